Source: an optimization exercise on an open RTL-to-GDS flow (aim: small area, a short achievable clock period and few clock cycles per item). Production flows keep margins and buffers that such runs may drop. Only simulation tests tie the RTL to the original design; equivalence was not proved. The runs stand in the order in which they began. Some may have run side by side, so a run need not build on the results above it, and the first need not be the original design. Some runs may be left out. An edit can pass the tests and still lose a function that they never use.

## flow/config.mk

```make
export PLATFORM = sky130hd
export DESIGN_NAME = fpu_top
export DESIGN_NICKNAME = fpu_top
export VERILOG_FILES = /design/flow/design.v
export SDC_FILE = /design/flow/constraint.sdc
export NUM_CORES = 4
export LEC_CHECK = 0
export CAP_MARGIN = 20
export CORE_MARGIN = 2
export CORE_UTILIZATION = 45
export PLACE_DENSITY = 0.6
export SLEW_MARGIN = 20
```

## flow/constraint.sdc

```tcl
create_clock -name core_clock -period 150.0 [get_ports {clk}]
set_input_delay 30.0000 -clock core_clock [delete_from_list [all_inputs] [get_ports {clk}]]
set_output_delay 30.0000 -clock core_clock [all_outputs]
set_load 0.01 [all_outputs]
```

## flow/design.v

```verilog
module add_sub(
    input clk,                  
    input [31:0] A, B,          
    input control, reset, addsub,  
    output reg [31:0] out,      
    output reg exception        
);
    reg [7:0] expA, expB, expOut;      
    reg [24:0] mantA, mantB, mantOut;  
    reg signA, signB, signOut;         
    reg [7:0] expDiff;                 
	 integer i;
    always @(*) begin
            signA = A[31];
            if (addsub) signB = ~B[31];  
            else signB = B[31];
            expA = A[30:23];
            expB = B[30:23];
            mantA = {2'b01, A[22:0]};  
            mantB = {2'b01, B[22:0]};  
            if (expA > expB) begin
                expDiff = expA - expB;
                mantB = mantB >> expDiff;
                expOut = expA;
            end else begin
                expDiff = expB - expA;
                mantA = mantA >> expDiff;
                expOut = expB;
            end
            if (signA == signB) begin
                mantOut = mantA + mantB;
                signOut = signA;
            end else begin
                if (mantA >= mantB) begin
                    mantOut = mantA - mantB;
                    signOut = signA;
                end else begin
                    mantOut = mantB - mantA;
                    signOut = signB;
                end
            end
            if (mantOut[24]) begin
                mantOut = mantOut >> 1;
                expOut = expOut + 1;
            end else begin
					for (i = 0; i < 23; i = i + 1) begin
						if (mantOut[23] == 0 && expOut > 0) begin
							mantOut = mantOut << 1;
							expOut = expOut - 1;
						end
					end
            end
    end
    always @(posedge clk or posedge reset) begin
        if (reset) begin
            out <= 32'h00000000;   
            exception <= 0;        
        end else if (control) begin
            out <= {signOut, expOut, mantOut[22:0]};
            exception <= (expOut == 8'hFF);  
        end
    end
endmodule
module multiplier (
    input clk,                 
    input [31:0] A, B,        
    input control, reset,      
    output reg [31:0] out,     
    output reg exception       
);
    reg sign_A, sign_B, sign_out;   
    reg [7:0] exp_A, exp_B, exp_out;   
    reg [23:0] mant_A, mant_B;   
    reg [47:0] product;   
    reg [31:0] out_n;     
    reg exception_n;      
    function [47:0] booth_multiply(input [23:0] m1, input [23:0] m2);
        reg [47:0] P;   
        integer i;
        begin
            P = 0;
            for (i = 0; i < 24; i = i + 1) begin
                if (m2[i])   
                    P = P + (m1 << i);
            end
            booth_multiply = P;   
        end
    endfunction
    always @(*) begin
            sign_A = A[31];
            sign_B = B[31];
            exp_A = A[30:23];
            exp_B = B[30:23];
            mant_A = {1'b1, A[22:0]};   
            mant_B = {1'b1, B[22:0]};   
            sign_out = sign_A ^ sign_B;
            exp_out = exp_A + exp_B - 127;
            product = booth_multiply(mant_A, mant_B);
            if (product[47]) begin
                out_n[22:0] = product[46:24];   
                exp_out = exp_out + 1;        
            end else begin
                out_n[22:0] = product[45:23];   
            end
            out_n[31] = sign_out;
            out_n[30:23] = exp_out;
            exception_n = (exp_out >= 255) ? 1 : 0;
    end
    always @(posedge clk or posedge reset) begin
        if (reset) begin
            out <= 32'b0;
            exception <= 0;
        end else if (control) begin
            out <= out_n;
            exception <= exception_n;
        end
    end
endmodule
module divider (
    input clk,           
    input [31:0] DD,     
    input [31:0] DS,     
    input control,       
    input reset,         
    output reg [31:0] out,       
    output reg exception,        
    output reg zeroDiv           
);
    reg [7:0] exp_dd, exp_ds, exp_out;
    reg [23:0] mant_dd, mant_ds;
    reg [24:0] mant_out;
    reg sign_dd, sign_ds, sign_out;
    reg [31:0] out_n;
    reg exception_n, zeroDiv_n;
    function [24:0] performDiv;
        input [23:0] DD;  
        input [23:0] DS;  
        reg [24:0] remainder;  
        reg [24:0] quotient;   
        integer i;
        begin
            remainder = {1'b0, DD};
            quotient = 25'b0;       
            for (i = 24; i >= 0; i = i - 1) begin
                if (remainder >= {1'b0, DS}) begin
                    remainder = remainder - {1'b0, DS};
                    quotient[i] = 1'b1;  
                end else begin
                    quotient[i] = 1'b0;  
                end
                remainder = remainder << 1;  
            end
            performDiv = quotient;
        end
    endfunction
    always @(*) begin
            sign_dd = DD[31];
            sign_ds = DS[31];
            exp_dd = DD[30:23];
            exp_ds = DS[30:23];
            mant_dd = {1'b1, DD[22:0]};  
            mant_ds = {1'b1, DS[22:0]};  
            sign_out = sign_dd ^ sign_ds;
            exp_out = 8'b0;
            mant_out = 25'b0;
            if (DS == 0) begin
                zeroDiv_n = 1;
                if (DD == 0) begin
                    out_n = 32'hFFC00000;  
                    exception_n = 1;
                end else begin
                    out_n = {sign_out, 8'hFF, 23'b0};  
                    exception_n = 1;
                end
            end else if (DD == 0) begin
                zeroDiv_n = 0;
                exception_n = 0;
                out_n = 32'h00000000;  
            end else begin
                zeroDiv_n = 0;
                exception_n = 0;
                exp_out = exp_dd - exp_ds + 127;
                mant_out = performDiv(mant_dd, mant_ds);
                if (mant_out[24] == 1) begin
                    out_n = {sign_out, exp_out[7:0], mant_out[23:1]};
                end else begin
                    exp_out = exp_out - 1;
                    out_n = {sign_out, exp_out[7:0], mant_out[22:0]};
                end
            end
    end
    always @(posedge clk or posedge reset) begin
        if (reset) begin
            out <= 32'b0;
            exception <= 1'b0;
            zeroDiv <= 1'b0;
        end else if (control) begin
            out <= out_n;
            exception <= exception_n;
            zeroDiv <= zeroDiv_n;
        end
    end
endmodule
module fpu_top (
    input clk,                 
    input reset,               
    input control,             
    input [1:0] select,        
    input [31:0] A,            
    input [31:0] B,            
    output reg [31:0] result,  
    output reg exception,      
    output reg zeroDiv,        
    output reg done            
);
    wire [31:0] add_sub_out, mul_out, div_out;
    wire add_sub_exception, mul_exception, div_exception, div_zeroDiv;
    reg [1:0] select_q;        
    reg pending;               
    add_sub add_sub_inst (
        .clk(clk),
        .A(A),
        .B(B),
        .control(control),
        .reset(reset),
        .addsub(select[0]),
        .out(add_sub_out),
        .exception(add_sub_exception)
    );
    multiplier mul_inst (
        .clk(clk),
        .A(A),
        .B(B),
        .control(control),
        .reset(reset),
        .out(mul_out),
        .exception(mul_exception)
    );
    divider div_inst (
        .clk(clk),
        .DD(A),
        .DS(B),
        .control(control),
        .reset(reset),
        .out(div_out),
        .exception(div_exception),
        .zeroDiv(div_zeroDiv)
    );
    always @(posedge clk or posedge reset) begin
        if (reset) begin
            result <= 32'b0;
            exception <= 1'b0;
            zeroDiv <= 1'b0;
            done <= 1'b0;
            pending <= 1'b0;
            select_q <= 2'b00;
        end else begin
            pending <= control;
            done <= pending;
            if (control)
                select_q <= select;
            if (pending) begin
                case (select_q)
                    2'b00, 2'b01: begin  
                        result <= add_sub_out;
                        exception <= add_sub_exception;
                        zeroDiv <= 1'b0;
                    end
                    2'b10: begin  
                        result <= mul_out;
                        exception <= mul_exception;
                        zeroDiv <= 1'b0;
                    end
                    default: begin  
                        result <= div_out;
                        exception <= div_exception;
                        zeroDiv <= div_zeroDiv;
                    end
                endcase
            end
        end
    end
endmodule
```

## flow/run.sh

```bash
#!/bin/bash
# synth_recipe.tcl (not shown) runs the flow's synth.tcl, then flattens the netlist and writes it again
# the make line also repeats each setting of config.mk as NAME=value (left out here)
make -C /OpenROAD-flow-scripts/flow DESIGN_CONFIG=/design/flow/config.mk WORK_HOME=/design/flow/orfs CLKGATE_MAP_FILE= SYNTH_SCRIPT=/design/flow/synth_recipe.tcl finish
```

==> PnR_summary.wiki, run 1 <==
{| class="wikitable"
! Metric !! Value
|-
| Final GP Congestion || 0.947
|-
| Number of different library cells in the post-synthesis netlist || 144
|-
| Via count of the routed design || 90.9k
|-
| Post-Syn Area || 84,500 µm²
|-
| Root buffer cell || sky130_fd_sc_hd__clkbuf_16
|-
| Number of flops mapped to enable cells by yosys || 0
|-
| Remaining design rule violation count || 0
|-
| Category of the most critical setup path || input port to flop
|-
| Worst Clk Skew || 28.6 ps
|-
| Combinational family with the most area after synthesis || compound AO/OA/AOI/OAI gates
|-
| Crit. Startpoint || B[0]
|-
| Max-capacitance violation count || 0
|-
| Post-layout min period || 143,250 ps
|-
| Met2 global-route usage || 51.6%
|-
| Crit. path cell count || 1,115
|-
| Critical register-to-register path endpoint || result[2]
|-
| Buffering stage count on the worst path with inverters included || 25
|-
| Post-layout nets || 13.5k
|-
| Clk slew on worst S/H paths || 80 ps
|-
| Post-layout utilization of the core || 49.0%
|-
| Instance count of the mapped netlist || 12.1k
|-
| Aggregate routed wire length || 313,000 µm
|-
| Most common flop cell mapped by yosys || sky130_fd_sc_hd__dfrtp_1
|-
| Met1 usage in global routing || 41.5%
|-
| Number of global-route vias before repair || 85.4k
|-
| Ratio of cells with drive above 1 in the final layout || 10.8%
|-
| Count of boundary I/O pins || 104
|-
| Overall die height || 437 µm
|-
| Critical-path maximum fanout || 22
|-
| Nets in the synthesized netlist || 13.4k
|-
| Share of the yosys chip area belonging to registers || 4.05%
|-
| Mux cell area share after synthesis || 10.0%
|-
| Hold/Removal Path Class || flop to flop
|-
| Seq cells post-synth || 137
|-
| Antenna violations before repair || 13
|-
| Crit. End Element || flop
|-
| Count of cells along the worst hold path || 1
|-
| Start of the worst register-to-register path || select_q[0]
|-
| Synth Area in Adders || 18.8%
|-
| Total iterations of the first detailed-routing run || 8
|-
| GRT Total Usage || 31.1%
|-
| Final setup vio count || 0
|-
| Clock latency of the later-clocked register in the worst-skew pair || 520 ps
|-
| Cell type with the highest occurrence count on the critical path || sky130_fd_sc_hd__a21o_1
|-
| Max Transition Viols Final || 0
|-
| Port-buffer cells || 103
|-
| Basic-gate share of the synthesized area counting and, or, nand and nor cells || 22.1%
|-
| Residual antenna-violating net count after detailed routing || 0
|-
| Starting density of the core || 45.2%
|-
| CORE AREA || 187,000 µm²
|-
| WHS Endpoint || add_sub_inst.out[27]
|-
| Congestion Overflow GR || 0
|-
| Crit path arrival time || 143,610 ps
|-
| Die Width || 437 µm
|-
| Status || timing/DRC/antenna clean
|-
| Req. time, crit path || 150,370 ps
|-
| Met3 global-route usage || 2.68%
|-
| Critical path endpoint || div_inst.out[0]
|-
| Clock tree buffer depth || 2
|-
| Category of the worst setup path launch point || input port
|-
| GRT busiest layer || met2
|-
| Final Cycle Share || 95.5%
|-
| Relative area change from synthesis to final layout || 8.44%
|-
| WHS || 492 ps
|-
| Achievable clock frequency || 0.00698 GHz
|-
| Yosys warnings || 4
|-
| Number of DRC markers after the initial detailed-route iteration || 6,805
|-
| Mean post-synth cell area || 6.97 µm²
|-
| Peak per-stage delay on the critical path || 410 ps
|-
| Die Area || 191,000 µm²
|-
| Via density per instance || 6.18
|-
| Standard-cell row count || 159
|-
| Leading cell type in the layout, fill and taps excluded || sky130_fd_sc_hd__ha_1
|-
| Post-synth ARST share || 100%
|-
| R2R Setup Slk || 147,550 ps
|-
| H-Tree Level Count || 4
|-
| Detail-routed net length per standard cell || 21.3 µm
|-
| Min-delay src || add_sub_inst.out[27]
|-
| Post-synthesis compound-gate area fraction || 32.3%
|-
| Final-layout setup total negative slack || 0 ps
|-
| Xor/xnor share of the synthesized area || 7.65%
|-
| Clock buffer count from CTS || 17
|-
| Slew HR || 23.5%
|-
| Number of buffers inserted for hold repair after clock tree synthesis || 0
|-
| Worst Max-Slew Pin Slew || 1150 ps
|-
| Wire length of the first global-routing pass || 482,000 µm
|-
| Library cell contributing the largest single delay on the critical path || sky130_fd_sc_hd__a221o_1
|-
| Maximum number of pins on one net before global-route repair || 73
|-
| Hold Vio Cnt, Final || 0
|-
| Commonest cells after routing, fill and taps aside || sky130_fd_sc_hd__ha_1, sky130_fd_sc_hd__nor2_1, sky130_fd_sc_hd__nand2_1
|-
| Sinks on Clock Net || 137
|-
| TritonCTS clock tree || yes
|-
| HPWL reported at the end of detailed placement || 247,000 µm
|-
| Worst reg2reg path depth || 4
|-
| Cell type group with the largest total delay on the critical path || compound AO/OA/AOI/OAI gates
|}
## layout make-up
type,count,area [µm²]
diodes,7,17.5
clock buffers,18,429
clock inverters,14,131
fillers,18800,95500
inverters,649,2440
multi-input cells,10900,78100
flip-flops and latches,137,3430
well taps,2495,3120
repair buffers,497,4040
## sequential cells by signal, summed over array words and instances, names as in the netlist
register                cells
result                     32
zeroDiv                     1
mul_inst.exception          1
div_inst.zeroDiv            1
exception                   1
pending                     1
done                        1
div_inst.out               32
select_q                    2
add_sub_inst.exception      1
mul_inst.out               32
add_sub_inst.out           32
## metal layers
metal	routed length (µm)	share of wire, %	up-vias
met2	142000	45	2556
li1	-	-	44600
met4	13600	4.3	0
met1	141000	45	43200
met3	17300	5.5	563
met5	0	0	-
## kinds of logic (layout without fill, tap and decap cells)
logic type | Yosys count | in the layout
AOI/OAI and AO/OA | 4227 | 4233
xor gates and xnor gates | 731 | 731
adders and majority gates | 1249 | 1249
buffers and inverters | 1112 | 1178
DFF | 137 | 137
muxes | 774 | 774
other | 0 | 7
and+or+nand+nor | 3900 | 3900
## metrics by stage
stage / cells / setup slack (ps) / instance area (µm²)
after floorplan: 12100 / 20.1 / 84900
after global placement: 14600 / 157 / 89300
after detailed placement: 14600 / -1680 / 89300
after CTS: 14600 / 23.4 / 90100
after global routing: 14700 / -723 / 91700
final: 14700 / 6750 / 91700
## synth_stat cells, drive strengths merged (148+ instances only)
master / instances / share of area, %
nand3: 189 / 1.1
nor2: 1217 / 5.4
and2: 252 / 1.9
nor3: 272 / 1.7
o31ai: 225 / 2.1
ha: 1211 / 18
clkbuf: 352 / 1.6
a21boi: 148 / 1.3
a21o: 475 / 4.2
o21ai: 1135 / 6.8
nand2b: 195 / 1.4
xor2: 200 / 2.1
a21oi: 1064 / 6.3
nand4: 153 / 1.1
o21a: 439 / 3.9
mux2: 417 / 5.6
nand2: 1031 / 4.6
nor2b: 153 / 1.1
mux2i: 345 / 4.1
inv: 640 / 2.8
xnor2: 530 / 5.5
## repair_timing
item                       in CTS  in global routing
gates cloned                    3                  6
resized for setup              19                339
setup endpoints to repair       1                  3
setup buffers                   8                 78
pin swaps                       3                129
Testbench counts, summed over its fixed seeds: cycles 19,200, ops 9,600.
Power of run 1 is not shown: the default activity estimate is doubtful for this run.
==> inputs of run 2 (changes only) <==
==> flow/design.v (replaced) <==
module add_sub (
    input  [31:0] A, B,
    input         addsub,           
    output [31:0] out,
    output        exception
);
    wire       signA = A[31];
    wire       signB = B[31] ^ addsub;
    wire [7:0] expA  = A[30:23];
    wire [7:0] expB  = B[30:23];
    wire [8:0] dAB = {1'b0, expA} - {1'b0, expB};
    wire [7:0] dBA = expB - expA;
    wire       agt = ~dAB[8] & (dAB[7:0] != 8'd0);    
    wire       aeq = (dAB[7:0] == 8'd0);
    wire [7:0] diff = agt ? dAB[7:0] : dBA;
    wire [7:0] expBig = agt ? expA : expB;
    wire [23:0] mBig = agt ? {1'b1, A[22:0]} : {1'b1, B[22:0]};
    wire [23:0] mSml = agt ? {1'b1, B[22:0]} : {1'b1, A[22:0]};
    wire [23:0] mShf = (diff[7:5] != 3'd0) ? 24'd0 : (mSml >> diff[4:0]);
    wire        same = (signA == signB);
    wire [24:0] sum  = {1'b0, mBig} + {1'b0, mShf};
    wire [24:0] dif  = {1'b0, mBig} - {1'b0, mShf};    
    wire        neg  = dif[24];
    wire [23:0] mag  = neg ? (mShf - mBig) : dif[23:0];
    wire [24:0] m    = same ? sum : {1'b0, mag};
    wire aGE = neg | (dif[23:0] == 24'd0);               
    wire signOut = (same | agt | (aeq & aGE)) ? signA : signB;
    reg [4:0] lz;
    integer i;
    always @(*) begin
        lz = 5'd23;
        for (i = 0; i < 23; i = i + 1)
            if (m[i + 1]) lz = 5'd22 - i[4:0];
        if (m[23]) lz = 5'd0;
    end
    wire [4:0] sh = (expBig < {3'b000, lz}) ? expBig[4:0] : lz;
    wire [23:0] mNorm = m[23:0] << sh;
    wire [7:0]  expOut = m[24] ? expBig + 8'd1 : expBig - {3'b000, sh};
    wire [22:0] frac   = m[24] ? m[23:1] : mNorm[22:0];
    assign out = {signOut, expOut, frac};
    assign exception = (expOut == 8'hFF);
endmodule
module multiplier (
    input  [31:0] A, B,
    output [31:0] out,
    output        exception
);
    wire [47:0] p = {1'b1, A[22:0]} * {1'b1, B[22:0]};
    wire [7:0]  e = A[30:23] + B[30:23] + 8'd129 + {7'd0, p[47]};    
    assign out = {A[31] ^ B[31], e, p[47] ? p[46:24] : p[45:23]};
    assign exception = (e == 8'hFF);
endmodule
module div_steps #(parameter N = 13) (
    input  [26:0]    ys, yc,        
    input  [23:0]    dv,            
    output [26:0]    ws, wc,        
    output [N-1:0]   qp, qn         
);
    reg [26:0] s, c, x, sn, cn;
    reg [3:0]  t;
    reg [N-1:0] p, n;
    integer k;
    always @(*) begin
        s = ys;
        c = yc;
        for (k = N - 1; k >= 0; k = k - 1) begin
            t = s[26:23] + c[26:23];               
            p[k] = ~t[3];                           
            n[k] = t[3] & (t != 4'b1111);           
            x = p[k] ? ~{3'b000, dv} : (n[k] ? {3'b000, dv} : 27'd0);
            sn = s ^ c ^ x;
            cn = {(s[25:0] & c[25:0]) | (s[25:0] & x[25:0]) | (c[25:0] & x[25:0]), p[k]};
            if (k > 0) begin
                s = {sn[25:0], 1'b0};
                c = {cn[25:0], 1'b0};
            end else begin
                s = sn;
                c = cn;
            end
        end
    end
    assign ws = s;
    assign wc = c;
    assign qp = p;
    assign qn = n;
endmodule
module divider (
    input  [31:0] DD, DS,
    input  [24:0] qp, qn,
    input  [26:0] ws, wc,
    output [31:0] out,
    output        exception,
    output        zeroDiv
);
    wire [26:0] w   = ws + wc;
    wire        neg = w[26];
    wire [24:0] q   = qp + ~qn + {24'd0, ~neg};      
    wire        sgn = DD[31] ^ DS[31];
    wire [7:0]  e   = DD[30:23] - DS[30:23] + 8'd127 - {7'd0, ~q[24]};
    wire        dsz = (DS == 32'd0);
    wire        ddz = (DD == 32'd0);
    assign out = dsz ? (ddz ? 32'hFFC00000 : {sgn, 8'hFF, 23'd0}) :
                 ddz ? 32'd0 :
                 {sgn, e, q[24] ? q[23:1] : q[22:0]};
    assign exception = dsz;
    assign zeroDiv   = dsz;
endmodule
module fpu_top (
    input clk,                 
    input reset,               
    input control,             
    input [1:0] select,        
    input [31:0] A,            
    input [31:0] B,            
    output reg [31:0] result,  
    output reg exception,      
    output reg zeroDiv,        
    output reg done            
);
    reg [31:0] a_q, b_q;
    reg [1:0]  sel_q;
    reg st1, st2;
    reg [26:0] ws_q, wc_q;
    reg [12:0] qp_q, qn_q;
    wire [31:0] as_out, mul_out, div_out;
    wire as_exc, mul_exc, div_exc, div_zd;
    add_sub add_sub_inst (.A(a_q), .B(b_q), .addsub(sel_q[0]), .out(as_out), .exception(as_exc));
    multiplier mul_inst (.A(a_q), .B(b_q), .out(mul_out), .exception(mul_exc));
    wire [26:0] ys = st2 ? {ws_q[25:0], 1'b0} : {3'b000, 1'b1, a_q[22:0]};
    wire [26:0] yc = st2 ? {wc_q[25:0], 1'b0} : 27'd0;
    wire [26:0] ws13, wc13, ws12, wc12;
    wire [12:0] qp13, qn13;
    wire [11:0] qp12, qn12;
    div_steps #(.N(12)) steps_a (.ys(ys), .yc(yc), .dv({1'b1, b_q[22:0]}),
                                 .ws(ws12), .wc(wc12), .qp(qp12), .qn(qn12));
    div_steps #(.N(1)) steps_b (.ys({ws12[25:0], 1'b0}), .yc({wc12[25:0], 1'b0}), .dv({1'b1, b_q[22:0]}),
                                .ws(ws13), .wc(wc13), .qp(qp13[0]), .qn(qn13[0]));
    assign qp13[12:1] = qp12;
    assign qn13[12:1] = qn12;
    divider div_inst (.DD(a_q), .DS(b_q), .qp({qp_q, qp12}), .qn({qn_q, qn12}),
                      .ws(ws12), .wc(wc12), .out(div_out), .exception(div_exc), .zeroDiv(div_zd));
    always @(posedge clk or posedge reset) begin
        if (reset) begin
            st1  <= 1'b0;
            st2  <= 1'b0;
            done <= 1'b0;
        end else begin
            st1  <= control;
            st2  <= st1 & (sel_q == 2'b11);
            done <= (st1 & (sel_q != 2'b11)) | st2;
        end
    end
    always @(posedge clk) begin
        if (control) begin
            a_q   <= A;
            b_q   <= B;
            sel_q <= select;
        end
        ws_q <= ws13;
        wc_q <= wc13;
        qp_q <= qp13;
        qn_q <= qn13;
        case (sel_q)
            2'b00, 2'b01: begin result <= as_out;  exception <= as_exc;  zeroDiv <= 1'b0;   end
            2'b10:        begin result <= mul_out; exception <= mul_exc; zeroDiv <= 1'b0;   end
            default:      begin result <= div_out; exception <= div_exc; zeroDiv <= div_zd; end
        endcase
    end
endmodule
==> run 2 against run 1 <==
Non-clock buffer count decreased by 253. Worst setup slack improved by 98000 ps. Sequential share of layout area up 4.6 points. Clock skew fell by 3.1 ps. Hold slack improved by 68 ps. Count of clock-buffer cells in the layout decreased by 1. Global-route usage increased by 3.0 points. Critical path type is now flop to flop.
==> PnR_summary.wiki, run 2 <==
{| class="wikitable"
! Metric !! Value
|-
| Antenna violations before repair || 8 (was 13)
|-
| Sinks on Clock Net || 179 (was 137)
|-
| Most common flop cell mapped by yosys || sky130_fd_sc_hd__dfxtp_1 (was sky130_fd_sc_hd__dfrtp_1)
|-
| Basic-gate share of the synthesized area counting and, or, nand and nor cells || 16.0% (was 22.1%)
|-
| TritonCTS clock tree || yes (unchanged)
|-
| Yosys warnings || 4 (unchanged)
|-
| Crit. End Element || flop (unchanged)
|-
| Critical-path maximum fanout || 53 (was 22)
|-
| Die Area || 109,000 µm² (was 191,000 µm²)
|-
| HPWL reported at the end of detailed placement || 142,000 µm (was 247,000 µm)
|-
| Final GP Congestion || 0.986 (was 0.947)
|-
| Number of flops mapped to enable cells by yosys || 66 (was 0)
|-
| Peak per-stage delay on the critical path || 980 ps (was 410 ps)
|-
| Req. time, crit path || 150,450 ps (was 150,370 ps)
|-
| Remaining design rule violation count || 0 (unchanged)
|-
| Final setup vio count || 0 (unchanged)
|-
| CORE AREA || 106,000 µm² (was 187,000 µm²)
|-
| Number of resized instances in the post-cts repair step || 0 (was 19)
|-
| Mean post-synth cell area || 8.37 µm² (was 6.97 µm²)
|-
| RSZ-0062 raised after global routing || no
|-
| Library cell contributing the largest single delay on the critical path || sky130_fd_sc_hd__dfrtp_2 (was sky130_fd_sc_hd__a221o_1)
|-
| Most instantiated library cell after synthesis || sky130_fd_sc_hd__inv_1 (was sky130_fd_sc_hd__nor2_1)
|-
| Commonest cells in the netlist || sky130_fd_sc_hd__inv_1, sky130_fd_sc_hd__fa_1, sky130_fd_sc_hd__nand2_1, sky130_fd_sc_hd__a21oi_1, sky130_fd_sc_hd__nor2_1 (was sky130_fd_sc_hd__nor2_1, sky130_fd_sc_hd__ha_1, sky130_fd_sc_hd__o21ai_0, sky130_fd_sc_hd__a21oi_1, sky130_fd_sc_hd__nand2_1)
|-
| Worst Max-Slew Pin Slew || 1110 ps (was 1150 ps)
|-
| Residual antenna-violating net count after detailed routing || 0 (unchanged)
|-
| Aggregate routed wire length || 183,000 µm (was 313,000 µm)
|-
| Post-layout min period || 45,030 ps (was 143,250 ps)
|-
| Standard-cell row count || 119 (was 159)
|-
| Clock latency of the later-clocked register in the worst-skew pair || 550 ps (was 520 ps)
|-
| Clk slew on worst S/H paths || 100 ps (was 80 ps)
|-
| Number of different library cells in the post-synthesis netlist || 119 (was 144)
|-
| Port-buffer cells || 103 (unchanged)
|-
| Filler Cells Inserted || 10.2k (was 18.8k)
|-
| Maximum number of pins on one net before global-route repair || 61 (was 73)
|-
| Synth Area in Adders || 43.1% (was 18.8%)
|-
| Combinational family with the most area after synthesis || adder cells (was compound AO/OA/AOI/OAI gates)
|-
| Setup WS pre-CTS || 105,360 ps (was -1680 ps)
|-
| Detail-routed net length per standard cell || 26.1 µm (was 21.3 µm)
|-
| Slew HR || 25.5% (was 23.5%)
|-
| Total iterations of the first detailed-routing run || 6 (was 8)
|-
| Category of the most critical setup path || flop to flop (was input port to flop)
|-
| Cell type group with the largest total delay on the critical path || adder cells (was compound AO/OA/AOI/OAI gates)
|-
| Crit path arrival time || 45,470 ps (was 143,610 ps)
|-
| Clock buffer count from CTS || 17 (unchanged)
|-
| Number of buffers added for setup after CTS || 0 (was 8)
|-
| Commonest cells after routing, fill and taps aside || sky130_fd_sc_hd__inv_1, sky130_fd_sc_hd__fa_1, sky130_fd_sc_hd__nand2_1 (was sky130_fd_sc_hd__ha_1, sky130_fd_sc_hd__nor2_1, sky130_fd_sc_hd__nand2_1)
|-
| Xor/xnor share of the synthesized area || 3.73% (was 7.65%)
|-
| Post-synth ARST share || 1.68% (was 100%)
|-
| Achievable clock frequency || 0.0222 GHz (was 0.00698 GHz)
|-
| Seq cells post-synth || 179 (was 137)
|-
| Number of global-route vias before repair || 41.9k (was 85.4k)
|-
| Category of the worst setup path launch point || flop (was input port)
|-
| Count of boundary I/O pins || 104 (unchanged)
|-
| Max Transition Viols Final || 0 (unchanged)
|-
| Post-synthesis compound-gate area fraction || 14.3% (was 32.3%)
|-
| Mux cell area share after synthesis || 3.63% (was 10.0%)
|-
| Cells after DPL || 6,992 (was 14.6k)
|-
| Portion of synthesized cell area occupied by the leading cell type || 33.2% (was 17.9%)
|-
| Registers with the most flip-flops || a_q x32, b_q x32, result x32
|-
| Instance count of the mapped netlist || 5,740 (was 12.1k)
|-
| H-Tree Level Count || 4 (unchanged)
|-
| Hold Vio Cnt, Final || 0 (unchanged)
|-
| Leading cell type in the layout, fill and taps excluded || sky130_fd_sc_hd__inv_1 (was sky130_fd_sc_hd__ha_1)
|-
| Hold/Removal Path Class || flop to flop (unchanged)
|-
| Root buffer cell || sky130_fd_sc_hd__clkbuf_16 (unchanged)
|-
| Overall die height || 331 µm (was 437 µm)
|-
| Via count of the routed design || 41.7k (was 90.9k)
|-
| Final Cycle Share || 30.0% (was 95.5%)
|-
| Via density per instance || 5.93 (was 6.18)
|-
| Clock tree buffer depth || 2 (unchanged)
|-
| Congestion Overflow GR || 0 (unchanged)
|-
| Relative area change from synthesis to final layout || 6.39% (was 8.44%)
|-
| Wire length of the first global-routing pass || 274,000 µm (was 482,000 µm)
|-
| Max-capacitance violation count || 0 (unchanged)
|-
| Worst setup margin || 104,970 ps (was 6750 ps)
|-
| Status || timing/DRC/antenna clean (unchanged)
|-
| Post-layout nets || 6,866 (was 13.5k)
|-
| Cell type with the highest occurrence count on the critical path || sky130_fd_sc_hd__inv_1 (was sky130_fd_sc_hd__a21o_1)
|-
| Nets in the synthesized netlist || 6,986 (was 13.4k)
|-
| Die Width || 331 µm (was 437 µm)
|-
| Top cells by area in the synthesized netlist || sky130_fd_sc_hd__fa_1, sky130_fd_sc_hd__ha_1, sky130_fd_sc_hd__inv_1 (was sky130_fd_sc_hd__ha_1, sky130_fd_sc_hd__o21ai_0, sky130_fd_sc_hd__a21oi_1)
|-
| Final-layout setup total negative slack || 0 ps (unchanged)
|-
| Number of DRC markers after the initial detailed-route iteration || 4,347 (was 6,805)
|-
| Number of buffers inserted for hold repair after clock tree synthesis || 0 (unchanged)
|-
| Post-Syn Area || 48,100 µm² (was 84,500 µm²)
|-
| Share of the yosys chip area belonging to registers || 8.86% (was 4.05%)
|-
| Worst Clk Skew || 25.5 ps (was 28.6 ps)
|-
| Largest area contributor in the synthesized netlist || sky130_fd_sc_hd__fa_1 (was sky130_fd_sc_hd__ha_1)
|-
| Cell Count, Final, Fillers Out || 7,032 (was 14.7k)
|-
| Starting density of the core || 45.5% (was 45.2%)
|-
| GRT Total Usage || 34.1% (was 31.1%)
|-
| Buffering stage count on the worst path with inverters included || 39 (was 25)
|-
| Ratio of cells with drive above 1 in the final layout || 5.25% (was 10.8%)
|}
==> run 2: cell type report <==
cell class	instances	area [µm²]	share of cell area, %
inverters	925	3470	6.79
diodes	8	20.0	0.0391
multi-input cells	4253	38900	76.1
flip-flops and latches	179	4260	8.33
clock buffers	17	425	0.832
well taps	1391	1740	3.40
repair buffers	244	2120	4.15
clock inverters	15	179	0.350
==> run 2: kinds of logic (layout without fill, tap and decap cells) <==
kind of cell             count (synthesis)  in the layout
AND/OR/NAND/NOR                       1636           1636
AO/OA/AOI/OAI                         1083           1083
XOR/XNOR                               191            191
multiplexers                           166            166
buffers and inverters                 1308           1201
adder cells (fa/ha/maj)               1177           1177
flip-flops                             179            179
other                                    0              8
==> run 2: per-layer routing <==
| layer | part of all wire [%] | global-route usage, % |
|---|---|---|
| met5 | 0.021 | 0 |
| met2 | 45 | 53.7 |
| met1 | 40 | 44.8 |
| met3 | 9.7 | 7.26 |
| met4 | 5.3 | 16.2 |
==> run 2: per-stage QoR <==
step	hold WS (ps)	util, %	instance area, µm²
floorplan	443	-	48100
global placement	523	47.9	50500
detailed placement	525	47.9	50500
CTS	560	48.4	51100
global route	561	48.4	51100
finish	560	48.4	51100
==> run 2: worst paths after layout <==
path | end | startpoint | slack [ps] | cells past startpoint
setup / recovery | result[30] | st2 | 104970 | 177
hold / removal | st2 | st1 | 560 | 1
setup reg to reg | result[30] | st2 | 104970 | 177
hold reg to reg | st2 | st1 | 560 | 1
max in group asynchronous | st2 | reset | 119970 | 2
min in group asynchronous | done | reset | 29740 | 2
==> run 2: worst reg2reg max path, delay by kind of cell, from the launching register on <==
family,cells,cell delay (ps)
fa+ha+maj,33,13060
compound gates,51,9370
buf+inv,39,7630
xor+xnor,29,7760
flops,1,980
simple gates,25,6160
Testbench counts for the RTL of run 2, summed over its fixed seeds: cycles 21,548, ops 9,600.
Power of run 2 is left out: the tool's default activity adds up to more than one toggle a clock period on the data nets, which glitch-free logic cannot reach.
==> inputs of run 3 (changes only) <==
==> flow/design.v (replaced) <==
module add_sub (
    input  [31:0] A, B,
    input         addsub,           
    output [31:0] out,
    output        exception
);
    function [24:0] rca24;
        input [23:0] a, b;
        input        ci;
        reg c;
        integer i;
        begin
            c = ci;
            for (i = 0; i < 24; i = i + 1) begin
                rca24[i] = a[i] ^ b[i] ^ c;
                c = (a[i] & b[i]) | (a[i] & c) | (b[i] & c);
            end
            rca24[24] = c;
        end
    endfunction
    function [8:0] rca8;
        input [7:0] a, b;
        input       ci;
        reg c;
        integer i;
        begin
            c = ci;
            for (i = 0; i < 8; i = i + 1) begin
                rca8[i] = a[i] ^ b[i] ^ c;
                c = (a[i] & b[i]) | (a[i] & c) | (b[i] & c);
            end
            rca8[8] = c;
        end
    endfunction
    reg ge;
    integer j;
    always @(*) begin
        ge = 1'b1;
        for (j = 0; j < 31; j = j + 1)
            ge = (A[j] & ~B[j]) | (~(A[j] ^ B[j]) & ge);
    end
    wire        signA = A[31];
    wire        signB = B[31] ^ addsub;
    wire [30:0] big   = ge ? A[30:0] : B[30:0];
    wire [30:0] sml   = ge ? B[30:0] : A[30:0];
    wire [7:0]  eBig  = big[30:23];
    wire [8:0]  dE    = rca8(eBig, ~sml[30:23], 1'b1);     
    wire [7:0]  diff  = dE[7:0];
    wire [23:0] mSml = {1'b1, sml[22:0]};
    wire [23:0] mShf = (diff[7:5] != 3'd0) ? 24'd0 : (mSml >> diff[4:0]);
    wire        same = (signA == signB);
    wire [24:0] m    = rca24({1'b1, big[22:0]}, same ? mShf : ~mShf, ~same);
    wire [24:0] mm   = {m[24] & same, m[23:0]};
    reg [4:0] lz;
    integer i;
    always @(*) begin
        lz = 5'd23;
        for (i = 0; i < 23; i = i + 1)
            if (mm[i + 1]) lz = 5'd22 - i[4:0];
    end
    wire [4:0]  sh    = (eBig < {3'b000, lz}) ? eBig[4:0] : lz;
    wire        ovf   = mm[24];
    wire [23:0] mSel  = ovf ? mm[24:1] : mm[23:0];
    wire [23:0] mNorm = mSel << (ovf ? 5'd0 : sh);
    wire [8:0]  eOut  = rca8(eBig, ovf ? 8'd0 : ~{3'b000, sh}, 1'b1);    
    wire [7:0]  expOut = eOut[7:0];
    assign out = {(same | ge) ? signA : signB, expOut, mNorm[22:0]};
    assign exception = (expOut == 8'hFF);
endmodule
module mul_rows (
    input  [22:0] s_in,          
    input  [23:0] c_in,          
    input  [23:0] ma,            
    input  [11:0] mb,            
    output [22:0] s_out,
    output [23:0] c_out,
    output        lsb            
);
    reg [23:0] s, c, x, sn;
    reg        l;
    integer k;
    always @(*) begin
        s = {1'b0, s_in};
        c = c_in;
        l = 1'b0;
        for (k = 0; k < 12; k = k + 1) begin
            x  = ma & {24{mb[k]}};
            sn = s ^ c ^ x;
            c  = (s & c) | (s & x) | (c & x);
            l  = sn[0];
            s  = {1'b0, sn[23:1]};
        end
    end
    assign s_out = s[22:0];
    assign c_out = c;
    assign lsb   = l;
endmodule
module multiplier (
    input  [31:0] A, B,
    input  [22:0] vs,
    input  [23:0] vc,
    input         p23,
    output [31:0] out,
    output        exception
);
    reg [24:0] p;                
    reg        c;
    integer i;
    always @(*) begin
        c = 1'b0;
        p[0] = p23;
        for (i = 0; i < 24; i = i + 1) begin
            p[i + 1] = (i < 23 ? vs[i] : 1'b0) ^ vc[i] ^ c;
            c = ((i < 23 ? vs[i] : 1'b0) & vc[i]) | ((i < 23 ? vs[i] : 1'b0) & c) | (vc[i] & c);
        end
    end
    wire [7:0] e = A[30:23] + B[30:23] + 8'd129 + {7'd0, p[24]};    
    assign out = {A[31] ^ B[31], e, p[24] ? p[23:1] : p[22:0]};
    assign exception = (e == 8'hFF);
endmodule
module div_steps #(parameter N = 9) (
    input  [26:0]  ys, yc,        
    input  [23:0]  dv,            
    output [26:0]  ws, wc,        
    output [N-1:0] qp, qn         
);
    reg [26:0]  s, c, x, sn, cn;
    reg [3:0]   t;
    reg [N-1:0] p, n;
    integer k;
    always @(*) begin
        s = ys;
        c = yc;
        for (k = N - 1; k >= 0; k = k - 1) begin
            t = s[26:23] + c[26:23];               
            p[k] = ~t[3];                           
            n[k] = t[3] & (t != 4'b1111);           
            x = {{3{p[k]}}, ({24{p[k]}} & ~dv) | ({24{n[k]}} & dv)};
            sn = s ^ c ^ x;
            cn = {(s[25:0] & c[25:0]) | (s[25:0] & x[25:0]) | (c[25:0] & x[25:0]), p[k]};
            if (k > 0) begin
                s = {sn[25:0], 1'b0};
                c = {cn[25:0], 1'b0};
            end else begin
                s = sn;
                c = cn;
            end
        end
    end
    assign ws = s;
    assign wc = c;
    assign qp = p;
    assign qn = n;
endmodule
module divider (
    input  [31:0] DD, DS,
    input  [17:0] qph, qnh,       
    input  [6:0]  qpl, qnl,       
    input  [26:0] ws, wc,         
    output [31:0] out,
    output        exception,
    output        zeroDiv
);
    reg [25:0] g, pr;
    integer i, l;
    always @(*) begin
        g  = ws[25:0] & wc[25:0];
        pr = ws[25:0] | wc[25:0];
        for (l = 1; l < 32; l = l * 2)
            for (i = 25; i >= 0; i = i - 1)
                if (i >= l && ((i + 1) % (2 * l)) == 0) begin
                    g[i]  = g[i] | (pr[i] & g[i - l]);
                    pr[i] = pr[i] & pr[i - l];
                end
    end
    wire c26 = g[25] | (pr[25] & (g[23] | (pr[23] & (g[15]))));
    wire neg = ws[26] ^ wc[26] ^ c26;
    function [18:0] sub18;    
        input [17:0] a, b;
        input        bi;
        reg c;
        integer j;
        begin
            c = ~bi;
            for (j = 0; j < 18; j = j + 1) begin
                sub18[j] = a[j] ^ ~b[j] ^ c;
                c = (a[j] & ~b[j]) | (a[j] & c) | (~b[j] & c);
            end
            sub18[18] = c;
        end
    endfunction
    wire [18:0] qh0 = sub18(qph, qnh, 1'b0);
    wire [18:0] qh1 = sub18(qph, qnh, 1'b1);
    reg [6:0] ql;
    reg       cl;
    integer j2;
    always @(*) begin
        cl = ~neg;
        for (j2 = 0; j2 < 7; j2 = j2 + 1) begin
            ql[j2] = qpl[j2] ^ ~qnl[j2] ^ cl;
            cl = (qpl[j2] & ~qnl[j2]) | (qpl[j2] & cl) | (~qnl[j2] & cl);
        end
    end
    wire [24:0] q = {cl ? qh0[17:0] : qh1[17:0], ql};
    wire        sgn = DD[31] ^ DS[31];
    wire [7:0]  e0  = DD[30:23] - DS[30:23] + 8'd127;
    wire [7:0]  e   = q[24] ? e0 : e0 - 8'd1;
    wire        dsz = (DS == 32'd0);
    wire        ddz = (DD == 32'd0);
    assign out = dsz ? (ddz ? 32'hFFC00000 : {sgn, 8'hFF, 23'd0}) :
                 ddz ? 32'd0 :
                 {sgn, e, q[24] ? q[23:1] : q[22:0]};
    assign exception = dsz;
    assign zeroDiv   = dsz;
endmodule
module fpu_top (
    input clk,                 
    input reset,               
    input control,             
    input [1:0] select,        
    input [31:0] A,            
    input [31:0] B,            
    output reg [31:0] result,  
    output reg exception,      
    output reg zeroDiv,        
    output reg done            
);
    reg [31:0] a_q, b_q;
    reg [1:0]  sel_q;
    reg st1, st2, st3;
    reg [26:0] vs_q, vc_q;
    reg [17:0] qp_q, qn_q;
    wire is_mul = (sel_q == 2'b10);
    wire is_div = (sel_q == 2'b11);
    wire [31:0] as_out;
    wire        as_exc;
    add_sub add_sub_inst (.A(a_q), .B(b_q), .addsub(sel_q[0]), .out(as_out), .exception(as_exc));
    wire [22:0] ms;
    wire [23:0] mc;
    wire        mlsb;
    mul_rows mrows (.s_in(st1 ? 23'd0 : vs_q[22:0]), .c_in(st1 ? 24'd0 : vc_q[23:0]),
                    .ma({1'b1, a_q[22:0]}), .mb(st1 ? b_q[11:0] : {1'b1, b_q[22:12]}),
                    .s_out(ms), .c_out(mc), .lsb(mlsb));
    wire [31:0] mul_out;
    wire        mul_exc;
    multiplier mul_inst (.A(a_q), .B(b_q), .vs(ms), .vc(mc), .p23(mlsb), .out(mul_out), .exception(mul_exc));
    wire [26:0] dys = st1 ? {3'b000, 1'b1, a_q[22:0]} : {vs_q[25:0], 1'b0};
    wire [26:0] dyc = st1 ? 27'd0 : {vc_q[25:0], 1'b0};
    wire [26:0] ws7, wc7, ws9, wc9;
    wire [6:0]  qp7, qn7;
    wire [1:0]  qp2, qn2;
    div_steps #(.N(7)) drows_a (.ys(dys), .yc(dyc), .dv({1'b1, b_q[22:0]}),
                                .ws(ws7), .wc(wc7), .qp(qp7), .qn(qn7));
    div_steps #(.N(2)) drows_b (.ys({ws7[25:0], 1'b0}), .yc({wc7[25:0], 1'b0}), .dv({1'b1, b_q[22:0]}),
                                .ws(ws9), .wc(wc9), .qp(qp2), .qn(qn2));
    wire [31:0] div_out;
    wire        div_exc, div_zd;
    divider div_inst (.DD(a_q), .DS(b_q), .qph(qp_q), .qnh(qn_q), .qpl(qp7), .qnl(qn7),
                      .ws(ws7), .wc(wc7), .out(div_out), .exception(div_exc), .zeroDiv(div_zd));
    always @(posedge clk or posedge reset) begin
        if (reset) begin
            st1  <= 1'b0;
            st2  <= 1'b0;
            st3  <= 1'b0;
            done <= 1'b0;
        end else begin
            st1  <= control;
            st2  <= st1 & sel_q[1];
            st3  <= st2 & is_div;
            done <= (st1 & ~sel_q[1]) | (st2 & is_mul) | st3;
        end
    end
    always @(posedge clk) begin
        if (control) begin
            a_q   <= A;
            b_q   <= B;
            sel_q <= select;
        end
        if (sel_q[0]) begin
            vs_q <= ws9;
            vc_q <= wc9;
        end else begin
            vs_q <= {4'd0, ms};
            vc_q <= {3'd0, mc};
        end
        qp_q <= {qp_q[8:0], qp7, qp2};
        qn_q <= {qn_q[8:0], qn7, qn2};
        case (sel_q)
            2'b00, 2'b01: begin result <= as_out;  exception <= as_exc;  zeroDiv <= 1'b0;   end
            2'b10:        begin result <= mul_out; exception <= mul_exc; zeroDiv <= 1'b0;   end
            default:      begin result <= div_out; exception <= div_exc; zeroDiv <= div_zd; end
        endcase
    end
endmodule
==> run 3 against run 2 <==
Register-to-register slack improved by 18000 ps. Non-clock buffer count down 50. First-iteration DRC count down 35%.
==> PnR_summary.wiki, run 3 <==
{| class="wikitable"
! Metric !! Value
|-
| Instance count of the mapped netlist || 3,684 (was 5,740)
|-
| Starting density of the core || 45.7% (was 45.5%)
|-
| Detail-routed net length per standard cell || 23.5 µm (was 26.1 µm)
|-
| Leading cell type in the layout, fill and taps excluded || sky130_fd_sc_hd__fa_1 (was sky130_fd_sc_hd__inv_1)
|-
| Via density per instance || 5.80 (was 5.93)
|-
| Maximum number of pins on one net before global-route repair || 80 (was 61)
|-
| Hold/Removal Path Class || flop to flop (unchanged)
|-
| Crit. path cell count || 1 (was 177)
|-
| Critical-path maximum fanout || 1 (was 53)
|-
| Residual antenna-violating net count after detailed routing || 0 (unchanged)
|-
| Final setup vio count || 0 (unchanged)
|-
| Max Transition Viols Final || 0 (unchanged)
|-
| Root buffer cell || sky130_fd_sc_hd__clkbuf_16 (unchanged)
|-
| Setup WS pre-CTS || 118,800 ps (was 105,360 ps)
|-
| Post-layout nets || 4,421 (was 6,866)
|-
| Commonest cells after routing, fill and taps aside || sky130_fd_sc_hd__fa_1, sky130_fd_sc_hd__nand2_1, sky130_fd_sc_hd__inv_1 (was sky130_fd_sc_hd__inv_1, sky130_fd_sc_hd__fa_1, sky130_fd_sc_hd__nand2_1)
|-
| WHS || 356 ps (was 560 ps)
|-
| Library cell contributing the largest single delay on the critical path || sky130_fd_sc_hd__clkdlybuf4s50_1 (was sky130_fd_sc_hd__dfrtp_2)
|-
| Number of buffers added for setup after CTS || 0 (unchanged)
|-
| Peak per-stage delay on the critical path || 530 ps (was 980 ps)
|-
| Worst setup margin || 118,640 ps (was 104,970 ps)
|-
| Count of boundary I/O pins || 104 (unchanged)
|-
| Port-buffer cells || 103 (unchanged)
|-
| Number of resized instances in the post-cts repair step || 0 (unchanged)
|-
| Min-delay src || qn_q[3] (was st1)
|-
| Congestion Overflow GR || 0 (unchanged)
|-
| Final Cycle Share || 20.9% (was 30.0%)
|-
| Die Area || 73,500 µm² (was 109,000 µm²)
|-
| Post-Syn Area || 32,100 µm² (was 48,100 µm²)
|-
| Remaining design rule violation count || 0 (unchanged)
|-
| Filler Cells Inserted || 6,828 (was 10.2k)
|-
| Final GP Congestion || 0.970 (was 0.986)
|-
| Standard-cell row count || 97 (was 119)
|-
| Most common flop cell mapped by yosys || sky130_fd_sc_hd__dfxtp_1 (unchanged)
|-
| Cell type group with the largest total delay on the critical path || buffers and inverters (was adder cells)
|-
| Mean post-synth cell area || 8.71 µm² (was 8.37 µm²)
|-
| CORE AREA || 70,300 µm² (was 106,000 µm²)
|-
| Achievable clock frequency || 0.0319 GHz (was 0.0222 GHz)
|-
| Crit path arrival time || 1360 ps (was 45,470 ps)
|-
| Ratio of cells with drive above 1 in the final layout || 5.89% (was 5.25%)
|-
| Wire length of the first global-routing pass || 166,000 µm (was 274,000 µm)
|-
| Crit. End Element || output port (was flop)
|-
| Post-layout utilization of the core || 49.5% (was 48.4%)
|-
| Worst reg2reg path depth || 97 (was 177)
|-
| GRT Total Usage || 30.0% (was 34.1%)
|-
| Largest area contributor in the synthesized netlist || sky130_fd_sc_hd__fa_1 (unchanged)
|-
| Commonest cells in the netlist || sky130_fd_sc_hd__fa_1, sky130_fd_sc_hd__nand2_1, sky130_fd_sc_hd__inv_1, sky130_fd_sc_hd__nor2_1, sky130_fd_sc_hd__a21oi_1 (was sky130_fd_sc_hd__inv_1, sky130_fd_sc_hd__fa_1, sky130_fd_sc_hd__nand2_1, sky130_fd_sc_hd__a21oi_1, sky130_fd_sc_hd__nor2_1)
|-
| RSZ-0062 raised after global routing || no (unchanged)
|-
| Relative area change from synthesis to final layout || 8.25% (was 6.39%)
|-
| Overall die height || 271 µm (was 331 µm)
|-
| Clock tree buffer depth || 2 (unchanged)
|-
| Most instantiated library cell after synthesis || sky130_fd_sc_hd__fa_1 (was sky130_fd_sc_hd__inv_1)
|-
| Count of cells along the worst hold path || 0 (was 1)
|-
| Hold Vio Cnt, Final || 0 (unchanged)
|-
| Number of global-route vias before repair || 26.6k (was 41.9k)
|-
| Clock buffer count from CTS || 17 (unchanged)
|-
| Req. time, crit path || 120,000 ps (was 150,450 ps)
|-
| Via count of the routed design || 26.7k (was 41.7k)
|-
| HPWL reported at the end of detailed placement || 84,300 µm (was 142,000 µm)
|-
| Post-layout min period || 31,360 ps (was 45,030 ps)
|-
| Final-layout setup total negative slack || 0 ps (unchanged)
|-
| Clk slew on worst S/H paths || 80 ps (was 100 ps)
|-
| Nets in the synthesized netlist || 4,451 (was 6,986)
|-
| Number of flops mapped to enable cells by yosys || 66 (unchanged)
|-
| Start of the worst register-to-register path || st1 (was st2)
|-
| Number of buffers inserted for hold repair after clock tree synthesis || 0 (unchanged)
|-
| R2R Setup Slk || 123,150 ps (was 104,970 ps)
|-
| Antenna violations before repair || 2 (was 8)
|-
| Sinks on Clock Net || 192 (was 179)
|-
| Seq cells post-synth || 192 (was 179)
|-
| Registers with the most flip-flops || a_q x32, b_q x32, result x32 (unchanged)
|-
| TritonCTS clock tree || yes (unchanged)
|-
| Status || timing/DRC/antenna clean (unchanged)
|-
| Category of the most critical setup path || flop to output port (was flop to flop)
|-
| Buffering stage count on the worst path with inverters included || 1 (was 39)
|-
| Total iterations of the first detailed-routing run || 6 (unchanged)
|-
| Portion of synthesized cell area occupied by the leading cell type || 33.0% (was 33.2%)
|-
| Max-capacitance violation count || 0 (unchanged)
|-
| Number of different library cells in the post-synthesis netlist || 100 (was 119)
|-
| H-Tree Level Count || 4 (unchanged)
|-
| Clock latency of the later-clocked register in the worst-skew pair || 520 ps (was 550 ps)
|-
| Worst Max-Slew Pin Slew || 1120 ps (was 1110 ps)
|-
| Worst Clk Skew || 15.6 ps (was 25.5 ps)
|-
| Aggregate routed wire length || 108,000 µm (was 183,000 µm)
|-
| Number of DRC markers after the initial detailed-route iteration || 2,820 (was 4,347)
|-
| Die Width || 271 µm (was 331 µm)
|-
| Yosys warnings || 7 (was 4)
|-
| Top cells by area in the synthesized netlist || sky130_fd_sc_hd__fa_1, sky130_fd_sc_hd__dfxtp_1, sky130_fd_sc_hd__ha_1 (was sky130_fd_sc_hd__fa_1, sky130_fd_sc_hd__ha_1, sky130_fd_sc_hd__inv_1)
|-
| Share of the yosys chip area belonging to registers || 14.1% (was 8.86%)
|-
| List of cells traversed by the critical path || clkdlybuf4s50_1
|-
| Post-synth ARST share || 2.08% (was 1.68%)
|-
| Category of the worst setup path launch point || flop (unchanged)
|-
| Slew HR || 25.1% (was 25.5%)
|-
| Crit. Startpoint || done (was st2)
|}
## run 3: path summary, 6_finish.rpt
check	end
max	done
min	qn_q[12]
max reg2reg	vs_q[3]
min reg2reg	qn_q[12]
max in group asynchronous	st1
min in group asynchronous	st3
## run 3: per-stage QoR
stage,instances,instance area [µm²]
finish,4609,34800
global route,4607,34700
CTS,4607,34700
detailed placement,4575,34200
global placement,4575,34200
floorplan,3684,32100
## run 3: per-layer routing
metal	up-vias	global-route usage [%]	part of all wire, %
met5	-	0	0.0074
met4	2	10.3	3.7
met3	189	6.99	9.8
met2	1186	47.1	45
met1	13300	40.8	41
li1	12000	-	-
## run 3: kinds of logic after synthesis
kind of cell / after synthesis / share of synthesized area (%)
AOI/OAI and AO/OA: 745 / 14.1
muxes: 127 / 4.90
and+or+nand+nor: 1127 / 15.6
adders and majority gates: 701 / 39.7
xor gates and xnor gates: 122 / 3.70
buffers and inverters: 670 / 7.96
DFF: 192 / 14.1
## run 3: final cells by class
cell class	instances	area [µm²]	share of cell area, %
antenna	2	5.00	0.0144
clock buffer	17	425	1.22
clock inverter	15	126	0.364
inverter	427	1620	4.66
multi-input combinational	2822	25200	72.4
sequential	192	4530	13.0
tap	940	1180	3.38
timing repair buffer	194	1710	4.92
## run 3: worst register-to-register path: cells and delay by family, from the launching register on
family	cells	cell delay [ps]
AOI/OAI and AO/OA	19	3230
adders and majority gates	20	8400
muxes	1	290
and+or+nand+nor	12	3560
xor gates and xnor gates	16	4470
DFF	1	710
buffers and inverters	29	6060
Testbench counts for the RTL of run 3, summed over its fixed seeds: cycles 26,295, ops 9,600.
Power of run 3 is left out for the same reason.
==> inputs of run 4 (changes only) <==
--- a/flow/design.v
+++ b/flow/design.v
@@ -98,3 +98,2 @@
 module multiplier (
-    input  [31:0] A, B,
     input  [22:0] vs,
@@ -102,6 +101,5 @@
     input         p23,
-    output [31:0] out,
-    output        exception
-);
-    reg [24:0] p;                
+    output [24:0] p
+);
+    reg [24:0] r;
     reg        c;
@@ -110,5 +108,5 @@
         c = 1'b0;
-        p[0] = p23;
+        r[0] = p23;
         for (i = 0; i < 24; i = i + 1) begin
-            p[i + 1] = (i < 23 ? vs[i] : 1'b0) ^ vc[i] ^ c;
+            r[i + 1] = (i < 23 ? vs[i] : 1'b0) ^ vc[i] ^ c;
             c = ((i < 23 ? vs[i] : 1'b0) & vc[i]) | ((i < 23 ? vs[i] : 1'b0) & c) | (vc[i] & c);
@@ -116,5 +114,3 @@
     end
-    wire [7:0] e = A[30:23] + B[30:23] + 8'd129 + {7'd0, p[24]};    
-    assign out = {A[31] ^ B[31], e, p[24] ? p[23:1] : p[22:0]};
-    assign exception = (e == 8'hFF);
+    assign p = r;
 endmodule
@@ -155,3 +151,2 @@
 module divider (
-    input  [31:0] DD, DS,
     input  [17:0] qph, qnh,       
@@ -159,5 +154,3 @@
     input  [26:0] ws, wc,         
-    output [31:0] out,
-    output        exception,
-    output        zeroDiv
+    output [24:0] q
 );
@@ -175,5 +168,5 @@
     end
-    wire c26 = g[25] | (pr[25] & (g[23] | (pr[23] & (g[15]))));
+    wire c26 = g[25] | (pr[25] & (g[23] | (pr[23] & g[15])));
     wire neg = ws[26] ^ wc[26] ^ c26;
-    function [18:0] sub18;    
+    function [17:0] sub18;
         input [17:0] a, b;
@@ -188,7 +181,6 @@
             end
-            sub18[18] = c;
         end
     endfunction
-    wire [18:0] qh0 = sub18(qph, qnh, 1'b0);
-    wire [18:0] qh1 = sub18(qph, qnh, 1'b1);
+    wire [17:0] qh0 = sub18(qph, qnh, 1'b0);
+    wire [17:0] qh1 = sub18(qph, qnh, 1'b1);
     reg [6:0] ql;
@@ -203,13 +195,3 @@
     end
-    wire [24:0] q = {cl ? qh0[17:0] : qh1[17:0], ql};
-    wire        sgn = DD[31] ^ DS[31];
-    wire [7:0]  e0  = DD[30:23] - DS[30:23] + 8'd127;
-    wire [7:0]  e   = q[24] ? e0 : e0 - 8'd1;
-    wire        dsz = (DS == 32'd0);
-    wire        ddz = (DD == 32'd0);
-    assign out = dsz ? (ddz ? 32'hFFC00000 : {sgn, 8'hFF, 23'd0}) :
-                 ddz ? 32'd0 :
-                 {sgn, e, q[24] ? q[23:1] : q[22:0]};
-    assign exception = dsz;
-    assign zeroDiv   = dsz;
+    assign q = {cl ? qh0 : qh1, ql};
 endmodule
@@ -222,7 +204,20 @@
     input [31:0] B,            
-    output reg [31:0] result,  
-    output reg exception,      
-    output reg zeroDiv,        
+    output [31:0] result,      
+    output exception,          
+    output zeroDiv,            
     output reg done            
 );
+    function [7:0] add8;
+        input [7:0] a, b;
+        input       ci;
+        reg c;
+        integer i;
+        begin
+            c = ci;
+            for (i = 0; i < 8; i = i + 1) begin
+                add8[i] = a[i] ^ b[i] ^ c;
+                c = (a[i] & b[i]) | (a[i] & c) | (b[i] & c);
+            end
+        end
+    endfunction
     reg [31:0] a_q, b_q;
@@ -232,4 +227,4 @@
     reg [17:0] qp_q, qn_q;
-    wire is_mul = (sel_q == 2'b10);
-    wire is_div = (sel_q == 2'b11);
+    wire is_div = sel_q[1] & sel_q[0];
+    wire last   = (st1 & ~sel_q[1]) | (st2 & ~sel_q[0]) | st3;
     wire [31:0] as_out;
@@ -243,5 +238,4 @@
                     .s_out(ms), .c_out(mc), .lsb(mlsb));
-    wire [31:0] mul_out;
-    wire        mul_exc;
-    multiplier mul_inst (.A(a_q), .B(b_q), .vs(ms), .vc(mc), .p23(mlsb), .out(mul_out), .exception(mul_exc));
+    wire [24:0] prod;            
+    multiplier mul_inst (.vs(ms), .vc(mc), .p23(mlsb), .p(prod));
     wire [26:0] dys = st1 ? {3'b000, 1'b1, a_q[22:0]} : {vs_q[25:0], 1'b0};
@@ -255,6 +249,21 @@
                                 .ws(ws9), .wc(wc9), .qp(qp2), .qn(qn2));
-    wire [31:0] div_out;
-    wire        div_exc, div_zd;
-    divider div_inst (.DD(a_q), .DS(b_q), .qph(qp_q), .qnh(qn_q), .qpl(qp7), .qnl(qn7),
-                      .ws(ws7), .wc(wc7), .out(div_out), .exception(div_exc), .zeroDiv(div_zd));
+    wire [24:0] quot;            
+    divider div_inst (.qph(qp_q), .qnh(qn_q), .qpl(qp7), .qnl(qn7), .ws(ws7), .wc(wc7), .q(quot));
+    wire [24:0] md   = is_div ? quot : prod;
+    wire [7:0]  eab  = add8(a_q[30:23], b_q[30:23] ^ {8{is_div}}, 1'b1);      
+    wire [7:0]  emd  = add8(eab, is_div ? 8'd126 : 8'd128, md[24]);          
+    wire        smd  = a_q[31] ^ b_q[31];
+    wire        dsz  = (b_q == 32'd0);
+    wire        ddz  = (a_q == 32'd0);
+    reg  [33:0] res;             
+    always @(*) begin
+        if (~sel_q[1])
+            res = {as_out, as_exc, 1'b0};
+        else if (is_div & dsz)
+            res = {ddz ? 32'hFFC00000 : {smd, 8'hFF, 23'd0}, 2'b11};
+        else if (is_div & ddz)
+            res = 34'd0;
+        else
+            res = {smd, emd, md[24] ? md[23:1] : md[22:0], ~is_div & (emd == 8'hFF), 1'b0};
+    end
     always @(posedge clk or posedge reset) begin
@@ -269,3 +278,3 @@
             st3  <= st2 & is_div;
-            done <= (st1 & ~sel_q[1]) | (st2 & is_mul) | st3;
+            done <= last;
         end
@@ -278,17 +287,17 @@
         end
-        if (sel_q[0]) begin
-            vs_q <= ws9;
-            vc_q <= wc9;
-        end else begin
-            vs_q <= {4'd0, ms};
-            vc_q <= {3'd0, mc};
-        end
+        if (last)
+            vs_q <= res[33:7];
+        else
+            vs_q <= sel_q[0] ? ws9 : {4'd0, ms};
+        vc_q[26:7] <= sel_q[0] ? wc9[26:7] : {3'd0, mc[23:7]};
+        if (last)
+            vc_q[6:0] <= res[6:0];
+        else
+            vc_q[6:0] <= sel_q[0] ? wc9[6:0] : mc[6:0];
         qp_q <= {qp_q[8:0], qp7, qp2};
         qn_q <= {qn_q[8:0], qn7, qn2};
-        case (sel_q)
-            2'b00, 2'b01: begin result <= as_out;  exception <= as_exc;  zeroDiv <= 1'b0;   end
-            2'b10:        begin result <= mul_out; exception <= mul_exc; zeroDiv <= 1'b0;   end
-            default:      begin result <= div_out; exception <= div_exc; zeroDiv <= div_zd; end
-        endcase
-    end
-endmodule
+    end
+    assign result    = {vs_q, vc_q[6:2]};
+    assign exception = vc_q[1];
+    assign zeroDiv   = vc_q[0];
+endmodule
--- a/flow/config.mk
+++ b/flow/config.mk
@@ -7,2 +7,3 @@
 export LEC_CHECK = 0
+export ABC_AREA = 1
 export CAP_MARGIN = 20
==> run 4 against run 3 <==
Synthesized area decreased by 6.0%. Hold slack got worse by 6.2 ps. Cell count increased by 3.2%. Via count decreased by 0.35%. Largest cell class unchanged.
==> PnR_summary.wiki, run 4 <==
{| class="wikitable"
! Metric !! Value
|-
| Status || timing/DRC/antenna clean (unchanged)
|-
| Buffering stage count on the worst path with inverters included || 1 (unchanged)
|-
| Number of global-route vias before repair || 26.1k (was 26.6k)
|-
| Leading cell type in the layout, fill and taps excluded || sky130_fd_sc_hd__nand2_1 (was sky130_fd_sc_hd__fa_1)
|-
| Seq cells post-synth || 159 (was 192)
|-
| Number of DRC markers after the initial detailed-route iteration || 2,935 (was 2,820)
|-
| Sinks on Clock Net || 159 (was 192)
|-
| Top cells by area in the synthesized netlist || sky130_fd_sc_hd__fa_1, sky130_fd_sc_hd__nand2_1, sky130_fd_sc_hd__inv_1 (was sky130_fd_sc_hd__fa_1, sky130_fd_sc_hd__dfxtp_1, sky130_fd_sc_hd__ha_1)
|-
| Clk slew on worst S/H paths || 80 ps (about the same)
|-
| Cell type group with the largest total delay on the critical path || buffers and inverters (unchanged)
|-
| Die Width || 263 µm (was 271 µm)
|-
| Count of cells along the worst hold path || 0 (unchanged)
|-
| Clock tree buffer depth || 2 (unchanged)
|-
| Clock buffer count from CTS || 17 (unchanged)
|-
| R2R Setup Slk || 120,860 ps (was 123,150 ps)
|-
| Number of buffers inserted for hold repair after clock tree synthesis || 0 (unchanged)
|-
| Hold/Removal Path Class || flop to flop (unchanged)
|-
| Most instantiated library cell after synthesis || sky130_fd_sc_hd__nand2_1 (was sky130_fd_sc_hd__fa_1)
|-
| Xor/xnor share of the synthesized area || 2.49% (was 3.70%)
|-
| Achievable clock frequency || 0.0318 GHz (was 0.0319 GHz)
|-
| Critical register-to-register path endpoint || exception (was vs_q[3])
|-
| Residual antenna-violating net count after detailed routing || 0 (unchanged)
|-
| Basic-gate share of the synthesized area counting and, or, nand and nor cells || 19.1% (was 15.6%)
|-
| Clock latency of the later-clocked register in the worst-skew pair || 530 ps (was 520 ps)
|-
| Via density per instance || 5.60 (was 5.80)
|-
| Max Transition Viols Final || 0 (unchanged)
|-
| CORE AREA || 66,100 µm² (was 70,300 µm²)
|-
| Synth Area in Adders || 42.1% (was 39.7%)
|-
| Category of the worst setup path launch point || flop (unchanged)
|-
| List of cells traversed by the critical path || clkdlybuf4s50_1 (unchanged)
|-
| Post-synthesis compound-gate area fraction || 12.6% (was 14.1%)
|-
| Via count of the routed design || 26.6k (was 26.7k)
|-
| Min-delay src || qn_q[3] (unchanged)
|-
| Post-layout min period || 31,440 ps (was 31,360 ps)
|-
| WHS Endpoint || qn_q[12] (unchanged)
|-
| Number of different library cells in the post-synthesis netlist || 65 (was 100)
|-
| Combinational family with the most area after synthesis || adder cells (unchanged)
|-
| Count of boundary I/O pins || 104 (unchanged)
|-
| Number of buffers added for setup after CTS || 0 (unchanged)
|-
| Starting density of the core || 45.7% (about the same)
|-
| GRT Total Usage || 33.8% (was 30.0%)
|-
| Commonest cells after routing, fill and taps aside || sky130_fd_sc_hd__nand2_1, sky130_fd_sc_hd__inv_1, sky130_fd_sc_hd__fa_1 (was sky130_fd_sc_hd__fa_1, sky130_fd_sc_hd__nand2_1, sky130_fd_sc_hd__inv_1)
|-
| Congestion Overflow GR || 0 (unchanged)
|-
| Final setup vio count || 0 (unchanged)
|-
| Antenna violations before repair || 4 (was 2)
|-
| Post-synth ARST share || 2.52% (was 2.08%)
|-
| Overall die height || 263 µm (was 271 µm)
|-
| Worst reg2reg path depth || 128 (was 97)
|-
| Mean post-synth cell area || 7.76 µm² (was 8.71 µm²)
|-
| Final-layout setup total negative slack || 0 ps (unchanged)
|-
| Most common flop cell mapped by yosys || sky130_fd_sc_hd__dfxtp_1 (unchanged)
|-
| Max-capacitance violation count || 0 (unchanged)
|-
| Maximum number of pins on one net before global-route repair || 82 (was 80)
|-
| Critical-path maximum fanout || 3 (was 1)
|-
| Total iterations of the first detailed-routing run || 7 (was 6)
|-
| H-Tree Level Count || 4 (unchanged)
|-
| Instance count of the mapped netlist || 3,891 (was 3,684)
|-
| Final Cycle Share || 21.0% (was 20.9%)
|-
| Remaining design rule violation count || 0 (unchanged)
|-
| Category of the most critical setup path || flop to output port (unchanged)
|-
| Crit. End Element || output port (unchanged)
|-
| Commonest cells in the netlist || sky130_fd_sc_hd__nand2_1, sky130_fd_sc_hd__inv_1, sky130_fd_sc_hd__fa_1, sky130_fd_sc_hd__o21ai_0, sky130_fd_sc_hd__nor2_1 (was sky130_fd_sc_hd__fa_1, sky130_fd_sc_hd__nand2_1, sky130_fd_sc_hd__inv_1, sky130_fd_sc_hd__nor2_1, sky130_fd_sc_hd__a21oi_1)
|-
| Peak per-stage delay on the critical path || 560 ps (was 530 ps)
|-
| Largest area contributor in the synthesized netlist || sky130_fd_sc_hd__fa_1 (unchanged)
|-
| Port-buffer cells || 103 (unchanged)
|-
| Worst Max-Slew Pin Slew || 1280 ps (was 1120 ps)
|-
| RSZ-0062 raised after global routing || no (unchanged)
|-
| Post-Syn Area || 30,200 µm² (was 32,100 µm²)
|-
| Aggregate routed wire length || 115,000 µm (was 108,000 µm)
|-
| Wire length of the first global-routing pass || 171,000 µm (was 166,000 µm)
|-
| Portion of synthesized cell area occupied by the leading cell type || 35.7% (was 33.0%)
|-
| Die Area || 69,200 µm² (was 73,500 µm²)
|-
| Yosys warnings || 7 (unchanged)
|-
| Nets in the synthesized netlist || 4,649 (was 4,451)
|-
| Post-layout nets || 4,635 (was 4,421)
|-
| Number of flops mapped to enable cells by yosys || 66 (unchanged)
|-
| Req. time, crit path || 120,000 ps (about the same)
|-
| Number of resized instances in the post-cts repair step || 0 (unchanged)
|-
| Library cell contributing the largest single delay on the critical path || sky130_fd_sc_hd__clkdlybuf4s50_1 (unchanged)
|-
| Registers with the most flip-flops || a_q x32, b_q x32, vs_q x27 (was a_q x32, b_q x32, result x32)
|-
| HPWL reported at the end of detailed placement || 93,400 µm (was 84,300 µm)
|-
| Relative area change from synthesis to final layout || 8.10% (was 8.25%)
|-
| Standard-cell row count || 94 (was 97)
|-
| Share of the yosys chip area belonging to registers || 12.8% (was 14.1%)
|-
| Ratio of cells with drive above 1 in the final layout || 4.88% (was 5.89%)
|-
| Slew HR || 14.4% (was 25.1%)
|-
| Detail-routed net length per standard cell || 24.2 µm (was 23.5 µm)
|-
| Hold Vio Cnt, Final || 0 (unchanged)
|-
| Start of the worst register-to-register path || st1 (unchanged)
|-
| TritonCTS clock tree || yes (unchanged)
|-
| Root buffer cell || sky130_fd_sc_hd__clkbuf_16 (unchanged)
|-
| Crit path arrival time || 1440 ps (was 1360 ps)
|-
| Worst Clk Skew || 29.4 ps (was 15.6 ps)
|-
| Crit. path cell count || 1 (unchanged)
|-
| Final GP Congestion || 1.04 (was 0.970)
|-
| Mux cell area share after synthesis || 0.0663% (was 4.90%)
|}
## run 4: changes by cell type in the layout (fill, tap and decap cells not counted), moves of 33 or more
cell                       previous run  this run
sky130_fd_sc_hd__nand2b_1            34         0
sky130_fd_sc_hd__nand2_1            522       968
sky130_fd_sc_hd__xnor2_1             71        20
sky130_fd_sc_hd__o21ai_0            176       340
sky130_fd_sc_hd__o21ai_1             14        70
sky130_fd_sc_hd__nand3_1             46       115
sky130_fd_sc_hd__nor2b_1             81         0
sky130_fd_sc_hd__nor2_1             291       235
sky130_fd_sc_hd__a21o_1              47         1
sky130_fd_sc_hd__mux2i_1             93         2
sky130_fd_sc_hd__dfxtp_1            122        89
sky130_fd_sc_hd__inv_1              419       621
sky130_fd_sc_hd__a21oi_1            288       107
## run 4: kinds of logic (layout without fill, tap and decap cells)
family,after synthesis,count (layout)
xor gates and xnor gates,85,85
DFF,159,159
and+or+nand+nor,1416,1416
buffers and inverters,861,860
adders and majority gates,694,694
AOI/OAI and AO/OA,674,674
other,0,2
muxes,2,2
## run 4: cell type report
cell class	instances	area [µm²]
Inverter	658	2480
Clock inverter	14	166
Antenna cell	2	5.00
Timing Repair Buffer	170	1530
Fill cell	6624	33500
Clock buffer	18	429
Sequential cell	159	3860
Multi-Input combinational cell	2871	23100
Tap cell	864	1080
## run 4: how the worst max path moves through the flow
stage / from / to
6_report: vs_q[22] / result[27]
5_1_grt: vs_q[22] / result[27]
4_1_cts: vs_q[22] / result[27]
3_5_place_dp: control / a_q[3]
3_3_place_gp: control / a_q[3]
2_1_floorplan: result[0] / result[0]
## run 4: through the flow
| stage | cell area [µm²] | std cells | util, % | hold WS [ps] | worst slack (ps) |
|---|---|---|---|---|---|
| floorplan | 30200 | 3891 | - | 331 | 119580 |
| finish | 32600 | 4756 | 49.4 | 350 | 118560 |
| global route | 32600 | 4754 | 49.4 | 349 | 118520 |
| detailed placement | 32000 | 4722 | 48.5 | 340 | 118720 |
| global placement | 32000 | 4722 | 48.5 | 334 | 118750 |
| CTS | 32600 | 4754 | 49.4 | 348 | 118530 |
## run 4: metal layers
metal,track usage [%],wire [µm]
met5,0,33
met4,16.7,6340
met3,8.19,11100
met2,51.3,50300
met1,45.4,47300
Testbench counts for the RTL of run 4, summed over its fixed seeds: cycles 26,295, ops 9,600.
Power of run 4 is left out for the same reason.
==> inputs of run 5 (changes only) <==
--- a/flow/design.v
+++ b/flow/design.v
@@ -151,4 +151,4 @@
 module divider (
-    input  [17:0] qph, qnh,       
-    input  [6:0]  qpl, qnl,       
+    input  [15:0] qph, qnh,       
+    input  [7:0]  qpl, qnl,       
     input  [26:0] ws, wc,         
@@ -170,4 +170,4 @@
     wire neg = ws[26] ^ wc[26] ^ c26;
-    function [17:0] sub18;
-        input [17:0] a, b;
+    function [16:0] sub17;
+        input [16:0] a, b;
         input        bi;
@@ -177,4 +177,4 @@
             c = ~bi;
-            for (j = 0; j < 18; j = j + 1) begin
-                sub18[j] = a[j] ^ ~b[j] ^ c;
+            for (j = 0; j < 17; j = j + 1) begin
+                sub17[j] = a[j] ^ ~b[j] ^ c;
                 c = (a[j] & ~b[j]) | (a[j] & c) | (~b[j] & c);
@@ -183,5 +183,5 @@
     endfunction
-    wire [17:0] qh0 = sub18(qph, qnh, 1'b0);
-    wire [17:0] qh1 = sub18(qph, qnh, 1'b1);
-    reg [6:0] ql;
+    wire [16:0] qh0 = sub17({1'b1, qph}, {1'b0, qnh}, 1'b0);
+    wire [16:0] qh1 = sub17({1'b1, qph}, {1'b0, qnh}, 1'b1);
+    reg [7:0] ql;
     reg       cl;
@@ -190,3 +190,3 @@
         cl = ~neg;
-        for (j2 = 0; j2 < 7; j2 = j2 + 1) begin
+        for (j2 = 0; j2 < 8; j2 = j2 + 1) begin
             ql[j2] = qpl[j2] ^ ~qnl[j2] ^ cl;
@@ -226,3 +226,3 @@
     reg [26:0] vs_q, vc_q;
-    reg [17:0] qp_q, qn_q;
+    reg [15:0] qp_q, qn_q;
     wire is_div = sel_q[1] & sel_q[0];
@@ -235,3 +235,3 @@
     wire        mlsb;
-    mul_rows mrows (.s_in(st1 ? 23'd0 : vs_q[22:0]), .c_in(st1 ? 24'd0 : vc_q[23:0]),
+    mul_rows mrows (.s_in(vs_q[22:0]), .c_in(vc_q[23:0]),
                     .ma({1'b1, a_q[22:0]}), .mb(st1 ? b_q[11:0] : {1'b1, b_q[22:12]}),
@@ -240,13 +240,8 @@
     multiplier mul_inst (.vs(ms), .vc(mc), .p23(mlsb), .p(prod));
-    wire [26:0] dys = st1 ? {3'b000, 1'b1, a_q[22:0]} : {vs_q[25:0], 1'b0};
-    wire [26:0] dyc = st1 ? 27'd0 : {vc_q[25:0], 1'b0};
-    wire [26:0] ws7, wc7, ws9, wc9;
-    wire [6:0]  qp7, qn7;
-    wire [1:0]  qp2, qn2;
-    div_steps #(.N(7)) drows_a (.ys(dys), .yc(dyc), .dv({1'b1, b_q[22:0]}),
-                                .ws(ws7), .wc(wc7), .qp(qp7), .qn(qn7));
-    div_steps #(.N(2)) drows_b (.ys({ws7[25:0], 1'b0}), .yc({wc7[25:0], 1'b0}), .dv({1'b1, b_q[22:0]}),
-                                .ws(ws9), .wc(wc9), .qp(qp2), .qn(qn2));
+    wire [26:0] ws8, wc8;
+    wire [7:0]  qp8, qn8;
+    div_steps #(.N(8)) drows (.ys(vs_q), .yc(vc_q), .dv({1'b1, b_q[22:0]}),
+                              .ws(ws8), .wc(wc8), .qp(qp8), .qn(qn8));
     wire [24:0] quot;            
-    divider div_inst (.qph(qp_q), .qnh(qn_q), .qpl(qp7), .qnl(qn7), .ws(ws7), .wc(wc7), .q(quot));
+    divider div_inst (.qph(qp_q), .qnh(qn_q), .qpl(qp8), .qnl(qn8), .ws(ws8), .wc(wc8), .q(quot));
     wire [24:0] md   = is_div ? quot : prod;
@@ -287,13 +282,18 @@
         end
-        if (last)
-            vs_q <= res[33:7];
-        else
-            vs_q <= sel_q[0] ? ws9 : {4'd0, ms};
-        vc_q[26:7] <= sel_q[0] ? wc9[26:7] : {3'd0, mc[23:7]};
-        if (last)
-            vc_q[6:0] <= res[6:0];
-        else
-            vc_q[6:0] <= sel_q[0] ? wc9[6:0] : mc[6:0];
-        qp_q <= {qp_q[8:0], qp7, qp2};
-        qn_q <= {qn_q[8:0], qn7, qn2};
+        if (control) begin
+            vs_q <= select[0] ? {3'b001, A[22:0], 1'b1} : 27'd0;
+            vc_q <= select[0] ? {3'b110, ~B[22:0], 1'b1} : 27'd0;
+        end else begin
+            if (last)
+                vs_q <= res[33:7];
+            else
+                vs_q <= sel_q[0] ? {ws8[25:0], 1'b0} : {4'd0, ms};
+            vc_q[26:7] <= sel_q[0] ? wc8[25:6] : {3'd0, mc[23:7]};
+            if (last)
+                vc_q[6:0] <= res[6:0];
+            else
+                vc_q[6:0] <= sel_q[0] ? {wc8[5:0], 1'b0} : mc[6:0];
+        end
+        qp_q <= {qp_q[7:0], qp8};
+        qn_q <= {qn_q[7:0], qn8};
     end
==> flow/flow/run.sh (new file) <==
#!/bin/bash
# The standard layout (standard.sh), except that the port buffers are
# sky130_fd_sc_hd__buf_1 cells instead of the default pick (a larger, slower
# delay buffer).  make's full output goes to standard.log; each ORFS step keeps
# its own log under orfs/logs.
set -euo pipefail
bash standard.sh "BUFFER_PORTS_ARGS=-buffer_cell sky130_fd_sc_hd__buf_1" finish > standard.log 2>&1
==> flow/standard.sh (new file) <==
#!/bin/bash
# synth_recipe.tcl (not shown) runs the flow's synth.tcl, then flattens the netlist and writes it again
# the make line also repeats each setting of config.mk as NAME=value (left out here)
make -C /OpenROAD-flow-scripts/flow DESIGN_CONFIG=/design/flow/config.mk WORK_HOME=/design/flow/orfs CLKGATE_MAP_FILE= SYNTH_SCRIPT=/design/flow/synth_recipe.tcl "${@:-finish}"
removed: flow/run.sh
==> run 5 against run 4 <==
Count of clock-buffer cells in the layout shrank 1. Fmax shrank 0.21%. Critical path depth grew 5. Cell count shrank 3.4%. Die area shrank 4.5%. Clock skew shrank 14 ps. Sequential cell count shrank 3. Worst setup slack lost 67 ps. Hold slack gained 3.5 ps. Synthesized area shrank 4.6%. Register-to-register slack lost 680 ps. First-iteration DRC count shrank 12%. Critical path type is now input port to flop. Critical endpoint is now vc_q[9]. Highest routed layer unchanged.
==> PnR_summary.wiki, run 5 <==
{| class="wikitable"
! Metric !! Value
|-
| HPWL reported at the end of detailed placement || 88,800 µm (was 93,400 µm)
|-
| Commonest cells in the netlist || sky130_fd_sc_hd__nand2_1, sky130_fd_sc_hd__fa_1, sky130_fd_sc_hd__inv_1, sky130_fd_sc_hd__o21ai_0, sky130_fd_sc_hd__clkbuf_1 (was sky130_fd_sc_hd__nand2_1, sky130_fd_sc_hd__inv_1, sky130_fd_sc_hd__fa_1, sky130_fd_sc_hd__o21ai_0, sky130_fd_sc_hd__nor2_1)
|-
| Share of the yosys chip area belonging to registers || 13.2% (was 12.8%)
|-
| Most common flop cell mapped by yosys || sky130_fd_sc_hd__dfxtp_1 (unchanged)
|-
| Die Width || 257 µm (was 263 µm)
|-
| Category of the worst setup path launch point || input port (was flop)
|-
| Final GP Congestion || 1.03 (was 1.04)
|-
| Crit. End Element || flop (was output port)
|-
| Registers with the most flip-flops || a_q x32, b_q x32 (was a_q x32, b_q x32, vs_q x27)
|-
| Final-layout setup total negative slack || 0 ps (unchanged)
|-
| List of cells traversed by the critical path || clkbuf_4, buf_4, buf_4, a21oi_1, o21ai_0, o21ai_0 (was clkdlybuf4s50_1)
|-
| Final Cycle Share || 21.0% (about the same)
|-
| Congestion Overflow GR || 0 (unchanged)
|-
| Worst Clk Skew || 15.7 ps (was 29.4 ps)
|-
| Number of global-route vias before repair || 25.1k (was 26.1k)
|-
| Clk slew on worst S/H paths || 80 ps (about the same)
|-
| Hold/Removal Path Class || flop to flop (unchanged)
|-
| Mean post-synth cell area || 7.66 µm² (was 7.76 µm²)
|-
| Post-Syn Area || 28,800 µm² (was 30,200 µm²)
|-
| Starting density of the core || 45.6% (was 45.7%)
|-
| Portion of synthesized cell area occupied by the leading cell type || 35.9% (was 35.7%)
|-
| Clock buffer count from CTS || 17 (unchanged)
|-
| Clock latency of the later-clocked register in the worst-skew pair || 520 ps (was 530 ps)
|-
| Leading cell type in the layout, fill and taps excluded || sky130_fd_sc_hd__nand2_1 (unchanged)
|-
| Root buffer cell || sky130_fd_sc_hd__clkbuf_16 (unchanged)
|-
| Post-layout min period || 31,510 ps (was 31,440 ps)
|-
| Number of buffers added for setup after CTS || 0 (unchanged)
|-
| Post-synth ARST share || 2.56% (was 2.52%)
|-
| Seq cells post-synth || 156 (was 159)
|-
| Instance count of the mapped netlist || 3,758 (was 3,891)
|-
| Number of flops mapped to enable cells by yosys || 66 (unchanged)
|-
| Library cell contributing the largest single delay on the critical path || sky130_fd_sc_hd__buf_4 (was sky130_fd_sc_hd__clkdlybuf4s50_1)
|-
| Aggregate routed wire length || 109,000 µm (was 115,000 µm)
|-
| RSZ-0062 raised after global routing || no (unchanged)
|-
| Remaining design rule violation count || 0 (unchanged)
|-
| Category of the most critical setup path || input port to flop (was flop to output port)
|-
| Count of boundary I/O pins || 104 (unchanged)
|-
| Clock tree buffer depth || 2 (unchanged)
|-
| GRT Total Usage || 33.6% (was 33.8%)
|-
| Number of resized instances in the post-cts repair step || 0 (unchanged)
|-
| ANT cells || 0 (was 2)
|-
| Buffering stage count on the worst path with inverters included || 3 (was 1)
|-
| Most instantiated library cell after synthesis || sky130_fd_sc_hd__nand2_1 (unchanged)
|-
| Relative area change from synthesis to final layout || 6.08% (was 8.10%)
|-
| Commonest cells after routing, fill and taps aside || sky130_fd_sc_hd__nand2_1, sky130_fd_sc_hd__fa_1, sky130_fd_sc_hd__inv_1 (was sky130_fd_sc_hd__nand2_1, sky130_fd_sc_hd__inv_1, sky130_fd_sc_hd__fa_1)
|-
| Via count of the routed design || 25.9k (was 26.6k)
|-
| Number of DRC markers after the initial detailed-route iteration || 2,581 (was 2,935)
|-
| Final setup vio count || 0 (unchanged)
|-
| Residual antenna-violating net count after detailed routing || 0 (unchanged)
|-
| Top cells by area in the synthesized netlist || sky130_fd_sc_hd__fa_1, sky130_fd_sc_hd__nand2_1, sky130_fd_sc_hd__edfxtp_1 (was sky130_fd_sc_hd__fa_1, sky130_fd_sc_hd__nand2_1, sky130_fd_sc_hd__inv_1)
|-
| Max-capacitance violation count || 0 (unchanged)
|-
| Die Area || 66,000 µm² (was 69,200 µm²)
|-
| Status || timing/DRC/antenna clean (unchanged)
|-
| Ratio of cells with drive above 1 in the final layout || 4.86% (was 4.88%)
|-
| Cell type group with the largest total delay on the critical path || buffers and inverters (unchanged)
|-
| Crit path arrival time || 31,890 ps (was 1440 ps)
|-
| Post-layout nets || 4,420 (was 4,635)
|-
| Via density per instance || 5.64 (was 5.60)
|-
| Critical-path maximum fanout || 68 (was 3)
|-
| Yosys warnings || 6 (was 7)
|-
| Port-buffer cells || 103 (unchanged)
|-
| Nets in the synthesized netlist || 4,444 (was 4,649)
|-
| Slew HR || 25.2% (was 14.4%)
|-
| Req. time, crit path || 150,380 ps (was 120,000 ps)
|-
| TritonCTS clock tree || yes (unchanged)
|-
| Number of buffers inserted for hold repair after clock tree synthesis || 0 (unchanged)
|-
| Standard-cell row count || 92 (was 94)
|-
| Sinks on Clock Net || 156 (was 159)
|-
| Largest area contributor in the synthesized netlist || sky130_fd_sc_hd__fa_1 (unchanged)
|-
| Hold Vio Cnt, Final || 0 (unchanged)
|-
| Number of different library cells in the post-synthesis netlist || 57 (was 65)
|-
| Maximum number of pins on one net before global-route repair || 109 (was 82)
|-
| Max Transition Viols Final || 0 (unchanged)
|-
| Total iterations of the first detailed-routing run || 6 (was 7)
|-
| Achievable clock frequency || 0.0317 GHz (was 0.0318 GHz)
|-
| H-Tree Level Count || 4 (unchanged)
|-
| CORE AREA || 63,200 µm² (was 66,100 µm²)
|-
| Detail-routed net length per standard cell || 23.6 µm (was 24.2 µm)
|-
| Wire length of the first global-routing pass || 163,000 µm (was 171,000 µm)
|-
| Peak per-stage delay on the critical path || 820 ps (was 560 ps)
|-
| Overall die height || 257 µm (was 263 µm)
|-
| Worst Max-Slew Pin Slew || 1120 ps (was 1280 ps)
|-
| Antenna violations before repair || 5 (was 4)
|}
run 5: changes by cell type after synthesis, sizes merged, moves of 9 or more:
cell     change
nand2      +154
inv        -116
nor2       -112
ha          -50
nand3       +36
a211oi      -35
fa          -22
o21bai      -22
o22ai       +15
o211ai      +14
o2111ai     +10
clkbuf       +9
nor3         +9
run 5: cell type report:
class / count / area (µm²)
Clock inverter: 15 / 209
Tap cell: 846 / 1060
Fill cell: 6489 / 32600
Multi-Input combinational cell: 2856 / 22200
Sequential cell: 156 / 3800
Timing Repair Buffer: 163 / 841
Clock buffer: 17 / 425
Inverter: 540 / 2040
run 5: cell families after synthesis:
kind of cell | count (synthesis) | share of synthesized area, %
and+or+nand+nor | 1512 | 21.7
buffers and inverters | 746 | 10.0
AOI/OAI and AO/OA | 649 | 12.4
adders and majority gates | 617 | 40.3
DFF | 156 | 13.2
xor gates and xnor gates | 75 | 2.31
muxes | 3 | 0.104
run 5: per-layer routing:
| layer | share of wire (%) | GRT usage [%] | vias to the layer above |
|---|---|---|---|
| met5 | 0.051 | 0 | - |
| met4 | 5.0 | 14.7 | 8 |
| met3 | 10 | 7.45 | 222 |
| met2 | 44 | 51.3 | 1276 |
| met1 | 41 | 46.0 | 12700 |
| li1 | - | - | 11700 |
run 5: path summary, 6_finish.rpt:
check,startpoint,to,slack (ps),depth (start not counted)
max,control,vc_q[9],118490,6
min,qn_q[1],qn_q[9],350,0
max reg2reg,vs_q[23],vc_q[1],120180,139
min reg2reg,qn_q[1],qn_q[9],350,0
max in group asynchronous,reset,st1,120470,2
min in group asynchronous,reset,st2,29350,2
run 5: worst reg2reg max path, delay by kind of cell, from the launching register on:
kind,cells,cell delay [ps]
buffers and inverters,28,4150
adder cells (fa/ha/maj),27,10950
AO/OA/AOI/OAI,28,5840
XOR/XNOR,6,1380
AND/OR/NAND/NOR,50,6880
flip-flops,1,530
run 5: metrics by stage:
stage / area, µm² / setup slack [ps] / hold slack [ps] / std cells / utilization (%)
floorplan: 28800 / 119190 / 331 / 3758 / -
detailed placement: 29900 / 117960 / 341 / 4561 / 47.3
CTS: 30500 / 118520 / 353 / 4593 / 48.3
global placement: 29900 / 118070 / 336 / 4561 / 47.3
finish: 30500 / 118490 / 353 / 4593 / 48.3
global route: 30500 / 118400 / 358 / 4593 / 48.3
Testbench counts for the RTL of run 5, summed over its fixed seeds: cycles 26,295, ops 9,600.
Power of run 5 is left out for the same reason.
==> inputs of run 6 (changes only) <==
--- a/flow/design.v
+++ b/flow/design.v
@@ -228,2 +228,3 @@
     wire is_div = sel_q[1] & sel_q[0];
+    wire idle   = ~(st1 | st2 | st3);
     wire last   = (st1 & ~sel_q[1]) | (st2 & ~sel_q[0]) | st3;
@@ -235,3 +236,3 @@
     wire        mlsb;
-    mul_rows mrows (.s_in(vs_q[22:0]), .c_in(vc_q[23:0]),
+    mul_rows mrows (.s_in(vs_q[22:0] & {23{~st1}}), .c_in(vc_q[23:0] & {24{~st1}}),
                     .ma({1'b1, a_q[22:0]}), .mb(st1 ? b_q[11:0] : {1'b1, b_q[22:12]}),
@@ -277,3 +278,3 @@
     always @(posedge clk) begin
-        if (control) begin
+        if (idle) begin
             a_q   <= A;
@@ -282,5 +283,5 @@
         end
-        if (control) begin
-            vs_q <= select[0] ? {3'b001, A[22:0], 1'b1} : 27'd0;
-            vc_q <= select[0] ? {3'b110, ~B[22:0], 1'b1} : 27'd0;
+        if (idle) begin
+            vs_q <= {3'b001, A[22:0], 1'b1};
+            vc_q <= {3'b110, ~B[22:0], 1'b1};
         end else begin
==> run 6 against run 5 <==
Non-clock buffer count is 8 lower. Global-route usage down 0.42 points. Core utilization about the same. Hold slack got worse by 1.6 ps. Critical path depth down 5. Count of clock-buffer cells in the layout unchanged. Cell count up 0.94%. Critical endpoint is now result[14].
==> PnR_summary.wiki, run 6 <==
{| class="wikitable"
! Metric !! Value
|-
| Cells after DPL || 4,603 (was 4,561)
|-
| Number of global-route vias before repair || 25.4k (was 25.1k)
|-
| Overall die height || 258 µm (was 257 µm)
|-
| Antenna violations before repair || 3 (was 5)
|-
| Achievable clock frequency || 0.0320 GHz (was 0.0317 GHz)
|-
| Clock latency of the later-clocked register in the worst-skew pair || 520 ps (about the same)
|-
| Number of resized instances in the post-cts repair step || 0 (unchanged)
|-
| Req. time, crit path || 120,000 ps (was 150,380 ps)
|-
| Category of the most critical setup path || flop to output port (was input port to flop)
|-
| Count of boundary I/O pins || 104 (unchanged)
|-
| R2R Setup Slk || 120,030 ps (was 120,180 ps)
|-
| RSZ-0062 raised after global routing || no (unchanged)
|-
| CORE AREA || 63,300 µm² (was 63,200 µm²)
|-
| Count of cells along the worst hold path || 0 (unchanged)
|-
| Mean post-synth cell area || 7.59 µm² (was 7.66 µm²)
|-
| Peak per-stage delay on the critical path || 490 ps (was 820 ps)
|-
| Leading cell type in the layout, fill and taps excluded || sky130_fd_sc_hd__nand2_1 (unchanged)
|-
| Start of the worst register-to-register path || vs_q[24] (was vs_q[23])
|-
| Clock buffer count from CTS || 17 (unchanged)
|-
| Residual antenna-violating net count after detailed routing || 0 (unchanged)
|-
| Ratio of cells with drive above 1 in the final layout || 4.46% (was 4.86%)
|-
| Commonest cells after routing, fill and taps aside || sky130_fd_sc_hd__nand2_1, sky130_fd_sc_hd__inv_1, sky130_fd_sc_hd__fa_1 (was sky130_fd_sc_hd__nand2_1, sky130_fd_sc_hd__fa_1, sky130_fd_sc_hd__inv_1)
|-
| Sinks on Clock Net || 156 (unchanged)
|-
| Max-capacitance violation count || 0 (unchanged)
|-
| Filler Cells Inserted || 6,522 (was 6,489)
|-
| Aggregate routed wire length || 108,000 µm (was 109,000 µm)
|-
| Post-layout min period || 31,230 ps (was 31,510 ps)
|-
| GRT Total Usage || 33.2% (was 33.6%)
|-
| Final setup vio count || 0 (unchanged)
|-
| Cell Count, Final, Fillers Out || 4,636 (was 4,593)
|-
| Post-Syn Area || 28,900 µm² (was 28,800 µm²)
|-
| Wire length of the first global-routing pass || 162,000 µm (was 163,000 µm)
|-
| Max Transition Viols Final || 0 (unchanged)
|-
| Via count of the routed design || 25.9k (about the same)
|-
| Die Width || 258 µm (was 257 µm)
|-
| Hold Vio Cnt, Final || 0 (unchanged)
|-
| Critical register-to-register path endpoint || vc_q[1] (unchanged)
|-
| Worst reg2reg path depth || 136 (was 139)
|-
| Via density per instance || 5.58 (was 5.64)
|-
| Category of the worst setup path launch point || flop (was input port)
|-
| Nets in the synthesized netlist || 4,497 (was 4,444)
|-
| Maximum number of pins on one net before global-route repair || 98 (was 109)
|-
| Number of flops mapped to enable cells by yosys || 66 (unchanged)
|-
| Final GP Congestion || 1.00 (was 1.03)
|-
| List of cells traversed by the critical path || buf_1 (was clkbuf_4, buf_4, buf_4, a21oi_1, o21ai_0, o21ai_0)
|-
| Commonest cells in the netlist || sky130_fd_sc_hd__nand2_1, sky130_fd_sc_hd__inv_1, sky130_fd_sc_hd__fa_1, sky130_fd_sc_hd__o21ai_0, sky130_fd_sc_hd__nor2_1 (was sky130_fd_sc_hd__nand2_1, sky130_fd_sc_hd__fa_1, sky130_fd_sc_hd__inv_1, sky130_fd_sc_hd__o21ai_0, sky130_fd_sc_hd__clkbuf_1)
|-
| Seq cells post-synth || 156 (unchanged)
|-
| Buffering stage count on the worst path with inverters included || 1 (was 3)
|-
| Clock tree buffer depth || 2 (unchanged)
|-
| Crit path arrival time || 1230 ps (was 31,890 ps)
|-
| Registers with the most flip-flops || a_q x32, b_q x32 (unchanged)
|-
| Remaining design rule violation count || 0 (unchanged)
|-
| Final Cell Area || 30,600 µm² (was 30,500 µm²)
|-
| Most common flop cell mapped by yosys || sky130_fd_sc_hd__dfxtp_1 (unchanged)
|-
| Post-synth ARST share || 2.56% (unchanged)
|-
| Post-layout nets || 4,461 (was 4,420)
|-
| Detail-routed net length per standard cell || 23.3 µm (was 23.6 µm)
|-
| Final Cycle Share || 20.8% (was 21.0%)
|-
| Standard-cell row count || 92 (unchanged)
|-
| Critical-path maximum fanout || 3 (was 68)
|-
| Yosys warnings || 6 (unchanged)
|-
| Root buffer cell || sky130_fd_sc_hd__clkbuf_16 (unchanged)
|-
| Slew HR || 25.2% (about the same)
|-
| Instance count of the mapped netlist || 3,812 (was 3,758)
|-
| Number of DRC markers after the initial detailed-route iteration || 2,609 (was 2,581)
|-
| Largest area contributor in the synthesized netlist || sky130_fd_sc_hd__fa_1 (unchanged)
|-
| Clk slew on worst S/H paths || 100 ps (was 80 ps)
|-
| Cell type group with the largest total delay on the critical path || flip-flops (was buffers and inverters)
|-
| Die Area || 66,400 µm² (was 66,000 µm²)
|-
| Status || timing/DRC/antenna clean (unchanged)
|-
| Total iterations of the first detailed-routing run || 6 (unchanged)
|-
| Most instantiated library cell after synthesis || sky130_fd_sc_hd__nand2_1 (unchanged)
|-
| Relative area change from synthesis to final layout || 5.66% (was 6.08%)
|-
| H-Tree Level Count || 4 (unchanged)
|-
| Share of the yosys chip area belonging to registers || 13.1% (was 13.2%)
|-
| Number of buffers inserted for hold repair after clock tree synthesis || 0 (unchanged)
|-
| WHS Endpoint || qn_q[10] (was qn_q[9])
|-
| Number of buffers added for setup after CTS || 0 (unchanged)
|-
| Crit. End Element || output port (was flop)
|-
| Port-buffer cells || 103 (unchanged)
|-
| TritonCTS clock tree || yes (unchanged)
|-
| Final-layout setup total negative slack || 0 ps (unchanged)
|-
| Congestion Overflow GR || 0 (unchanged)
|-
| Library cell contributing the largest single delay on the critical path || sky130_fd_sc_hd__dfxtp_1 (was sky130_fd_sc_hd__buf_4)
|-
| Area of placed instances || 30,000 µm² (was 29,900 µm²)
|-
| HPWL reported at the end of detailed placement || 87,600 µm (was 88,800 µm)
|-
| Hold/Removal Path Class || flop to flop (unchanged)
|-
| Worst Clk Skew || 28.9 ps (was 15.7 ps)
|-
| Min-delay src || qn_q[2] (was qn_q[1])
|-
| Starting density of the core || 45.7% (was 45.6%)
|-
| Worst Max-Slew Pin Slew || 1110 ps (was 1120 ps)
|-
| Number of different library cells in the post-synthesis netlist || 61 (was 57)
|-
| WHS || 351 ps (was 353 ps)
|-
| Top cells by area in the synthesized netlist || sky130_fd_sc_hd__fa_1, sky130_fd_sc_hd__nand2_1, sky130_fd_sc_hd__inv_1 (was sky130_fd_sc_hd__fa_1, sky130_fd_sc_hd__nand2_1, sky130_fd_sc_hd__edfxtp_1)
|-
| Portion of synthesized cell area occupied by the leading cell type || 35.8% (was 35.9%)
|}
[run 6: cell count changes in the layout (fill, tap and decap cells not counted), moves of 9 or more]
| cell | previous run | this run |
|---|---|---|
| sky130_fd_sc_hd__nor2_1 | 125 | 216 |
| sky130_fd_sc_hd__inv_1 | 515 | 561 |
| sky130_fd_sc_hd__nand2_1 | 1112 | 1067 |
| sky130_fd_sc_hd__nand3_1 | 151 | 117 |
| sky130_fd_sc_hd__o211ai_1 | 29 | 56 |
| sky130_fd_sc_hd__a21oi_1 | 109 | 100 |
| sky130_fd_sc_hd__o21a_1 | 15 | 6 |
[run 6: routing by layer]
layer | up-vias | global-route usage [%] | wire, µm
li1 | 11800 | - | -
met1 | 12700 | 43.2 | 43200
met2 | 1154 | 52.3 | 49000
met3 | 239 | 8.36 | 10400
met4 | 2 | 15.1 | 5590
met5 | - | 0 | 13
[run 6: logic make-up (layout without fill, tap and decap cells)]
| kind of cell | count (synthesis) | after routing | synth area share [%] |
|---|---|---|---|
| and+or+nand+nor | 1507 | 1507 | 21.1 |
| AOI/OAI and AO/OA | 662 | 662 | 12.6 |
| muxes | 3 | 3 | 0.104 |
| buffers and inverters | 786 | 763 | 10.5 |
| xor gates and xnor gates | 80 | 80 | 2.47 |
| DFF | 156 | 156 | 13.1 |
| other | 0 | 1 | 0 |
| adders and majority gates | 618 | 618 | 40.1 |
[run 6: layout make-up]
cell class | instances | area, µm² | share of cell area (%)
Tap cell | 846 | 1060 | 3.46
Clock inverter | 15 | 175 | 0.573
Clock buffer | 17 | 425 | 1.39
Sequential cell | 156 | 3800 | 12.4
Multi-Input combinational cell | 2870 | 22200 | 72.5
Antenna cell | 1 | 2.50 | 0.00818
Timing Repair Buffer | 155 | 777 | 2.54
Inverter | 576 | 2160 | 7.08
[run 6: how the worst max path moves through the flow]
stage	start	endpoint	slack, ps	cells past startpoint
after floorplan	vc_q[2]	result[0]	119520	1
after CTS	vc_q[1]	exception	118740	1
after global routing	vs_q[24]	vc_q[1]	118090	135
after detailed placement	vc_q[1]	exception	119280	1
final	vs_q[9]	result[14]	118770	1
after global placement	vc_q[1]	exception	119270	1
[run 6: stage by stage]
step,setup slack (ps),util (%)
2_1_floorplan,119520,-
3_3_place_gp,119270,47.4
3_5_place_dp,119280,47.4
4_1_cts,118740,48.3
5_1_grt,118090,48.3
6_report,118770,48.3
Testbench counts for the RTL of run 6, summed over its fixed seeds: cycles 26,295, ops 9,600.
Power of run 6 is left out for the same reason.
==> inputs of run 7 (changes only) <==
--- a/flow/design.v
+++ b/flow/design.v
@@ -70,32 +70,65 @@
 module mul_rows (
-    input  [22:0] s_in,          
-    input  [23:0] c_in,          
+    input  [23:0] s_in,          
+    input  [24:0] c_in,          
+    input         ci,            
     input  [23:0] ma,            
+    input  [25:0] ma3,           
     input  [11:0] mb,            
-    output [22:0] s_out,
-    output [23:0] c_out,
-    output        lsb            
+    output [23:0] s_out,
+    output [24:0] c_out,
+    output        co,
+    output        p_hi           
 );
-    reg [23:0] s, c, x, sn;
-    reg        l;
+    reg [25:0] s, c, x, sn, mj;
+    reg [2:0]  l;
+    reg        cy, hi;
     integer k;
     always @(*) begin
-        s = {1'b0, s_in};
-        c = c_in;
-        l = 1'b0;
-        for (k = 0; k < 12; k = k + 1) begin
-            x  = ma & {24{mb[k]}};
+        s  = {2'b00, s_in};
+        c  = {1'b0, c_in};
+        cy = ci;
+        hi = 1'b0;
+        for (k = 0; k < 6; k = k + 1) begin
+            case (mb[2*k+1 -: 2])
+                2'd0:    x = 26'd0;
+                2'd1:    x = {2'b00, ma};
+                2'd2:    x = {1'b0, ma, 1'b0};
+                default: x = ma3;
+            endcase
             sn = s ^ c ^ x;
-            c  = (s & c) | (s & x) | (c & x);
-            l  = sn[0];
-            s  = {1'b0, sn[23:1]};
+            mj = (s & c) | (s & x) | (c & x);
+            l  = {2'b00, sn[0]} + {1'b0, sn[1], 1'b0} + {1'b0, mj[0], 1'b0} + {2'b00, cy};
+            hi = l[1];
+            cy = l[2];
+            s  = {2'b00, sn[25:2]};
+            c  = {1'b0, mj[25:1]};
         end
     end
-    assign s_out = s[22:0];
-    assign c_out = c;
-    assign lsb   = l;
+    assign s_out = s[23:0];
+    assign c_out = c[24:0];
+    assign co    = cy;
+    assign p_hi  = hi;
+endmodule
+module mul_triple (
+    input  [23:0] ma,
+    output [25:0] ma3
+);
+    reg [25:0] t;
+    reg        c;
+    integer i;
+    always @(*) begin
+        c = 1'b0;
+        t[0] = ma[0];
+        for (i = 1; i < 25; i = i + 1) begin
+            t[i] = (i < 24 ? ma[i] : 1'b0) ^ ma[i - 1] ^ c;
+            c = ((i < 24 ? ma[i] : 1'b0) & ma[i - 1]) | ((i < 24 ? ma[i] : 1'b0) & c) | (ma[i - 1] & c);
+        end
+        t[25] = c;
+    end
+    assign ma3 = t;
 endmodule
 module multiplier (
-    input  [22:0] vs,
-    input  [23:0] vc,
+    input  [23:0] vs,
+    input  [24:0] vc,
+    input         ci,
     input         p23,
@@ -107,7 +140,7 @@
     always @(*) begin
-        c = 1'b0;
+        c = ci;
         r[0] = p23;
         for (i = 0; i < 24; i = i + 1) begin
-            r[i + 1] = (i < 23 ? vs[i] : 1'b0) ^ vc[i] ^ c;
-            c = ((i < 23 ? vs[i] : 1'b0) & vc[i]) | ((i < 23 ? vs[i] : 1'b0) & c) | (vc[i] & c);
+            r[i + 1] = vs[i] ^ vc[i] ^ c;
+            c = (vs[i] & vc[i]) | (vs[i] & c) | (vc[i] & c);
         end
@@ -170,3 +203,3 @@
     wire neg = ws[26] ^ wc[26] ^ c26;
-    function [16:0] sub17;
+    function [17:0] sub17;
         input [16:0] a, b;
@@ -181,17 +214,14 @@
             end
+            sub17[17] = c;
         end
     endfunction
-    wire [16:0] qh0 = sub17({1'b1, qph}, {1'b0, qnh}, 1'b0);
-    wire [16:0] qh1 = sub17({1'b1, qph}, {1'b0, qnh}, 1'b1);
-    reg [7:0] ql;
-    reg       cl;
-    integer j2;
-    always @(*) begin
-        cl = ~neg;
-        for (j2 = 0; j2 < 8; j2 = j2 + 1) begin
-            ql[j2] = qpl[j2] ^ ~qnl[j2] ^ cl;
-            cl = (qpl[j2] & ~qnl[j2]) | (qpl[j2] & cl) | (~qnl[j2] & cl);
-        end
-    end
-    assign q = {cl ? qh0 : qh1, ql};
+    wire [17:0] qh0 = sub17({1'b1, qph}, {1'b0, qnh}, 1'b0);
+    wire [17:0] qh1 = sub17({1'b1, qph}, {1'b0, qnh}, 1'b1);
+    wire [17:0] ql0 = sub17({9'd0, qpl}, {9'd0, qnl}, 1'b0);
+    wire [17:0] ql1 = sub17({9'd0, qpl}, {9'd0, qnl}, 1'b1);
+    wire        nb0 = ~ql0[8];
+    wire        nb1 = ~ql1[8];
+    wire        nb  = neg ? nb1 : nb0;
+    wire [7:0]  ql  = neg ? ql1[7:0] : ql0[7:0];
+    assign q = {nb ? qh0[16:0] : qh1[16:0], ql};
 endmodule
@@ -233,10 +263,13 @@
     add_sub add_sub_inst (.A(a_q), .B(b_q), .addsub(sel_q[0]), .out(as_out), .exception(as_exc));
-    wire [22:0] ms;
-    wire [23:0] mc;
-    wire        mlsb;
-    mul_rows mrows (.s_in(vs_q[22:0] & {23{~st1}}), .c_in(vc_q[23:0] & {24{~st1}}),
-                    .ma({1'b1, a_q[22:0]}), .mb(st1 ? b_q[11:0] : {1'b1, b_q[22:12]}),
-                    .s_out(ms), .c_out(mc), .lsb(mlsb));
+    wire [23:0] ms;
+    wire [24:0] mc;
+    wire        mco, mhi;
+    wire [25:0] ma3;
+    mul_triple mtri (.ma({1'b1, a_q[22:0]}), .ma3(ma3));
+    mul_rows mrows (.s_in(vs_q[23:0] & {24{~st1}}), .c_in(vc_q[24:0] & {25{~st1}}),
+                    .ci(vs_q[24] & ~st1), .ma({1'b1, a_q[22:0]}), .ma3(ma3),
+                    .mb(st1 ? b_q[11:0] : {1'b1, b_q[22:12]}),
+                    .s_out(ms), .c_out(mc), .co(mco), .p_hi(mhi));
     wire [24:0] prod;            
-    multiplier mul_inst (.vs(ms), .vc(mc), .p23(mlsb), .p(prod));
+    multiplier mul_inst (.vs(ms), .vc(mc), .ci(mco), .p23(mhi), .p(prod));
     wire [26:0] ws8, wc8;
@@ -249,3 +282,5 @@
     wire [7:0]  eab  = add8(a_q[30:23], b_q[30:23] ^ {8{is_div}}, 1'b1);      
-    wire [7:0]  emd  = add8(eab, is_div ? 8'd126 : 8'd128, md[24]);          
+    wire [7:0]  emd0 = add8(eab, is_div ? 8'd126 : 8'd128, 1'b0);
+    wire [7:0]  emd1 = add8(eab, is_div ? 8'd126 : 8'd128, 1'b1);
+    wire [7:0]  emd  = md[24] ? emd1 : emd0;
     wire        smd  = a_q[31] ^ b_q[31];
@@ -290,4 +325,4 @@
             else
-                vs_q <= sel_q[0] ? {ws8[25:0], 1'b0} : {4'd0, ms};
-            vc_q[26:7] <= sel_q[0] ? wc8[25:6] : {3'd0, mc[23:7]};
+                vs_q <= sel_q[0] ? {ws8[25:0], 1'b0} : {2'd0, mco, ms};
+            vc_q[26:7] <= sel_q[0] ? wc8[25:6] : {2'd0, mc[24:7]};
             if (last)
==> flow/flow/run.sh (replaced) <==
#!/bin/bash
# The standard layout (standard.sh) with two changes:
#  - synthesis maps the logic with flow/abc_area.script (ABC's area-oriented
#    mapper, amap) in place of ORFS's abc_area.script.  The rest of synthesis
#    is ORFS's own, run from an unchanged copy of its scripts, so the
#    registers are those of the standard synthesis;
#  - the port buffers are sky130_fd_sc_hd__buf_1 cells instead of the
#    default pick (a larger, slower delay buffer).
# make's full output goes to synth.log and finish.log; each ORFS step keeps
# its own log under orfs/logs.
set -euo pipefail
work=$(pwd)
rm -rf "$work/orfs_scripts"
cp -r "$FLOW_HOME/scripts" "$work/orfs_scripts"
cp "$work/flow/abc_area.script" "$work/orfs_scripts/abc_area.script"
ports="BUFFER_PORTS_ARGS=-buffer_cell sky130_fd_sc_hd__buf_1"
bash standard.sh "SCRIPTS_DIR=$work/orfs_scripts" "$ports" synth > synth.log 2>&1
bash standard.sh "$ports" finish > finish.log 2>&1
==> flow/flow/abc_area.script (new file) <==
strash
dch -f
amap
topo
stime -c
buffer -c
upsize -c
dnsize -c
==> run 7 against run 6 <==
Synthesized area is 8.2% lower. Worst setup slack got worse by 4200 ps. Via count grew 4.6%. Still clean. Non-clock buffer count is 45 higher. Critical endpoint is now vc_q[1]. Routed wire length rose by 31%.
==> PnR_summary.wiki, run 7 <==
{| class="wikitable"
! Metric !! Value
|-
| Top cells by area in the synthesized netlist || sky130_fd_sc_hd__fa_1, sky130_fd_sc_hd__o22ai_1, sky130_fd_sc_hd__edfxtp_1 (was sky130_fd_sc_hd__fa_1, sky130_fd_sc_hd__nand2_1, sky130_fd_sc_hd__inv_1)
|-
| Clock latency of the later-clocked register in the worst-skew pair || 520 ps (about the same)
|-
| Critical register-to-register path endpoint || vc_q[1] (unchanged)
|-
| Final Cycle Share || 23.6% (was 20.8%)
|-
| Worst reg2reg path depth || 155 (was 136)
|-
| Portion of synthesized cell area occupied by the leading cell type || 30.7% (was 35.8%)
|-
| CORE AREA || 58,700 µm² (was 63,300 µm²)
|-
| Max Transition Viols Final || 0 (unchanged)
|-
| Number of different library cells in the post-synthesis netlist || 81 (was 61)
|-
| Clock tree buffer depth || 2 (unchanged)
|-
| Most common flop cell mapped by yosys || sky130_fd_sc_hd__dfxtp_1 (unchanged)
|-
| Final Cell Area || 28,200 µm² (was 30,600 µm²)
|-
| Final setup vio count || 0 (unchanged)
|-
| Final GP Congestion || 1.09 (was 1.00)
|-
| Die Width || 247 µm (was 258 µm)
|-
| Total iterations of the first detailed-routing run || 9 (was 6)
|-
| Clk slew on worst S/H paths || 90 ps (was 100 ps)
|-
| Post-synth ARST share || 2.56% (unchanged)
|-
| Aggregate routed wire length || 142,000 µm (was 108,000 µm)
|-
| Category of the worst setup path launch point || flop (unchanged)
|-
| Root buffer cell || sky130_fd_sc_hd__clkbuf_16 (unchanged)
|-
| Ratio of cells with drive above 1 in the final layout || 8.44% (was 4.46%)
|-
| Area of placed instances || 27,700 µm² (was 30,000 µm²)
|-
| Leading cell type in the layout, fill and taps excluded || sky130_fd_sc_hd__o22ai_1 (was sky130_fd_sc_hd__nand2_1)
|-
| Post-Syn Area || 26,600 µm² (was 28,900 µm²)
|-
| Wire length of the first global-routing pass || 198,000 µm (was 162,000 µm)
|-
| Area occupied by registers || 3800 µm² (unchanged)
|-
| Final-layout setup total negative slack || 0 ps (unchanged)
|-
| Clock buffer count from CTS || 17 (unchanged)
|-
| GRT Total Usage || 46.8% (was 33.2%)
|-
| Hold/Removal Path Class || flop to flop (unchanged)
|-
| Max-capacitance violation count || 0 (unchanged)
|-
| Die Area || 61,000 µm² (was 66,400 µm²)
|-
| Number of resized instances in the post-cts repair step || 0 (unchanged)
|-
| Congestion Overflow GR || 0 (unchanged)
|-
| Min-delay src || qn_q[0] (was qn_q[2])
|-
| RSZ-0062 raised after global routing || no (unchanged)
|-
| Via density per instance || 6.92 (was 5.58)
|-
| Category of the most critical setup path || flop to flop (was flop to output port)
|-
| Filler Cells Inserted || 5,779 (was 6,522)
|-
| Port-buffer cells || 103 (unchanged)
|-
| Hold Vio Cnt, Final || 0 (unchanged)
|-
| H-Tree Level Count || 4 (unchanged)
|-
| Crit path arrival time || 35,830 ps (was 1230 ps)
|-
| Maximum number of pins on one net before global-route repair || 82 (was 98)
|-
| Post-layout min period || 35,470 ps (was 31,230 ps)
|-
| Req. time, crit path || 150,360 ps (was 120,000 ps)
|-
| WHS || 390 ps (was 351 ps)
|-
| Instance count of the mapped netlist || 3,134 (was 3,812)
|-
| TritonCTS clock tree || yes (unchanged)
|-
| HPWL reported at the end of detailed placement || 112,000 µm (was 87,600 µm)
|-
| Remaining design rule violation count || 0 (unchanged)
|-
| Largest area contributor in the synthesized netlist || sky130_fd_sc_hd__fa_1 (unchanged)
|-
| Critical-path maximum fanout || 30 (was 3)
|-
| Via count of the routed design || 27.1k (was 25.9k)
|-
| Registers with the most flip-flops || a_q x32, b_q x32 (unchanged)
|-
| Residual antenna-violating net count after detailed routing || 0 (unchanged)
|-
| Count of boundary I/O pins || 104 (unchanged)
|-
| Cell type with the highest occurrence count on the critical path || sky130_fd_sc_hd__nor2_1
|-
| Share of the yosys chip area belonging to registers || 14.3% (was 13.1%)
|-
| Peak per-stage delay on the critical path || 1060 ps (was 490 ps)
|-
| Mean post-synth cell area || 8.48 µm² (was 7.59 µm²)
|-
| Commonest cells after routing, fill and taps aside || sky130_fd_sc_hd__o22ai_1, sky130_fd_sc_hd__inv_1, sky130_fd_sc_hd__fa_1 (was sky130_fd_sc_hd__nand2_1, sky130_fd_sc_hd__inv_1, sky130_fd_sc_hd__fa_1)
|-
| Library cell contributing the largest single delay on the critical path || sky130_fd_sc_hd__clkinv_1 (was sky130_fd_sc_hd__dfxtp_1)
|-
| Seq cells post-synth || 156 (unchanged)
|-
| Post-layout utilization of the core || 48.1% (was 48.3%)
|-
| Most instantiated library cell after synthesis || sky130_fd_sc_hd__o22ai_1 (was sky130_fd_sc_hd__nand2_1)
|-
| Post-layout nets || 3,722 (was 4,461)
|-
| Yosys warnings || 7 (was 6)
|-
| Number of flops mapped to enable cells by yosys || 66 (unchanged)
|-
| Number of global-route vias before repair || 26.4k (was 25.4k)
|-
| R2R Setup Slk || 114,530 ps (was 120,030 ps)
|-
| Number of buffers inserted for hold repair after clock tree synthesis || 0 (unchanged)
|-
| Worst Clk Skew || 22.3 ps (was 28.9 ps)
|-
| Overall die height || 247 µm (was 258 µm)
|-
| Sinks on Clock Net || 156 (unchanged)
|-
| Relative area change from synthesis to final layout || 6.31% (was 5.66%)
|-
| Number of buffers added for setup after CTS || 0 (unchanged)
|-
| Slew HR || 17.5% (was 25.2%)
|-
| Antenna violations before repair || 6 (was 3)
|-
| Starting density of the core || 45.3% (was 45.7%)
|-
| Status || timing/DRC/antenna clean (unchanged)
|-
| Nets in the synthesized netlist || 3,729 (was 4,497)
|-
| Worst Max-Slew Pin Slew || 1240 ps (was 1110 ps)
|-
| Achievable clock frequency || 0.0282 GHz (was 0.0320 GHz)
|-
| Standard-cell row count || 89 (was 92)
|-
| Number of DRC markers after the initial detailed-route iteration || 4,000 (was 2,609)
|-
| Commonest cells in the netlist || sky130_fd_sc_hd__o22ai_1, sky130_fd_sc_hd__inv_1, sky130_fd_sc_hd__fa_1, sky130_fd_sc_hd__nor2_1, sky130_fd_sc_hd__clkbuf_1 (was sky130_fd_sc_hd__nand2_1, sky130_fd_sc_hd__inv_1, sky130_fd_sc_hd__fa_1, sky130_fd_sc_hd__o21ai_0, sky130_fd_sc_hd__nor2_1)
|-
| Start of the worst register-to-register path || vc_q[23] (was vs_q[24])
|-
| Crit. End Element || flop (was output port)
|-
| Count of cells along the worst hold path || 0 (unchanged)
|-
| WHS Endpoint || qn_q[8] (was qn_q[10])
|-
| Detail-routed net length per standard cell || 36.2 µm (was 23.3 µm)
|-
| Area taken by multi-input logic gates || 20,000 µm² (was 22,200 µm²)
|}
==> run 7: changes by cell type after synthesis, moves of 26 or more <==
| cell | before | now |
|---|---|---|
| sky130_fd_sc_hd__o22a_1 | 0 | 75 |
| sky130_fd_sc_hd__xor2_1 | 62 | 3 |
| sky130_fd_sc_hd__inv_1 | 562 | 434 |
| sky130_fd_sc_hd__nand2_1 | 1068 | 114 |
| sky130_fd_sc_hd__nor2_1 | 219 | 374 |
| sky130_fd_sc_hd__nor3_1 | 12 | 48 |
| sky130_fd_sc_hd__o221ai_1 | 1 | 27 |
| sky130_fd_sc_hd__o211ai_1 | 56 | 2 |
| sky130_fd_sc_hd__fa_1 | 517 | 407 |
| sky130_fd_sc_hd__o21ai_0 | 396 | 94 |
| sky130_fd_sc_hd__nand3_1 | 117 | 28 |
| sky130_fd_sc_hd__o22ai_1 | 11 | 501 |
| sky130_fd_sc_hd__nor2b_1 | 0 | 60 |
==> run 7: final cells by class <==
class / count / share of cell area (%)
clock inverters: 12 / 0.363
inverters: 472 / 6.29
repair buffers: 200 / 3.92
diodes: 3 / 0.0266
well taps: 773 / 3.42
clock buffers: 20 / 1.66
flip-flops and latches: 156 / 13.5
multi-input cells: 2280 / 70.8
==> run 7: how the worst max path moves through the flow <==
stage              from         to  depth (start not counted)
3_3_place_gp   vc_q[23]    vc_q[1]                        157
4_1_cts        vc_q[23]    vc_q[1]                        157
3_5_place_dp   vc_q[23]    vc_q[1]                        157
6_report       vc_q[23]    vc_q[1]                        155
5_1_grt        vc_q[23]    vc_q[1]                        157
2_1_floorplan   vc_q[2]  result[0]                          1
==> run 7: metrics by stage <==
step	std cells	setup WS [ps]
6_report	3916	114530
5_1_grt	3914	112530
4_1_cts	3913	115330
3_5_place_dp	3881	115440
3_3_place_gp	3879	113060
2_1_floorplan	3134	119520
==> run 7: cell families after synthesis <==
group | Yosys count | synth area share [%]
AND/OR/NAND/NOR | 707 | 11.9
XOR/XNOR | 21 | 0.805
buffers and inverters | 698 | 10.5
adder cells (fa/ha/maj) | 526 | 36.3
AO/OA/AOI/OAI | 1026 | 26.2
flip-flops | 156 | 14.3
==> run 7: routing by layer <==
layer | global-route usage, % | part of all wire (%) | up-vias
met5 | 1.55 | 0.092 | -
met4 | 33.8 | 9.2 | 8
met3 | 15.6 | 13 | 538
met2 | 67.2 | 41 | 2138
met1 | 58.5 | 37 | 13300
li1 | - | - | 11100
==> run 7: worst max-delay path: cells and delay by family (launching register included) <==
kind,cells,cell delay [ps]
simple gates,71,8640
fa+ha+maj,17,6940
flops,1,680
buf+inv,30,9040
compound gates,37,9800
Testbench counts for the RTL of run 7, summed over its fixed seeds: cycles 26,295, ops 9,600.
Power of run 7 is left out for the same reason.
==> inputs of run 8 (changes only) <==
==> flow/flow/run.sh (replaced) <==
#!/bin/bash
# The standard layout (standard.sh), except that the port buffers are
# sky130_fd_sc_hd__buf_1 cells instead of the default pick (a larger, slower
# delay buffer).  make's full output goes to standard.log; each ORFS step keeps
# its own log under orfs/logs.
set -euo pipefail
bash standard.sh "BUFFER_PORTS_ARGS=-buffer_cell sky130_fd_sc_hd__buf_1" finish > standard.log 2>&1
removed: flow/flow/abc_area.script
==> run 8 against run 7 <==
Core utilization fell by 0.25 points. Sequential cell count did not move. Synthesized cell count rose by 23%. Routed wire length fell by 13%. First-iteration DRC count fell by 18%. Register-to-register slack improved by 8900 ps. Cell count rose by 20%. Fmax rose by 13%. Non-clock buffer count fell by 28. Synthesized area rose by 6.9%. Global-route usage fell by 8.1 points. Hold slack got worse by 41 ps.
==> PnR_summary.wiki, run 8 <==
{| class="wikitable"
! Metric !! Value
|-
| Hold/Removal Path Class || flop to flop (unchanged)
|-
| GRT Total Usage || 38.7% (was 46.8%)
|-
| Sinks on Clock Net || 156 (unchanged)
|-
| Port-buffer cells || 103 (unchanged)
|-
| Number of global-route vias before repair || 25.8k (was 26.4k)
|-
| Via density per instance || 5.85 (was 6.92)
|-
| Count of cells along the worst hold path || 0 (unchanged)
|-
| Crit. End Element || output port (was flop)
|-
| Most instantiated library cell after synthesis || sky130_fd_sc_hd__nand2_1 (was sky130_fd_sc_hd__o22ai_1)
|-
| Buffering stage count on the worst path with inverters included || 1 (was 30)
|-
| Peak per-stage delay on the critical path || 690 ps (was 1060 ps)
|-
| Worst Clk Skew || 30.9 ps (was 22.3 ps)
|-
| Detail-routed net length per standard cell || 26.5 µm (was 36.2 µm)
|-
| Number of buffers inserted for hold repair after clock tree synthesis || 0 (unchanged)
|-
| Number of resized instances in the post-cts repair step || 0 (unchanged)
|-
| Registers with the most flip-flops || a_q x32, b_q x32 (unchanged)
|-
| Via count of the routed design || 27.4k (was 27.1k)
|-
| Largest area contributor in the synthesized netlist || sky130_fd_sc_hd__fa_1 (unchanged)
|-
| Post-layout min period || 31,420 ps (was 35,470 ps)
|-
| Leading cell type in the layout, fill and taps excluded || sky130_fd_sc_hd__nand2_1 (was sky130_fd_sc_hd__o22ai_1)
|-
| Total iterations of the first detailed-routing run || 6 (was 9)
|-
| Mean post-synth cell area || 7.38 µm² (was 8.48 µm²)
|-
| Category of the most critical setup path || flop to output port (was flop to flop)
|-
| H-Tree Level Count || 4 (unchanged)
|-
| Critical-path maximum fanout || 3 (was 30)
|-
| Count of boundary I/O pins || 104 (unchanged)
|-
| Number of flops mapped to enable cells by yosys || 66 (unchanged)
|-
| Worst Max-Slew Pin Slew || 1010 ps (was 1240 ps)
|-
| Cell type group with the largest total delay on the critical path || flip-flops (was compound AO/OA/AOI/OAI gates)
|-
| Standard-cell row count || 92 (was 89)
|-
| Number of DRC markers after the initial detailed-route iteration || 3,268 (was 4,000)
|-
| Category of the worst setup path launch point || flop (unchanged)
|-
| Relative area change from synthesis to final layout || 5.74% (was 6.31%)
|-
| Overall die height || 255 µm (was 247 µm)
|-
| CORE AREA || 62,700 µm² (was 58,700 µm²)
|-
| Status || timing/DRC/antenna clean (unchanged)
|-
| Remaining design rule violation count || 0 (unchanged)
|-
| Max Transition Viols Final || 0 (unchanged)
|-
| Antenna violations before repair || 1 (was 6)
|-
| Final GP Congestion || 1.04 (was 1.09)
|-
| Min-delay src || qn_q[1] (was qn_q[0])
|-
| Post-Syn Area || 28,400 µm² (was 26,600 µm²)
|-
| Hold Vio Cnt, Final || 0 (unchanged)
|-
| Clock buffer count from CTS || 17 (unchanged)
|-
| Library cell contributing the largest single delay on the critical path || sky130_fd_sc_hd__dfxtp_1 (was sky130_fd_sc_hd__clkinv_1)
|-
| Aggregate routed wire length || 124,000 µm (was 142,000 µm)
|-
| Seq cells post-synth || 156 (unchanged)
|-
| Starting density of the core || 45.3% (about the same)
|-
| Yosys warnings || 7 (unchanged)
|-
| Final Cycle Share || 20.9% (was 23.6%)
|-
| Number of different library cells in the post-synthesis netlist || 69 (was 81)
|-
| Max-capacitance violation count || 0 (unchanged)
|-
| Final setup vio count || 0 (unchanged)
|-
| Residual antenna-violating net count after detailed routing || 0 (unchanged)
|-
| Clk slew on worst S/H paths || 90 ps (about the same)
|-
| Post-layout utilization of the core || 47.9% (was 48.1%)
|-
| Start of the worst register-to-register path || vc_q[23] (unchanged)
|-
| Commonest cells in the netlist || sky130_fd_sc_hd__nand2_1, sky130_fd_sc_hd__inv_1, sky130_fd_sc_hd__o21ai_0, sky130_fd_sc_hd__fa_1, sky130_fd_sc_hd__nor2_1 (was sky130_fd_sc_hd__o22ai_1, sky130_fd_sc_hd__inv_1, sky130_fd_sc_hd__fa_1, sky130_fd_sc_hd__nor2_1, sky130_fd_sc_hd__clkbuf_1)
|-
| Commonest cells after routing, fill and taps aside || sky130_fd_sc_hd__nand2_1, sky130_fd_sc_hd__inv_1, sky130_fd_sc_hd__o21ai_0 (was sky130_fd_sc_hd__o22ai_1, sky130_fd_sc_hd__inv_1, sky130_fd_sc_hd__fa_1)
|-
| R2R Setup Slk || 123,440 ps (was 114,530 ps)
|-
| Filler Cells Inserted || 6,331 (was 5,779)
|-
| Die Width || 255 µm (was 247 µm)
|-
| HPWL reported at the end of detailed placement || 100,000 µm (was 112,000 µm)
|-
| Wire length of the first global-routing pass || 180,000 µm (was 198,000 µm)
|-
| Congestion Overflow GR || 0 (unchanged)
|-
| Most common flop cell mapped by yosys || sky130_fd_sc_hd__dfxtp_1 (unchanged)
|-
| Final-layout setup total negative slack || 0 ps (unchanged)
|-
| Number of buffers added for setup after CTS || 0 (unchanged)
|-
| Die Area || 65,200 µm² (was 61,000 µm²)
|-
| Worst reg2reg path depth || 118 (was 155)
|-
| List of cells traversed by the critical path || buf_1
|-
| Post-layout nets || 4,416 (was 3,722)
|-
| Req. time, crit path || 120,000 ps (was 150,360 ps)
|-
| Clock latency of the later-clocked register in the worst-skew pair || 530 ps (was 520 ps)
|-
| Critical register-to-register path endpoint || vc_q[1] (unchanged)
|-
| Top cells by area in the synthesized netlist || sky130_fd_sc_hd__fa_1, sky130_fd_sc_hd__nand2_1, sky130_fd_sc_hd__o21ai_0 (was sky130_fd_sc_hd__fa_1, sky130_fd_sc_hd__o22ai_1, sky130_fd_sc_hd__edfxtp_1)
|-
| Share of the yosys chip area belonging to registers || 13.4% (was 14.3%)
|-
| Post-synth ARST share || 2.56% (unchanged)
|-
| Portion of synthesized cell area occupied by the leading cell type || 28.7% (was 30.7%)
|-
| Slew HR || 32.8% (was 17.5%)
|-
| TritonCTS clock tree || yes (unchanged)
|-
| RSZ-0062 raised after global routing || no (unchanged)
|-
| Root buffer cell || sky130_fd_sc_hd__clkbuf_16 (unchanged)
|-
| Ratio of cells with drive above 1 in the final layout || 4.80% (was 8.44%)
|-
| Nets in the synthesized netlist || 4,442 (was 3,729)
|-
| Clock tree buffer depth || 2 (unchanged)
|-
| Area occupied by registers || 3800 µm² (unchanged)
|-
| Achievable clock frequency || 0.0318 GHz (was 0.0282 GHz)
|-
| WHS Endpoint || qn_q[9] (was qn_q[8])
|-
| Area taken by multi-input logic gates || 21,300 µm² (was 20,000 µm²)
|-
| Instance count of the mapped netlist || 3,847 (was 3,134)
|-
| Crit path arrival time || 1420 ps (was 35,830 ps)
|-
| Maximum number of pins on one net before global-route repair || 108 (was 82)
|}
-- run 8: cells by family after synthesis --
kind of cell             count (synthesis)  share of synthesized area [%]
AO/OA/AOI/OAI                          933                           19.1
XOR/XNOR                                91                           2.90
adder cells (fa/ha/maj)                527                           34.0
buffers and inverters                  841                           11.8
flip-flops                             156                           13.4
multiplexers                             3                          0.106
AND/OR/NAND/NOR                       1296                           18.8
-- run 8: layer usage --
metal	vias to the layer above	share of wire [%]	GRT usage, %
li1	12400	-	-
met1	13200	41	52.0
met2	1523	42	56.9
met3	289	11	10.9
met4	2	6.1	19.8
met5	-	0.0097	0
-- run 8: worst max-delay path by stage --
stage / from / to / slack (ps) / cells past startpoint
floorplan: vc_q[2] / result[0] / 119520 / 1
global placement: vc_q[4] / result[2] / 119220 / 1
detailed placement: vc_q[3] / result[1] / 119220 / 1
CTS: vc_q[3] / result[1] / 118660 / 1
global route: vc_q[4] / result[2] / 118630 / 1
finish: vc_q[3] / result[1] / 118580 / 1
-- run 8: final cells by class --
class,count,area share [%]
multi-input cells,2850,70.8
diodes,1,0.00833
repair buffers,172,3.01
clock inverters,15,0.687
inverters,624,7.84
flip-flops and latches,156,12.7
clock buffers,17,1.42
well taps,846,3.52
-- run 8: stage by stage --
stage,std cells,area (µm²),hold WS [ps],setup slack [ps]
6_report,4681,30000,349,118580
2_1_floorplan,3847,28400,331,119520
5_1_grt,4680,30000,348,118630
3_5_place_dp,4648,29400,336,119220
4_1_cts,4680,30000,350,118660
3_3_place_gp,4648,29400,336,119220
Power of run 8 is left out for the same reason.
==> inputs of run 9 (changes only) <==
==> flow/flow/run.sh (replaced) <==
#!/bin/bash
# The standard layout (standard.sh) with three changes:
#  - synthesis maps the logic with flow/abc_area.script (ABC's area-oriented
#    mapper, amap) in place of ORFS's abc_area.script.  The rest of synthesis
#    is ORFS's own, run from an unchanged copy of its scripts, so the
#    registers are those of the standard synthesis;
#  - the port buffers are sky130_fd_sc_hd__buf_1 cells instead of the
#    default pick (a larger, slower delay buffer);
#  - ORFS's timing repair (after clock tree synthesis and global routing)
#    works to a setup margin of 119 ns, that is, it repairs the paths longer
#    than 31 ns; the constraints themselves (constraint.sdc) are unchanged.
# make's full output goes to synth.log and finish.log; each ORFS step keeps
# its own log under orfs/logs.
set -euo pipefail
work=$(pwd)
rm -rf "$work/orfs_scripts"
cp -r "$FLOW_HOME/scripts" "$work/orfs_scripts"
cp "$work/flow/abc_area.script" "$work/orfs_scripts/abc_area.script"
ports="BUFFER_PORTS_ARGS=-buffer_cell sky130_fd_sc_hd__buf_1"
bash standard.sh "SCRIPTS_DIR=$work/orfs_scripts" "$ports" synth > synth.log 2>&1
bash standard.sh "$ports" SETUP_SLACK_MARGIN=119 finish > finish.log 2>&1
==> flow/flow/abc_area.script (new file) <==
strash
dch -f
amap
topo
stime -c
buffer -c
upsize -c
dnsize -c
==> run 9 against run 8 <==
Non-clock buffer count up 79. Critical path type unchanged. Cell count down 15%. Count of clock-buffer cells in the layout grew 3. Routed wire length grew 16%. Fmax increased by 1.1%. Hold slack better by 45 ps. Via count is essentially flat. Critical path depth unchanged. Worst setup slack gained 360 ps. Critical endpoint is now result[28]. Global-route usage up 8.5 points. Sequential cell count unchanged.
==> PnR_summary.wiki, run 9 <==
{| class="wikitable"
! Metric !! Value
|-
| Number of different library cells in the post-synthesis netlist || 81 (was 69)
|-
| Most common flop cell mapped by yosys || sky130_fd_sc_hd__dfxtp_1 (unchanged)
|-
| Buffering stage count on the worst path with inverters included || 1 (unchanged)
|-
| Root buffer cell || sky130_fd_sc_hd__clkbuf_16 (unchanged)
|-
| Commonest cells in the netlist || sky130_fd_sc_hd__o22ai_1, sky130_fd_sc_hd__inv_1, sky130_fd_sc_hd__fa_1, sky130_fd_sc_hd__nor2_1, sky130_fd_sc_hd__clkbuf_1 (was sky130_fd_sc_hd__nand2_1, sky130_fd_sc_hd__inv_1, sky130_fd_sc_hd__o21ai_0, sky130_fd_sc_hd__fa_1, sky130_fd_sc_hd__nor2_1)
|-
| Residual antenna-violating net count after detailed routing || 0 (unchanged)
|-
| Number of buffers inserted for hold repair after clock tree synthesis || 0 (unchanged)
|-
| Via density per instance || 6.90 (was 5.85)
|-
| Worst Clk Skew || 26.9 ps (was 30.9 ps)
|-
| RSZ-0062 raised after global routing || yes (was no)
|-
| Instance count of the mapped netlist || 3,134 (was 3,847)
|-
| Sinks on Clock Net || 156 (unchanged)
|-
| Relative area change from synthesis to final layout || 9.49% (was 5.74%)
|-
| Share of the yosys chip area belonging to registers || 14.3% (was 13.4%)
|-
| Remaining design rule violation count || 0 (unchanged)
|-
| Cell type group with the largest total delay on the critical path || flip-flops (unchanged)
|-
| TritonCTS clock tree || yes (unchanged)
|-
| H-Tree Level Count || 4 (unchanged)
|-
| Detail-routed net length per standard cell || 36.1 µm (was 26.5 µm)
|-
| Nets in the synthesized netlist || 3,729 (was 4,442)
|-
| Post-layout min period || 31,060 ps (was 31,420 ps)
|-
| Wire length of the first global-routing pass || 200,000 µm (was 180,000 µm)
|-
| Hold/Removal Path Class || flop to flop (unchanged)
|-
| CORE AREA || 58,700 µm² (was 62,700 µm²)
|-
| Mean post-synth cell area || 8.48 µm² (was 7.38 µm²)
|-
| Final-layout setup total negative slack || 0 ps (unchanged)
|-
| Maximum number of pins on one net before global-route repair || 82 (was 108)
|-
| Worst Max-Slew Pin Slew || 1220 ps (was 1010 ps)
|-
| Total iterations of the first detailed-routing run || 7 (was 6)
|-
| Critical-path maximum fanout || 4 (was 3)
|-
| Final Cycle Share || 20.7% (was 20.9%)
|-
| Post-layout nets || 3,775 (was 4,416)
|-
| Count of boundary I/O pins || 104 (unchanged)
|-
| Status || timing/DRC/antenna clean (unchanged)
|-
| Clock latency of the later-clocked register in the worst-skew pair || 530 ps (about the same)
|-
| Portion of synthesized cell area occupied by the leading cell type || 30.7% (was 28.7%)
|-
| Largest area contributor in the synthesized netlist || sky130_fd_sc_hd__fa_1 (unchanged)
|-
| Max-capacitance violation count || 0 (unchanged)
|-
| Yosys warnings || 7 (unchanged)
|-
| Final setup vio count || 0 (unchanged)
|-
| Post-Syn Area || 26,600 µm² (was 28,400 µm²)
|-
| Most instantiated library cell after synthesis || sky130_fd_sc_hd__o22ai_1 (was sky130_fd_sc_hd__nand2_1)
|-
| Library cell contributing the largest single delay on the critical path || sky130_fd_sc_hd__dfxtp_4 (was sky130_fd_sc_hd__dfxtp_1)
|-
| Slew HR || 18.4% (was 32.8%)
|-
| Port-buffer cells || 103 (unchanged)
|-
| Antenna violations before repair || 8 (was 1)
|-
| Ratio of cells with drive above 1 in the final layout || 12.5% (was 4.80%)
|-
| Post-synth ARST share || 2.56% (unchanged)
|-
| Congestion Overflow GR || 0 (unchanged)
|-
| Aggregate routed wire length || 143,000 µm (was 124,000 µm)
|-
| Die Width || 247 µm (was 255 µm)
|-
| Die Area || 61,000 µm² (was 65,200 µm²)
|-
| Seq cells post-synth || 156 (unchanged)
|-
| Achievable clock frequency || 0.0322 GHz (was 0.0318 GHz)
|-
| Hold Vio Cnt, Final || 0 (unchanged)
|-
| HPWL reported at the end of detailed placement || 112,000 µm (was 100,000 µm)
|-
| Peak per-stage delay on the critical path || 430 ps (was 690 ps)
|-
| Clock tree buffer depth || 2 (unchanged)
|-
| Final GP Congestion || 1.09 (was 1.04)
|-
| GRT Total Usage || 47.2% (was 38.7%)
|-
| Category of the worst setup path launch point || flop (unchanged)
|-
| List of cells traversed by the critical path || buf_6 (was buf_1)
|-
| Overall die height || 247 µm (was 255 µm)
|-
| Registers with the most flip-flops || a_q x32, b_q x32 (unchanged)
|-
| Max Transition Viols Final || 0 (unchanged)
|-
| Clock buffer count from CTS || 17 (unchanged)
|-
| Number of global-route vias before repair || 26.6k (was 25.8k)
|-
| Number of flops mapped to enable cells by yosys || 66 (unchanged)
|-
| Clk slew on worst S/H paths || 80 ps (was 90 ps)
|-
| Commonest cells after routing, fill and taps aside || sky130_fd_sc_hd__o22ai_1, sky130_fd_sc_hd__inv_1, sky130_fd_sc_hd__fa_1 (was sky130_fd_sc_hd__nand2_1, sky130_fd_sc_hd__inv_1, sky130_fd_sc_hd__o21ai_0)
|-
| Via count of the routed design || 27.4k (about the same)
|-
| Top cells by area in the synthesized netlist || sky130_fd_sc_hd__fa_1, sky130_fd_sc_hd__o22ai_1, sky130_fd_sc_hd__edfxtp_1 (was sky130_fd_sc_hd__fa_1, sky130_fd_sc_hd__nand2_1, sky130_fd_sc_hd__o21ai_0)
|-
| Starting density of the core || 45.3% (about the same)
|-
| Crit. End Element || output port (unchanged)
|-
| Category of the most critical setup path || flop to output port (unchanged)
|-
| Standard-cell row count || 89 (was 92)
|-
| Crit path arrival time || 1060 ps (was 1420 ps)
|-
| Leading cell type in the layout, fill and taps excluded || sky130_fd_sc_hd__o22ai_1 (was sky130_fd_sc_hd__nand2_1)
|-
| Req. time, crit path || 120,000 ps (about the same)
|-
| Number of DRC markers after the initial detailed-route iteration || 3,924 (was 3,268)
|}
[run 9: cell count changes in the layout (fill, tap and decap cells not counted), moves of 93 or more]
cell	before	now
sky130_fd_sc_hd__nor2_1	258	369
sky130_fd_sc_hd__o22ai_1	57	501
sky130_fd_sc_hd__nand3_1	121	28
sky130_fd_sc_hd__o21ai_0	494	92
sky130_fd_sc_hd__inv_1	596	429
sky130_fd_sc_hd__nand2_1	809	113
[run 9: path summary, 6_finish.rpt]
check	start	end	slack [ps]	depth (start not counted)
max	vs_q[23]	result[28]	118940	1
min	qn_q[0]	qn_q[8]	390	0
max reg2reg	vs_q[24]	vc_q[1]	120620	156
min reg2reg	qn_q[0]	qn_q[8]	390	0
max in group asynchronous	reset	st1	120360	2
min in group asynchronous	reset	done	29390	2
[run 9: layout make-up]
type | count | area, µm²
inverter | 472 | 1820
clock inverter | 12 | 103
fill | 5679 | 29600
sequential | 156 | 3890
tap | 773 | 967
multi-input combinational | 2280 | 20100
timing repair buffer | 251 | 1700
timing repair inverter | 2 | 10.0
antenna | 3 | 7.51
clock buffer | 20 | 468
[run 9: kinds of logic (layout without fill, tap and decap cells)]
family,after synthesis,count (layout),share of synthesized area (%)
DFF,156,156,14.3
other,0,3,0
buffers and inverters,698,757,10.5
adders and majority gates,526,526,36.3
xor gates and xnor gates,21,21,0.805
AOI/OAI and AO/OA,1026,1026,26.2
and+or+nand+nor,707,707,11.9
[run 9: per-stage QoR]
stage / area [µm²] / hold slack [ps] / worst slack, ps / std cells / util (%)
global placement: 27600 / 377 / 113060 / 3879 / 47.1
CTS: 28900 / 389 / 118950 / 3951 / 49.2
finish: 29100 / 394 / 118940 / 3969 / 49.6
floorplan: 26600 / 331 / 119520 / 3134 / -
detailed placement: 27700 / 377 / 115440 / 3881 / 47.1
global route: 29100 / 391 / 118960 / 3967 / 49.6
[run 9: layer usage]
| layer | GRT usage (%) | up-vias | wire length [µm] |
|---|---|---|---|
| li1 | - | 11200 | - |
| met1 | 58.4 | 13600 | 52500 |
| met2 | 67.9 | 2124 | 59500 |
| met3 | 17.2 | 521 | 18500 |
| met4 | 33.8 | 8 | 12800 |
| met5 | 0 | - | 50 |
[run 9: repair_timing]
item                       4_1_cts  5_1_grt
resized for setup              120       32
cloned                           2        0
setup endpoints to repair       67       49
setup buffers                   36       15
pin swaps                        0        2
Power of run 9 is left out for the same reason.
==> inputs of run 10 (changes only) <==
--- a/flow/flow/run.sh
+++ b/flow/flow/run.sh
@@ -9,4 +9,4 @@
 #  - ORFS's timing repair (after clock tree synthesis and global routing)
-#    works to a setup margin of 119 ns, that is, it repairs the paths longer
-#    than 31 ns; the constraints themselves (constraint.sdc) are unchanged.
+#    works to a setup margin of 118 ns, that is, it repairs the paths longer
+#    than 32 ns; the constraints themselves (constraint.sdc) are unchanged.
 # make's full output goes to synth.log and finish.log; each ORFS step keeps
@@ -20,2 +20,2 @@
 bash standard.sh "SCRIPTS_DIR=$work/orfs_scripts" "$ports" synth > synth.log 2>&1
-bash standard.sh "$ports" SETUP_SLACK_MARGIN=119 finish > finish.log 2>&1
+bash standard.sh "$ports" SETUP_SLACK_MARGIN=118 finish > finish.log 2>&1
==> run 10 against run 9 <==
Die area did not move. Core utilization down 0.99 points. Largest cell class unchanged. Routed wire length fell by 0.73%. Fmax down 0.69%. Global-route usage fell by 0.25 points. Cell count shrank 0.88%. Sequential cell count did not move. Critical endpoint is now result[7]. Still clean.
==> PnR_summary.wiki, run 10 <==
{| class="wikitable"
! Metric !! Value
|-
| Seq cells post-synth || 156 (unchanged)
|-
| Buffering stage count on the worst path with inverters included || 1 (unchanged)
|-
| Residual antenna-violating net count after detailed routing || 0 (unchanged)
|-
| Yosys warnings || 7 (unchanged)
|-
| Congestion Overflow GR || 0 (unchanged)
|-
| Count of cells along the worst hold path || 0 (unchanged)
|-
| Worst reg2reg path depth || 156 (unchanged)
|-
| Post-layout min period || 31,280 ps (was 31,060 ps)
|-
| Portion of synthesized cell area occupied by the leading cell type || 30.7% (unchanged)
|-
| Library cell contributing the largest single delay on the critical path || sky130_fd_sc_hd__dfxtp_1 (was sky130_fd_sc_hd__dfxtp_4)
|-
| Filler Cells Inserted || 5,748 (was 5,679)
|-
| Peak per-stage delay on the critical path || 570 ps (was 430 ps)
|-
| Slew HR || 17.7% (was 18.4%)
|-
| Crit. path cell count || 1 (unchanged)
|-
| Clock latency of the later-clocked register in the worst-skew pair || 520 ps (was 530 ps)
|-
| Nets in the synthesized netlist || 3,729 (unchanged)
|-
| Cell type group with the largest total delay on the critical path || flip-flops (unchanged)
|-
| Starting density of the core || 45.3% (unchanged)
|-
| Relative area change from synthesis to final layout || 7.30% (was 9.49%)
|-
| Clock tree buffer depth || 2 (unchanged)
|-
| Number of flops mapped to enable cells by yosys || 66 (unchanged)
|-
| H-Tree Level Count || 4 (unchanged)
|-
| GRT Total Usage || 47.0% (was 47.2%)
|-
| Share of the yosys chip area belonging to registers || 14.3% (unchanged)
|-
| Area taken by multi-input logic gates || 20,100 µm² (about the same)
|-
| Req. time, crit path || 120,000 ps (about the same)
|-
| Final setup vio count || 0 (unchanged)
|-
| Post-Syn Area || 26,600 µm² (unchanged)
|-
| Max-capacitance violation count || 0 (unchanged)
|-
| Port-buffer cells || 103 (unchanged)
|-
| Detail-routed net length per standard cell || 36.2 µm (was 36.1 µm)
|-
| Count of boundary I/O pins || 104 (unchanged)
|-
| Clock buffer count from CTS || 17 (unchanged)
|-
| Number of different library cells in the post-synthesis netlist || 81 (unchanged)
|-
| Via count of the routed design || 27.2k (was 27.4k)
|-
| TritonCTS clock tree || yes (unchanged)
|-
| Number of DRC markers after the initial detailed-route iteration || 4,100 (was 3,924)
|-
| Mean post-synth cell area || 8.48 µm² (unchanged)
|-
| Achievable clock frequency || 0.0320 GHz (was 0.0322 GHz)
|-
| Die Area || 61,000 µm² (unchanged)
|-
| Post-synth ARST share || 2.56% (unchanged)
|-
| Post-layout nets || 3,738 (was 3,775)
|-
| Max Transition Viols Final || 0 (unchanged)
|-
| List of cells traversed by the critical path || buf_1 (was buf_6)
|-
| Leading cell type in the layout, fill and taps excluded || sky130_fd_sc_hd__o22ai_1 (unchanged)
|-
| Worst Clk Skew || 20.0 ps (was 26.9 ps)
|-
| Hold/Removal Path Class || flop to flop (unchanged)
|-
| Total iterations of the first detailed-routing run || 9 (was 7)
|-
| Most common flop cell mapped by yosys || sky130_fd_sc_hd__dfxtp_1 (unchanged)
|-
| Remaining design rule violation count || 0 (unchanged)
|-
| Largest area contributor in the synthesized netlist || sky130_fd_sc_hd__fa_1 (unchanged)
|-
| Registers with the most flip-flops || a_q x32, b_q x32 (unchanged)
|-
| Commonest cells in the netlist || sky130_fd_sc_hd__o22ai_1, sky130_fd_sc_hd__inv_1, sky130_fd_sc_hd__fa_1, sky130_fd_sc_hd__nor2_1, sky130_fd_sc_hd__clkbuf_1 (unchanged)
|-
| Category of the worst setup path launch point || flop (unchanged)
|-
| Via density per instance || 6.92 (was 6.90)
|-
| Die Width || 247 µm (unchanged)
|-
| CORE AREA || 58,700 µm² (unchanged)
|-
| Top cells by area in the synthesized netlist || sky130_fd_sc_hd__fa_1, sky130_fd_sc_hd__o22ai_1, sky130_fd_sc_hd__edfxtp_1 (unchanged)
|-
| Antenna violations before repair || 9 (was 8)
|-
| Wire length of the first global-routing pass || 199,000 µm (was 200,000 µm)
|-
| Commonest cells after routing, fill and taps aside || sky130_fd_sc_hd__o22ai_1, sky130_fd_sc_hd__inv_1, sky130_fd_sc_hd__fa_1 (unchanged)
|-
| Area occupied by registers || 3810 µm² (was 3890 µm²)
|-
| Standard-cell row count || 89 (unchanged)
|-
| Final Cycle Share || 20.9% (was 20.7%)
|-
| Number of global-route vias before repair || 26.5k (was 26.6k)
|-
| Final GP Congestion || 1.09 (unchanged)
|-
| Hold Vio Cnt, Final || 0 (unchanged)
|-
| Category of the most critical setup path || flop to output port (unchanged)
|-
| HPWL reported at the end of detailed placement || 112,000 µm (unchanged)
|-
| Final-layout setup total negative slack || 0 ps (unchanged)
|-
| Crit path arrival time || 1280 ps (was 1060 ps)
|-
| Ratio of cells with drive above 1 in the final layout || 9.25% (was 12.5%)
|-
| Number of buffers inserted for hold repair after clock tree synthesis || 0 (unchanged)
|-
| Aggregate routed wire length || 142,000 µm (was 143,000 µm)
|-
| Root buffer cell || sky130_fd_sc_hd__clkbuf_16 (unchanged)
|-
| Clk slew on worst S/H paths || 90 ps (was 80 ps)
|-
| WHS || 391 ps (was 394 ps)
|-
| RSZ-0062 raised after global routing || no (was yes)
|-
| Critical-path maximum fanout || 3 (was 4)
|-
| Sinks on Clock Net || 156 (unchanged)
|-
| Status || timing/DRC/antenna clean (unchanged)
|-
| Most instantiated library cell after synthesis || sky130_fd_sc_hd__o22ai_1 (unchanged)
|-
| Instance count of the mapped netlist || 3,134 (unchanged)
|-
| Overall die height || 247 µm (unchanged)
|-
| Crit. End Element || output port (unchanged)
|-
| Maximum number of pins on one net before global-route repair || 82 (unchanged)
|-
| Worst Max-Slew Pin Slew || 1230 ps (was 1220 ps)
|}
-- run 10: cell count changes in the layout (fill, tap and decap cells not counted), sizes merged --
cell	delta
inv	+2
diode	+2
buf	-35
clkbuf	-2
clkinvlp	-1
clkinv	-1
-- run 10: logic make-up after synthesis --
logic type                 share of synthesized area (%)
AOI/OAI and AO/OA                                   26.2
xor gates and xnor gates                           0.805
adders and majority gates                           36.3
and+or+nand+nor                                     11.9
buffers and inverters                               10.5
DFF                                                 14.3
-- run 10: what timing repair did --
action                     CTS  global route
setup buffers                7             7
resized for setup           11            25
cloned                       2             0
pin swaps                    0             2
setup endpoints to repair   32            32
-- run 10: layout make-up --
class / instances / share of cell area [%]
Clock buffer: 20 / 1.64
Antenna cell: 5 / 0.0439
Sequential cell: 156 / 13.4
Timing Repair inverter: 2 / 0.0351
Timing Repair Buffer: 214 / 4.31
Clock inverter: 12 / 0.360
Inverter: 472 / 6.35
Multi-Input combinational cell: 2280 / 70.5
Tap cell: 773 / 3.39
-- run 10: routing by layer --
metal  vias up  share of wire (%)  global-route usage [%]
li1      11100                  -                       -
met1     13500                 37                    58.8
met2      2165                 41                    67.4
met3       500                 13                    15.5
met4        10                9.0                    33.9
met5         -               0.21                    3.10
-- run 10: per-stage QoR --
step	area, µm²	utilization (%)	instances	setup slack, ps
floorplan	26600	-	3134	119520
global placement	27600	47.1	3879	113060
detailed placement	27700	47.1	3881	115440
CTS	28400	48.3	3922	118060
global route	28500	48.6	3930	117960
finish	28500	48.6	3934	118720
-- run 10: worst register-to-register path, delay by kind of cell (launching register included) --
family                   cells  cell delay (ps)
adder cells (fa/ha/maj)     17             7030
flip-flops                   1              510
buffers and inverters       29             5720
AND/OR/NAND/NOR             72             9170
AO/OA/AOI/OAI               38             7780
-- run 10: path summary, 6_finish.rpt --
| check | start | to | slack (ps) |
|---|---|---|---|
| hold reg to reg | qn_q[0] | qn_q[8] | 390 |
| max in group asynchronous | reset | st1 | 120360 |
| setup / recovery | vs_q[2] | result[7] | 118720 |
| hold / removal | qn_q[0] | qn_q[8] | 390 |
| min in group asynchronous | reset | done | 29390 |
| setup reg to reg | vc_q[23] | vc_q[1] | 119690 |
Power of run 10 is left out for the same reason.
==> inputs of run 11 (changes only) <==
--- a/flow/flow/run.sh
+++ b/flow/flow/run.sh
@@ -3,3 +3,3 @@
 #  - synthesis maps the logic with flow/abc_area.script (ABC's area-oriented
-#    mapper, amap) in place of ORFS's abc_area.script.  The rest of synthesis
+#    mapper, amap, run twice) in place of ORFS's abc_area.script.  The rest of synthesis
 #    is ORFS's own, run from an unchanged copy of its scripts, so the
==> flow/flow/abc_area.script (replaced) <==
strash
dch -f
amap
strash
dch -f
amap
topo
stime -c
buffer -c
upsize -c
dnsize -c
==> run 11 against run 10 <==
First-iteration DRC count down 2.1%. Critical endpoint is now result[29]. Hold slack worse by 23 ps. Synthesized area decreased by 1.8%. Critical path depth stayed put. Highest routed layer unchanged. Still clean. Cell count decreased by 1.8%.
==> PnR_summary.wiki, run 11 <==
{| class="wikitable"
! Metric !! Value
|-
| Final Cycle Share || 20.9% (about the same)
|-
| Start of the worst register-to-register path || vs_q[24] (was vc_q[23])
|-
| Congestion Overflow GR || 0 (unchanged)
|-
| GRT Total Usage || 43.7% (was 47.0%)
|-
| RSZ-0062 raised after global routing || no (unchanged)
|-
| Category of the most critical setup path || flop to output port (unchanged)
|-
| Starting density of the core || 45.4% (was 45.3%)
|-
| Number of flops mapped to enable cells by yosys || 66 (unchanged)
|-
| Category of the worst setup path launch point || flop (unchanged)
|-
| Number of global-route vias before repair || 25.6k (was 26.5k)
|-
| Die Area || 59,900 µm² (was 61,000 µm²)
|-
| Worst Max-Slew Pin Slew || 1170 ps (was 1230 ps)
|-
| Worst Clk Skew || 21.8 ps (was 20.0 ps)
|-
| Status || timing/DRC/antenna clean (unchanged)
|-
| Mean post-synth cell area || 8.46 µm² (was 8.48 µm²)
|-
| Sinks on Clock Net || 156 (unchanged)
|-
| Number of buffers inserted for hold repair after clock tree synthesis || 0 (unchanged)
|-
| Clock buffer count from CTS || 17 (unchanged)
|-
| Cell type group with the largest total delay on the critical path || buffers and inverters (was flip-flops)
|-
| Share of the yosys chip area belonging to registers || 14.6% (was 14.3%)
|-
| Post-layout utilization of the core || 48.9% (was 48.6%)
|-
| Cells after DPL || 3,821 (was 3,881)
|-
| Post-synth ARST share || 2.56% (unchanged)
|-
| Crit. End Element || output port (unchanged)
|-
| Registers with the most flip-flops || a_q x32, b_q x32 (unchanged)
|-
| Overall die height || 245 µm (was 247 µm)
|-
| Filler Cells Inserted || 5,688 (was 5,748)
|-
| Aggregate routed wire length || 132,000 µm (was 142,000 µm)
|-
| Clock latency of the later-clocked register in the worst-skew pair || 510 ps (was 520 ps)
|-
| Number of different library cells in the post-synthesis netlist || 78 (was 81)
|-
| Crit. Startpoint || vs_q[24] (was vs_q[2])
|-
| Instance count of the mapped netlist || 3,083 (was 3,134)
|-
| Top cells by area in the synthesized netlist || sky130_fd_sc_hd__fa_1, sky130_fd_sc_hd__o22ai_1, sky130_fd_sc_hd__edfxtp_1 (unchanged)
|-
| Req. time, crit path || 120,000 ps (about the same)
|-
| Number of DRC markers after the initial detailed-route iteration || 4,013 (was 4,100)
|-
| Detailed-routing wirelength on met1 || 50,600 µm (was 52,200 µm)
|-
| Buffering stage count on the worst path with inverters included || 1 (unchanged)
|-
| List of cells traversed by the critical path || buf_1 (unchanged)
|-
| Total iterations of the first detailed-routing run || 12 (was 9)
|-
| Crit. path cell count || 1 (unchanged)
|-
| Clk slew on worst S/H paths || 90 ps (about the same)
|-
| Root buffer cell || sky130_fd_sc_hd__clkbuf_16 (unchanged)
|-
| Most common flop cell mapped by yosys || sky130_fd_sc_hd__dfxtp_1 (unchanged)
|-
| Max-capacitance violation count || 0 (unchanged)
|-
| Final setup vio count || 0 (unchanged)
|-
| Final GP Congestion || 1.06 (was 1.09)
|-
| Routed length on met3 || 17,100 µm (was 18,100 µm)
|-
| Crit path arrival time || 1370 ps (was 1280 ps)
|-
| Achievable clock frequency || 0.0319 GHz (was 0.0320 GHz)
|-
| Hold/Removal Path Class || flop to flop (unchanged)
|-
| Die Width || 245 µm (was 247 µm)
|-
| Final-layout setup total negative slack || 0 ps (unchanged)
|-
| TritonCTS clock tree || yes (unchanged)
|-
| Post-layout min period || 31,370 ps (was 31,280 ps)
|-
| Count of boundary I/O pins || 104 (unchanged)
|-
| Wire length of the first global-routing pass || 185,000 µm (was 199,000 µm)
|-
| Library cell contributing the largest single delay on the critical path || sky130_fd_sc_hd__buf_1 (was sky130_fd_sc_hd__dfxtp_1)
|-
| Critical path endpoint || result[29] (was result[7])
|-
| Count of cells along the worst hold path || 0 (unchanged)
|-
| Critical register-to-register path endpoint || vc_q[1] (unchanged)
|-
| Via density per instance || 6.86 (was 6.92)
|-
| Max Transition Viols Final || 0 (unchanged)
|-
| Peak per-stage delay on the critical path || 460 ps (was 570 ps)
|-
| Top Metal Used || met5 (unchanged)
|-
| Leading cell type in the layout, fill and taps excluded || sky130_fd_sc_hd__inv_1 (was sky130_fd_sc_hd__o22ai_1)
|-
| Worst reg2reg path depth || 163 (was 156)
|-
| Largest area contributor in the synthesized netlist || sky130_fd_sc_hd__fa_1 (unchanged)
|-
| Commonest cells in the netlist || sky130_fd_sc_hd__inv_1, sky130_fd_sc_hd__o22ai_1, sky130_fd_sc_hd__fa_1, sky130_fd_sc_hd__nor2_1, sky130_fd_sc_hd__clkbuf_1 (was sky130_fd_sc_hd__o22ai_1, sky130_fd_sc_hd__inv_1, sky130_fd_sc_hd__fa_1, sky130_fd_sc_hd__nor2_1, sky130_fd_sc_hd__clkbuf_1)
|-
| Port-buffer cells || 103 (unchanged)
|-
| Relative area change from synthesis to final layout || 7.67% (was 7.30%)
|-
| Detail-routed net length per standard cell || 34.1 µm (was 36.2 µm)
|-
| R2R Setup Slk || 120,040 ps (was 119,690 ps)
|-
| Most instantiated library cell after synthesis || sky130_fd_sc_hd__inv_1 (was sky130_fd_sc_hd__o22ai_1)
|-
| Cell Count, Final, Fillers Out || 3,863 (was 3,934)
|-
| Total length of routed met2 wires || 55,000 µm (was 58,900 µm)
|-
| Hold Vio Cnt, Final || 0 (unchanged)
|-
| Post-layout nets || 3,679 (was 3,738)
|-
| HPWL reported at the end of detailed placement || 106,000 µm (was 112,000 µm)
|-
| Critical-path maximum fanout || 4 (was 3)
|-
| Post-Syn Area || 26,100 µm² (was 26,600 µm²)
|-
| Standard-cell row count || 88 (was 89)
|-
| Antenna violations before repair || 6 (was 9)
|-
| Via count of the routed design || 26.5k (was 27.2k)
|-
| Residual antenna-violating net count after detailed routing || 0 (unchanged)
|-
| Seq cells post-synth || 156 (unchanged)
|-
| Ratio of cells with drive above 1 in the final layout || 7.36% (was 9.25%)
|-
| Yosys warnings || 7 (unchanged)
|-
| Clock tree buffer depth || 2 (unchanged)
|-
| Commonest cells after routing, fill and taps aside || sky130_fd_sc_hd__inv_1, sky130_fd_sc_hd__o22ai_1, sky130_fd_sc_hd__fa_1 (was sky130_fd_sc_hd__o22ai_1, sky130_fd_sc_hd__inv_1, sky130_fd_sc_hd__fa_1)
|-
| Slew HR || 21.3% (was 17.7%)
|-
| Maximum number of pins on one net before global-route repair || 81 (was 82)
|-
| Portion of synthesized cell area occupied by the leading cell type || 31.2% (was 30.7%)
|-
| CORE AREA || 57,500 µm² (was 58,700 µm²)
|-
| Nets in the synthesized netlist || 3,678 (was 3,729)
|-
| Remaining design rule violation count || 0 (unchanged)
|-
| H-Tree Level Count || 4 (unchanged)
|}
-- run 11: per-layer routing --
metal	up-vias	track usage [%]
li1	10900	-
met4	6	25.3
met3	410	12.4
met5	-	0
met2	2039	63.3
met1	13200	58.4
-- run 11: cell type report --
cell class	count	area (µm²)	area share, %
clock inverters	14	168	0.597
repair buffers	206	1160	4.13
flip-flops and latches	156	3800	13.5
diodes	1	2.50	0.00891
repair inverters	2	10.0	0.0356
inverters	498	1890	6.72
clock buffers	18	450	1.60
well taps	765	957	3.41
multi-input cells	2203	19700	70.0
-- run 11: worst register-to-register path, delay by kind of cell, from the launching register on --
kind	cells	cell delay [ps]
AO/OA/AOI/OAI	41	7950
adder cells (fa/ha/maj)	16	6500
buffers and inverters	30	5760
flip-flops	1	390
AND/OR/NAND/NOR	76	9290
-- run 11: through the flow --
step                      area (µm²)  hold slack, ps  worst slack [ps]
after CTS                      27900             367            118040
final                          28100             367            118630
after global placement         27300             361            119160
after global routing           28100             376            117940
after detailed placement       27300             345            118160
after floorplan                26100             331            119520
-- run 11: cells by family (layout without fill, tap and decap cells) --
logic type                 after synthesis  after routing  share of synthesized area, %
AOI/OAI and AO/OA                      988            988                          26.4
buffers and inverters                  724            738                          10.6
DFF                                    156            156                          14.6
adders and majority gates              526            526                          36.9
other                                    0              1                             0
and+or+nand+nor                        682            682                          11.2
xor gates and xnor gates                 7              7                         0.264
-- run 11: worst min-delay path by stage --
stage	start	end	slack, ps
CTS	qn_q[4]	qn_q[12]	370
floorplan	qn_q[2]	qn_q[10]	330
finish	qn_q[4]	qn_q[12]	370
global route	qn_q[4]	qn_q[12]	380
detailed placement	qn_q[4]	qn_q[12]	350
global placement	qn_q[4]	qn_q[12]	360
-- run 11: repair_timing --
| item | in CTS | in global routing |
|---|---|---|
| gates resized for setup | 0 | 23 |
| buffers inserted | 0 | 7 |
| endpoints found under the setup margin | 0 | 32 |
Power of run 11 is left out for the same reason.

-- static timing again, ports no longer ideal --
In the flow no input, the clock included, has a driving cell. The finished layouts below were timed again as built, in two steps. Step 1 assumes that a clkbuf_16 drives the clock port and a buf_2 every other input. Step 2 adds t to the input delays and takes it off the output delays; t is the mean of the earliest and latest rising clock arrival at the registers after step 1. Input paths then give back, and output paths get back, about the clock's delay inside the block. Three values: ideal ports, drivers, drivers and shift; two values: the first two.
run | shift t [ns] | setup slack, ns | worst setup path after step 2 | clock arrival spread, ns
run 1 | 0.571 | 6.755 / 6.677 / 6.107 | input to register | 0.029 / 0.029
run 2 | 0.607 | 104.974 / 104.974 / 104.974 | register to register | 0.026 / 0.026
run 3 | 0.573 | 118.639 / 118.575 / 118.788 | input to register | 0.016 / 0.015
run 4 | 0.581 | 118.560 / 118.493 / 118.791 | input to register | 0.030 / 0.029
run 5 | 0.570 | 118.493 / 118.533 / 117.963 | input to register | 0.015 / 0.016
run 6 | 0.568 | 118.767 / 118.703 / 119.271 | register to output | 0.028 / 0.029
run 7 | 0.568 | 114.534 / 114.534 / 114.534 | register to register | 0.022 / 0.022
run 8 | 0.581 | 118.581 / 118.511 / 119.093 | register to output | 0.031 / 0.031
run 9 | 0.574 | 118.936 / 118.878 / 118.734 | input to register | 0.026 / 0.027
run 10 | 0.569 | 118.721 / 118.660 / 118.725 | input to register | 0.020 / 0.020
run 11 | 0.569 | 118.631 / 118.561 / 119.130 | register to output | 0.022 / 0.022
After both steps setup and hold are still met in every run listed. For run 1, which loses most, drivers alone change the setup slack by -0.078 ns; drivers and shift together by -0.648 ns.
